Background: an optimization exercise with open tools, aiming at small area. Do not read the settings as production practice. Where RTL was checked, it was by simulation tests only, not by an equivalence proof against the original. Runs are listed by start time; runs that overlapped did not see each other's results, and the first one shown may already differ from the original design. The series may have gaps, and a smaller design here may also do less where the tests do not look. Function not checked in runs 3 to 8: the RTL went through the layout flow alone.

$ cat run.sh
#!/bin/bash
# synth_recipe.tcl (not shown) runs the flow's synth.tcl, then flattens the netlist and writes it again
# the make line also repeats each setting of config.mk as NAME=value (left out here)
make -C /OpenROAD-flow-scripts/flow DESIGN_CONFIG=/design/flow/config.mk WORK_HOME=/design/flow/orfs CLKGATE_MAP_FILE= SYNTH_SCRIPT=/design/flow/synth_recipe.tcl finish
$ cat design.v
package csi2_data_types_pkg;
parameter bit [5:0] NULL            = 6'h10;
parameter bit [5:0] BLANKING        = 6'h11;
parameter bit [5:0] EMBEDDED        = 6'h12;
parameter bit [5:0] YUV_420_8       = 6'h18;
parameter bit [5:0] YUV_420_10      = 6'h19;
parameter bit [5:0] YUV_420_LEGACY  = 6'h1a;
parameter bit [5:0] YUV_8_CR_SHIFT  = 6'h1c;
parameter bit [5:0] YUV_10_CR_SHIFT = 6'h1d;
parameter bit [5:0] YUV_422_8       = 6'h1e;
parameter bit [5:0] YUV_422_10      = 6'h1f;
parameter bit [5:0] RGB_444         = 6'h20;
parameter bit [5:0] RGB_555         = 6'h21;
parameter bit [5:0] RGB_565         = 6'h22;
parameter bit [5:0] RGB_666         = 6'h23;
parameter bit [5:0] RGB_888         = 6'h24;
parameter bit [5:0] RAW_6           = 6'h28;
parameter bit [5:0] RAW_7           = 6'h29;
parameter bit [5:0] RAW_8           = 6'h2a;
parameter bit [5:0] RAW_10          = 6'h2b;
parameter bit [5:0] RAW_12          = 6'h2c;
parameter bit [5:0] RAW_14          = 6'h2d;
parameter bit [5:0] FRAME_START     = 6'h0;
parameter bit [5:0] FRAME_END       = 6'h1;
parameter bit [5:0] LINE_START      = 6'h2;
parameter bit [5:0] LINE_END        = 6'h3;
endpackage
module dphy_byte_align
(
  input                clk_i,
  input                rst_i,
  input        [7 : 0] unaligned_byte_i,
  input                reset_align_i,
  input                hs_data_valid_i,
  output logic         valid_o,
  output logic [7 : 0] aligned_byte_o
);
localparam bit [7 : 0] SYNC_PATTERN = 8'b10111000;
logic [7 : 0]  unaligned_byte_d1;
logic [7 : 0]  unaligned_byte_d2;
logic [3 : 0]  sync_offset;
logic          found_sync;
logic [15 : 0] compare_window;
logic [3 : 0]  align_shift;
logic          sync_done;
always_ff @( posedge clk_i, posedge rst_i )
  if( rst_i )
    begin
      unaligned_byte_d1 <= '0;
      unaligned_byte_d2 <= '0;
    end
  else
    begin
      unaligned_byte_d1 <= unaligned_byte_i;
      unaligned_byte_d2 <= unaligned_byte_d1;
    end
always_comb
  begin
    sync_offset = 4'd0;
    found_sync  = 1'b0;
    compare_window = { unaligned_byte_d1, unaligned_byte_d2 };
    if( hs_data_valid_i )
      for( int i = 7; i >= 0; i-- )
        begin
          compare_window = { unaligned_byte_d1, unaligned_byte_d2 } >> i;
          if( compare_window[7 : 0] == SYNC_PATTERN )
            begin
              sync_offset = 4'( i );
              found_sync  = 1'b1;
            end
        end
  end
always_ff @( posedge clk_i, posedge rst_i )
  if( rst_i )
    begin
      align_shift <= 3'd0;
      sync_done   <= 1'b0;
    end
  else
    if( !sync_done && found_sync )
      begin
        align_shift <= sync_offset;
        sync_done   <= 1'b1;
      end
    else
      if( reset_align_i )
        sync_done <= 1'b0;
always_ff @( posedge clk_i, posedge rst_i )
  if( rst_i )
    valid_o <= 1'b0;
  else
    if( reset_align_i || !hs_data_valid_i)
      valid_o <= 1'b0;
    else
      valid_o <= sync_done;
always_ff @( posedge clk_i, posedge rst_i )
  if( rst_i )
    aligned_byte_o <= '0;
  else
    for( int i = 0; i < 8; i++ )
      if( 4'( i ) == align_shift )
        aligned_byte_o <= { unaligned_byte_d1, unaligned_byte_d2 } >> i;
endmodule
module dphy_word_align #(
  parameter int DATA_LANES = 4
)(
  input                                    clk_i,
  input                                    rst_i,
  input                                    eop_i,
  input        [DATA_LANES - 1 : 0][7 : 0] byte_data_i,
  input        [DATA_LANES - 1 : 0]        valid_i,
  output logic                             reset_align_o,
  output logic [DATA_LANES - 1 : 0][7 : 0] word_o,
  output logic                             valid_o
);
logic [DATA_LANES - 1 : 0][7 : 0] word_d1;
logic [DATA_LANES - 1 : 0][7 : 0] word_d2;
logic [DATA_LANES - 1 : 0][7 : 0] word_d3;
logic [DATA_LANES - 1 : 0]        valid_d1;
logic [DATA_LANES - 1 : 0]        valid_d2;
logic [DATA_LANES - 1 : 0]        valid_d3;
logic [DATA_LANES - 1 : 0][1 : 0] sel_delay;
logic [DATA_LANES - 1 : 0][1 : 0] sel_delay_reg;
logic                             one_lane_sync;
logic                             all_lanes_valid;
logic                             invalid_start;
assign all_lanes_valid = &valid_d1;
assign invalid_start   = one_lane_sync && !all_lanes_valid;
assign reset_align_o   = eop_i || invalid_start;
always_ff @( posedge clk_i, posedge rst_i )
  if( rst_i )
    begin
      word_d1  <= '0;
      word_d2  <= '0;
      word_d3  <= '0;
      valid_d1 <= '0;
      valid_d2 <= '0;
      valid_d3 <= '0;
    end
  else
    begin
      word_d1  <= byte_data_i;
      word_d2  <= word_d1;
      word_d3  <= word_d2;
      valid_d1 <= valid_i;
      valid_d2 <= valid_d1;
      valid_d3 <= valid_d2;
    end
always_ff @( posedge clk_i, posedge rst_i )
  if( rst_i )
    valid_o <= 1'b0;
  else
    if( eop_i )
      valid_o <= 1'b0;
    else
      if( all_lanes_valid && &valid_i )
        valid_o <= 1'b1;
always_comb
  begin
    one_lane_sync = 1'b0;
    for( int i = 0; i < DATA_LANES; i++ )
      if( valid_d1[i] && valid_d2[i] && valid_d3[i] )
        one_lane_sync = 1'b1;
  end
always_ff @( posedge clk_i, posedge rst_i )
  if( rst_i )
    sel_delay_reg <= '0;
  else
    sel_delay_reg <= sel_delay;
always_comb
  begin
    sel_delay = sel_delay_reg;
    if( all_lanes_valid && !valid_o )
      for( int i = 0; i < DATA_LANES; i++ )
        if( valid_d3[i] )
          sel_delay[i] = 2'd2;
        else
          if( valid_d2[i] )
            sel_delay[i] = 2'd1;
          else
            sel_delay[i] = 2'd0;
  end
always_ff @( posedge clk_i, posedge rst_i )
  if( rst_i )
    word_o <= '0;
  else
    for( int i = 0; i < DATA_LANES; i++ )
      if( sel_delay[i] == 2'd2 )
        word_o[i] <= word_d3[i];
      else
        if( sel_delay[i] == 2'd1 )
          word_o[i] <= word_d2[i];
        else
          word_o[i] <= word_d1[i];
endmodule
module dphy_32b_map #(
  parameter int DATA_LANES = 4
)(
  input                                    clk_i,
  input                                    rst_i,
  input        [DATA_LANES - 1 : 0][7 : 0] word_data_i,
  input                                    valid_i,
  input                                    eop_i,
  output logic [31:0]                      maped_data_o,
  output logic                             valid_o
);
logic [3 : 0] word_pos;
logic         word_done;
always_ff @( posedge clk_i, posedge rst_i )
  if( rst_i )
    word_pos <= 'b1;
  else
    if( word_done || eop_i )
      word_pos <= 'b1;
    else
      if( valid_i )
        word_pos <= { word_pos[2 : 0], word_pos[3] };
generate
  case( DATA_LANES )
    1:
      begin : one_lane
        always_ff @( posedge clk_i, posedge rst_i )
          if( rst_i )
            maped_data_o <= '0;
          else
            for( int i = 0; i < 4; i++ )
              if( word_pos[i] )
                maped_data_o[(i + 1) * 8 - 1 -: 8] <= word_data_i;
        always_ff @( posedge clk_i, posedge rst_i )
          if( rst_i )
            valid_o <= 1'b0;
          else
            if( word_pos == 4'b1000 && !eop_i )
              valid_o <= valid_i;
            else
              valid_o <= 1'b0;
          assign word_done = ( word_pos == 4'b1000 && valid_i );
      end
    2:
      begin : two_lanes
        always_ff @( posedge clk_i, posedge rst_i )
          if( rst_i )
            maped_data_o <= '0;
          else
            for( int i = 0; i < 2; i++ )
              if( word_pos[i] )
                maped_data_o[( i + 1) * 16 - 1 -: 16] <= word_data_i;
        always_ff @( posedge clk_i, posedge rst_i )
          if( rst_i )
            valid_o <= 1'b0;
          else
            if( ( word_pos == 4'b1000 || word_pos == 4'b0010 ) &&
                !eop_i )
              valid_o <= valid_i;
            else
              valid_o <= 1'b0;
        assign word_done = ( ( word_pos == 4'b1000 || word_pos == 4'b0010 ) && valid_i );
      end
    3:
      begin : three_lanes
        logic [15:0] old_bytes;
        always_ff @( posedge clk_i, posedge rst_i )
          if( rst_i )
            begin
              maped_data_o <= '0;
              old_bytes    <= '0;
            end
          else
            case( word_pos )
              4'b0001:
                begin
                  maped_data_o[23 : 0] <= word_data_i;
                end
              4'b0010:
                begin
                  maped_data_o[31 : 24] <= word_data_i[0];
                  old_bytes             <= word_data_i[2:1];
                end
              4'b0100:
                begin
                  maped_data_o[15 : 0]  <= old_bytes;
                  maped_data_o[31 : 16] <= word_data_i[1 : 0];
                  old_bytes[7 : 0]      <= word_data_i[2];
                end
              4'b1000:
                begin
                  maped_data_o[7 : 0]  <= old_bytes[7 : 0];
                  maped_data_o[31 : 8] <= word_data_i;
                end
              default:
                begin
                  maped_data_o <= maped_data_o;
                  old_bytes    <= old_bytes;
                end
            endcase
        always_ff @( posedge clk_i, posedge rst_i )
          if( rst_i )
            valid_o <= 1'b0;
          else
            if( word_pos != 4'b0001 && !eop_i )
              valid_o <= valid_i;
            else
              valid_o <= 1'b0;
        assign word_done = ( word_pos == 4'b1000 && valid_i );
      end
    4:
      begin : four_lanes
        always_ff @( posedge clk_i, posedge rst_i )
          if( rst_i )
            maped_data_o <= '0;
          else
            maped_data_o <= word_data_i;
        always_ff @( posedge clk_i, posedge rst_i )
          if( rst_i )
            valid_o <= 1'b0;
          else
            if( !eop_i )
              valid_o <= valid_i;
        assign word_done = valid_i;
      end
    default:
      begin : unspecified_lanes
        always_ff @( posedge clk_i, posedge rst_i )
          if( rst_i )
            maped_data_o <= '0;
          else
            maped_data_o <= maped_data_o;
        always_ff @( posedge clk_i, posedge rst_i )
          if( rst_i )
            valid_o <= 1'b0;
          else
            valid_o <= valid_o;
        assign word_done = 1'b0;
      end
  endcase
endgenerate
endmodule
module csi2_hamming_dec
(
  input                 clk_i,
  input                 rst_i,
  input                 valid_i,
  input        [31 : 0] data_i,
  input                 pkt_done_i,
  output logic          error_o,
  output logic          error_corrected_o,
  output logic [31 : 0] data_o,
  output logic          valid_o
);
logic [5 : 0]         generated_parity;
logic [5 : 0]         syndrome;
logic [4 : 0]         err_bit_pos;
logic [31 : 0]        data_d;
logic                 valid_d;
logic                 header_valid;
logic                 header_passed;
logic                 error_detected;
assign syndrome       = generated_parity ^ data_i[29 : 24];
logic [4 : 0] err_bit_rom_q;
always_comb
  case( syndrome )
    6'd0: err_bit_rom_q = 5'h1F;
    6'd1: err_bit_rom_q = 5'h1F;
    6'd2: err_bit_rom_q = 5'h1F;
    6'd3: err_bit_rom_q = 5'h1F;
    6'd4: err_bit_rom_q = 5'h1F;
    6'd5: err_bit_rom_q = 5'h1F;
    6'd6: err_bit_rom_q = 5'h1F;
    6'd7: err_bit_rom_q = 5'h00;
    6'd8: err_bit_rom_q = 5'h1F;
    6'd9: err_bit_rom_q = 5'h1F;
    6'd10: err_bit_rom_q = 5'h1F;
    6'd11: err_bit_rom_q = 5'h01;
    6'd12: err_bit_rom_q = 5'h1F;
    6'd13: err_bit_rom_q = 5'h02;
    6'd14: err_bit_rom_q = 5'h03;
    6'd15: err_bit_rom_q = 5'h1F;
    6'd16: err_bit_rom_q = 5'h1F;
    6'd17: err_bit_rom_q = 5'h1F;
    6'd18: err_bit_rom_q = 5'h1F;
    6'd19: err_bit_rom_q = 5'h04;
    6'd20: err_bit_rom_q = 5'h1F;
    6'd21: err_bit_rom_q = 5'h05;
    6'd22: err_bit_rom_q = 5'h06;
    6'd23: err_bit_rom_q = 5'h1F;
    6'd24: err_bit_rom_q = 5'h1F;
    6'd25: err_bit_rom_q = 5'h07;
    6'd26: err_bit_rom_q = 5'h08;
    6'd27: err_bit_rom_q = 5'h1F;
    6'd28: err_bit_rom_q = 5'h09;
    6'd29: err_bit_rom_q = 5'h1F;
    6'd30: err_bit_rom_q = 5'h1F;
    6'd31: err_bit_rom_q = 5'h14;
    6'd32: err_bit_rom_q = 5'h1F;
    6'd33: err_bit_rom_q = 5'h1F;
    6'd34: err_bit_rom_q = 5'h1F;
    6'd35: err_bit_rom_q = 5'h0A;
    6'd36: err_bit_rom_q = 5'h1F;
    6'd37: err_bit_rom_q = 5'h0B;
    6'd38: err_bit_rom_q = 5'h0C;
    6'd39: err_bit_rom_q = 5'h1F;
    6'd40: err_bit_rom_q = 5'h1F;
    6'd41: err_bit_rom_q = 5'h0D;
    6'd42: err_bit_rom_q = 5'h0E;
    6'd43: err_bit_rom_q = 5'h1F;
    6'd44: err_bit_rom_q = 5'h0F;
    6'd45: err_bit_rom_q = 5'h1F;
    6'd46: err_bit_rom_q = 5'h1F;
    6'd47: err_bit_rom_q = 5'h15;
    6'd48: err_bit_rom_q = 5'h1F;
    6'd49: err_bit_rom_q = 5'h10;
    6'd50: err_bit_rom_q = 5'h11;
    6'd51: err_bit_rom_q = 5'h1F;
    6'd52: err_bit_rom_q = 5'h12;
    6'd53: err_bit_rom_q = 5'h1F;
    6'd54: err_bit_rom_q = 5'h1F;
    6'd55: err_bit_rom_q = 5'h16;
    6'd56: err_bit_rom_q = 5'h13;
    6'd57: err_bit_rom_q = 5'h1F;
    6'd58: err_bit_rom_q = 5'h1F;
    6'd59: err_bit_rom_q = 5'h17;
    6'd60: err_bit_rom_q = 5'h1F;
    6'd61: err_bit_rom_q = 5'h1F;
    6'd62: err_bit_rom_q = 5'h1F;
    6'd63: err_bit_rom_q = 5'h1F;
    default: err_bit_rom_q = 5'h1F;
  endcase
assign header_valid   = valid_d && !header_passed && !pkt_done_i;
always_ff @( posedge clk_i, posedge rst_i )
  if( rst_i )
    err_bit_pos <= '1;
  else
    err_bit_pos <= err_bit_rom_q;
always_ff @( posedge clk_i, posedge rst_i )
  if( rst_i )
    header_passed <= 1'b0;
  else
    if( pkt_done_i )
      header_passed <= 1'b0;
    else
      if( header_valid )
        header_passed <= 1'b1;
always_ff @( posedge clk_i, posedge rst_i )
  if( rst_i )
    error_detected <= 1'b0;
  else
    if( pkt_done_i )
      error_detected <= 1'b0;
    else
      if( syndrome != 6'd0 )
        error_detected <= 1'b1;
      else
        error_detected <= 1'b0;
always_ff @( posedge clk_i, posedge rst_i )
  if( rst_i )
    begin
      data_d  <= '0;
      valid_d <= '0;
    end
  else
    if( pkt_done_i )
      begin
        data_d  <= 32'd0;
        valid_d <= 1'b0;
      end
    else
      begin
        data_d  <= data_i;
        valid_d <= valid_i;
      end
always_comb
  begin
    generated_parity[0] = data_i[0]  ^ data_i[1]  ^ data_i[2]  ^ data_i[4]  ^ data_i[5]  ^
                          data_i[7]  ^ data_i[10] ^ data_i[11] ^ data_i[13] ^ data_i[16] ^
                          data_i[20] ^ data_i[21] ^ data_i[22] ^ data_i[23];
    generated_parity[1] = data_i[0]  ^ data_i[1]  ^ data_i[3]  ^ data_i[4]  ^ data_i[6]  ^
                          data_i[8]  ^ data_i[10] ^ data_i[12] ^ data_i[14] ^ data_i[17] ^
                          data_i[20] ^ data_i[21] ^ data_i[22] ^ data_i[23];
    generated_parity[2] = data_i[0]  ^ data_i[2]  ^ data_i[3]  ^ data_i[5]  ^ data_i[6]  ^
                          data_i[9]  ^ data_i[11] ^ data_i[12] ^ data_i[15] ^ data_i[18] ^
                          data_i[20] ^ data_i[21] ^ data_i[22];
    generated_parity[3] = data_i[1]  ^ data_i[2]  ^ data_i[3]  ^ data_i[7]  ^ data_i[8]  ^
                          data_i[9]  ^ data_i[13] ^ data_i[14] ^ data_i[15] ^ data_i[19] ^
                          data_i[20] ^ data_i[21] ^ data_i[23];
    generated_parity[4] = data_i[4]  ^ data_i[5]  ^ data_i[6]  ^ data_i[7]  ^ data_i[8]  ^
                          data_i[9]  ^ data_i[16] ^ data_i[17] ^ data_i[18] ^ data_i[19] ^
                          data_i[20] ^ data_i[22] ^ data_i[23];
    generated_parity[5] = data_i[10] ^ data_i[11] ^ data_i[12] ^ data_i[13] ^ data_i[14] ^
                          data_i[15] ^ data_i[16] ^ data_i[17] ^ data_i[18] ^ data_i[19] ^
                          data_i[21] ^ data_i[22] ^ data_i[23];
  end
always_ff @( posedge clk_i, posedge rst_i )
  if( rst_i )
    begin
      error_o           <= 1'b0;
      error_corrected_o <= 1'b0;
    end
  else
    if( pkt_done_i )
      begin
        error_o           <= 1'b0;
        error_corrected_o <= 1'b0;
      end
    else
      if( header_valid && error_detected )
        begin
          error_o <= 1'b1;
          if( err_bit_pos != 5'h1f )
            error_corrected_o <= 1'b1;
        end
always_ff @( posedge clk_i, posedge rst_i )
  if( rst_i )
    data_o <= '0;
  else
    begin
      data_o <= data_d;
      if( header_valid && error_detected && err_bit_pos != 5'h1f )
        for( int i = 0; i < 24; i++ )
          if( i == err_bit_pos )
            data_o[i] <= !data_d[i];
    end
always_ff @( posedge clk_i, posedge rst_i )
  if( rst_i )
    valid_o <= 1'b0;
  else
    if( pkt_done_i )
      valid_o <= 1'b0;
    else
      valid_o <= valid_d;
endmodule
import csi2_data_types_pkg::*;
module csi2_to_axi4_stream #(
  parameter int FRAMES_TO_IGNORE = 20
)(
  input                 clk_i,
  input                 rst_i,
  input                 enable_i,
  input [31 : 0]        data_i,
  input                 valid_i,
  input                 error_i,
  output                phy_rst_o,
  output logic [31 : 0] pkt_o_tdata,
  output logic [3 : 0]  pkt_o_tstrb,
  output logic          pkt_o_tlast,
  output logic          pkt_o_tvalid
);
localparam int FRAME_CNT_WIDTH = $clog2( FRAMES_TO_IGNORE ) + 1;
logic                           valid_d1;
logic                           pkt_running;
logic                           last_word;
logic                           header_valid;
logic                           short_pkt;
logic                           long_pkt;
logic [15 : 0]                  byte_cnt, byte_cnt_comb;
logic                           disable_flag;
logic                           enable_d1;
logic                           enable_d2;
logic                           frame_start;
logic                           stream_stable;
logic [FRAME_CNT_WIDTH - 1 : 0] ignore_cnt;
assign header_valid = valid_i && !valid_d1 && !error_i && 
                      !pkt_running;
assign long_pkt     = header_valid && data_i[5 : 0] >= 6'h10;
assign short_pkt    = header_valid && data_i[5 : 0] <  6'h10;
assign last_word    = pkt_running && byte_cnt_comb == '0;
assign phy_rst_o    = short_pkt || last_word || error_i || disable_flag;
assign frame_start  = header_valid && data_i[5 : 0] == FRAME_START;
always_ff @( posedge clk_i, posedge rst_i )
  if( rst_i )
    begin
      enable_d1 <= '0;
      enable_d2 <= '0;
    end
  else
    begin
      enable_d1 <= enable_i;
      enable_d2 <= enable_d1;
    end
always_ff @( posedge clk_i, posedge rst_i )
  if( rst_i )
    disable_flag <= 1'b0;
  else
    if( ( !pkt_running && !header_valid || last_word ) && !enable_d2 )
      disable_flag <= 1'b1;
    else
      if( enable_d2 )
        disable_flag <= 1'b0;
always_ff @( posedge clk_i, posedge rst_i )
  if( rst_i )
    valid_d1 <= '0;
  else
    valid_d1 <= valid_i;
always_ff @( posedge clk_i, posedge rst_i )
  if( rst_i )
    pkt_running <= '0;
  else
    if( long_pkt )
      pkt_running <= 1'b1;
    else
      if( phy_rst_o )
        pkt_running <= 1'b0;
always_ff @( posedge clk_i, posedge rst_i )
  if( rst_i )
    byte_cnt <= '0;
  else
    byte_cnt <= byte_cnt_comb;
always_comb
  begin
    byte_cnt_comb = byte_cnt;
    if( long_pkt )
      byte_cnt_comb = data_i[23 : 8] + 2'd2;
    else
      if( valid_i )
        if( byte_cnt < 16'd4 )
          byte_cnt_comb = '0;
        else
          byte_cnt_comb = byte_cnt - 3'd4;
  end
always_ff @( posedge clk_i, posedge rst_i )
  if( rst_i )
    ignore_cnt <= '0;
  else
    if( disable_flag )
      ignore_cnt <= '0;
    else
      if( frame_start && ignore_cnt < FRAMES_TO_IGNORE )
        ignore_cnt <= ignore_cnt + 1'b1;
assign stream_stable = ignore_cnt == FRAMES_TO_IGNORE;
always_ff @( posedge clk_i, posedge rst_i )
  if( rst_i )
    begin
      pkt_o_tvalid <= '0;
      pkt_o_tdata  <= '0;
    end
  else
    if( header_valid || pkt_running && valid_i && stream_stable )
      begin
        pkt_o_tvalid <= 1'b1;
        pkt_o_tdata  <= data_i;
      end
    else
      begin
        pkt_o_tvalid <= 1'b0;
        pkt_o_tdata  <= '0;
      end
always_ff @( posedge clk_i, posedge rst_i )
  if( rst_i )
    pkt_o_tstrb <= '0;
  else
    if( last_word )
      for( int i = 0; i < 4; i++ )
        if( i < byte_cnt )
          pkt_o_tstrb[i] <= 1'b1;
        else
          pkt_o_tstrb[i] <= 1'b0;
    else
      pkt_o_tstrb <= '1;
always_ff @( posedge clk_i, posedge rst_i )
  if( rst_i )
    pkt_o_tlast <= '0;
  else
    if( short_pkt || last_word )
      pkt_o_tlast <= 1'b1;
    else
      pkt_o_tlast <= 1'b0;
endmodule
module crc_calc #(
  parameter int                    POLY       = 16'h1021,
  parameter int                    CRC_SIZE   = 16,
  parameter int                    DATA_WIDTH = 32,
  parameter bit [CRC_SIZE - 1 : 0] INIT       = '1,
  parameter bit                    REF_IN     = 1'b1,
  parameter bit                    REF_OUT    = 1'b1,
  parameter bit [CRC_SIZE - 1 : 0] XOR_OUT    = '0
)(
  input                             clk_i,
  input                             rst_i,
  input                             soft_reset_i,
  input                             valid_i,
  input        [DATA_WIDTH - 1 : 0] data_i,
  output logic [CRC_SIZE - 1 : 0]   crc_o
);
logic [CRC_SIZE - 1 : 0] crc;
logic [CRC_SIZE - 1 : 0] crc_next;
logic                    fb;
always_comb
  begin
    crc_next = crc;
    for( int i = 0; i < DATA_WIDTH; i++ )
      begin
        fb       = crc_next[CRC_SIZE - 1] ^
                   ( REF_IN ? data_i[i] : data_i[DATA_WIDTH - 1 - i] );
        crc_next = { crc_next[CRC_SIZE - 2 : 0], 1'b0 } ^
                   ( fb ? POLY[CRC_SIZE - 1 : 0] : '0 );
      end
  end
always_ff @( posedge clk_i, posedge rst_i )
  if( rst_i )
    crc <= INIT;
  else
    if( soft_reset_i )
      crc <= INIT;
    else
      if( valid_i )
        crc <= crc_next;
always_comb
  for( int i = 0; i < CRC_SIZE; i++ )
    crc_o[i] = ( REF_OUT ? crc[CRC_SIZE - 1 - i] : crc[i] ) ^ XOR_OUT[i];
endmodule
module csi2_crc_calc
(
  input                 clk_i,
  input                 rst_i,
  input  [31 : 0]       tdata_i,
  input  [3 : 0]        tstrb_i,
  input                 tvalid_i,
  input                 tlast_i,
  output logic          crc_passed_o,
  output logic          crc_failed_o
);
localparam int CSI2_CRC_POLY = 16'h1021;
logic [15 : 0] main_crc;
logic [15 : 0] crc_8bit;
logic [15 : 0] crc_8bit_prev;
logic [15 : 0] crc_16bit;
logic [15 : 0] crc_16bit_prev;
logic [15 : 0] crc_24bit;
logic [15 : 0] crc_24bit_prev;
logic [15 : 0] crc_32bit;
logic [15 : 0] crc_32bit_prev;
logic          payload_in_progress;
logic          long_pkt_payload_valid;
logic [31 : 0] long_pkt_payload;
logic          long_pkt_eop;
logic          long_pkt_eop_d1;
logic          crc_passed;
logic          crc_failed;
assign long_pkt_payload       = tdata_i;
assign long_pkt_payload_valid = tvalid_i && payload_in_progress;
assign long_pkt_eop           = tlast_i && payload_in_progress;
always_ff @( posedge clk_i, posedge rst_i )
  if( rst_i )
    payload_in_progress <= '0;
  else
    if( !payload_in_progress && tvalid_i &&
        tdata_i[7 : 0] > 8'hf )
      payload_in_progress <= 1'b1;
    else
      if( payload_in_progress && tvalid_i &&
          tlast_i )
        payload_in_progress <= 1'b0;
always_ff @( posedge clk_i, posedge rst_i )
  if( rst_i )
    long_pkt_eop_d1 <= 1'b0;
  else
    long_pkt_eop_d1 <= long_pkt_eop;
crc_calc #(
  .POLY         ( CSI2_CRC_POLY          ),
  .CRC_SIZE     ( 16                     ),
  .DATA_WIDTH   ( 32                     ),
  .INIT         ( 16'hffff               ),
  .REF_IN       ( 1                      ),
  .REF_OUT      ( 1                      ),
  .XOR_OUT      ( 16'h0                  )
) main_calc (
  .clk_i        ( clk_i                  ),
  .rst_i        ( rst_i                  ),
  .soft_reset_i ( long_pkt_eop_d1        ),
  .valid_i      ( long_pkt_payload_valid ),
  .data_i       ( long_pkt_payload       ),
  .crc_o        ( main_crc               )
);
always_comb
  begin
    crc_8bit      = main_crc;
    crc_8bit_prev = main_crc;
    for( int i = 0; i < 8; i++ )
      begin
        crc_8bit[15] = crc_8bit_prev[0] ^ long_pkt_payload[i];
        for( int j = 1; j < 16; j++ )
          if( CSI2_CRC_POLY[j] )
            crc_8bit[15 - j] = crc_8bit_prev[16 - j] ^ crc_8bit_prev[0] ^ 
                               long_pkt_payload[i];
          else
            crc_8bit[15 - j] = crc_8bit_prev[16 - j];
        crc_8bit_prev = crc_8bit;
      end
  end
always_comb
  begin
    crc_16bit      = main_crc;
    crc_16bit_prev = main_crc;
    for( int i = 0; i < 16; i++ )
      begin
        crc_16bit[15] = crc_16bit_prev[0] ^ long_pkt_payload[i];
        for( int j = 1; j < 16; j++ )
          if( CSI2_CRC_POLY[j] )
            crc_16bit[15 - j] = crc_16bit_prev[16 - j] ^ crc_16bit_prev[0] ^ 
                                long_pkt_payload[i];
          else
            crc_16bit[15 - j] = crc_16bit_prev[16 - j];
        crc_16bit_prev = crc_16bit;
      end
  end
always_comb
  begin
    crc_24bit      = main_crc;
    crc_24bit_prev = main_crc;
    for( int i = 0; i < 24; i++ )
      begin
        crc_24bit[15] = crc_24bit_prev[0] ^ long_pkt_payload[i];
        for( int j = 1; j < 16; j++ )
          if( CSI2_CRC_POLY[j] )
            crc_24bit[15 - j] = crc_24bit_prev[16 - j] ^ crc_24bit_prev[0] ^ 
                               long_pkt_payload[i];
          else
            crc_24bit[15 - j] = crc_24bit_prev[16 - j];
        crc_24bit_prev = crc_24bit;
      end
  end
always_comb
  begin
    crc_32bit      = main_crc;
    crc_32bit_prev = main_crc;
    for( int i = 0; i < 32; i++ )
      begin
        crc_32bit[15] = crc_32bit_prev[0] ^ long_pkt_payload[i];
        for( int j = 1; j < 16; j++ )
          if( CSI2_CRC_POLY[j] )
            crc_32bit[15 - j] = crc_32bit_prev[16 - j] ^ crc_32bit_prev[0] ^ 
                               long_pkt_payload[i];
          else
            crc_32bit[15 - j] = crc_32bit_prev[16 - j];
        crc_32bit_prev = crc_32bit;
      end
  end
assign crc_passed = ( long_pkt_eop &&
                      ( ( tstrb_i == 4'b0001 && crc_8bit  == '0 ) ||
                        ( tstrb_i == 4'b0011 && crc_16bit == '0 ) ||
                        ( tstrb_i == 4'b0111 && crc_24bit == '0 ) ||
                        ( tstrb_i == 4'b1111 && crc_32bit == '0 ) ) );
assign crc_failed = ( long_pkt_eop &&
                      ( ( tstrb_i == 4'b0001 && crc_8bit  != '0 ) ||
                        ( tstrb_i == 4'b0011 && crc_16bit != '0 ) ||
                        ( tstrb_i == 4'b0111 && crc_24bit != '0 ) ||
                        ( tstrb_i == 4'b1111 && crc_32bit != '0 ) ) );
always_ff @( posedge clk_i, posedge rst_i )
  if( rst_i )
    begin
      crc_passed_o <= '0;
      crc_failed_o <= '0;
    end
  else
    begin
      crc_passed_o <= crc_passed;
      crc_failed_o <= crc_failed;
    end
endmodule
import csi2_data_types_pkg::*;
module csi2_pkt_handler
(
  input                 clk_i,
  input                 rst_i,
  input        [31 : 0] pkt_i_tdata,
  input        [3 : 0]  pkt_i_tstrb,
  input                 pkt_i_tvalid,
  output logic          pkt_i_tready,
  output logic          frame_start_o,
  output logic          frame_end_o,
  output logic [31 : 0] pkt_o_tdata,
  output logic          pkt_o_tvalid,
  output logic          pkt_o_tlast,
  input                 pkt_o_tready
);
assign pkt_i_tready = pkt_o_tready;
enum logic [1 : 0] { IDLE_S,
                     RUN_S,
                     IGNORE_CRC_S } state, next_state;
logic [15 : 0] byte_cnt, byte_cnt_comb;
logic [15 : 0] pkt_size;
always_ff @( posedge clk_i, posedge rst_i )
  if( rst_i )
    state <= IDLE_S;
  else
    state <= next_state;
always_comb
  begin
    next_state = state;
    case( state )
      IDLE_S:
        begin
          if( pkt_i_tvalid && pkt_i_tready &&
              pkt_i_tdata[5 : 0] == RAW_10 )
            next_state = RUN_S;
        end
      RUN_S:
        begin
          if( pkt_i_tready &&
              byte_cnt >= pkt_size )
            if( pkt_size[1 : 0] == 2'd0 || pkt_size[1 : 0] == 2'd3 )
              next_state = IGNORE_CRC_S;
            else
              next_state = IDLE_S;
        end
      IGNORE_CRC_S:
        begin
          if(pkt_i_tvalid && pkt_i_tready )
            next_state = IDLE_S;
        end
    endcase
  end
always_ff @( posedge clk_i, posedge rst_i )
  if( rst_i )
    pkt_size <= '0;
  else
    if( state == IDLE_S && pkt_i_tvalid && pkt_i_tready &&
        pkt_i_tdata[5 : 0] == RAW_10 )
      pkt_size <= pkt_i_tdata[23 : 8];
always_ff @( posedge clk_i, posedge rst_i )
  if ( rst_i )
    byte_cnt <= '0;
  else
    byte_cnt <= byte_cnt_comb;
always_comb
  begin
    byte_cnt_comb = byte_cnt;
    if( state == RUN_S )
      begin
        if( pkt_i_tvalid && pkt_i_tready )
          for( int i = 0; i < 4; i ++ )
            if( pkt_i_tstrb[i] )
              byte_cnt_comb = byte_cnt_comb + 1'b1;
      end
    else
      byte_cnt_comb = '0;
  end
always_ff @( posedge clk_i, posedge rst_i )
  if( rst_i )
    frame_start_o <= '0;
  else
    if( pkt_i_tvalid && pkt_i_tready )
      if( pkt_i_tdata[5 : 0] == FRAME_START && state == IDLE_S )
        frame_start_o <= 1'b1;
      else
        frame_start_o <= 1'b0;
always_ff @( posedge clk_i, posedge rst_i )
  if( rst_i )
    frame_end_o <= '0;
  else
    if( pkt_i_tvalid && pkt_i_tready  )
      if( pkt_i_tdata[5 : 0] == FRAME_END && state == IDLE_S )
        frame_end_o <= 1'b1;
      else
        frame_end_o <= 1'b0;
always_ff @( posedge clk_i, posedge rst_i )
  if( rst_i )
    pkt_o_tdata <= '0;
  else
    if( pkt_i_tvalid && pkt_i_tready )
      pkt_o_tdata <= pkt_i_tdata;
always_ff @( posedge clk_i, posedge rst_i )
  if( rst_i )
    pkt_o_tvalid <= '0;
  else
    if( state == RUN_S && pkt_i_tvalid && 
        pkt_i_tready && byte_cnt < pkt_size )
      pkt_o_tvalid <= 1'b1;
    else
      if( pkt_i_tready )
        pkt_o_tvalid <= 1'b0;
always_ff @( posedge clk_i, posedge rst_i )
  if( rst_i )
    pkt_o_tlast <= '0;
  else
    if( state == RUN_S && byte_cnt_comb >= pkt_size &&
        byte_cnt < pkt_size )
      pkt_o_tlast <= 1'b1;
    else
      if( pkt_i_tready )
        pkt_o_tlast <= 1'b0;
endmodule
module csi2_raw10_32b_40b_gbx
(
  input                 clk_i,
  input                 rst_i,
  input        [31 : 0] pkt_i_tdata,
  input                 pkt_i_tvalid,
  input                 pkt_i_tlast,
  output logic          pkt_i_tready,
  output logic [39 : 0] pkt_o_tdata,
  output logic          pkt_o_tvalid,
  output logic          pkt_o_tlast,
  input                 pkt_o_tready
);
logic [31 : 0] tdata_d1;
assign pkt_i_tready = pkt_o_tready;
enum logic [2 : 0] { FIRST_WORD_S,
                     SECOND_WORD_S,
                     THIRD_WORD_S,
                     FOURTH_WORD_S,
                     FITH_WORD_S } state, next_state;
always_ff @( posedge clk_i, posedge rst_i )
  if( rst_i )
    state <= FIRST_WORD_S;
  else
    state <= next_state;
always_comb
  begin
    next_state = state;
    case( state )
      FIRST_WORD_S:
        begin
          if( pkt_i_tvalid && pkt_i_tready && !pkt_i_tlast )
            next_state = SECOND_WORD_S;
        end
      SECOND_WORD_S:
        begin
          if( pkt_i_tvalid && pkt_i_tready )
            if( pkt_i_tlast )
              next_state = FIRST_WORD_S;
            else
              next_state = THIRD_WORD_S;
        end
      THIRD_WORD_S:
        begin
          if( pkt_i_tvalid && pkt_i_tready )
            if( pkt_i_tlast )
              next_state = FIRST_WORD_S;
            else
              next_state = FOURTH_WORD_S;
        end
      FOURTH_WORD_S:
        begin
          if( pkt_i_tvalid && pkt_i_tready )
            if( pkt_i_tlast )
              next_state = FIRST_WORD_S;
            else
              next_state = FITH_WORD_S;
        end
      FITH_WORD_S:
        begin
          if( pkt_i_tvalid && pkt_i_tready )
            next_state = FIRST_WORD_S;
        end
    endcase
  end
always_ff @( posedge clk_i, posedge rst_i )
  if( rst_i )
    tdata_d1  <= '0;
  else
    if( pkt_i_tready && pkt_i_tvalid )
      tdata_d1  <= pkt_i_tdata;
always_ff @( posedge clk_i, posedge rst_i )
  if ( rst_i )
    pkt_o_tdata <= '0;
  else
    if( pkt_i_tvalid && pkt_i_tready )
      case( state )
        FIRST_WORD_S:
          begin
            pkt_o_tdata[7 : 0]   <= pkt_i_tdata[7 : 0];
            pkt_o_tdata[15 : 8]  <= pkt_i_tdata[15 : 8];
            pkt_o_tdata[23 : 16] <= pkt_i_tdata[23 : 16];
            pkt_o_tdata[31 : 24] <= pkt_i_tdata[31 : 24];
          end
        SECOND_WORD_S:
          begin
            pkt_o_tdata[39 : 32] <= pkt_i_tdata[7 : 0];
          end
        THIRD_WORD_S:
          begin
            pkt_o_tdata[7 : 0]   <= tdata_d1[15 : 8];
            pkt_o_tdata[15 : 8]  <= tdata_d1[23 : 16];
            pkt_o_tdata[23 : 16] <= tdata_d1[31 : 24];
            pkt_o_tdata[31 : 24] <= pkt_i_tdata[7 : 0];
            pkt_o_tdata[39 : 32] <= pkt_i_tdata[15 : 8];
          end
        FOURTH_WORD_S:
          begin
            pkt_o_tdata[7 : 0]   <= tdata_d1[23 : 16];
            pkt_o_tdata[15 : 8]  <= tdata_d1[31 : 24];
            pkt_o_tdata[23 : 16] <= pkt_i_tdata[7 : 0];
            pkt_o_tdata[31 : 24] <= pkt_i_tdata[15 : 8];
            pkt_o_tdata[39 : 32] <= pkt_i_tdata[23 : 16];
          end
        FITH_WORD_S:
          begin
            pkt_o_tdata[7 : 0]   <= tdata_d1[31 : 24];
            pkt_o_tdata[15 : 8]  <= pkt_i_tdata[7 : 0];
            pkt_o_tdata[23 : 16] <= pkt_i_tdata[15 : 8];
            pkt_o_tdata[31 : 24] <= pkt_i_tdata[23 : 16];
            pkt_o_tdata[39 : 32] <= pkt_i_tdata[31 : 24];
          end
      endcase
always_ff @( posedge clk_i, posedge rst_i )
  if( rst_i )
    pkt_o_tvalid <= 1'b0;
  else
    if( state != FIRST_WORD_S && pkt_i_tvalid && pkt_i_tready )
      pkt_o_tvalid <= 1'b1;
    else
      if( pkt_o_tready )
        pkt_o_tvalid <= 1'b0;
always_ff @( posedge clk_i, posedge rst_i )
  if( rst_i )
    pkt_o_tlast <= 1'b0;
  else
    if( pkt_i_tvalid && pkt_i_tready )
      pkt_o_tlast <= pkt_i_tlast;
endmodule
module csi2_rx_core
(
  input                clk_i,
  input                rst_i,
  input                enable_i,
  input  [15 : 0]      byte_data_i,
  input  [1 : 0]       hs_data_valid_i,
  output               header_err_o,
  output               corr_header_err_o,
  output               crc_err_o,
  output               frame_start_o,
  output               frame_end_o,
  output [39 : 0]      px_tdata_o,
  output               px_tvalid_o,
  output               px_tlast_o
);
localparam int DATA_LANES = 2;
logic [DATA_LANES - 1 : 0]        hs_data_valid_d1;
logic [DATA_LANES - 1 : 0]        hs_data_valid_d2;
logic [DATA_LANES - 1 : 0][7 : 0] aligned_byte_data;
logic [DATA_LANES - 1 : 0]        aligned_byte_valid;
logic                             reset_align;
logic [DATA_LANES - 1 : 0][7 : 0] word_data;
logic                             word_valid;
logic          phy_rst;
logic [31 : 0] phy_data;
logic          phy_data_valid;
logic          header_error;
logic          header_error_corrected;
logic          pkt_error;
logic          crc_passed;
logic          crc_failed;
logic [31 : 0] corrected_phy_data;
logic          corrected_phy_data_valid;
logic [31 : 0] pkt_tdata;
logic [3 : 0]  pkt_tstrb;
logic          pkt_tlast;
logic          pkt_tvalid;
logic [31 : 0] payload_tdata;
logic          payload_tvalid;
logic          payload_tlast;
logic          payload_tready;
logic          pkt_tready;
always_ff @( posedge clk_i, posedge rst_i )
  if( rst_i )
    begin
      hs_data_valid_d1 <= '0;
      hs_data_valid_d2 <= '0;
    end
  else
    begin
      hs_data_valid_d1 <= hs_data_valid_i;
      hs_data_valid_d2 <= hs_data_valid_d1;
    end
generate
  for( genvar i = 0; i < DATA_LANES; i++ )
    begin : byte_align
      dphy_byte_align byte_align
      (
        .clk_i            ( clk_i                         ),
        .rst_i            ( rst_i                         ),
        .unaligned_byte_i ( byte_data_i[i * 8 + 7 -: 8]   ),
        .reset_align_i    ( reset_align                   ),
        .hs_data_valid_i  ( hs_data_valid_d2[i]           ),
        .valid_o          ( aligned_byte_valid[i]         ),
        .aligned_byte_o   ( aligned_byte_data[i]          )
      );
    end
endgenerate
dphy_word_align #(
  .DATA_LANES    ( DATA_LANES         )
) word_align (
  .clk_i         ( clk_i              ),
  .rst_i         ( rst_i              ),
  .eop_i         ( phy_rst            ),
  .byte_data_i   ( aligned_byte_data  ),
  .valid_i       ( aligned_byte_valid ),
  .reset_align_o ( reset_align        ),
  .word_o        ( word_data          ),
  .valid_o       ( word_valid         )
);
dphy_32b_map #(
  .DATA_LANES   ( DATA_LANES     )
) mapper (
  .clk_i        ( clk_i          ),
  .rst_i        ( rst_i          ),
  .word_data_i  ( word_data      ),
  .eop_i        ( phy_rst        ),
  .valid_i      ( word_valid     ),
  .maped_data_o ( phy_data       ),
  .valid_o      ( phy_data_valid )
);
assign pkt_error         = header_error && !header_error_corrected;
assign crc_err_o         = crc_failed;
assign header_err_o      = header_error;
assign corr_header_err_o = header_error_corrected;
csi2_hamming_dec header_corrector (
  .clk_i             ( clk_i                    ),
  .rst_i             ( rst_i                    ),
  .valid_i           ( phy_data_valid           ),
  .data_i            ( phy_data                 ),
  .pkt_done_i        ( phy_rst                  ),
  .error_o           ( header_error             ),
  .error_corrected_o ( header_error_corrected   ),
  .data_o            ( corrected_phy_data       ),
  .valid_o           ( corrected_phy_data_valid )
);
csi2_to_axi4_stream #(
  .FRAMES_TO_IGNORE ( 0                        )
) axi4_conv (
  .clk_i            ( clk_i                    ),
  .rst_i            ( rst_i                    ),
  .enable_i         ( enable_i                 ),
  .data_i           ( corrected_phy_data       ),
  .valid_i          ( corrected_phy_data_valid ),
  .error_i          ( pkt_error                ),
  .phy_rst_o        ( phy_rst                  ),
  .pkt_o_tdata      ( pkt_tdata                ),
  .pkt_o_tstrb      ( pkt_tstrb                ),
  .pkt_o_tlast      ( pkt_tlast                ),
  .pkt_o_tvalid     ( pkt_tvalid               )
);
csi2_crc_calc crc_calc (
  .clk_i        ( clk_i        ),
  .rst_i        ( rst_i        ),
  .tdata_i      ( pkt_tdata    ),
  .tstrb_i      ( pkt_tstrb    ),
  .tvalid_i     ( pkt_tvalid   ),
  .tlast_i      ( pkt_tlast    ),
  .crc_passed_o ( crc_passed   ),
  .crc_failed_o ( crc_failed   )
);
csi2_pkt_handler payload_extractor
(
  .clk_i         ( clk_i          ),
  .rst_i         ( rst_i          ),
  .pkt_i_tdata   ( pkt_tdata      ),
  .pkt_i_tstrb   ( 4'b1111        ),
  .pkt_i_tvalid  ( pkt_tvalid     ),
  .pkt_i_tready  ( pkt_tready     ),
  .frame_start_o ( frame_start_o  ),
  .frame_end_o   ( frame_end_o    ),
  .pkt_o_tdata   ( payload_tdata  ),
  .pkt_o_tvalid  ( payload_tvalid ),
  .pkt_o_tlast   ( payload_tlast  ),
  .pkt_o_tready  ( payload_tready )
);
csi2_raw10_32b_40b_gbx gbx
(
  .clk_i        ( clk_i          ),
  .rst_i        ( rst_i          ),
  .pkt_i_tdata  ( payload_tdata  ),
  .pkt_i_tvalid ( payload_tvalid ),
  .pkt_i_tlast  ( payload_tlast  ),
  .pkt_i_tready ( payload_tready ),
  .pkt_o_tdata  ( px_tdata_o     ),
  .pkt_o_tvalid ( px_tvalid_o    ),
  .pkt_o_tlast  ( px_tlast_o     ),
  .pkt_o_tready ( 1'b1           )
);
endmodule
$ cat config.mk
export PLATFORM = sky130hd
export DESIGN_NAME = csi2_rx_core
export DESIGN_NICKNAME = csi2_rx_core
export VERILOG_FILES = /design/flow/design.v
export SDC_FILE = /design/flow/constraint.sdc
export NUM_CORES = 4
export LEC_CHECK = 0
export CAP_MARGIN = 20
export CORE_MARGIN = 2
export CORE_UTILIZATION = 40
export SLEW_MARGIN = 20
$ cat constraint.sdc
create_clock -name core_clock -period 5.0 [get_ports {clk_i}]
set_input_delay 1.0000 -clock core_clock [delete_from_list [all_inputs] [get_ports {clk_i}]]
set_output_delay 1.0000 -clock core_clock [all_outputs]
set_load 0.01 [all_outputs]
==> flow_summary.ini, run 1 <==
[final_layout]
seqCellArea_sq_um = 11700
n_antenna_cell = 0
design_area_sq_um = 26600
n_fill_cell = 5377
final_nets = 2253
top_register = gbx.pkt_o_tdata
largest_reg_flops = 40
area_delta_synth_final_pct = 14.4
multiInputGateArea_sq_um = 11100
stdcell_count = 2987
drive_gt1_frac = 0.146

[min_path]
hold_class = flip-flop to flip-flop

[logic_synthesis]
synth_seq_area_share = 0.503
synth-edff-count = 0
syn-cell-area_sq_um = 23200
synth_area_per_cell_sq_um = 10.9
yosysWarnings = 10
ys_async_sr_fraction = 1.00
synth_nets = 2194
synth.distinct_cells = 86
ys.flop_type = dfrtp_1
ys_seq_elements = 466
syn_inst = 2125

[timing]
holdWs_ns = 0.343
slew_viol_final = 0
worst_slack_ns = 0.207
hold_violations = 0
fmax_mhz = 209
tightest_slew_ns = 1.07
relSlewSlack = 0.289
fin_crit_ns = 4.79
period_share = 0.959
fin_skew_ns = 0.0330
setup_viol_count_final = 0

[cts]
root_buffer = clkbuf_16
numCtsBuffers = 49
cts.sinks = 466
clk_latency_ns = 0.60
cts_tree = built
clk_pin_slew_ns = 0.06
cts_hold_buf = 0
h-tree-depth = 2
clockBufferDepth = 3

[worst_setup_path]
arrival_ns = 5.25
required_ns = 5.46
end_kind = flip-flop
path_buf_inv = 1
path_class = flip-flop to flip-flop
critPathMaxFanout = 11
worstPathCellList = ha_1 -> buf_4 -> or4b_1 -> nand3_2 -> nand4_1 -> or4_4 -> or4_4 -> nor3b_4 -> xnor2_1 -> nand4bb_1 -> o2111ai_2 -> o311ai_2 -> ha_1 -> and3_1 -> a221oi_1 -> a21oi_1
cp_slowest_cell = or4_4
start_kind = flip-flop
cpPeakStageDelay_ns = 0.56
cp_top_family = simple AND/OR/NAND/NOR gates

[global_route]
gr-usage-all-layers = 0.179
grt_pass1_vias = 16200
grt_overflow = 0
grt_antenna_before_repair = 0
grt_pass1_wl_mm = 87.3
grt_max_degree = 133

[placement]
dp_hpwl_mm = 37.6
dp_slack_ns = 0.120
gp_congestion = 0.897
dp_cells = 2898
port_buffers = 67
detailed_place.area_sq_um = 24800

[detailed_routing]
dr_total_vias = 15900
highest_layer = met4
via_per_inst = 5.32
routed_wl_mm = 52.3
first_pass_iters = 5
drt-met1-wl_mm = 23.0
post_drt_wl_per_cell_microns = 17.5
wl_met2_mm = 25.7
ant_nets = 0
drc_errors = 0
initialDrtViolationCount = 984
met3_length_mm = 2.00

[floorplanning]
io_pins = 68
die_w_microns = 245
start_util = 0.404
std_cell_rows = 88
die_y_microns = 245
core_sq_um = 57600
die_area_sq_um = 60100

[outcome]
status = complete, no violations

[job]
cap_violations = 0
==> cells in the final DEF, fill, tap and decap left out, types with 32 or more instances in the layout <==
cell,count
nand2_1,179
nor3_1,33
a21oi_1,63
nor2_1,158
xnor2_1,145
a221oi_1,47
clkdlybuf4s50_1,67
xor2_1,80
mux2_2,119
and3_1,42
dfrtp_1,442
mux2i_1,67
o21ai_0,96
nand3_1,39
buf_4,32
clkbuf_16,49
ha_1,47
and2_1,48
inv_1,51
==> through the flow <==
step	TNS [ns]	utilization
final	0	0.462
after global routing	-0.00500	0.462
after CTS	0	0.461
after detailed placement	0	0.431
after global placement	0	0.431
after floorplan	-1029.13	-
==> layer usage <==
layer  GRT usage  vias to the layer above
li1            -                     7609
met1       0.236                     7864
met2       0.303                      329
met3      0.0225                       95
met4      0.0610                        0
met5           0                        -
==> path summary, 6_finish.rpt <==
path	depth (start not counted)	slack, ns	start	endpoint
setup / recovery	16	0.21	payload_extractor.byte_cnt[0]$_DFF_PP0_	payload_extractor.pkt_o_tlast$_DFF_PP0_
hold / removal	0	0.34	byte_align[0].byte_align.aligned_byte_o[7]$_DFFE_PP0P_	word_align.word_d1[7]$_DFF_PP0_
setup reg to reg	16	0.21	payload_extractor.byte_cnt[0]$_DFF_PP0_	payload_extractor.pkt_o_tlast$_DFF_PP0_
hold reg to reg	0	0.34	byte_align[0].byte_align.aligned_byte_o[7]$_DFFE_PP0P_	word_align.word_d1[7]$_DFF_PP0_
max in group asynchronous	3	2.97	rst_i	gbx.state[0]$_DFFE_PP0P_
min in group asynchronous	2	0.86	rst_i	byte_align[0].byte_align.unaligned_byte_d1[1]$_DFF_PP0_
==> cells by family after synthesis <==
logic type / Yosys count / share of synthesized area
multiplexers: 190 / 0.0904
buffers and inverters: 148 / 0.0242
XOR/XNOR: 252 / 0.107
AND/OR/NAND/NOR: 663 / 0.146
adder cells (fa/ha/maj): 48 / 0.0258
flip-flops: 466 / 0.503
AO/OA/AOI/OAI: 358 / 0.104
==> cells in the mapped netlist, drive strengths merged (22+ instances only) <==
cell type  number  share of area
dfrtp         444           0.48
nand2         179          0.029
xnor2         165          0.071
nor2          158          0.026
mux2          119          0.058
o21ai          99          0.021
xor2           86          0.035
clkbuf         80          0.013
mux2i          67          0.029
a21oi          64          0.014
inv            52         0.0084
a221oi         48          0.018
and2           48          0.013
ha             48          0.026
and3           42          0.011
nand3          40         0.0088
nor3           33         0.0071
nand2b         27         0.0073
nor2b          25         0.0067
dfstp          22          0.025
==> timing repair <==
item | 4_1_cts | 5_1_grt
setup endpoints to repair | 0 | 1
resized for setup | 0 | 10
buffers inserted | 0 | 0
==> final cells by class <==
| type | instances | share of cell area |
|---|---|---|
| Inverter | 53 | 0.00762 |
| Clock buffer | 71 | 0.0537 |
| Clock inverter | 18 | 0.00932 |
| Multi-Input combinational cell | 1511 | 0.416 |
| Tap cell | 765 | 0.0360 |
| Timing Repair Buffer | 103 | 0.0371 |
| Sequential cell | 466 | 0.440 |
Power of run 1 is not shown: the default activity estimate is doubtful for this run.
==> run 2: changes to the inputs <==
==> design.v (replaced) <==
module csi2_rx_core
(
  input                 clk_i,
  input                 rst_i,
  input                 enable_i,
  input  [15 : 0]       byte_data_i,
  input  [1 : 0]        hs_data_valid_i,
  output logic          header_err_o,
  output logic          corr_header_err_o,
  output logic          crc_err_o,
  output logic          frame_start_o,
  output logic          frame_end_o,
  output logic [39 : 0] px_tdata_o,
  output logic          px_tvalid_o,
  output logic          px_tlast_o
);
localparam bit [7 : 0] SYNC_PATTERN = 8'b10111000;
logic phy_rst;
logic [1 : 0] hs_d1;
logic [1 : 0] hs_d2;
logic         en_d1;
logic         en_d2;
always_ff @( posedge clk_i, posedge rst_i )
  if( rst_i )
    begin
      hs_d1 <= '0;
      hs_d2 <= '0;
      en_d1 <= 1'b0;
      en_d2 <= 1'b0;
    end
  else
    begin
      hs_d1 <= hs_data_valid_i;
      hs_d2 <= hs_d1;
      en_d1 <= enable_i;
      en_d2 <= en_d1;
    end
logic [1 : 0][7 : 0] ub_d1;
logic [1 : 0][7 : 0] ub_d2;
logic [1 : 0][7 : 0] ba_byte;
logic [1 : 0][2 : 0] ba_shift;
logic [1 : 0]        ba_done;
logic [1 : 0]        ba_valid;
logic [1 : 0][2 : 0] ba_offs;
logic [1 : 0]        ba_found;
logic [1 : 0]        ba_lock;
logic                reset_align;
always_comb
  for( int l = 0; l < 2; l++ )
    begin
      ba_offs[l]  = 3'd0;
      ba_found[l] = 1'b0;
      for( int i = 7; i >= 0; i-- )
        if( 8'( { ub_d1[l], ub_d2[l] } >> i ) == SYNC_PATTERN )
          begin
            ba_offs[l]  = 3'( i );
            ba_found[l] = 1'b1;
          end
      ba_lock[l] = !ba_done[l] && ba_found[l] && hs_d2[l];
    end
always_ff @( posedge clk_i )
  for( int l = 0; l < 2; l++ )
    begin
      ub_d1[l]   <= byte_data_i[l * 8 +: 8];
      ub_d2[l]   <= ub_d1[l];
      ba_byte[l] <= 8'( { ub_d1[l], ub_d2[l] } >> ba_shift[l] );
      if( ba_lock[l] )
        ba_shift[l] <= ba_offs[l];
    end
always_ff @( posedge clk_i, posedge rst_i )
  if( rst_i )
    begin
      ba_done  <= '0;
      ba_valid <= '0;
    end
  else
    for( int l = 0; l < 2; l++ )
      begin
        if( ba_lock[l] )
          ba_done[l] <= 1'b1;
        else
          if( reset_align )
            ba_done[l] <= 1'b0;
        ba_valid[l] <= !reset_align && hs_d2[l] && ba_done[l];
      end
logic [1 : 0][7 : 0] wd1;
logic [1 : 0][7 : 0] wd2;
logic [1 : 0][7 : 0] wd3;
logic [1 : 0][7 : 0] wa_word;
logic [1 : 0]        vd1;
logic [1 : 0]        vd2;
logic [1 : 0]        vd3;
logic [1 : 0][1 : 0] sel_reg;
logic [1 : 0][1 : 0] sel;
logic                wa_valid;
logic                all_valid;
assign all_valid   = &vd1;
assign reset_align = phy_rst || ( |( vd1 & vd2 & vd3 ) && !all_valid );
always_comb
  for( int l = 0; l < 2; l++ )
    if( all_valid && !wa_valid )
      sel[l] = vd3[l] ? 2'd2 : vd2[l] ? 2'd1 : 2'd0;
    else
      sel[l] = sel_reg[l];
always_ff @( posedge clk_i )
  begin
    wd1     <= ba_byte;
    wd2     <= wd1;
    wd3     <= wd2;
    sel_reg <= sel;
    for( int l = 0; l < 2; l++ )
      wa_word[l] <= sel[l][1] ? wd3[l] : sel[l][0] ? wd2[l] : wd1[l];
  end
always_ff @( posedge clk_i, posedge rst_i )
  if( rst_i )
    begin
      vd1      <= '0;
      vd2      <= '0;
      vd3      <= '0;
      wa_valid <= 1'b0;
    end
  else
    begin
      vd1 <= ba_valid;
      vd2 <= vd1;
      vd3 <= vd2;
      if( phy_rst )
        wa_valid <= 1'b0;
      else
        if( all_valid && &ba_valid )
          wa_valid <= 1'b1;
    end
logic          map_hi;
logic [31 : 0] map_data;
logic          map_valid;
always_ff @( posedge clk_i )
  if( map_hi )
    map_data[31 : 16] <= wa_word;
  else
    map_data[15 : 0]  <= wa_word;
always_ff @( posedge clk_i, posedge rst_i )
  if( rst_i )
    begin
      map_hi    <= 1'b0;
      map_valid <= 1'b0;
    end
  else
    begin
      if( phy_rst )
        map_hi <= 1'b0;
      else
        if( wa_valid )
          map_hi <= !map_hi;
      map_valid <= map_hi && wa_valid && !phy_rst;
    end
logic [31 : 0] hdr_word;
logic          hdr_valid_d;
logic          hdr_passed;
logic          hdr_flip;
logic          hdr_valid;
logic          hdr_first;
logic [5 : 0]  parity;
logic [5 : 0]  syndrome;
logic [23 : 0] err_mask;
logic          correctable;
logic [31 : 0] word_c;
logic          pkt_error;
localparam bit [143 : 0] ERR_SYNDROME = {
  6'd59, 6'd55, 6'd47, 6'd31, 6'd56, 6'd52, 6'd50, 6'd49,
  6'd44, 6'd42, 6'd41, 6'd38, 6'd37, 6'd35, 6'd28, 6'd26,
  6'd25, 6'd22, 6'd21, 6'd19, 6'd14, 6'd13, 6'd11, 6'd7 };
always_comb
  begin
    parity[0] = hdr_word[0]  ^ hdr_word[1]  ^ hdr_word[2]  ^ hdr_word[4]  ^ hdr_word[5]  ^
                hdr_word[7]  ^ hdr_word[10] ^ hdr_word[11] ^ hdr_word[13] ^ hdr_word[16] ^
                hdr_word[20] ^ hdr_word[21] ^ hdr_word[22] ^ hdr_word[23];
    parity[1] = hdr_word[0]  ^ hdr_word[1]  ^ hdr_word[3]  ^ hdr_word[4]  ^ hdr_word[6]  ^
                hdr_word[8]  ^ hdr_word[10] ^ hdr_word[12] ^ hdr_word[14] ^ hdr_word[17] ^
                hdr_word[20] ^ hdr_word[21] ^ hdr_word[22] ^ hdr_word[23];
    parity[2] = hdr_word[0]  ^ hdr_word[2]  ^ hdr_word[3]  ^ hdr_word[5]  ^ hdr_word[6]  ^
                hdr_word[9]  ^ hdr_word[11] ^ hdr_word[12] ^ hdr_word[15] ^ hdr_word[18] ^
                hdr_word[20] ^ hdr_word[21] ^ hdr_word[22];
    parity[3] = hdr_word[1]  ^ hdr_word[2]  ^ hdr_word[3]  ^ hdr_word[7]  ^ hdr_word[8]  ^
                hdr_word[9]  ^ hdr_word[13] ^ hdr_word[14] ^ hdr_word[15] ^ hdr_word[19] ^
                hdr_word[20] ^ hdr_word[21] ^ hdr_word[23];
    parity[4] = hdr_word[4]  ^ hdr_word[5]  ^ hdr_word[6]  ^ hdr_word[7]  ^ hdr_word[8]  ^
                hdr_word[9]  ^ hdr_word[16] ^ hdr_word[17] ^ hdr_word[18] ^ hdr_word[19] ^
                hdr_word[20] ^ hdr_word[22] ^ hdr_word[23];
    parity[5] = hdr_word[10] ^ hdr_word[11] ^ hdr_word[12] ^ hdr_word[13] ^ hdr_word[14] ^
                hdr_word[15] ^ hdr_word[16] ^ hdr_word[17] ^ hdr_word[18] ^ hdr_word[19] ^
                hdr_word[21] ^ hdr_word[22] ^ hdr_word[23];
  end
assign syndrome = parity ^ hdr_word[29 : 24];
always_comb
  for( int i = 0; i < 24; i++ )
    err_mask[i] = syndrome == ERR_SYNDROME[i * 6 +: 6];
assign correctable = |err_mask;
assign hdr_first   = hdr_valid_d && !hdr_passed && !phy_rst;
assign word_c      = { hdr_word[31 : 24],
                       hdr_word[23 : 0] ^ ( hdr_flip ? err_mask : 24'd0 ) };
assign pkt_error   = header_err_o && !corr_header_err_o;
always_ff @( posedge clk_i )
  begin
    if( map_valid )
      hdr_word <= map_data;
    hdr_flip <= hdr_first && correctable;
  end
always_ff @( posedge clk_i, posedge rst_i )
  if( rst_i )
    begin
      hdr_valid_d       <= 1'b0;
      hdr_passed        <= 1'b0;
      hdr_valid         <= 1'b0;
      header_err_o      <= 1'b0;
      corr_header_err_o <= 1'b0;
    end
  else
    if( phy_rst )
      begin
        hdr_valid_d       <= 1'b0;
        hdr_passed        <= 1'b0;
        hdr_valid         <= 1'b0;
        header_err_o      <= 1'b0;
        corr_header_err_o <= 1'b0;
      end
    else
      begin
        hdr_valid_d <= map_valid;
        hdr_valid   <= hdr_valid_d;
        if( hdr_first )
          begin
            hdr_passed <= 1'b1;
            if( syndrome != 6'd0 )
              header_err_o <= 1'b1;
            if( correctable )
              corr_header_err_o <= 1'b1;
          end
      end
logic          ax_running;
logic          ax_disable;
logic [15 : 0] ax_cnt;
logic          ax_tvalid;
logic          ax_tlast;
logic [1 : 0]  ax_strb;
logic [31 : 0] ax_data;
logic          ax_header;
logic          ax_long;
logic          ax_short;
logic          ax_last;
logic          ax_take;
assign ax_header = hdr_valid && !pkt_error && !ax_running;
assign ax_long   = ax_header && ( word_c[5 : 4] != 2'd0 );
assign ax_short  = ax_header && ( word_c[5 : 4] == 2'd0 );
assign ax_last   = ax_running &&
                   ( hdr_valid ? ( ( ax_cnt[15 : 2] == 14'd0 && ax_cnt[1 : 0] != 2'd3 ) ||
                                   &ax_cnt[15 : 1] )
                               : ( ax_cnt == 16'hfffe ) );
assign ax_take   = ax_header || ax_running && hdr_valid;
assign phy_rst   = ax_short || ax_last || pkt_error || ax_disable;
always_ff @( posedge clk_i )
  begin
    if( ax_long )
      ax_cnt <= word_c[23 : 8];
    else
      if( hdr_valid )
        ax_cnt[15 : 2] <= ax_cnt[15 : 2] - 1'b1;
    if( ax_take )
      ax_data <= word_c;
    ax_strb <= ax_last ? ax_cnt[1 : 0] + 1'b1 : 2'd3;
  end
always_ff @( posedge clk_i, posedge rst_i )
  if( rst_i )
    begin
      ax_running <= 1'b0;
      ax_disable <= 1'b0;
      ax_tvalid  <= 1'b0;
      ax_tlast   <= 1'b0;
    end
  else
    begin
      if( ax_long )
        ax_running <= 1'b1;
      else
        if( phy_rst )
          ax_running <= 1'b0;
      if( ( !ax_running && !ax_header || ax_last ) && !en_d2 )
        ax_disable <= 1'b1;
      else
        if( en_d2 )
          ax_disable <= 1'b0;
      ax_tvalid <= ax_take;
      ax_tlast  <= ax_short || ax_last;
    end
logic          crc_run;
logic          crc_eop_d1;
logic [15 : 0] crc;
logic [4 : 0][15 : 0] crc_b;
logic          crc_eop;
logic          crc_bad;
function automatic logic [15 : 0] crc_step( input logic [15 : 0] c, input logic [7 : 0] b );
  logic [15 : 0] r;
  r = c;
  for( int i = 0; i < 8; i++ )
    r = ( r >> 1 ) ^ ( ( r[0] ^ b[i] ) ? 16'h8408 : 16'h0 );
  crc_step = r;
endfunction
assign crc_b[0] = crc;
assign crc_b[1] = crc_step( crc_b[0], ax_data[7 : 0]   );
assign crc_b[2] = crc_step( crc_b[1], ax_data[15 : 8]  );
assign crc_b[3] = crc_step( crc_b[2], ax_data[23 : 16] );
assign crc_b[4] = crc_step( crc_b[3], ax_data[31 : 24] );
assign crc_eop = ax_tlast && crc_run;
always_comb
  case( ax_strb )
    2'd0:    crc_bad = crc_b[1] != 16'd0;
    2'd1:    crc_bad = crc_b[2] != 16'd0;
    2'd2:    crc_bad = crc_b[3] != 16'd0;
    default: crc_bad = crc_b[4] != 16'd0;
  endcase
always_ff @( posedge clk_i, posedge rst_i )
  if( rst_i )
    begin
      crc_run    <= 1'b0;
      crc_eop_d1 <= 1'b0;
      crc        <= 16'hffff;
      crc_err_o  <= 1'b0;
    end
  else
    begin
      if( !crc_run && ax_tvalid && ax_data[7 : 0] > 8'hf )
        crc_run <= 1'b1;
      else
        if( crc_run && ax_tvalid && ax_tlast )
          crc_run <= 1'b0;
      crc_eop_d1 <= crc_eop;
      if( crc_eop_d1 )
        crc <= 16'hffff;
      else
        if( ax_tvalid && crc_run )
          crc <= crc_b[4];
      crc_err_o <= crc_eop && ax_tvalid && crc_bad;
    end
localparam bit [1 : 0] IDLE_S = 2'd0;
localparam bit [1 : 0] RUN_S  = 2'd1;
localparam bit [1 : 0] IGN_S  = 2'd2;
logic [1 : 0]  pl_state;
logic [13 : 0] pl_left;
logic          pl_inf;
logic          pl_ign;
logic          pl_tvalid;
logic          pl_tlast;
logic          pl_start;
logic          pl_done;
assign pl_start = pl_state == IDLE_S && ax_tvalid && ax_data[5 : 0] == 6'h2b;
assign pl_done  = !pl_inf && pl_left == 14'd0;
always_ff @( posedge clk_i )
  if( pl_start )
    begin
      pl_left <= ax_data[23 : 10] + ( ax_data[9 : 8] != 2'd0 );
      pl_inf  <= &ax_data[23 : 10] && ax_data[9 : 8] != 2'd0;
      pl_ign  <= ax_data[9] == ax_data[8];
    end
  else
    if( ax_tvalid )
      pl_left <= pl_left - 1'b1;
always_ff @( posedge clk_i, posedge rst_i )
  if( rst_i )
    begin
      pl_state      <= IDLE_S;
      frame_start_o <= 1'b0;
      frame_end_o   <= 1'b0;
      pl_tvalid     <= 1'b0;
      pl_tlast      <= 1'b0;
    end
  else
    begin
      case( pl_state )
        IDLE_S:
          if( pl_start )
            pl_state <= RUN_S;
        RUN_S:
          if( pl_done )
            pl_state <= pl_ign ? IGN_S : IDLE_S;
        IGN_S:
          if( ax_tvalid )
            pl_state <= IDLE_S;
        default:
          pl_state <= pl_state;
      endcase
      if( ax_tvalid )
        begin
          frame_start_o <= pl_state == IDLE_S && ax_data[5 : 0] == 6'h00;
          frame_end_o   <= pl_state == IDLE_S && ax_data[5 : 0] == 6'h01;
        end
      pl_tvalid <= pl_state == RUN_S && ax_tvalid && !pl_done;
      pl_tlast  <= pl_state == RUN_S && ax_tvalid && !pl_inf && pl_left == 14'd1;
    end
localparam bit [2 : 0] G1_S = 3'd0;
localparam bit [2 : 0] G2_S = 3'd1;
localparam bit [2 : 0] G3_S = 3'd2;
localparam bit [2 : 0] G4_S = 3'd3;
localparam bit [2 : 0] G5_S = 3'd4;
logic [2 : 0]  gb_state;
logic [31 : 8] gb_prev;
always_ff @( posedge clk_i )
  if( pl_tvalid )
    gb_prev <= ax_data[31 : 8];
always_ff @( posedge clk_i, posedge rst_i )
  if( rst_i )
    begin
      gb_state    <= G1_S;
      px_tdata_o  <= '0;
      px_tvalid_o <= 1'b0;
      px_tlast_o  <= 1'b0;
    end
  else
    begin
      px_tvalid_o <= gb_state != G1_S && pl_tvalid;
      if( pl_tvalid )
        begin
          px_tlast_o <= pl_tlast;
          case( gb_state )
            G1_S:
              begin
                px_tdata_o[31 : 0] <= ax_data;
                if( !pl_tlast )
                  gb_state <= G2_S;
              end
            G2_S:
              begin
                px_tdata_o[39 : 32] <= ax_data[7 : 0];
                gb_state <= pl_tlast ? G1_S : G3_S;
              end
            G3_S:
              begin
                px_tdata_o <= { ax_data[15 : 0], gb_prev[31 : 8] };
                gb_state <= pl_tlast ? G1_S : G4_S;
              end
            G4_S:
              begin
                px_tdata_o <= { ax_data[23 : 0], gb_prev[31 : 16] };
                gb_state <= pl_tlast ? G1_S : G5_S;
              end
            G5_S:
              begin
                px_tdata_o <= { ax_data[31 : 0], gb_prev[31 : 24] };
                gb_state <= G1_S;
              end
            default:
              gb_state <= gb_state;
          endcase
        end
    end
endmodule
==> run 2 against run 1 <==
Register-to-register slack better by 0.64 ns. Die area down 25%. Area after synthesis down 26%. Synthesized cell count down 31%.
==> flow_summary.ini, run 2 <==
[logic_synthesis]
synth-edff-count = 158
syn-cell-area_sq_um = 17300
synth.distinct_cells = 73
synth_area_per_cell_sq_um = 11.8
ys_async_sr_fraction = 0.261
synth_nets = 1508
synthXorXnorAreaFrac = 0.136
synth_seq_area_share = 0.554
synth_area_leaders = edfxtp_1 (27%), dfxtp_1 (14%), dfrtp_1 (12%), mux2i_1 (5.0%), xnor2_1 (4.9%)
yosysWarnings = 1
synth.mux.area_fraction = 0.0670
netlist.area_leader.share = 0.274
synth_common_cells = edfxtp_1 (158), nor2_1 (134), dfxtp_1 (119)
syn_inst = 1473
ys.flop_type = edfxtp_1
ys_seq_elements = 375
synth_compound_area_frac = 0.0888
synth_top_family_by_area = XOR/XNOR gates
netlist.top_cell.by_area = edfxtp_1
synth.most_common_cell = edfxtp_1
synth_adder_area_share = 0.0101
yosys.area_share.simple = 0.117

[worst_setup_path]
path_class = flip-flop to flip-flop
cp_top_family = XOR/XNOR gates
cpPeakStageDelay_ns = 0.71
end_kind = flip-flop
worstPathCellList = xor2_1 -> xnor3_2 -> xor2_1 -> nand3_1 -> and2_4 -> or4_1 -> nand2_1 -> o21a_1 -> mux2_2
path_buf_inv = 0
critPathMaxFanout = 16
cp_slowest_cell = o21a_1
setup.worst_path.start = hdr_word[22]$_DFFE_PP_
crit_path_frequent_cell = xor2_1
reg2reg_from = hdr_word[22]$_DFFE_PP_
rrSetupSlack_ns = 0.85
timing.rr.end = ax_cnt[15]$_DFFE_PP_
arrival_ns = 4.44
required_ns = 5.29
start_kind = flip-flop
worstRegToRegCells = 9

[timing]
period_share = 0.831
hold_violations = 0
fin_skew_ns = 0.0436
tns_ns = 0
fmax_mhz = 241
setup_viol_count_final = 0
tightest_slew_ns = 0.956
fin_crit_ns = 4.15
rsz0062_at_grt = no
slew_viol_final = 0
relSlewSlack = 0.361

[floorplanning]
std_cell_rows = 76
core_sq_um = 42900
start_util = 0.404
io_pins = 68
die_area_sq_um = 45000
die_y_microns = 212
die_w_microns = 212

[detailed_routing]
wl_met2_mm = 19.9
drt-met1-wl_mm = 17.6
met3_length_mm = 1.90
drc_errors = 0
highest_layer = met4
post_drt_wl_per_cell_microns = 18.7
first_pass_iters = 5
dr_total_vias = 11200
ant_nets = 0
via_per_inst = 5.20
initialDrtViolationCount = 865
routed_wl_mm = 40.3

[cts]
numCtsBuffers = 41
cts.sinks = 375
cts_resized = 0
h-tree-depth = 2
clockBufferDepth = 3
root_buffer = clkbuf_16
cts_hold_buf = 0
clk_latency_ns = 0.58
cts_tree = built
clk_pin_slew_ns = 0.06
cts_setup_buffers = 0

[final_layout]
n_antenna_cell = 0
top_register = px_tdata_o
area_delta_synth_final_pct = 15.5
mostFrequentLayoutCells = edfxtp_1 (158), nor2_1 (133), dfxtp_1 (119)
largest_reg_flops = 40
layout_commonest_cell = edfxtp_1
final_nets = 1567
n_fill_cell = 3924
drive_gt1_frac = 0.110

[min_path]
worstHoldStart = ba_byte[9]$_DFF_P_
hold-path-endpoint = wd1[9]$_DFF_P_
hold_class = flip-flop to flip-flop
hold_depth = 0

[placement]
port_buffers = 67
gp_congestion = 0.880
dp_hpwl_mm = 29.0

[global_route]
grt_antenna_before_repair = 0
grt_pass1_vias = 11000
gr-usage-all-layers = 0.181
grt_max_degree = 56
grt_pass1_wl_mm = 62.5
grt_overflow = 0

[outcome]
status = complete, no violations

[job]
cap_violations = 0
-- run 2: worst register-to-register path, stage by stage, from the launching register on --
cell      delay [ns]
edfxtp_1        0.46
xor2_1          0.29
xnor3_2         0.55
xor2_1          0.47
nand3_1         0.17
and2_4          0.20
or4_1           0.50
nand2_1         0.10
o21a_1          0.71
mux2_2          0.43
-- run 2: layout make-up --
cell class,instances,area [sq um],area share
sequential,375,9600,0.480
multi-input combinational,985,7270,0.363
clock buffer,51,1120,0.0559
timing repair buffer,85,806,0.0403
tap,585,732,0.0366
clock inverter,25,313,0.0156
inverter,44,168,0.00838
-- run 2: through the flow --
step / util / instances / setup slack [ns] / hold WS (ns) / cell area (sq um)
after global placement: 0.433 / 2074 / 0.983 / 0.310 / 18600
after floorplan: - / 1473 / 1.46 / 0.310 / 17300
final: 0.467 / 2150 / 0.847 / 0.323 / 20000
after CTS: 0.466 / 2150 / 0.857 / 0.323 / 20000
after detailed placement: 0.433 / 2074 / 0.916 / 0.312 / 18600
after global routing: 0.467 / 2150 / 0.628 / 0.327 / 20000
-- run 2: cell families (layout without fill, tap and decap cells) --
kind of cell               count (synthesis)  after routing
xor gates and xnor gates                 209            209
adders and majority gates                 14             14
buffers and inverters                    113            205
DFF                                      375            375
and+or+nand+nor                          417            417
muxes                                    110            110
AOI/OAI and AO/OA                        235            235
-- run 2: worst max path at each step --
stage          slack [ns]  cells past startpoint                     end
5_1_grt              0.63                      9    ax_cnt[15]$_DFFE_PP_
2_1_floorplan        1.46                      1  ax_disable$_DFFE_PP0P_
3_3_place_gp         0.98                      9     ax_cnt[6]$_DFFE_PP_
4_1_cts              0.86                      9    ax_cnt[15]$_DFFE_PP_
6_report             0.85                      9    ax_cnt[15]$_DFFE_PP_
3_5_place_dp         0.92                      9    ax_cnt[15]$_DFFE_PP_
-- run 2: routing by layer --
metal,global-route usage,up-vias
met5,0,-
met4,0.0585,0
met3,0.0292,57
met2,0.313,279
met1,0.232,5439
li1,-,5408
Power of run 2 is not shown: the default activity estimate is doubtful for this run.
==> run 3: changes to the inputs <==
--- a/design.v
+++ b/design.v
@@ -135,8 +135,5 @@
 logic          map_valid;
 always_ff @( posedge clk_i )
-  if( map_hi )
-    map_data[31 : 16] <= wa_word;
-  else
-    map_data[15 : 0]  <= wa_word;
+  map_data <= { wa_word, map_data[31 : 16] };
 always_ff @( posedge clk_i, posedge rst_i )
   if( rst_i )
--- a/config.mk
+++ b/config.mk
@@ -9,3 +9,4 @@
 export CORE_MARGIN = 2
 export CORE_UTILIZATION = 40
+export CTS_BUF_LIST = sky130_fd_sc_hd__clkbuf_4
 export SLEW_MARGIN = 20
==> run 3 against run 2 <==
Still clean on timing, DRC and antenna. Area after synthesis down 0.84%. Via count up 3.2%. Routed wire length down 1.1%. Highest routed layer unchanged.
==> flow_summary.ini, run 3 <==
[outcome]
status = complete, no violations

[min_path]
worstHoldStart = ba_byte[2]$_DFF_P_
hold-path-endpoint = wd1[2]$_DFF_P_
hold_depth = 0
hold_class = flip-flop to flip-flop

[timing]
relSlewSlack = 0.332
fin_crit_ns = 3.97
slew_viol_final = 0
setup_viol_count_final = 0
rsz0062_at_grt = no
tns_ns = 0
tightest_slew_ns = 0.998
fmax_mhz = 252
period_share = 0.794
hold_violations = 0
fin_skew_ns = 0.0748

[floorplanning]
io_pins = 68
die_w_microns = 211
std_cell_rows = 75
die_area_sq_um = 44600
core_sq_um = 42100
die_y_microns = 211
start_util = 0.408

[job]
cap_violations = 0

[cts]
numCtsBuffers = 97
h-tree-depth = 3
clk_pin_slew_ns = 0.07
cts.sinks = 375
cts_resized = 0
cts_hold_buf = 0
root_buffer = clkbuf_4
cts_setup_buffers = 0
cts_tree = built
clockBufferDepth = 3
clk_latency_ns = 0.79

[logic_synthesis]
ys_async_sr_fraction = 0.261
ys_seq_elements = 375
synth_adder_area_share = 0.0102
synth_seq_area_share = 0.540
synth_compound_area_frac = 0.0867
synth-edff-count = 126
synthXorXnorAreaFrac = 0.146
yosysWarnings = 1
netlist.top_cell.by_area = edfxtp_1
synth.distinct_cells = 80
netlist.area_leader.share = 0.220
synth_area_leaders = edfxtp_1 (22%), dfxtp_1 (18%), dfrtp_1 (12%), mux2i_1 (5.1%), xnor2_1 (4.8%)
synth_area_per_cell_sq_um = 11.4
syn-cell-area_sq_um = 17200
synth.most_common_cell = dfxtp_1
syn_inst = 1502
synth.mux.area_fraction = 0.0682
synth_top_family_by_area = XOR/XNOR gates
synth_nets = 1537
yosys.area_share.simple = 0.123
synth_common_cells = dfxtp_1 (151), nand2_1 (141), nor2_1 (131)
ys.flop_type = dfxtp_1

[worst_setup_path]
end_kind = flip-flop
setup.worst_path.start = hdr_word[1]$_DFFE_PP_
critPathMaxFanout = 10
start_kind = flip-flop
timing.rr.end = ax_cnt[12]$_DFFE_PP_
required_ns = 5.50
arrival_ns = 4.47
rrSetupSlack_ns = 1.03
reg2reg_from = hdr_word[1]$_DFFE_PP_
path_class = flip-flop to flip-flop
worstRegToRegCells = 10

[detailed_routing]
via_per_inst = 5.16
post_drt_wl_per_cell_microns = 17.8
dr_total_vias = 11500
initialDrtViolationCount = 687
first_pass_iters = 5
drc_errors = 0
routed_wl_mm = 39.8
ant_nets = 0

[final_layout]
largest_reg_flops = 40
area_delta_synth_final_pct = 14.7
layout_commonest_cell = dfxtp_1
top_register = px_tdata_o
final_nets = 1656
mostFrequentLayoutCells = dfxtp_1 (151), clkbuf_4 (147), nand2_1 (141)
drive_gt1_frac = 0.151

[placement]
gp_congestion = 0.875
port_buffers = 67
dp_hpwl_mm = 28.2

[global_route]
grt_antenna_before_repair = 2
grt_overflow = 0
gr-usage-all-layers = 0.182
grt_pass1_vias = 11600
grt_max_degree = 65
grt_pass1_wl_mm = 63.1
-- run 3: cell count changes in the layout (fill, tap and decap cells not counted), moves of 8 or more --
cell,previous run,this run
clkinv_1,5,21
dfxtp_1,119,151
o22a_1,17,4
o221ai_1,3,23
edfxtp_1,158,126
a21oi_1,56,67
o21ai_0,71,79
clkbuf_16,42,0
and3_1,12,4
clkbuf_4,1,147
a221oi_1,43,18
nor3_1,34,44
nand2_1,112,141
-- run 3: area by class of cell --
cell class | count | area, sq um
fill | 3909 | 22400
sequential | 375 | 9280
multi-input combinational | 1019 | 7470
clock buffer | 147 | 1100
timing repair buffer | 90 | 843
tap | 539 | 674
clock inverter | 28 | 165
inverter | 38 | 145
antenna | 2 | 5.00
-- run 3: worst max-delay path, cell delays in order (launching register included) --
cell,delay [ns]
edfxtp_1,0.44
xnor3_1,0.46
xnor3_2,0.55
nand2b_1,0.21
mux2_2,0.31
a211o_1,0.30
a21o_1,0.21
a211oi_2,0.24
and2b_1,0.39
buf_4,0.29
mux2_4,0.32
-- run 3: kinds of logic after synthesis --
kind of cell             count (synthesis)
AO/OA/AOI/OAI                          238
AND/OR/NAND/NOR                        443
flip-flops                             375
multiplexers                           111
XOR/XNOR                               213
adder cells (fa/ha/maj)                 14
buffers and inverters                  108
-- run 3: how the worst max path moves through the flow --
stage / endpoint / cells after the start
4_1_cts: ax_cnt[12]$_DFFE_PP_ / 10
6_report: ax_cnt[12]$_DFFE_PP_ / 10
3_3_place_gp: ax_cnt[11]$_DFFE_PP_ / 10
5_1_grt: ax_cnt[11]$_DFFE_PP_ / 10
2_1_floorplan: ax_disable$_DFFE_PP0P_ / 1
3_5_place_dp: ax_cnt[7]$_DFFE_PP_ / 10
-- run 3: per-stage QoR --
stage	std cells	util	area [sq um]	hold WS [ns]	setup WS (ns)
6_report	2238	0.467	19700	0.288	1.03
5_1_grt	2238	0.467	19700	0.307	0.751
4_1_cts	2236	0.467	19700	0.300	0.988
3_5_place_dp	2061	0.437	18400	0.312	1.05
3_3_place_gp	2061	0.437	18400	0.310	1.09
2_1_floorplan	1502	-	17200	0.310	1.46
-- run 3: per-layer routing --
layer,global-route usage,up-vias,part of all wire
met4,0.0675,0,0.023
li1,-,5612,-
met2,0.313,336,0.49
met5,0,-,0
met1,0.220,5520,0.43
met3,0.0458,72,0.056
Power of run 3 is not shown: the default activity estimate is doubtful for this run.
==> run 4: changes to the inputs <==
--- a/config.mk
+++ b/config.mk
@@ -9,4 +9,5 @@
 export CORE_MARGIN = 2
 export CORE_UTILIZATION = 40
-export CTS_BUF_LIST = sky130_fd_sc_hd__clkbuf_4
+export CTS_BUF_LIST = sky130_fd_sc_hd__clkbuf_2
+export CTS_CLUSTER_SIZE = 20
 export SLEW_MARGIN = 20
==> run 4 against run 3 <==
Routed wire length is 0.71% lower. Highest routed layer unchanged. Critical endpoint unchanged. Still clean. Utilization is 0.91 points lower. Final cell count hardly changed. Worst setup slack worse by 0.012 ns. Maximum frequency is 0.31% lower.
==> flow_summary.ini, run 4 <==
[outcome]
status = complete, no violations

[detailed_routing]
post_drt_wl_per_cell_microns = 17.7
drc_errors = 0
drt-met1-wl_mm = 17.2
met3_length_mm = 2.06
initialDrtViolationCount = 777
ant_nets = 0
dr_total_vias = 11500
routed_wl_mm = 39.6
first_pass_iters = 5
highest_layer = met4
via_per_inst = 5.12
wl_met2_mm = 19.4

[worst_setup_path]
path_class = flip-flop to flip-flop
cpPeakStageDelay_ns = 0.52
cp_slowest_cell = edfxtp_1
required_ns = 5.72
rrSetupSlack_ns = 1.02
end_kind = flip-flop
critPathMaxFanout = 10
path_buf_inv = 1
arrival_ns = 4.70
cp_top_family = XOR/XNOR gates
start_kind = flip-flop
worstPathCellList = xor3_2 -> xnor3_1 -> nand2b_1 -> mux2_2 -> a211o_1 -> a21o_1 -> a211oi_2 -> and2b_1 -> buf_4 -> mux2_4

[job]
cap_violations = 0

[floorplanning]
die_y_microns = 211
core_sq_um = 42100
std_cell_rows = 75
io_pins = 68
die_w_microns = 211
start_util = 0.408
die_area_sq_um = 44600

[final_layout]
layout_commonest_cell = dfxtp_1
final_core_util = 0.458
mostFrequentLayoutCells = dfxtp_1 (151), clkbuf_2 (147), nand2_1 (141)
design_area_sq_um = 19300
final_nets = 1656
drive_gt1_frac = 0.151
top_register = px_tdata_o
area_delta_synth_final_pct = 12.4
largest_reg_flops = 40

[logic_synthesis]
ys_seq_elements = 375
synth.most_common_cell = dfxtp_1
synth_common_cells = dfxtp_1 (151), nand2_1 (141), nor2_1 (131)
yosysWarnings = 1
syn-cell-area_sq_um = 17200
synth_area_leaders = edfxtp_1 (22%), dfxtp_1 (18%), dfrtp_1 (12%), mux2i_1 (5.1%), xnor2_1 (4.8%)
ys_async_sr_fraction = 0.261
netlist.area_leader.share = 0.220
synth_area_per_cell_sq_um = 11.4
netlist.top_cell.by_area = edfxtp_1
synth_nets = 1537
synth.distinct_cells = 80
synth_seq_area_share = 0.540
syn_inst = 1502
ys.flop_type = dfxtp_1
synth-edff-count = 126

[cts]
root_buffer = clkbuf_2
numCtsBuffers = 97
clockBufferDepth = 3
cts_resized = 0
cts_setup_buffers = 0
cts_tree = built
h-tree-depth = 3
clk_latency_ns = 1.00
cts_hold_buf = 0
clk_pin_slew_ns = 0.10
cts.sinks = 375

[timing]
tns_ns = 0
tightest_slew_ns = 0.995
relSlewSlack = 0.334
fmax_mhz = 251
setup_viol_count_final = 0
slew_viol_final = 0
fin_skew_ns = 0.110
period_share = 0.797
fin_crit_ns = 3.98
hold_violations = 0
rsz0062_at_grt = no

[placement]
port_buffers = 67
detailed_place.area_sq_um = 18400
dp_hpwl_mm = 28.2
gp_congestion = 0.875

[global_route]
grt_overflow = 0
grt_pass1_vias = 11500
gr-usage-all-layers = 0.181
grt_pass1_wl_mm = 62.7
grt_max_degree = 65
grt_antenna_before_repair = 2

[min_path]
hold_class = flip-flop to flip-flop
==> run 4: cell counts after synthesis <==
No cell type changed its count.
==> run 4: cells by family (layout without fill, tap and decap cells) <==
kind of cell / Yosys count / in the layout / synth area share
AO/OA/AOI/OAI: 238 / 238 / 0.0867
XOR/XNOR: 213 / 213 / 0.146
AND/OR/NAND/NOR: 443 / 443 / 0.123
other: 0 / 3 / 0
flip-flops: 375 / 375 / 0.540
multiplexers: 111 / 111 / 0.0682
adder cells (fa/ha/maj): 14 / 14 / 0.0102
buffers and inverters: 108 / 304 / 0.0254
==> run 4: layer usage <==
metal,GRT usage,vias up
met3,0.0419,69
li1,-,5615
met2,0.311,302
met5,0,-
met4,0.0651,0
met1,0.222,5489
==> run 4: per-stage QoR <==
| stage | hold slack (ns) | cells | setup WS [ns] |
|---|---|---|---|
| after floorplan | 0.310 | 1502 | 1.46 |
| after global placement | 0.310 | 2061 | 1.09 |
| after detailed placement | 0.312 | 2061 | 1.05 |
| after CTS | 0.275 | 2237 | 0.949 |
| after global routing | 0.293 | 2239 | 0.713 |
| final | 0.270 | 2240 | 1.02 |
==> run 4: worst reg2reg max path, delay by kind of cell (launching register included) <==
family / cells / cell delay, ns
flip-flops: 1 / 0.52
XOR/XNOR: 2 / 0.98
buffers and inverters: 1 / 0.29
multiplexers: 2 / 0.63
AND/OR/NAND/NOR: 2 / 0.54
AO/OA/AOI/OAI: 3 / 0.74
==> run 4: area by class of cell <==
type / instances / area (sq um)
sequential: 375 / 9280
antenna: 3 / 7.51
timing repair buffer: 90 / 843
inverter: 38 / 145
clock inverter: 29 / 149
multi-input combinational: 1019 / 7470
clock buffer: 147 / 736
fill: 3946 / 22800
tap: 539 / 674
==> run 4: worst paths after layout <==
path,from,end,cells after the start
worst max-delay path,hdr_word[21]$_DFFE_PP_,ax_cnt[12]$_DFFE_PP_,10
worst min-delay path,wd1[13]$_DFF_P_,wd2[13]$_DFF_P_,0
worst max register to register,hdr_word[21]$_DFFE_PP_,ax_cnt[12]$_DFFE_PP_,10
worst min register to register,wd1[13]$_DFF_P_,wd2[13]$_DFF_P_,0
max in group asynchronous,rst_i,crc[12]$_DFFE_PP1P_,3
min in group asynchronous,rst_i,vd3[1]$_DFF_PP0_,2
Power of run 4 is not shown: the default activity estimate is doubtful for this run.
==> run 5: changes to the inputs <==
--- a/config.mk
+++ b/config.mk
@@ -9,5 +9,4 @@
 export CORE_MARGIN = 2
 export CORE_UTILIZATION = 40
-export CTS_BUF_LIST = sky130_fd_sc_hd__clkbuf_2
-export CTS_CLUSTER_SIZE = 20
+export CTS_BUF_LIST = sky130_fd_sc_hd__clkbuf_8
 export SLEW_MARGIN = 20
==> run 5 against run 4 <==
Still clean. Sequential share of layout area is 0.84 points lower. Register-to-register slack hardly changed. Utilization is 0.82 points higher. Routed wire length is 0.24% lower. Clock skew is 0.079 ns lower. Final cell count is 2.9% lower. Clock-buffer cell count is 75 lower. Critical path depth stayed put. First-iteration DRC count is 7.3% higher. Worst setup slack better by 0.012 ns. Synthesized cell count stayed put. Critical path type unchanged. Highest routed layer unchanged.
==> flow_summary.ini, run 5 <==
[outcome]
status = complete, no violations

[min_path]
hold-path-endpoint = wd1[2]$_DFF_P_
worstHoldStart = ba_byte[2]$_DFF_P_
hold_class = flip-flop to flip-flop
hold_depth = 0

[detailed_routing]
post_drt_wl_per_cell_microns = 18.1
initialDrtViolationCount = 834
via_per_inst = 5.19
drc_errors = 0
first_pass_iters = 5
ant_nets = 0
dr_total_vias = 11300
routed_wl_mm = 39.5

[floorplanning]
io_pins = 68
core_sq_um = 42100
die_w_microns = 211
die_y_microns = 211
die_area_sq_um = 44600
std_cell_rows = 75
start_util = 0.408

[timing]
tns_ns = 0
fin_skew_ns = 0.0309
period_share = 0.794
slew_viol_final = 0
fin_crit_ns = 3.97
fmax_mhz = 252
rsz0062_at_grt = no
hold_violations = 0
relSlewSlack = 0.335
tightest_slew_ns = 0.994
setup_viol_count_final = 0

[final_layout]
n_fill_cell = 3866
seqCellArea_sq_um = 9280
mostFrequentLayoutCells = dfxtp_1 (151), nand2_1 (141), nor2_1 (131)
layout_commonest_cell = dfxtp_1
top_register = px_tdata_o
multiInputGateArea_sq_um = 7470
area_delta_synth_final_pct = 14.4
n_antenna_cell = 0
final_nets = 1620
drive_gt1_frac = 0.114
largest_reg_flops = 40

[worst_setup_path]
arrival_ns = 4.37
reg2reg_from = hdr_word[1]$_DFFE_PP_
cp_slowest_cell = xnor3_2
critPathMaxFanout = 10
cpPeakStageDelay_ns = 0.54
rrSetupSlack_ns = 1.03
start_kind = flip-flop
timing.rr.end = ax_cnt[12]$_DFFE_PP_
end_kind = flip-flop
path_buf_inv = 1
cp_top_family = XOR/XNOR gates
path_class = flip-flop to flip-flop
required_ns = 5.39
worstRegToRegCells = 10
worstPathCellList = xnor3_1 -> xnor3_2 -> nand2b_1 -> mux2_2 -> a211o_1 -> a21o_1 -> a211oi_2 -> and2b_1 -> buf_4 -> mux2_4

[logic_synthesis]
syn_inst = 1502
synth_area_per_cell_sq_um = 11.4
synth_nets = 1537
synth-edff-count = 126
synth.distinct_cells = 80
synth.most_common_cell = dfxtp_1
syn-cell-area_sq_um = 17200
synth_seq_area_share = 0.540
ys_seq_elements = 375
netlist.area_leader.share = 0.220
yosysWarnings = 1
synth_area_leaders = edfxtp_1 (22%), dfxtp_1 (18%), dfrtp_1 (12%), mux2i_1 (5.1%), xnor2_1 (4.8%)
netlist.top_cell.by_area = edfxtp_1
ys.flop_type = dfxtp_1
ys_async_sr_fraction = 0.261
synth_common_cells = dfxtp_1 (151), nand2_1 (141), nor2_1 (131)

[cts]
cts.sinks = 375
clockBufferDepth = 3
cts_setup_buffers = 0
numCtsBuffers = 61
cts_tree = built
cts_hold_buf = 0
root_buffer = clkbuf_8
cts_resized = 0
clk_pin_slew_ns = 0.07
clk_latency_ns = 0.67
h-tree-depth = 2

[global_route]
grt_overflow = 0
gr-usage-all-layers = 0.180
grt_max_degree = 65
grt_pass1_vias = 11200
grt_pass1_wl_mm = 62.2
grt_antenna_before_repair = 0

[placement]
gp_congestion = 0.875
port_buffers = 67
dp_hpwl_mm = 28.2

[job]
cap_violations = 0
-- run 5: cell counts after synthesis --
Identical to the previous run, type by type.
-- run 5: worst max path at each step --
stage | cells after the start | slack [ns] | endpoint | startpoint
6_report | 10 | 1.03 | ax_cnt[12]$_DFFE_PP_ | hdr_word[1]$_DFFE_PP_
5_1_grt | 10 | 0.74 | ax_cnt[7]$_DFFE_PP_ | hdr_word[20]$_DFFE_PP_
4_1_cts | 10 | 0.99 | ax_cnt[12]$_DFFE_PP_ | hdr_word[1]$_DFFE_PP_
3_5_place_dp | 10 | 1.05 | ax_cnt[7]$_DFFE_PP_ | hdr_word[1]$_DFFE_PP_
3_3_place_gp | 10 | 1.09 | ax_cnt[11]$_DFFE_PP_ | hdr_word[21]$_DFFE_PP_
2_1_floorplan | 1 | 1.46 | ax_disable$_DFFE_PP0P_ | rst_i
-- run 5: worst reg2reg max path: cells and delay by family (launching register included) --
| kind | cells | cell delay, ns |
|---|---|---|
| AO/OA/AOI/OAI | 3 | 0.74 |
| XOR/XNOR | 2 | 1.00 |
| buffers and inverters | 1 | 0.29 |
| flip-flops | 1 | 0.44 |
| multiplexers | 2 | 0.63 |
| AND/OR/NAND/NOR | 2 | 0.60 |
-- run 5: metrics by stage --
step | utilization | cell area (sq um) | instances | setup slack (ns) | hold slack, ns
2_1_floorplan | - | 17200 | 1502 | 1.46 | 0.310
3_3_place_gp | 0.437 | 18400 | 2061 | 1.09 | 0.310
3_5_place_dp | 0.437 | 18400 | 2061 | 1.05 | 0.312
4_1_cts | 0.466 | 19600 | 2175 | 0.986 | 0.323
5_1_grt | 0.466 | 19700 | 2175 | 0.745 | 0.326
6_report | 0.466 | 19700 | 2175 | 1.03 | 0.319
-- run 5: layout make-up --
cell class / count / area share
clock buffers: 72 / 0.0504
clock inverters: 42 / 0.0125
inverters: 38 / 0.00739
multi-input cells: 1019 / 0.380
flip-flops and latches: 375 / 0.472
well taps: 539 / 0.0343
repair buffers: 90 / 0.0429
-- run 5: kinds of logic (layout without fill, tap and decap cells) --
family,Yosys count,count (layout),share of synthesized area
AND/OR/NAND/NOR,443,443,0.123
flip-flops,375,375,0.540
AO/OA/AOI/OAI,238,238,0.0867
XOR/XNOR,213,213,0.146
multiplexers,111,111,0.0682
buffers and inverters,108,242,0.0254
adder cells (fa/ha/maj),14,14,0.0102
-- run 5: per-layer routing --
| layer | routed length [microns] | track usage | vias up |
|---|---|---|---|
| met1 | 17200 | 0.226 | 5452 |
| li1 | - | - | 5487 |
| met3 | 1920 | 0.0320 | 77 |
| met5 | 0 | 0 | - |
| met2 | 19300 | 0.306 | 275 |
| met4 | 1130 | 0.0738 | 0 |
Power of run 5 is not shown: the default activity estimate is doubtful for this run.
==> run 6: changes to the inputs <==
--- a/design.v
+++ b/design.v
@@ -262,6 +262,7 @@
       if( hdr_valid )
         ax_cnt[15 : 2] <= ax_cnt[15 : 2] - 1'b1;
-    if( ax_take )
+    if( hdr_valid )
       ax_data <= word_c;
+    ax_tlast <= ax_short || ax_last;
     ax_strb <= ax_last ? ax_cnt[1 : 0] + 1'b1 : 2'd3;
   end
@@ -272,5 +273,4 @@
       ax_disable <= 1'b0;
       ax_tvalid  <= 1'b0;
-      ax_tlast   <= 1'b0;
     end
   else
@@ -287,5 +287,4 @@
           ax_disable <= 1'b0;
       ax_tvalid <= ax_take;
-      ax_tlast  <= ax_short || ax_last;
     end
 logic          crc_run;
@@ -315,11 +314,18 @@
     default: crc_bad = crc_b[4] != 16'd0;
   endcase
+always_ff @( posedge clk_i )
+  begin
+    crc_eop_d1 <= crc_eop;
+    if( crc_eop_d1 || !crc_run )
+      crc <= 16'hffff;
+    else
+      if( ax_tvalid )
+        crc <= crc_b[4];
+  end
 always_ff @( posedge clk_i, posedge rst_i )
   if( rst_i )
     begin
-      crc_run    <= 1'b0;
-      crc_eop_d1 <= 1'b0;
-      crc        <= 16'hffff;
-      crc_err_o  <= 1'b0;
+      crc_run   <= 1'b0;
+      crc_err_o <= 1'b0;
     end
   else
@@ -330,10 +336,4 @@
         if( crc_run && ax_tvalid && ax_tlast )
           crc_run <= 1'b0;
-      crc_eop_d1 <= crc_eop;
-      if( crc_eop_d1 )
-        crc <= 16'hffff;
-      else
-        if( ax_tvalid && crc_run )
-          crc <= crc_b[4];
       crc_err_o <= crc_eop && ax_tvalid && crc_bad;
     end
@@ -345,4 +345,5 @@
 logic          pl_inf;
 logic          pl_ign;
+logic          pl_rem;
 logic          pl_tvalid;
 logic          pl_tlast;
@@ -350,9 +351,13 @@
 logic          pl_done;
 assign pl_start = pl_state == IDLE_S && ax_tvalid && ax_data[5 : 0] == 6'h2b;
-assign pl_done  = !pl_inf && pl_left == 14'd0;
+assign pl_done  = !pl_inf && pl_left == ( pl_rem ? 14'h3fff : 14'd0 );
+always_ff @( posedge clk_i )
+  pl_tlast <= pl_state == RUN_S && ax_tvalid && !pl_inf &&
+              pl_left == ( pl_rem ? 14'd0 : 14'd1 );
 always_ff @( posedge clk_i )
   if( pl_start )
     begin
-      pl_left <= ax_data[23 : 10] + ( ax_data[9 : 8] != 2'd0 );
+      pl_left <= ax_data[23 : 10];
+      pl_rem  <= ax_data[9 : 8] != 2'd0;
       pl_inf  <= &ax_data[23 : 10] && ax_data[9 : 8] != 2'd0;
       pl_ign  <= ax_data[9] == ax_data[8];
@@ -368,5 +373,4 @@
       frame_end_o   <= 1'b0;
       pl_tvalid     <= 1'b0;
-      pl_tlast      <= 1'b0;
     end
   else
@@ -391,5 +395,4 @@
         end
       pl_tvalid <= pl_state == RUN_S && ax_tvalid && !pl_done;
-      pl_tlast  <= pl_state == RUN_S && ax_tvalid && !pl_inf && pl_left == 14'd1;
     end
 localparam bit [2 : 0] G1_S = 3'd0;
--- a/config.mk
+++ b/config.mk
@@ -10,3 +10,5 @@
 export CORE_UTILIZATION = 40
 export CTS_BUF_LIST = sky130_fd_sc_hd__clkbuf_8
+export CTS_CLUSTER_DIAMETER = 60
+export CTS_CLUSTER_SIZE = 16
 export SLEW_MARGIN = 20
==> run 6 against run 5 <==
Clock-buffer cell count shrank 35. Synthesized cell count is 0.73% lower. Routed wire length down 0.96%. Still clean. Maximum frequency down 9.7%.
==> flow_summary.ini, run 6 <==
[outcome]
status = complete, no violations

[timing]
period_share = 0.879
fmax_mhz = 227
fin_crit_ns = 4.40
rsz0062_at_grt = no
tns_ns = 0
slew_viol_final = 0
setup_viol_count_final = 0
hold_violations = 0
relSlewSlack = 0.342
fin_skew_ns = 0.0397
tightest_slew_ns = 0.978

[worst_setup_path]
worstPathCellList = xnor3_1 -> xor2_1 -> xor2_1 -> nand3_1 -> a222oi_1 -> xor2_1 -> nor4_1 -> nor4_2 -> and4_1
crit_path_frequent_cell = xor2_1
path_buf_inv = 0
arrival_ns = 4.94
end_kind = flip-flop
cp_top_family = XOR/XNOR gates
critPathMaxFanout = 13
start_kind = flip-flop
required_ns = 5.55
cpPeakStageDelay_ns = 0.83
cp_slowest_cell = nor4_2
path_class = flip-flop to flip-flop

[detailed_routing]
routed_wl_mm = 39.1
via_per_inst = 5.28
post_drt_wl_per_cell_microns = 18.5
drc_errors = 0
ant_nets = 0
dr_total_vias = 11200
first_pass_iters = 7
initialDrtViolationCount = 887

[logic_synthesis]
synth.distinct_cells = 72
ys.flop_type = dfxtp_1
synth_seq_area_share = 0.548
synth_area_per_cell_sq_um = 11.2
synth.most_common_cell = dfxtp_1
syn-cell-area_sq_um = 16800
synth_nets = 1523
netlist.top_cell.by_area = edfxtp_1
netlist.area_leader.share = 0.227
synth-edff-count = 127
ys_async_sr_fraction = 0.210
syn_inst = 1491
synth_area_leaders = edfxtp_1 (23%), dfxtp_1 (20%), dfrtp_1 (12%), xnor2_1 (5.9%), mux2i_1 (5.7%)
ys_seq_elements = 376
synth_common_cells = dfxtp_1 (170), nand2_1 (146), edfxtp_1 (127)
yosysWarnings = 1

[cts]
cts_hold_buf = 0
cts_tree = built
clockBufferDepth = 3
cts_setup_buffers = 0
cts.sinks = 376
clk_latency_ns = 0.61
cts_resized = 0
numCtsBuffers = 35
root_buffer = clkbuf_8
h-tree-depth = 2
clk_pin_slew_ns = 0.10

[final_layout]
largest_reg_flops = 40
n_fill_cell = 3957
area_delta_synth_final_pct = 11.8
n_antenna_cell = 0
drive_gt1_frac = 0.0774
layout_commonest_cell = dfxtp_1
top_register = px_tdata_o
mostFrequentLayoutCells = dfxtp_1 (170), nand2_1 (146), edfxtp_1 (127)
final_nets = 1582

[placement]
gp_congestion = 0.887
port_buffers = 67
dp_hpwl_mm = 28.2

[floorplanning]
die_area_sq_um = 43600
std_cell_rows = 75
io_pins = 68
die_w_microns = 209
core_sq_um = 41700
die_y_microns = 209
start_util = 0.403

[min_path]
hold_class = flip-flop to flip-flop

[global_route]
gr-usage-all-layers = 0.182
grt_overflow = 0
grt_antenna_before_repair = 1
grt_pass1_wl_mm = 62.0
grt_max_degree = 65
grt_pass1_vias = 10900

[job]
cap_violations = 0
[run 6: worst paths after layout]
check | start | endpoint | slack [ns] | cells past startpoint
worst min-delay path | ba_byte[14]$_DFF_P_ | wd1[14]$_DFF_P_ | 0.31 | 0
worst min register to register | ba_byte[14]$_DFF_P_ | wd1[14]$_DFF_P_ | 0.31 | 0
min in group asynchronous | rst_i | hs_d1[1]$_DFF_PP0_ | 0.82 | 2
max in group asynchronous | rst_i | gb_state[0]$_DFFE_PP0P_ | 3.15 | 3
worst max-delay path | hdr_word[22]$_DFFE_PP_ | ba_valid[0]$_DFF_PP0_ | 0.60 | 9
worst max register to register | hdr_word[22]$_DFFE_PP_ | ba_valid[0]$_DFF_PP0_ | 0.60 | 9
[run 6: per-stage QoR]
stage,hold slack (ns),utilization,cell area [sq um],setup WS [ns],instances
CTS,0.319,0.450,18700,0.642,2116
finish,0.315,0.450,18800,0.603,2116
floorplan,0.310,-,16800,1.38,1491
detailed placement,0.312,0.433,18000,0.652,2052
global placement,0.310,0.433,18000,0.754,2052
global route,0.331,0.450,18800,0.232,2116
[run 6: kinds of logic (layout without fill, tap and decap cells)]
| kind of cell | Yosys count | after routing | share of synthesized area |
|---|---|---|---|
| AND/OR/NAND/NOR | 432 | 432 | 0.125 |
| flip-flops | 376 | 376 | 0.548 |
| AO/OA/AOI/OAI | 237 | 237 | 0.0891 |
| XOR/XNOR | 209 | 209 | 0.133 |
| multiplexers | 117 | 117 | 0.0715 |
| buffers and inverters | 109 | 195 | 0.0251 |
| adder cells (fa/ha/maj) | 11 | 11 | 0.00821 |
[run 6: layout make-up]
type | count | area [sq um] | area share
Sequential cell | 376 | 9200 | 0.490
Multi-Input combinational cell | 1006 | 7180 | 0.383
Timing Repair Buffer | 93 | 866 | 0.0462
Tap cell | 539 | 674 | 0.0360
Clock buffer | 37 | 509 | 0.0272
Clock inverter | 27 | 181 | 0.00968
Inverter | 38 | 144 | 0.00767
[run 6: per-layer routing]
layer  global-route usage  share of wire  up-vias
li1                     -              -     5436
met2                0.301           0.48      313
met4               0.0648          0.028        2
met1                0.236           0.44     5358
met5                    0        0.00033        -
met3               0.0385          0.054       70
Power of run 6 is not shown: the default activity estimate is doubtful for this run.
==> run 7: changes to the inputs <==
--- a/config.mk
+++ b/config.mk
@@ -9,6 +9,6 @@
 export CORE_MARGIN = 2
 export CORE_UTILIZATION = 40
-export CTS_BUF_LIST = sky130_fd_sc_hd__clkbuf_8
-export CTS_CLUSTER_DIAMETER = 60
-export CTS_CLUSTER_SIZE = 16
+export CTS_BUF_LIST = sky130_fd_sc_hd__clkbuf_16
+export CTS_CLUSTER_DIAMETER = 80
+export CTS_CLUSTER_SIZE = 25
 export SLEW_MARGIN = 20
==> run 7 against run 6 <==
Die area unchanged. Critical endpoint unchanged. Sequential cell count unchanged. Critical path depth did not move.
==> flow_summary.ini, run 7 <==
[detailed_routing]
first_pass_iters = 7
drt-met1-wl_mm = 17.1
ant_nets = 0
highest_layer = met5
wl_met2_mm = 18.7
drc_errors = 0
post_drt_wl_per_cell_microns = 18.6
dr_total_vias = 11200
routed_wl_mm = 38.9
initialDrtViolationCount = 892
via_per_inst = 5.33
met3_length_mm = 2.10

[placement]
port_buffers = 67
gp_congestion = 0.887
dp_hpwl_mm = 28.2

[logic_synthesis]
yosys.area_share.simple = 0.125
ys_seq_elements = 376
synth.distinct_cells = 72
synth_seq_area_share = 0.548
synth.most_common_cell = dfxtp_1
synth_area_per_cell_sq_um = 11.2
syn_inst = 1491
yosysWarnings = 1
synth_top_family_by_area = XOR/XNOR gates
synth.mux.area_fraction = 0.0715
syn-cell-area_sq_um = 16800
synthXorXnorAreaFrac = 0.133
synth_common_cells = dfxtp_1 (170), nand2_1 (146), edfxtp_1 (127)
synth_adder_area_share = 0.00821
netlist.top_cell.by_area = edfxtp_1
synth-edff-count = 127
ys_async_sr_fraction = 0.210
synth_nets = 1523
netlist.area_leader.share = 0.227
ys.flop_type = dfxtp_1
synth_compound_area_frac = 0.0891
synth_area_leaders = edfxtp_1 (23%), dfxtp_1 (20%), dfrtp_1 (12%), xnor2_1 (5.9%), mux2i_1 (5.7%)

[job]
cap_violations = 0

[worst_setup_path]
cp_slowest_cell = nor4_2
start_kind = flip-flop
path_class = flip-flop to flip-flop
worstRegToRegCells = 9
arrival_ns = 4.86
end_kind = flip-flop
worstPathCellList = xnor3_1 -> xor2_1 -> xor2_1 -> nand3_1 -> a222oi_1 -> xor2_1 -> nor4_1 -> nor4_2 -> and4_1
path_buf_inv = 0
crit_cells = 9
critPathMaxFanout = 13
cp_top_family = XOR/XNOR gates
required_ns = 5.49
crit_path_frequent_cell = xor2_1
cpPeakStageDelay_ns = 0.83

[cts]
cts_tree = built
cts.sinks = 376
h-tree-depth = 1
cts_resized = 0
numCtsBuffers = 23
root_buffer = clkbuf_16
clockBufferDepth = 3
clk_pin_slew_ns = 0.09
clk_latency_ns = 0.55
cts_setup_buffers = 0
cts_hold_buf = 0

[floorplanning]
die_w_microns = 209
std_cell_rows = 75
die_y_microns = 209
io_pins = 68
die_area_sq_um = 43600
start_util = 0.403
core_sq_um = 41700

[timing]
tns_ns = 0
hold_violations = 0
fin_skew_ns = 0.0192
tightest_slew_ns = 0.982
slew_viol_final = 0
fmax_mhz = 229
fin_crit_ns = 4.37
period_share = 0.875
relSlewSlack = 0.340
setup_viol_count_final = 0
rsz0062_at_grt = no

[final_layout]
top_register = px_tdata_o
largest_reg_flops = 40
final_nets = 1570
layout_commonest_cell = dfxtp_1
drive_gt1_frac = 0.0689
n_antenna_cell = 0
area_delta_synth_final_pct = 12.4
mostFrequentLayoutCells = dfxtp_1 (170), nand2_1 (146), edfxtp_1 (127)

[global_route]
grt_antenna_before_repair = 1
grt_pass1_vias = 10700
grt_max_degree = 65
grt_overflow = 0
grt_pass1_wl_mm = 61.6
gr-usage-all-layers = 0.179

[min_path]
hold_depth = 0
hold_class = flip-flop to flip-flop

[outcome]
status = complete, no violations
-- run 7: layout make-up --
| class | count | area [sq um] |
|---|---|---|
| Clock buffer | 25 | 626 |
| Fill cell | 3930 | 22800 |
| Inverter | 38 | 144 |
| Timing Repair Buffer | 93 | 866 |
| Tap cell | 539 | 674 |
| Clock inverter | 16 | 158 |
| Multi-Input combinational cell | 1006 | 7180 |
| Sequential cell | 376 | 9200 |
-- run 7: metal layers --
metal | GRT usage | up-vias
li1 | - | 5405
met1 | 0.236 | 5384
met2 | 0.302 | 314
met3 | 0.0280 | 59
met4 | 0.0569 | 2
met5 | 0 | -
-- run 7: path summary, 6_finish.rpt --
kind	endpoint	slack, ns	start
max in group asynchronous	gb_state[0]$_DFFE_PP0P_	3.08	rst_i
worst max register to register	ba_valid[0]$_DFF_PP0_	0.63	hdr_word[22]$_DFFE_PP_
worst max-delay path	ba_valid[0]$_DFF_PP0_	0.63	hdr_word[22]$_DFFE_PP_
worst min register to register	ub_d2[7]$_DFF_P_	0.32	ub_d1[7]$_DFF_P_
min in group asynchronous	hs_d1[1]$_DFF_PP0_	0.87	rst_i
worst min-delay path	ub_d2[7]$_DFF_P_	0.32	ub_d1[7]$_DFF_P_
-- run 7: kinds of logic after synthesis --
logic type	count (synthesis)
AO/OA/AOI/OAI	237
buffers and inverters	109
AND/OR/NAND/NOR	432
multiplexers	117
flip-flops	376
XOR/XNOR	209
adder cells (fa/ha/maj)	11
-- run 7: metrics by stage --
step	setup slack (ns)	cells	cell area (sq um)	hold WS, ns	util
floorplan	1.38	1491	16800	0.310	-
global placement	0.754	2052	18000	0.310	0.433
detailed placement	0.652	2052	18000	0.312	0.433
CTS	0.648	2093	18800	0.320	0.452
global route	0.229	2093	18800	0.325	0.452
finish	0.627	2093	18800	0.318	0.452
-- run 7: worst register-to-register path, delay by kind of cell (launching register included) --
family | cells | cell delay [ns]
DFF | 1 | 0.51
AOI/OAI and AO/OA | 1 | 0.37
and+or+nand+nor | 4 | 1.55
xor gates and xnor gates | 4 | 1.89
Power of run 7 is not shown: the default activity estimate is doubtful for this run.
==> run 8: changes to the inputs <==
--- a/config.mk
+++ b/config.mk
@@ -6,9 +6,10 @@
 export NUM_CORES = 4
 export LEC_CHECK = 0
+export ABC_AREA = 1
 export CAP_MARGIN = 20
 export CORE_MARGIN = 2
 export CORE_UTILIZATION = 40
-export CTS_BUF_LIST = sky130_fd_sc_hd__clkbuf_16
-export CTS_CLUSTER_DIAMETER = 80
-export CTS_CLUSTER_SIZE = 25
+export CTS_BUF_LIST = sky130_fd_sc_hd__clkbuf_8
+export CTS_CLUSTER_DIAMETER = 60
+export CTS_CLUSTER_SIZE = 16
 export SLEW_MARGIN = 20
==> run 8 against run 7 <==
Clock-buffer cell count increased by 12. Utilization grew 0.15 points. Still clean. Largest cell class unchanged. Area after synthesis up 2.6%. Sequential cell count did not move. Critical path depth increased by 14. First-iteration DRC count is 59% higher. Register-to-register slack better by 0.82 ns.
==> flow_summary.ini, run 8 <==
[placement]
port_buffers = 67
dp_hpwl_mm = 37.8
detailed_place.area_sq_um = 18400
gp_congestion = 0.979

[logic_synthesis]
synth_common_cells = nand2_1 (431), inv_1 (181), dfxtp_1 (170)
ys_async_sr_fraction = 0.210
netlist.top_cell.by_area = edfxtp_1
ys.flop_type = dfxtp_1
synth.most_common_cell = nand2_1
synth-edff-count = 127
yosysWarnings = 1
synth_seq_area_share = 0.534
syn_inst = 1934
synth.distinct_cells = 54
syn-cell-area_sq_um = 17200
synth_area_leaders = edfxtp_1 (22%), dfxtp_1 (20%), dfrtp_1 (11%), nand2_1 (9.4%), o21ai_0 (4.5%)
synth_nets = 1966
netlist.area_leader.share = 0.222
ys_seq_elements = 376
synth_area_per_cell_sq_um = 8.90

[global_route]
grt_antenna_before_repair = 0
gr-usage-all-layers = 0.224
gr-usage-met1 = 0.300
grt_overflow = 0
use_met3 = 0.0316
busiest_layer = met2
use_met2 = 0.370
grt_pass1_wl_mm = 76.4
grt_pass1_vias = 13000
grt_max_degree = 48

[cts]
numCtsBuffers = 34
cts_resized = 0
cts_hold_buf = 0
root_buffer = clkbuf_8
cts.sinks = 376
cts_tree = built
cts_setup_buffers = 0
clk_pin_slew_ns = 0.10
clk_latency_ns = 0.61
h-tree-depth = 2
clockBufferDepth = 3

[floorplanning]
start_util = 0.408
die_area_sq_um = 44700
die_w_microns = 211
io_pins = 68
std_cell_rows = 75
die_y_microns = 211
core_sq_um = 42200

[final_layout]
top_register = px_tdata_o
area_delta_synth_final_pct = 11.3
final_core_util = 0.454
final_nets = 2035
drive_gt1_frac = 0.0794
design_area_sq_um = 19200
largest_reg_flops = 40
mostFrequentLayoutCells = nand2_1 (431), inv_1 (191), dfxtp_1 (170)
layout_commonest_cell = nand2_1
n_antenna_cell = 0

[worst_setup_path]
critPathMaxFanout = 8
required_ns = 5.48
path_buf_inv = 1
cp_top_family = simple AND/OR/NAND/NOR gates
end_kind = flip-flop
cpPeakStageDelay_ns = 0.51
path_class = flip-flop to flip-flop
worstPathCellList = inv_2 -> nand2_1 -> nand2_1 -> xor2_1 -> nand2_1 -> nand2_1 -> nand3_1 -> nand2_2 -> nand2_2 -> nand2_1 -> nand2_1 -> nand3_2 -> nand2_2 -> nand2_1 -> nand3_1 -> nand2_2 -> nand2_2 -> nand2_2 -> nand2_1 -> nand2_1 -> nand3_1 -> nor2_1 -> a21oi_1
arrival_ns = 4.03
cp_slowest_cell = edfxtp_1
crit_path_frequent_cell = nand2_1
start_kind = flip-flop

[timing]
hold_violations = 0
fin_skew_ns = 0.0348
fmax_mhz = 282
rsz0062_at_grt = no
period_share = 0.710
tightest_slew_ns = 0.899
tns_ns = 0
slew_viol_final = 0
fin_crit_ns = 3.55
setup_viol_count_final = 0
relSlewSlack = 0.398

[detailed_routing]
via_per_inst = 5.28
drc_errors = 0
ant_nets = 0
post_drt_wl_per_cell_microns = 19.2
routed_wl_mm = 49.4
first_pass_iters = 6
dr_total_vias = 13600
initialDrtViolationCount = 1419

[job]
cap_violations = 0

[min_path]
hold_class = flip-flop to flip-flop

[outcome]
status = complete, no violations
-- run 8: cell types whose count changed in the layout (fill, tap and decap cells not counted), moves of 18 or more --
cell | before | now
clkbuf_8 | 0 | 37
nor3_1 | 42 | 24
inv_1 | 39 | 191
a21oi_1 | 58 | 36
nand2_1 | 146 | 431
clkbuf_16 | 25 | 0
nand3_1 | 27 | 142
xnor3_1 | 21 | 2
mux2i_1 | 93 | 11
nand2_2 | 0 | 46
mux2_2 | 21 | 2
o21ai_0 | 84 | 154
nor2_1 | 99 | 152
xnor2_1 | 113 | 62
-- run 8: final cells by class --
| cell class | instances | area [sq um] |
|---|---|---|
| repair buffers | 79 | 761 |
| clock buffers | 37 | 509 |
| flip-flops and latches | 376 | 9200 |
| clock inverters | 24 | 208 |
| fillers | 4128 | 23100 |
| multi-input cells | 1318 | 7080 |
| well taps | 539 | 674 |
| inverters | 194 | 736 |
-- run 8: worst reg2reg max path: cells and delay by family, from the launching register on --
family	cells	cell delay [ns]
and+or+nand+nor	20	2.33
DFF	1	0.51
xor gates and xnor gates	1	0.32
buffers and inverters	1	0.18
AOI/OAI and AO/OA	1	0.07
-- run 8: layer usage --
layer	part of all wire	up-vias
met3	0.054	112
met5	0	-
met1	0.45	6379
li1	-	6613
met2	0.46	460
met4	0.036	0
-- run 8: kinds of logic after synthesis --
group / after synthesis / share of synthesized area
AND/OR/NAND/NOR: 875 / 0.227
flip-flops: 376 / 0.534
AO/OA/AOI/OAI: 292 / 0.101
buffers and inverters: 240 / 0.0545
XOR/XNOR: 127 / 0.0675
multiplexers: 13 / 0.00771
adder cells (fa/ha/maj): 11 / 0.00800
-- run 8: path summary, 6_finish.rpt --
kind,startpoint,endpoint,slack [ns],cells after the start
worst max-delay path,ax_data[1]$_DFFE_PP_,crc_err_o$_DFF_PP0_,1.45,23
worst min-delay path,wa_word[11]$_DFF_P_,map_data[27]$_DFF_P_,0.33,0
worst max register to register,ax_data[1]$_DFFE_PP_,crc_err_o$_DFF_PP0_,1.45,23
worst min register to register,wa_word[11]$_DFF_P_,map_data[27]$_DFF_P_,0.33,0
max in group asynchronous,rst_i,px_tdata_o[6]$_DFFE_PP0P_,3.26,3
min in group asynchronous,rst_i,px_tdata_o[4]$_DFFE_PP0P_,0.83,2
-- run 8: metrics by stage --
| step | hold slack (ns) | std cells | worst slack, ns |
|---|---|---|---|
| 2_1_floorplan | 0.310 | 1934 | 1.98 |
| 3_3_place_gp | 0.311 | 2506 | 1.47 |
| 3_5_place_dp | 0.312 | 2506 | 1.50 |
| 4_1_cts | 0.325 | 2567 | 1.47 |
| 5_1_grt | 0.333 | 2567 | 1.08 |
| 6_report | 0.327 | 2567 | 1.45 |
Power of run 8 is not shown: the default activity estimate is doubtful for this run.
==> run 9: changes to the inputs <==
--- a/design.v
+++ b/design.v
@@ -396,10 +396,5 @@
       pl_tvalid <= pl_state == RUN_S && ax_tvalid && !pl_done;
     end
-localparam bit [2 : 0] G1_S = 3'd0;
-localparam bit [2 : 0] G2_S = 3'd1;
-localparam bit [2 : 0] G3_S = 3'd2;
-localparam bit [2 : 0] G4_S = 3'd3;
-localparam bit [2 : 0] G5_S = 3'd4;
-logic [2 : 0]  gb_state;
+logic [4 : 0]  gb_st;
 logic [31 : 8] gb_prev;
 always_ff @( posedge clk_i )
@@ -409,5 +404,5 @@
   if( rst_i )
     begin
-      gb_state    <= G1_S;
+      gb_st       <= 5'b00001;
       px_tdata_o  <= '0;
       px_tvalid_o <= 1'b0;
@@ -416,38 +411,19 @@
   else
     begin
-      px_tvalid_o <= gb_state != G1_S && pl_tvalid;
+      px_tvalid_o <= !gb_st[0] && pl_tvalid;
       if( pl_tvalid )
         begin
           px_tlast_o <= pl_tlast;
-          case( gb_state )
-            G1_S:
-              begin
-                px_tdata_o[31 : 0] <= ax_data;
-                if( !pl_tlast )
-                  gb_state <= G2_S;
-              end
-            G2_S:
-              begin
-                px_tdata_o[39 : 32] <= ax_data[7 : 0];
-                gb_state <= pl_tlast ? G1_S : G3_S;
-              end
-            G3_S:
-              begin
-                px_tdata_o <= { ax_data[15 : 0], gb_prev[31 : 8] };
-                gb_state <= pl_tlast ? G1_S : G4_S;
-              end
-            G4_S:
-              begin
-                px_tdata_o <= { ax_data[23 : 0], gb_prev[31 : 16] };
-                gb_state <= pl_tlast ? G1_S : G5_S;
-              end
-            G5_S:
-              begin
-                px_tdata_o <= { ax_data[31 : 0], gb_prev[31 : 24] };
-                gb_state <= G1_S;
-              end
-            default:
-              gb_state <= gb_state;
-          endcase
+          gb_st      <= ( pl_tlast || gb_st[4] ) ? 5'b00001 : { gb_st[3 : 0], 1'b0 };
+          if( gb_st[0] )
+            px_tdata_o[31 : 0] <= ax_data;
+          if( gb_st[1] )
+            px_tdata_o[39 : 32] <= ax_data[7 : 0];
+          if( gb_st[2] )
+            px_tdata_o <= { ax_data[15 : 0], gb_prev[31 : 8] };
+          if( gb_st[3] )
+            px_tdata_o <= { ax_data[23 : 0], gb_prev[31 : 16] };
+          if( gb_st[4] )
+            px_tdata_o <= { ax_data[31 : 0], gb_prev[31 : 24] };
         end
     end
==> flow/run.sh (new file) <==
#!/bin/bash
# The standard layout flow; only the port buffers are the smallest
# buffer cell instead of the delay buffer buffer_ports picks by default.
bash standard.sh BUFFER_PORTS_ARGS="-buffer_cell sky130_fd_sc_hd__buf_1" finish > standard.log 2>&1
==> standard.sh (new file) <==
#!/bin/bash
# synth_recipe.tcl (not shown) runs the flow's synth.tcl, then flattens the netlist and writes it again
# the make line also repeats each setting of config.mk as NAME=value (left out here)
make -C /OpenROAD-flow-scripts/flow DESIGN_CONFIG=/design/flow/config.mk WORK_HOME=/design/flow/orfs CLKGATE_MAP_FILE= SYNTH_SCRIPT=/design/flow/synth_recipe.tcl "${@:-finish}"
--- a/config.mk
+++ b/config.mk
@@ -6,5 +6,4 @@
 export NUM_CORES = 4
 export LEC_CHECK = 0
-export ABC_AREA = 1
 export CAP_MARGIN = 20
 export CORE_MARGIN = 2
removed: run.sh
==> run 9 against run 8 <==
Still clean on timing, DRC and antenna. Clock-buffer cell count stayed put. Die area decreased by 2.9%. Routed wire length down 25%. Hold slack improved by 0.0016 ns. Worst setup slack got worse by 0.39 ns. Final cell count down 18%. Sequential share of layout area rose by 2.7 points. Critical path type unchanged.
==> flow_summary.ini, run 9 <==
[global_route]
use_met3 = 0.0297
use_met2 = 0.285
busiest_layer = met2
grt_antenna_before_repair = 0
grt_pass1_vias = 10000
gr-usage-all-layers = 0.171
gr-usage-met1 = 0.227
grt_max_degree = 83
grt_overflow = 0
grt_pass1_wl_mm = 58.0

[cts]
root_buffer = clkbuf_8
numCtsBuffers = 35
cts_setup_buffers = 0
h-tree-depth = 2
clk_pin_slew_ns = 0.10
clockBufferDepth = 3
cts.sinks = 378
cts_resized = 0
cts_hold_buf = 0
clk_latency_ns = 0.61
cts_tree = built

[worst_setup_path]
reg2reg_from = hdr_word[23]$_DFFE_PP_
rrSetupSlack_ns = 1.06
critPathMaxFanout = 16
start_kind = flip-flop
setup.worst_path.start = hdr_word[23]$_DFFE_PP_
cp_slowest_cell = o21ai_2
worstPathCellList = xnor2_1 -> xnor3_1 -> xnor3_1 -> or3b_1 -> nor3_2 -> xnor2_1 -> inv_2 -> o21ai_2 -> mux2_1
cpPeakStageDelay_ns = 0.66
required_ns = 5.37
path_class = flip-flop to flip-flop
arrival_ns = 4.30
end_kind = flip-flop

[logic_synthesis]
syn_inst = 1500
synth_area_per_cell_sq_um = 11.1
netlist.area_leader.share = 0.228
synth_nets = 1532
ys_async_sr_fraction = 0.214
synth_seq_area_share = 0.554
netlist.top_cell.by_area = edfxtp_1
synth-edff-count = 127
synth.distinct_cells = 67
synth.most_common_cell = dfxtp_1
synth_area_leaders = edfxtp_1 (23%), dfxtp_1 (20%), dfrtp_1 (12%), xnor2_1 (4.8%), a21oi_1 (4.3%)
ys_seq_elements = 378
syn-cell-area_sq_um = 16700
ys.flop_type = dfxtp_1
yosysWarnings = 1
synth_common_cells = dfxtp_1 (170), a21oi_1 (143), nor2_1 (142)

[detailed_routing]
post_drt_wl_per_cell_microns = 17.7
via_per_inst = 5.09
first_pass_iters = 5
initialDrtViolationCount = 898
dr_total_vias = 10700
routed_wl_mm = 37.2
ant_nets = 0
drc_errors = 0

[floorplanning]
io_pins = 68
die_area_sq_um = 43400
die_w_microns = 208
std_cell_rows = 74
start_util = 0.407
die_y_microns = 208
core_sq_um = 41000

[final_layout]
largest_reg_flops = 40
drive_gt1_frac = 0.0694
top_register = px_tdata_o
area_delta_synth_final_pct = 9.35
layout_commonest_cell = dfxtp_1
n_antenna_cell = 0
mostFrequentLayoutCells = dfxtp_1 (170), nor2_1 (142), a21oi_1 (141)
final_nets = 1575

[timing]
slew_viol_final = 0
fin_skew_ns = 0.0299
period_share = 0.787
rsz0062_at_grt = no
fin_crit_ns = 3.94
setup_viol_count_final = 0
hold_violations = 0
relSlewSlack = 0.382
tns_ns = 0
tightest_slew_ns = 0.903
fmax_mhz = 254

[outcome]
status = complete, no violations

[min_path]
hold_class = input pin to asynchronous set/reset pin

[placement]
dp_hpwl_mm = 26.3
gp_congestion = 0.851
port_buffers = 67

[job]
cap_violations = 0
-- run 9: critical path, delay by kind of cell (launching register included) --
kind | cells | cell delay [ns]
DFF | 1 | 0.47
and+or+nand+nor | 2 | 0.66
AOI/OAI and AO/OA | 1 | 0.66
buffers and inverters | 1 | 0.07
xor gates and xnor gates | 4 | 1.42
muxes | 1 | 0.40
-- run 9: metrics by stage --
step                instances  area, sq um  utilization  setup slack, ns  hold slack, ns
detailed placement       2037        17400        0.425             1.06           0.312
global placement         2037        17400        0.425             1.19           0.310
CTS                      2101        18200        0.444             1.04           0.328
finish                   2102        18300        0.445             1.06           0.328
global route             2102        18300        0.445            0.821           0.316
floorplan                1500        16700            -             1.59           0.310
-- run 9: area by class of cell --
type                       instances  area (sq um)
clock buffer                      37           509
tap                              532           666
fill                            3813         22800
multi-input combinational       1011          7050
sequential                       378          9250
clock inverter                    27           285
inverter                          38           144
timing repair buffer              79           354
-- run 9: path summary, 6_finish.rpt --
path,endpoint,cells after the start
max in group asynchronous,gb_st[0]$_DFFE_PP1P_,4
min in group core_clock,map_data[27]$_DFF_P_,0
max,ax_cnt[9]$_DFFE_PP_,9
min reg2reg,map_data[27]$_DFF_P_,0
max reg2reg,ax_cnt[9]$_DFFE_PP_,9
min,vd2[0]$_DFF_PP0_,2
-- run 9: logic make-up after synthesis --
family	synth area share
buffers and inverters	0.0256
xor gates and xnor gates	0.140
adders and majority gates	0.00824
AOI/OAI and AO/OA	0.0883
and+or+nand+nor	0.127
DFF	0.554
muxes	0.0574
-- run 9: per-layer routing --
metal	vias up	part of all wire	wire, microns
met5	-	0	0
met4	0	0.021	785
met3	49	0.051	1910
met2	282	0.48	17700
met1	5029	0.45	16800
li1	5339	-	-
Power of run 9 is not shown: the default activity estimate is doubtful for this run.
==> run 10: changes to the inputs <==
--- a/config.mk
+++ b/config.mk
@@ -8,5 +8,5 @@
 export CAP_MARGIN = 20
 export CORE_MARGIN = 2
-export CORE_UTILIZATION = 40
+export CORE_UTILIZATION = 65
 export CTS_BUF_LIST = sky130_fd_sc_hd__clkbuf_8
 export CTS_CLUSTER_DIAMETER = 60
==> run 10 against run 9 <==
Still clean. Sequential cell count is the same. Worst setup slack lost 0.033 ns. Non-clock buffer count grew 3. Largest cell class unchanged.
==> flow_summary.ini, run 10 <==
[outcome]
status = complete, no violations

[timing]
tns_ns = 0
fin_skew_ns = 0.0294
period_share = 0.794
fin_crit_ns = 3.97
holdWs_ns = 0.333
slew_viol_final = 0
relSlewSlack = 0.386
hold_violations = 0
fmax_mhz = 252
tightest_slew_ns = 0.920
setup_viol_count_final = 0
rsz0062_at_grt = no

[global_route]
grt_max_degree = 83
gr-usage-all-layers = 0.274
grt_pass1_vias = 10500
grt_pass1_wl_mm = 57.2
grt_overflow = 0
grt_antenna_before_repair = 0

[cts]
clk_pin_slew_ns = 0.09
cts_resized = 0
clockBufferDepth = 3
h-tree-depth = 2
cts_tree = built
cts_hold_buf = 0
clk_latency_ns = 0.56
cts_setup_buffers = 0
root_buffer = clkbuf_8
numCtsBuffers = 34
cts.sinks = 378

[logic_synthesis]
ys_seq_elements = 378
synth_seq_area_share = 0.554
netlist.area_leader.share = 0.228
ys.flop_type = dfxtp_1
yosysWarnings = 1
synth_top_family_by_area = XOR/XNOR gates
synth.most_common_cell = dfxtp_1
synth_area_leaders = edfxtp_1 (23%), dfxtp_1 (20%), dfrtp_1 (12%), xnor2_1 (4.8%), a21oi_1 (4.3%)
synth.mux.area_fraction = 0.0574
syn_inst = 1500
syn-cell-area_sq_um = 16700
synth_adder_area_share = 0.00824
synth_common_cells = dfxtp_1 (170), a21oi_1 (143), nor2_1 (142)
synth_compound_area_frac = 0.0883
synth.distinct_cells = 67
synth_area_per_cell_sq_um = 11.1
synth-edff-count = 127
synthXorXnorAreaFrac = 0.140
netlist.top_cell.by_area = edfxtp_1
synth_nets = 1532
yosys.area_share.simple = 0.127
ys_async_sr_fraction = 0.214

[worst_setup_path]
end_kind = flip-flop
cp_top_family = XOR/XNOR gates
setup.worst_path.start = hdr_word[23]$_DFFE_PP_
start_kind = flip-flop
timing.rr.end = ax_cnt[5]$_DFFE_PP_
crit_cells = 9
worstPathCellList = xnor2_1 -> xnor3_1 -> xnor3_1 -> or3b_1 -> nor3_2 -> xnor2_1 -> inv_2 -> o21ai_2 -> mux2_1
reg2reg_from = hdr_word[23]$_DFFE_PP_
path_buf_inv = 1
cpPeakStageDelay_ns = 0.69
worstRegToRegCells = 9
critPathMaxFanout = 16
required_ns = 5.29
arrival_ns = 4.26
cp_slowest_cell = o21ai_2
path_class = flip-flop to flip-flop
rrSetupSlack_ns = 1.03
critPathCapture = ax_cnt[5]$_DFFE_PP_

[floorplanning]
die_y_microns = 164
io_pins = 68
core_sq_um = 25200
die_area_sq_um = 27000
start_util = 0.663
std_cell_rows = 58
die_w_microns = 164

[final_layout]
stdcell_count = 1899
final_nets = 1577
largest_reg_flops = 40
layout_commonest_cell = dfxtp_1
mostFrequentLayoutCells = dfxtp_1 (170), a21oi_1 (142), nor2_1 (142)
drive_gt1_frac = 0.0682
top_register = px_tdata_o
final_core_util = 0.713
area_delta_synth_final_pct = 7.47
n_antenna_cell = 0

[placement]
dp_hpwl_mm = 25.6
gp_congestion = 0.911
port_buffers = 67
dp_cells = 1839

[min_path]
hold_class = flip-flop to flip-flop

[detailed_routing]
post_drt_wl_per_cell_microns = 19.0
routed_wl_mm = 36.1
initialDrtViolationCount = 1019
dr_total_vias = 11000
ant_nets = 0
first_pass_iters = 5
via_per_inst = 5.79
drc_errors = 0

[job]
cap_violations = 0
==> run 10: changes by cell type in the layout (fill, tap and decap cells not counted), moves of 3 or more <==
cell	before	now
clkinv_2	1	4
clkinv_8	3	0
inv_6	5	1
buf_4	11	15
==> run 10: layout make-up <==
cell class	instances	area, sq um
clock buffer	37	509
clock inverter	23	224
fill	1828	7240
inverter	38	144
multi-input combinational	1011	7040
sequential	378	9250
tap	330	413
timing repair buffer	82	364
==> run 10: per-stage QoR <==
step / cell area [sq um] / worst slack, ns
floorplan: 16700 / 1.59
global placement: 17200 / 1.21
detailed placement: 17200 / 1.10
CTS: 17900 / 1.02
global route: 17900 / 0.865
finish: 17900 / 1.03
==> run 10: cells by family after synthesis <==
group | count (synthesis)
buffers and inverters | 111
adder cells (fa/ha/maj) | 11
multiplexers | 88
AO/OA/AOI/OAI | 273
AND/OR/NAND/NOR | 441
flip-flops | 378
XOR/XNOR | 198
==> run 10: metal layers <==
layer	GRT usage	share of wire
met1	0.367	0.43
met2	0.463	0.48
met3	0.0343	0.052
met4	0.0957	0.034
met5	0	0
==> run 10: worst register-to-register path, stage by stage, from the launching register on <==
cell	delay, ns
edfxtp_1	0.46
xnor2_1	0.33
xnor3_1	0.45
xnor3_1	0.48
or3b_1	0.50
nor3_2	0.16
xnor2_1	0.19
inv_2	0.06
o21ai_2	0.69
mux2_1	0.40
==> run 10: how the worst min path moves through the flow <==
stage / cells after the start / end / slack, ns / start
final: 0 / wd1[2]$_DFF_P_ / 0.33 / ba_byte[2]$_DFF_P_
after global placement: 0 / wd1[14]$_DFF_P_ / 0.31 / ba_byte[14]$_DFF_P_
after floorplan: 0 / map_data[16]$_DFF_P_ / 0.31 / wa_word[0]$_DFF_P_
after detailed placement: 0 / map_data[25]$_DFF_P_ / 0.31 / wa_word[9]$_DFF_P_
after CTS: 0 / wd1[6]$_DFF_P_ / 0.33 / ba_byte[6]$_DFF_P_
after global routing: 0 / map_data[28]$_DFF_P_ / 0.34 / wa_word[12]$_DFF_P_
Power of run 10 is not shown: the default activity estimate is doubtful for this run.
==> run 11: changes to the inputs <==
==> flow/run.sh (replaced) <==
#!/bin/bash
# The standard layout flow (standard.sh) with two changes:
#  1. after the standard synthesis, its combinational logic is mapped
#     again by ABC with an area-oriented script (flow/area.abc); the
#     registers, their names and cells are left as they are;
#  2. the port buffers are the smallest buffer cell (buf_1) instead of
#     the delay buffer that buffer_ports picks by default.
# Each tool's output goes to a log file of its own in this folder.
set -euo pipefail
F=flow
RES=orfs/results/$FLOW_PLATFORM/csi2_rx_core/base
LIB=$FLOW_HOME/platforms/$FLOW_PLATFORM/lib/sky130_fd_sc_hd__tt_025C_1v80.lib
YOSYS=$FLOW_HOME/../tools/install/yosys/bin/yosys
[ -x "$YOSYS" ] || YOSYS=yosys

# 1. standard synthesis
bash standard.sh synth > 1_standard_synth.log 2>&1

# 2. area re-mapping of the combinational logic
mkdir -p resyn
python3 $F/split_lib.py $LIB resyn/keep.lib resyn/comb.lib
DONT_USE=$(grep -o -- "-dont_use [A-Za-z0-9_]*" orfs/logs/$FLOW_PLATFORM/csi2_rx_core/base/1_2_yosys.log | sort -u | tr '\n' ' ')
cp $RES/1_2_yosys.v resyn/1_2_yosys.standard.v
cat > resyn/resyn.ys <<EOT
read_liberty -lib resyn/keep.lib
read_liberty -ignore_miss_func resyn/comb.lib
read_verilog resyn/1_2_yosys.standard.v
hierarchy -top $FLOW_TOP
flatten
opt_clean -purge
tee -o resyn/stat_before.txt stat -liberty $LIB
abc -script $F/area.abc -liberty $LIB $DONT_USE
read_liberty -lib -overwrite resyn/comb.lib
opt_clean -purge
setundef -zero
splitnets
opt_clean -purge
hilomap -singleton -hicell sky130_fd_sc_hd__conb_1 HI -locell sky130_fd_sc_hd__conb_1 LO
insbuf -buf sky130_fd_sc_hd__buf_4 A X
check -assert -mapped
tee -o resyn/stat_after.txt stat -liberty $LIB
write_verilog -noattr -nohex -nodec resyn/1_2_yosys.area.v
EOT
$YOSYS -s resyn/resyn.ys > 2_resyn_yosys.log 2>&1
cp resyn/1_2_yosys.area.v $RES/1_2_yosys.v
rm -f $RES/1_synth.odb $RES/1_synth.sdc

# 3. the rest of the standard flow, with buf_1 port buffers
bash standard.sh BUFFER_PORTS_ARGS="-buffer_cell sky130_fd_sc_hd__buf_1" finish > 3_standard_finish.log 2>&1
==> flow/area.abc (new file) <==
strash
dc2
dch -f
amap
mfs2
strash
dc2
dch -f
amap
==> flow/split_lib.py (new file) <==
#!/usr/bin/env python3
"""Split a Liberty file into the cells kept as they are (flip-flops,
latches, tie cells: seq.lib) and the combinational cells whose
functions are read in for re-mapping (comb.lib)."""
import re
import sys

text = open(sys.argv[1]).read()
starts = [m.start() for m in re.finditer(r'\n\s*cell\s*\(', text)]
head = text[:starts[0]]
end = text.rindex('}')
cells = [text[s:(starts[i + 1] if i + 1 < len(starts) else end)]
         for i, s in enumerate(starts)]
keep = [c for c in cells
        if re.search(r'\b(ff|latch|statetable)\s*\(', c) or 'conb' in c[:80]]
comb = [c for c in cells if c not in keep]
open(sys.argv[2], 'w').write(head + ''.join(keep) + '\n}\n')
open(sys.argv[3], 'w').write(head + ''.join(comb) + '\n}\n')
--- a/config.mk
+++ b/config.mk
@@ -8,5 +8,5 @@
 export CAP_MARGIN = 20
 export CORE_MARGIN = 2
-export CORE_UTILIZATION = 65
+export CORE_UTILIZATION = 40
 export CTS_BUF_LIST = sky130_fd_sc_hd__clkbuf_8
 export CTS_CLUSTER_DIAMETER = 60
==> run 11 against run 10 <==
Hold slack worse by 0.012 ns. Maximum frequency is 14% lower. Clock skew is 0.0096 ns higher. Sequential share of layout area is 2.8 points higher. First-iteration DRC count is 7.4% lower. Non-clock buffer count is 22 higher. Synthesized cell count is 2.4% higher.
==> flow_summary.ini, run 11 <==
[cts]
clk_latency_ns = 0.60
root_buffer = clkbuf_8
numCtsBuffers = 36
h-tree-depth = 2
clockBufferDepth = 3
clk_pin_slew_ns = 0.09
cts_tree = built
cts.sinks = 378

[timing]
fin_skew_ns = 0.0390
period_share = 0.920
tns_ns = 0
hold_violations = 0
fin_crit_ns = 4.60
setup_viol_count_final = 0
tightest_slew_ns = 1.09
fmax_mhz = 217
holdWs_ns = 0.320
relSlewSlack = 0.274
slew_viol_final = 0
rsz0062_at_grt = no

[worst_setup_path]
worstPathCellList = nor2_1 -> nand2_1 -> or2_0 -> or2_0 -> or2_0 -> or2_0 -> or2_0 -> or2_0 -> or2_0 -> or3_1 -> nor2_1 -> nand2_1 -> or4_1 -> o41ai_1 -> nor2_1 -> o21ai_0 -> nor2_1 -> o311ai_1 -> nor2b_1 -> or2_0
path_buf_inv = 0
cp_slowest_cell = edfxtp_1
crit_path_frequent_cell = or2_0
critPathMaxFanout = 4
path_class = flip-flop to flip-flop
start_kind = flip-flop
end_kind = flip-flop
required_ns = 5.46
cpPeakStageDelay_ns = 0.41
cp_top_family = simple AND/OR/NAND/NOR gates
arrival_ns = 5.06
rrSetupSlack_ns = 0.40

[detailed_routing]
first_pass_iters = 10
routed_wl_mm = 41.3
drc_errors = 0
post_drt_wl_per_cell_microns = 19.0
initialDrtViolationCount = 944
ant_nets = 0
dr_total_vias = 11900
via_per_inst = 5.49

[placement]
gp_congestion = 0.955
dp_hpwl_mm = 30.4
dp_cells = 2111
port_buffers = 67

[job]
cap_violations = 0

[floorplanning]
std_cell_rows = 71
io_pins = 68
start_util = 0.407
die_w_microns = 200
die_y_microns = 200
die_area_sq_um = 40000
core_sq_um = 37800

[final_layout]
layout_commonest_cell = nor2_1
final_core_util = 0.451
largest_reg_flops = 40
top_register = px_tdata_o
area_delta_synth_final_pct = 10.7
stdcell_count = 2176
mostFrequentLayoutCells = nor2_1 (179), dfxtp_1 (170), clkinv_1 (168)
drive_gt1_frac = 0.0601
n_antenna_cell = 0
final_nets = 1659

[global_route]
grt_max_degree = 50
gr-usage-all-layers = 0.208
grt_pass1_vias = 11200
grt_pass1_wl_mm = 63.7
grt_antenna_before_repair = 0
grt_overflow = 0

[logic_synthesis]
yosysWarnings = 1
syn_inst = 1536
synth_area_per_cell_sq_um = 10.0
syn-cell-area_sq_um = 15400
synth_nets = 1557

[outcome]
status = complete, no violations

[min_path]
hold_class = flip-flop to flip-flop
[run 11: repair_timing]
action                                  in CTS  in global routing
hold buffers                                 0                  0
gates resized for setup                      0                  3
endpoints found under the hold margin        0                  0
setup buffers                                0                  0
endpoints found under the setup margin       0                 11
[run 11: final timing paths]
kind                                     startpoint                         end  cells after the start
worst max-delay path            ax_cnt[2]$_DFFE_PP_      ba_done[0]$_DFFE_PP0P_                     20
worst min-delay path            ba_byte[15]$_DFF_P_             wd1[15]$_DFF_P_                      0
worst max register to register  ax_cnt[2]$_DFFE_PP_      ba_done[0]$_DFFE_PP0P_                     20
worst min register to register  ba_byte[15]$_DFF_P_             wd1[15]$_DFF_P_                      0
max in group asynchronous                     rst_i   frame_start_o$_DFFE_PP0P_                      3
min in group asynchronous                     rst_i  px_tdata_o[28]$_DFFE_PP0P_                      2
[run 11: area by class of cell]
class,count,area [sq um]
Clock buffer,39,537
Sequential cell,378,9250
Fill cell,3667,20700
Clock inverter,26,218
Inverter,169,636
Multi-Input combinational cell,949,5220
Timing Repair Buffer,104,529
Tap cell,511,639
[run 11: worst register-to-register path, delay by kind of cell, from the launching register on]
| family | cells | cell delay, ns |
|---|---|---|
| simple gates | 17 | 3.66 |
| flops | 1 | 0.41 |
| compound gates | 3 | 0.43 |
[run 11: per-layer routing]
layer	wire, microns	GRT usage	vias to the layer above	share of wire
met5	0	0	-	0
met4	1970	0.0985	0	0.048
met3	2200	0.0274	104	0.053
met2	20000	0.360	419	0.48
met1	17100	0.259	5557	0.41
li1	-	-	5857	-
[run 11: metrics by stage]
stage	cell area [sq um]	worst slack (ns)
after detailed placement	16300	0.391
after CTS	17000	0.364
after global placement	16300	0.517
final	17000	0.399
after global routing	17000	0.0192
after floorplan	15400	0.493
Power of run 11 is not shown: the default activity estimate is doubtful for this run.
==> run 12: changes to the inputs <==
--- a/flow/run.sh
+++ b/flow/run.sh
@@ -28,4 +28,5 @@
 hierarchy -top $FLOW_TOP
 flatten
+rename -hide w:*.*
 opt_clean -purge
 tee -o resyn/stat_before.txt stat -liberty $LIB
==> run 12 against run 11 <==
Worst setup slack better by 0.031 ns. Clock skew is 0.010 ns lower. Hold slack better by 0.011 ns. Non-clock buffer count is 11 lower. Global-route usage is 0.12 points lower. Highest routed layer unchanged.
==> flow_summary.ini, run 12 <==
[timing]
hold_violations = 0
tightest_slew_ns = 1.04
rsz0062_at_grt = no
slew_viol_final = 0
relSlewSlack = 0.309
fin_crit_ns = 4.57
period_share = 0.914
fin_skew_ns = 0.0286
tns_ns = 0
setup_viol_count_final = 0
fmax_mhz = 219

[floorplanning]
die_area_sq_um = 39300
io_pins = 68
core_sq_um = 37400
die_w_microns = 198
die_y_microns = 198
std_cell_rows = 71
start_util = 0.403

[worst_setup_path]
worstPathCellList = nor2_1 -> nand2_1 -> or2_0 -> or2_0 -> or2_0 -> or2_0 -> or2_0 -> or2_0 -> or2_0 -> or3_1 -> nor2_1 -> nand2_1 -> or4_1 -> o41ai_1 -> nor2_1 -> o21ai_0 -> nor2_1 -> o311ai_1 -> nor2b_1 -> or2_0
timing.rr.end = ba_done[0]$_DFFE_PP0P_
path_buf_inv = 0
start_kind = flip-flop
cp_top_family = simple AND/OR/NAND/NOR gates
cp_slowest_cell = edfxtp_1
path_class = flip-flop to flip-flop
critPathMaxFanout = 4
required_ns = 5.46
worstRegToRegCells = 20
cpPeakStageDelay_ns = 0.42
crit_path_frequent_cell = or2_0
end_kind = flip-flop
reg2reg_from = ax_cnt[2]$_DFFE_PP_
rrSetupSlack_ns = 0.43
arrival_ns = 5.03

[cts]
cts_setup_buffers = 0
clk_pin_slew_ns = 0.09
root_buffer = clkbuf_8
cts.sinks = 378
numCtsBuffers = 34
clk_latency_ns = 0.58
clockBufferDepth = 3
cts_tree = built
h-tree-depth = 2

[min_path]
hold_depth = 0
worstHoldStart = ub_d1[7]$_DFF_P_
hold_class = flip-flop to flip-flop
hold-path-endpoint = ub_d2[7]$_DFF_P_

[placement]
gp_congestion = 0.963
port_buffers = 67
dp_hpwl_mm = 29.9

[final_layout]
area_delta_synth_final_pct = 11.9
n_antenna_cell = 0
multiInputGateArea_sq_um = 5220
layout_commonest_cell = nor2_1
largest_reg_flops = 40
seqCellArea_sq_um = 9250
mostFrequentLayoutCells = nor2_1 (180), clkinv_1 (170), dfxtp_1 (170)
n_fill_cell = 3579
top_register = px_tdata_o
drive_gt1_frac = 0.0485
final_nets = 1646

[logic_synthesis]
syn-cell-area_sq_um = 15100
yosysWarnings = 1
syn_inst = 1496
synth_area_per_cell_sq_um = 10.1
synth_nets = 1517

[global_route]
grt_max_degree = 53
grt_antenna_before_repair = 0
grt_overflow = 0
grt_pass1_vias = 11100
gr-usage-all-layers = 0.207
grt_pass1_wl_mm = 62.3

[detailed_routing]
drc_errors = 0
ant_nets = 0
via_per_inst = 5.43
routed_wl_mm = 40.4
dr_total_vias = 11700
first_pass_iters = 8
initialDrtViolationCount = 953
post_drt_wl_per_cell_microns = 18.7

[job]
cap_violations = 0

[outcome]
status = complete, no violations
## run 12: cell types whose count changed in the layout (fill, tap and decap cells not counted), sizes merged
cell | before | now
bufinv | 1 | 2
buf | 104 | 93
clkbuf | 39 | 35
clkinvlp | 2 | 1
## run 12: worst reg2reg max path, cell delays in order, from the launching register on
cell	delay (ns)
edfxtp_1	0.42
nor2_1	0.19
nand2_1	0.10
or2_0	0.24
or2_0	0.25
or2_0	0.26
or2_0	0.25
or2_0	0.25
or2_0	0.26
or2_0	0.27
or3_1	0.41
nor2_1	0.17
nand2_1	0.08
or4_1	0.39
o41ai_1	0.13
nor2_1	0.11
o21ai_0	0.13
nor2_1	0.11
o311ai_1	0.14
nor2b_1	0.10
or2_0	0.21
## run 12: area by class of cell
class	instances	area share
Timing Repair Buffer	93	0.0265
Clock buffer	35	0.0286
Inverter	169	0.0378
Multi-Input combinational cell	949	0.309
Sequential cell	378	0.548
Tap cell	511	0.0379
Clock inverter	26	0.0114
## run 12: how the worst max path moves through the flow
stage / start / endpoint / slack (ns) / cells past startpoint
floorplan: gb_st[4]$_DFFE_PP0P_ / px_tdata_o[19]$_DFFE_PP0P_ / 0.49 / 5
global placement: ax_cnt[2]$_DFFE_PP_ / ba_done[1]$_DFFE_PP0P_ / 0.50 / 20
detailed placement: ax_cnt[2]$_DFFE_PP_ / ba_done[0]$_DFFE_PP0P_ / 0.40 / 20
CTS: ax_cnt[2]$_DFFE_PP_ / ba_done[0]$_DFFE_PP0P_ / 0.39 / 20
global route: ax_cnt[2]$_DFFE_PP_ / ba_done[0]$_DFFE_PP0P_ / 0.005 / 20
finish: ax_cnt[2]$_DFFE_PP_ / ba_done[0]$_DFFE_PP0P_ / 0.43 / 20
## run 12: metrics by stage
step / hold slack [ns] / setup WS (ns) / cells / instance area (sq um) / utilization
detailed placement: 0.312 / 0.402 / 2100 / 16200 / 0.433
CTS: 0.333 / 0.391 / 2161 / 16900 / 0.451
global placement: 0.310 / 0.500 / 2100 / 16200 / 0.433
floorplan: 0.310 / 0.493 / 1496 / 15100 / -
global route: 0.341 / 0.00520 / 2161 / 16900 / 0.451
finish: 0.331 / 0.430 / 2161 / 16900 / 0.451
## run 12: repair_timing
| action | CTS | global route |
|---|---|---|
| endpoints found under the setup margin | 0 | 5 |
| gates resized for setup | 0 | 3 |
| hold buffers | 0 | 0 |
## run 12: per-layer routing
metal / part of all wire / GRT usage
met1: 0.41 / 0.250
met2: 0.49 / 0.360
met3: 0.057 / 0.0359
met4: 0.043 / 0.0955
met5: 0 / 0
Power of run 12 is not shown: the default activity estimate is doubtful for this run.
==> run 13: changes to the inputs <==
--- a/config.mk
+++ b/config.mk
@@ -8,5 +8,5 @@
 export CAP_MARGIN = 20
 export CORE_MARGIN = 2
-export CORE_UTILIZATION = 40
+export CORE_UTILIZATION = 70
 export CTS_BUF_LIST = sky130_fd_sc_hd__clkbuf_8
 export CTS_CLUSTER_DIAMETER = 60
==> run 13 against run 12 <==
Sequential cell count did not move. Largest cell class unchanged. Still clean on timing, DRC and antenna. Sequential share of layout area rose by 1.6 points. Clock skew rose by 0.021 ns. Highest routed layer unchanged.
==> flow_summary.ini, run 13 <==
[outcome]
status = complete, no violations

[logic_synthesis]
synth_area_per_cell_sq_um = 10.1
syn-cell-area_sq_um = 15100
synth_nets = 1517
yosysWarnings = 1
syn_inst = 1496

[timing]
period_share = 0.944
tns_ns = 0
relSlewSlack = 0.253
setup_viol_count_final = 0
holdWs_ns = 0.324
fin_skew_ns = 0.0494
fin_crit_ns = 4.72
fmax_mhz = 212
slew_viol_final = 0
tightest_slew_ns = 1.12
hold_violations = 0

[detailed_routing]
met3_length_mm = 3.31
post_drt_wl_per_cell_microns = 20.8
drc_errors = 0
ant_nets = 0
dr_total_vias = 12400
highest_layer = met4
via_per_inst = 6.49
wl_met2_mm = 19.3
first_pass_iters = 9
drt-met1-wl_mm = 14.5
initialDrtViolationCount = 1403
routed_wl_mm = 39.7

[cts]
cts_hold_buf = 0
clk_latency_ns = 0.63
numCtsBuffers = 28
root_buffer = clkbuf_8
clockBufferDepth = 3
clk_pin_slew_ns = 0.10
h-tree-depth = 1
cts.sinks = 378
cts_tree = built

[final_layout]
final_core_util = 0.777
multiInputGateArea_sq_um = 5240
n_fill_cell = 1404
mostFrequentLayoutCells = nor2_1 (177), dfxtp_1 (170), clkinv_1 (168)
stdcell_count = 1909
drive_gt1_frac = 0.0410
largest_reg_flops = 40
top_register = px_tdata_o
final_nets = 1635
n_antenna_cell = 0
layout_commonest_cell = nor2_1
seqCellArea_sq_um = 9250
area_delta_synth_final_pct = 8.70

[floorplanning]
die_area_sq_um = 22700
core_sq_um = 21100
io_pins = 68
std_cell_rows = 53
start_util = 0.715
die_y_microns = 151
die_w_microns = 151

[worst_setup_path]
cp_slowest_cell = edfxtp_1
worstPathCellList = nor2_2 -> nand2_1 -> or2_0 -> or2_0 -> or2_0 -> or2_0 -> or2_0 -> or2_0 -> or2_0 -> or3_1 -> nor2_2 -> nand2_1 -> or4_1 -> o41ai_1 -> nor2_1 -> o21ai_1 -> nor2_1 -> o311ai_1 -> nor2b_1 -> or2_0
path_class = flip-flop to flip-flop
critPathMaxFanout = 4
required_ns = 5.52
cpPeakStageDelay_ns = 0.43
arrival_ns = 5.24
end_kind = flip-flop
crit_path_frequent_cell = or2_0
start_kind = flip-flop

[min_path]
hold_class = flip-flop to flip-flop

[global_route]
grt_pass1_wl_mm = 61.1
grt_overflow = 0
grt_max_degree = 50
grt_antenna_before_repair = 0
gr-usage-all-layers = 0.351
grt_pass1_vias = 11700

[placement]
dp_cells = 1858
port_buffers = 67
gp_congestion = 1.05
dp_hpwl_mm = 28.5

[job]
cap_violations = 0
-- run 13: final cells by class --
cell class,count,area share
clock buffers,29,0.0244
clock inverters,21,0.00710
inverters,169,0.0388
multi-input cells,949,0.320
flip-flops and latches,378,0.564
well taps,275,0.0210
repair buffers,88,0.0250
-- run 13: critical path, delay by kind of cell (launching register included) --
| family | cells | cell delay, ns |
|---|---|---|
| flip-flops | 1 | 0.43 |
| AND/OR/NAND/NOR | 17 | 3.73 |
| AO/OA/AOI/OAI | 3 | 0.45 |
-- run 13: path summary, 6_finish.rpt --
path | start | endpoint | slack (ns) | cells after the start
setup / recovery | ax_cnt[2]$_DFFE_PP_ | ba_done[1]$_DFFE_PP0P_ | 0.28 | 20
hold / removal | wa_word[2]$_DFF_P_ | map_data[18]$_DFF_P_ | 0.32 | 0
setup reg to reg | ax_cnt[2]$_DFFE_PP_ | ba_done[1]$_DFFE_PP0P_ | 0.28 | 20
hold reg to reg | wa_word[2]$_DFF_P_ | map_data[18]$_DFF_P_ | 0.32 | 0
max in group asynchronous | rst_i | crc_err_o$_DFF_PP0_ | 3.47 | 3
min in group asynchronous | rst_i | px_tdata_o[7]$_DFFE_PP0P_ | 0.49 | 2
-- run 13: metal layers --
layer | vias to the layer above | global-route usage
li1 | 5800 | -
met1 | 5698 | 0.434
met2 | 724 | 0.594
met3 | 173 | 0.0509
met4 | 0 | 0.200
met5 | - | 0
-- run 13: through the flow --
stage | area (sq um) | setup slack [ns]
2_1_floorplan | 15100 | 0.493
3_3_place_gp | 15800 | 0.413
3_5_place_dp | 15800 | 0.317
4_1_cts | 16400 | 0.217
5_1_grt | 16400 | -0.0219
6_report | 16400 | 0.280
-- run 13: what timing repair did --
item | 4_1_cts | 5_1_grt
setup endpoints to repair | 0 | 26
setup buffers | 0 | 1
gates resized for setup | 0 | 11
Power of run 13 is not shown: the default activity estimate is doubtful for this run.
==> run 14: changes to the inputs <==
==> flow/area.abc (replaced) <==
strash
&get -n
&deepsyn -T 30
&put
dch -f
amap
mfs2
strash
dch -f
amap
--- a/config.mk
+++ b/config.mk
@@ -8,5 +8,5 @@
 export CAP_MARGIN = 20
 export CORE_MARGIN = 2
-export CORE_UTILIZATION = 70
+export CORE_UTILIZATION = 40
 export CTS_BUF_LIST = sky130_fd_sc_hd__clkbuf_8
 export CTS_CLUSTER_DIAMETER = 60
==> run 14 against run 13 <==
Still clean on timing, DRC and antenna. First-iteration DRC count fell by 36%. Cell area up 2.4%. Sequential cell count did not move. Maximum frequency up 3.6%. Global-route usage fell by 14 points. Synthesized cell count about the same. Utilization fell by 32 points. Final cell count is 12% higher.
==> flow_summary.ini, run 14 <==
[cts]
clockBufferDepth = 3
clk_latency_ns = 0.58
cts.sinks = 378
root_buffer = clkbuf_8
clk_pin_slew_ns = 0.10
cts_tree = built
numCtsBuffers = 37
h-tree-depth = 2

[timing]
hold_violations = 0
relSlewSlack = 0.402
setup_viol_count_final = 0
fin_crit_ns = 4.56
slew_viol_final = 0
tns_ns = 0
rsz0062_at_grt = no
tightest_slew_ns = 0.897
fin_skew_ns = 0.0231
period_share = 0.911
fmax_mhz = 219

[final_layout]
final_nets = 1654
mostFrequentLayoutCells = nor2_1 (271), dfxtp_1 (170), clkinv_1 (167)
largest_reg_flops = 40
layout_commonest_cell = nor2_1
n_antenna_cell = 0
area_delta_synth_final_pct = 12.7
n_fill_cell = 3536
top_register = px_tdata_o
drive_gt1_frac = 0.0584

[placement]
dp_hpwl_mm = 30.2
gp_congestion = 0.940
port_buffers = 67

[global_route]
grt_pass1_vias = 11100
grt_overflow = 0
grt_antenna_before_repair = 0
grt_pass1_wl_mm = 62.9
gr-usage-all-layers = 0.211
grt_max_degree = 56

[detailed_routing]
dr_total_vias = 11700
first_pass_iters = 6
via_per_inst = 5.51
post_drt_wl_per_cell_microns = 19.0
drc_errors = 0
routed_wl_mm = 40.6
ant_nets = 0
initialDrtViolationCount = 899

[worst_setup_path]
start_kind = flip-flop
critPathMaxFanout = 4
required_ns = 5.48
arrival_ns = 5.03
worstPathCellList = nor2_1 -> nand2_1 -> or2_0 -> or2_0 -> or2_0 -> or2_0 -> or2_0 -> or2_0 -> or2_0 -> or2_0 -> or3_1 -> a2111oi_0 -> nor2_1 -> nor2_2 -> nor2_1 -> o21ai_0 -> nor2_1 -> o21ai_0 -> nor2b_1 -> or2_0
cpPeakStageDelay_ns = 0.42
crit_path_frequent_cell = or2_0
cp_slowest_cell = edfxtp_1
end_kind = flip-flop
path_class = flip-flop to flip-flop

[outcome]
status = complete, no violations

[floorplanning]
start_util = 0.407
die_w_microns = 197
die_area_sq_um = 38800
std_cell_rows = 70
io_pins = 68
core_sq_um = 36600
die_y_microns = 197

[job]
cap_violations = 0

[logic_synthesis]
synth_area_per_cell_sq_um = 9.95
syn-cell-area_sq_um = 14900
yosysWarnings = 1
synth_nets = 1518
syn_inst = 1497

[min_path]
hold_class = flip-flop to flip-flop
## run 14: changes by cell type in the layout (fill, tap and decap cells not counted), moves of 15 or more
cell     change
nor2_1      +94
nand2_1     -49
o22a_1      -19
a22oi_1     -15
a21oi_1     +17
nor3_1      +25
o21ai_0     -42
## run 14: area by class of cell
| type | instances | area [sq um] | area share |
|---|---|---|---|
| Clock buffer | 39 | 537 | 0.0320 |
| Clock inverter | 29 | 260 | 0.0155 |
| Inverter | 168 | 633 | 0.0377 |
| Multi-Input combinational cell | 951 | 5040 | 0.300 |
| Sequential cell | 378 | 9250 | 0.551 |
| Tap cell | 468 | 586 | 0.0349 |
| Timing Repair Buffer | 97 | 477 | 0.0284 |
## run 14: what timing repair did
item                                    4_1_cts  5_1_grt
hold buffers                                  0        0
gates resized for setup                       0        8
endpoints found under the setup margin        0       20
buffers inserted                              0        0
## run 14: final timing paths
| check | from | endpoint | slack, ns | depth (start not counted) |
|---|---|---|---|---|
| setup / recovery | ax_cnt[2]$_DFFE_PP_ | ba_done[1]$_DFFE_PP0P_ | 0.44 | 20 |
| hold / removal | ba_byte[10]$_DFF_P_ | wd1[10]$_DFF_P_ | 0.32 | 0 |
| setup reg to reg | ax_cnt[2]$_DFFE_PP_ | ba_done[1]$_DFFE_PP0P_ | 0.44 | 20 |
| hold reg to reg | ba_byte[10]$_DFF_P_ | wd1[10]$_DFF_P_ | 0.32 | 0 |
| max in group asynchronous | rst_i | hdr_valid$_DFF_PP0_ | 3.54 | 3 |
| min in group asynchronous | rst_i | px_tdata_o[4]$_DFFE_PP0P_ | 0.53 | 2 |
## run 14: through the flow
step / instance area, sq um / hold slack (ns) / util / setup slack (ns) / cells
floorplan: 14900 / 0.310 / - / 0.667 / 1497
global placement: 16000 / 0.310 / 0.436 / 0.345 / 2062
detailed placement: 16000 / 0.312 / 0.436 / 0.180 / 2062
CTS: 16800 / 0.320 / 0.458 / 0.151 / 2130
global route: 16800 / 0.328 / 0.458 / 0.00748 / 2130
finish: 16800 / 0.319 / 0.458 / 0.443 / 2130
## run 14: metal layers
metal / track usage / vias to the layer above / share of wire
met5: 0 / - / 0
met4: 0.0841 / 0 / 0.037
met3: 0.0337 / 83 / 0.062
met2: 0.366 / 422 / 0.49
met1: 0.264 / 5464 / 0.41
li1: - / 5761 / -
## run 14: critical path, delay by kind of cell (launching register included)
kind             cells  cell delay (ns)
AND/OR/NAND/NOR     17             3.47
AO/OA/AOI/OAI        3             0.56
flip-flops           1             0.42
Power of run 14 is not shown: the default activity estimate is doubtful for this run.
==> run 15: changes to the inputs <==
--- a/config.mk
+++ b/config.mk
@@ -6,9 +6,9 @@
 export NUM_CORES = 4
 export LEC_CHECK = 0
-export CAP_MARGIN = 20
+export CAP_MARGIN = 0
 export CORE_MARGIN = 2
-export CORE_UTILIZATION = 40
+export CORE_UTILIZATION = 65
 export CTS_BUF_LIST = sky130_fd_sc_hd__clkbuf_8
 export CTS_CLUSTER_DIAMETER = 60
 export CTS_CLUSTER_SIZE = 16
-export SLEW_MARGIN = 20
+export SLEW_MARGIN = 0
==> run 15 against run 14 <==
Area after synthesis stayed put. Sequential cell count stayed put. Non-clock buffer count is 1 higher. Global-route usage is 12 points higher. Clock skew is 0.0070 ns higher.
==> flow_summary.ini, run 15 <==
[cts]
cts_setup_buffers = 0
root_buffer = clkbuf_8
numCtsBuffers = 29
clk_latency_ns = 0.63
cts_tree = built
cts_hold_buf = 0
clk_pin_slew_ns = 0.10
cts.sinks = 378
h-tree-depth = 1
clockBufferDepth = 3

[worst_setup_path]
critPathMaxFanout = 4
required_ns = 5.51
worstRegToRegCells = 20
reg2reg_from = ax_cnt[2]$_DFFE_PP_
end_kind = flip-flop
rrSetupSlack_ns = 0.43
start_kind = flip-flop
timing.rr.end = ba_done[0]$_DFFE_PP0P_
arrival_ns = 5.07
path_class = flip-flop to flip-flop

[detailed_routing]
ant_nets = 0
dr_total_vias = 12000
post_drt_wl_per_cell_microns = 20.9
drc_errors = 0
initialDrtViolationCount = 1335
routed_wl_mm = 40.3
via_per_inst = 6.23
first_pass_iters = 7

[timing]
fin_skew_ns = 0.0301
setup_viol_count_final = 0
tns_ns = 0
period_share = 0.914
tightest_slew_ns = 0.890
rsz0062_at_grt = no
slew_viol_final = 0
worst_slack_ns = 0.432
hold_violations = 0
fmax_mhz = 219
fin_crit_ns = 4.57
relSlewSlack = 0.406

[floorplanning]
start_util = 0.660
io_pins = 68
die_area_sq_um = 24100
core_sq_um = 22600
die_w_microns = 155
die_y_microns = 155
std_cell_rows = 55

[final_layout]
n_fill_cell = 1668
final_nets = 1647
largest_reg_flops = 40
area_delta_synth_final_pct = 9.38
final_core_util = 0.722
layout_commonest_cell = nor2_1
stdcell_count = 1931
top_register = px_tdata_o
mostFrequentLayoutCells = nor2_1 (271), dfxtp_1 (170), clkinv_1 (167)
drive_gt1_frac = 0.0474
n_antenna_cell = 0

[min_path]
worstHoldStart = ub_d1[15]$_DFF_P_
hold-path-endpoint = ub_d2[15]$_DFF_P_
hold_depth = 0
hold_class = flip-flop to flip-flop

[logic_synthesis]
synth_nets = 1518
yosysWarnings = 1
syn-cell-area_sq_um = 14900
syn_inst = 1497
synth_area_per_cell_sq_um = 9.95

[global_route]
grt_max_degree = 49
grt_pass1_vias = 11400
grt_pass1_wl_mm = 62.0
grt_overflow = 0
gr-usage-all-layers = 0.334
grt_antenna_before_repair = 0

[outcome]
status = complete, no violations

[placement]
dp_cells = 1880
dp_hpwl_mm = 30.2
port_buffers = 67
dp_slack_ns = 0.169
gp_congestion = 1.02

[job]
cap_violations = 0
run 15: cell count changes in the layout (fill, tap and decap cells not counted), moves of 2 or more:
cell       previous run  this run
clkbuf_8             39        30
inv_6                 6         1
inv_1                10        14
inv_4                 3         0
bufinv_16             2         0
inv_12                2         0
run 15: final cells by class:
| class | count | area [sq um] | area share |
|---|---|---|---|
| repair buffers | 98 | 484 | 0.0297 |
| clock buffers | 30 | 413 | 0.0253 |
| well taps | 285 | 357 | 0.0219 |
| inverters | 168 | 632 | 0.0388 |
| flip-flops and latches | 378 | 9250 | 0.568 |
| multi-input cells | 951 | 5050 | 0.310 |
| clock inverters | 21 | 114 | 0.00699 |
run 15: worst max path at each step:
stage,slack [ns],from,end,cells after the start
detailed placement,0.17,ax_data[1]$_DFFE_PP_,crc_err_o$_DFF_PP0_,21
finish,0.43,ax_cnt[2]$_DFFE_PP_,ba_done[0]$_DFFE_PP0P_,20
global route,0.04,ax_cnt[2]$_DFFE_PP_,ba_done[1]$_DFFE_PP0P_,20
global placement,0.34,ax_data[1]$_DFFE_PP_,crc_err_o$_DFF_PP0_,21
CTS,0.14,ax_data[1]$_DFFE_PP_,crc_err_o$_DFF_PP0_,21
floorplan,0.67,ax_data[1]$_DFFE_PP_,crc_err_o$_DFF_PP0_,21
run 15: what timing repair did:
item                                    4_1_cts  5_1_grt
gates resized for setup                       0       10
endpoints found under the setup margin        0       23
hold endpoints to repair                      0        0
run 15: per-stage QoR:
stage	area (sq um)	hold slack, ns
floorplan	14900	0.310
global placement	15700	0.310
detailed placement	15700	0.312
CTS	16300	0.320
global route	16300	0.311
finish	16300	0.321
run 15: per-layer routing:
layer	track usage	routed length [microns]	vias to the layer above
met5	0	0	-
met4	0.175	2440	0
met1	0.413	15300	5479
met2	0.565	19400	668
li1	-	-	5729
met3	0.0568	3240	150
run 15: critical path, cell delays in order (launching register included):
cell and delay, ns:
edfxtp_1 0.41, nor2_1 0.22, nand2_1 0.11, or2_0 0.24
or2_0 0.25, or2_0 0.25, or2_0 0.25, or2_0 0.25
or2_0 0.26, or2_0 0.26, or2_0 0.27, or3_1 0.43
a2111oi_1 0.28, nor2_1 0.09, nor2_2 0.15, nor2_1 0.07
o21ai_0 0.10, nor2_1 0.13, o21ai_0 0.15, nor2b_1 0.09
or2_0 0.21
Power of run 15 is not shown: the default activity estimate is doubtful for this run.
==> run 16: changes to the inputs <==
--- a/flow/run.sh
+++ b/flow/run.sh
@@ -5,5 +5,6 @@
 #     registers, their names and cells are left as they are;
 #  2. the port buffers are the smallest buffer cell (buf_1) instead of
-#     the delay buffer that buffer_ports picks by default.
+#     the delay buffer that buffer_ports picks by default;
+#  3. clock tree synthesis adds no dummy loads.
 # Each tool's output goes to a log file of its own in this folder.
 set -euo pipefail
@@ -48,3 +49,5 @@
 
 # 3. the rest of the standard flow, with buf_1 port buffers
-bash standard.sh BUFFER_PORTS_ARGS="-buffer_cell sky130_fd_sc_hd__buf_1" finish > 3_standard_finish.log 2>&1
+bash standard.sh BUFFER_PORTS_ARGS="-buffer_cell sky130_fd_sc_hd__buf_1" \
+  CTS_ARGS="-sink_clustering_enable -repair_clock_nets -dont_use_dummy_load -sink_clustering_size 16 -sink_clustering_max_diameter 60 -buf_list sky130_fd_sc_hd__clkbuf_8" \
+  finish > 3_standard_finish.log 2>&1
--- a/config.mk
+++ b/config.mk
@@ -12,3 +12,4 @@
 export CTS_CLUSTER_DIAMETER = 60
 export CTS_CLUSTER_SIZE = 16
+export GPL_TIMING_DRIVEN = 0
 export SLEW_MARGIN = 0
==> run 16 against run 15 <==
Utilization down 0.55 points. Non-clock buffer count down 23. Maximum frequency shrank 1.2%. Area after synthesis did not move. Die area unchanged. Sequential cell count unchanged. Global-route usage decreased by 2.4 points. Final cell count down 2.0%. Highest routed layer unchanged. Critical path type unchanged.
==> flow_summary.ini, run 16 <==
[min_path]
hold-path-endpoint = wd1[11]$_DFF_P_
worstHoldStart = ba_byte[11]$_DFF_P_
hold_depth = 0
hold_class = flip-flop to flip-flop

[detailed_routing]
via_per_inst = 6.27
dr_total_vias = 11900
ant_nets = 0
first_pass_iters = 6
initialDrtViolationCount = 1152
post_drt_wl_per_cell_microns = 20.0
drc_errors = 0
routed_wl_mm = 37.9

[logic_synthesis]
yosysWarnings = 1
syn-cell-area_sq_um = 14900
synth_area_per_cell_sq_um = 9.95
synth_nets = 1518
syn_inst = 1497

[timing]
setup_viol_count_final = 0
period_share = 0.925
hold_violations = 0
worst_slack_ns = 0.377
slew_viol_final = 0
tightest_slew_ns = 1.37
relSlewSlack = 0.0850
fin_skew_ns = 0.0565
fmax_mhz = 216
fin_crit_ns = 4.62

[worst_setup_path]
start_kind = flip-flop
rrSetupSlack_ns = 0.38
required_ns = 5.39
worstRegToRegCells = 18
arrival_ns = 5.01
critPathMaxFanout = 6
timing.rr.end = crc_err_o$_DFF_PP0_
reg2reg_from = ax_data[2]$_DFFE_PP_
path_class = flip-flop to flip-flop
end_kind = flip-flop

[global_route]
grt_pass1_vias = 10600
grt_overflow = 0
grt_antenna_before_repair = 0
grt_pass1_wl_mm = 57.7
gr-usage-all-layers = 0.310
grt_max_degree = 82

[floorplanning]
start_util = 0.660
die_y_microns = 155
core_sq_um = 22600
io_pins = 68
die_w_microns = 155
std_cell_rows = 55
die_area_sq_um = 24100

[final_layout]
layout_commonest_cell = nor2_1
area_delta_synth_final_pct = 8.54
final_core_util = 0.716
top_register = px_tdata_o
n_antenna_cell = 0
drive_gt1_frac = 0.0442
design_area_sq_um = 16200
mostFrequentLayoutCells = nor2_1 (269), dfxtp_1 (170), clkinv_1 (162)
largest_reg_flops = 40
final_nets = 1630

[outcome]
status = complete, no violations

[job]
cap_violations = 0

[placement]
dp_slack_ns = -0.689
dp_hpwl_mm = 27.6
detailed_place.area_sq_um = 15600
gp_congestion = 0.987
port_buffers = 67

[cts]
cts_tree = built
clk_pin_slew_ns = 0.10
root_buffer = clkbuf_8
numCtsBuffers = 34
clockBufferDepth = 3
cts.sinks = 378
h-tree-depth = 2
clk_latency_ns = 0.55
cts_hold_buf = 0
==> run 16: repair_timing <==
action / CTS / global route
buffers inserted: 0 / 5
endpoints found under the setup margin: 2 / 33
gates cloned: 0 / 1
gates resized for setup: 6 / 28
pin swaps: 0 / 0
==> run 16: layer usage <==
| layer | up-vias | global-route usage | part of all wire | wire length [microns] |
|---|---|---|---|---|
| li1 | 5669 | - | - | - |
| met1 | 5440 | 0.426 | 0.41 | 15400 |
| met2 | 641 | 0.495 | 0.46 | 17300 |
| met3 | 108 | 0.0490 | 0.090 | 3400 |
| met4 | 0 | 0.129 | 0.044 | 1670 |
| met5 | - | 0 | 0 | 0 |
==> run 16: per-stage QoR <==
step           hold slack [ns]  std cells  TNS, ns
2_1_floorplan            0.310       1497        0
3_3_place_gp             0.310       1849   -45.08
3_5_place_dp             0.312       1852   -0.787
4_1_cts                  0.273       1886        0
5_1_grt                  0.271       1892  -0.0505
6_report                 0.268       1892        0
==> run 16: how the worst max path moves through the flow <==
stage,from,end,slack [ns]
after detailed placement,ax_data[1]$_DFFE_PP_,crc_err_o$_DFF_PP0_,-0.69
after floorplan,ax_data[1]$_DFFE_PP_,crc_err_o$_DFF_PP0_,0.67
after global routing,ax_cnt[2]$_DFFE_PP_,ba_done[1]$_DFFE_PP0P_,-0.03
after global placement,gb_st[4]$_DFFE_PP0P_,px_tdata_o[31]$_DFFE_PP0P_,-1.45
after CTS,ax_data[1]$_DFFE_PP_,crc_err_o$_DFF_PP0_,0.04
final,ax_data[2]$_DFFE_PP_,crc_err_o$_DFF_PP0_,0.38
==> run 16: layout make-up <==
cell class / count / area [sq um]
Timing Repair Buffer: 75 / 332
Sequential cell: 378 / 9250
Clock buffer: 34 / 468
Multi-Input combinational cell: 951 / 5110
Timing Repair inverter: 1 / 7.51
Tap cell: 285 / 357
Fill cell: 1683 / 6400
Inverter: 168 / 646
==> run 16: critical path, cell delays in order, from the launching register on <==
cell and delay, ns:
edfxtp_1 0.43, clkinv_1 0.30, a21oi_2 0.34, nand2_1 0.10
o21ai_1 0.19, clkinv_1 0.20, o21ai_1 0.32, clkinv_1 0.25
o21ai_0 0.37, clkinv_1 0.19, o22ai_1 0.26, nor2_1 0.10
a21oi_2 0.17, nor2_1 0.07, a21oi_1 0.21, nand4_1 0.12
o32a_1 0.36, nor4b_4 0.33, nor3_1 0.19
Power of run 16 is not shown: the default activity estimate is doubtful for this run.
==> run 17: changes to the inputs <==
--- a/config.mk
+++ b/config.mk
@@ -12,4 +12,3 @@
 export CTS_CLUSTER_DIAMETER = 60
 export CTS_CLUSTER_SIZE = 16
-export GPL_TIMING_DRIVEN = 0
 export SLEW_MARGIN = 0
==> run 17 against run 16 <==
Maximum frequency rose by 1.3%. Die area did not move. Non-clock buffer count rose by 23. First-iteration DRC count rose by 14%. Sequential cell count did not move. Via count rose by 1.5%. Hold slack improved by 0.016 ns. Critical path depth rose by 2. Critical endpoint is now ba_done[0]$_DFFE_PP0P_. Largest cell class unchanged.
==> flow_summary.ini, run 17 <==
[worst_setup_path]
start_kind = flip-flop
worstPathCellList = nor2_1 -> nand2_1 -> or2_0 -> or2_0 -> or2_0 -> or2_0 -> or2_0 -> or2_0 -> or2_0 -> or2_0 -> or3_1 -> a2111oi_1 -> nor2_1 -> nor2_2 -> nor2_1 -> o21ai_0 -> nor2_1 -> o21ai_0 -> nor2b_1 -> or2_0
arrival_ns = 5.07
cpPeakStageDelay_ns = 0.43
critPathMaxFanout = 4
crit_path_frequent_cell = or2_0
required_ns = 5.50
cp_slowest_cell = or3_1
end_kind = flip-flop
path_class = flip-flop to flip-flop

[detailed_routing]
via_per_inst = 6.30
drc_errors = 0
dr_total_vias = 12000
first_pass_iters = 7
ant_nets = 0
initialDrtViolationCount = 1318
post_drt_wl_per_cell_microns = 21.1
routed_wl_mm = 40.3

[timing]
rsz0062_at_grt = no
period_share = 0.913
fin_crit_ns = 4.56
relSlewSlack = 0.393
tightest_slew_ns = 0.910
tns_ns = 0
hold_violations = 0
fin_skew_ns = 0.0498
setup_viol_count_final = 0
slew_viol_final = 0
fmax_mhz = 219

[final_layout]
top_register = px_tdata_o
layout_commonest_cell = nor2_1
largest_reg_flops = 40
drive_gt1_frac = 0.0431
final_nets = 1647
n_fill_cell = 1686
mostFrequentLayoutCells = nor2_1 (271), dfxtp_1 (170), clkinv_1 (167)
area_delta_synth_final_pct = 8.56

[min_path]
hold_class = flip-flop to flip-flop

[placement]
gp_congestion = 1.02
port_buffers = 67
dp_hpwl_mm = 30.2

[floorplanning]
die_area_sq_um = 24100
die_w_microns = 155
io_pins = 68
die_y_microns = 155
std_cell_rows = 55
start_util = 0.660
core_sq_um = 22600

[global_route]
grt_antenna_before_repair = 0
gr-usage-all-layers = 0.333
grt_overflow = 0
grt_max_degree = 49
grt_pass1_wl_mm = 61.8
grt_pass1_vias = 11300

[logic_synthesis]
yosysWarnings = 1
syn_inst = 1497
syn-cell-area_sq_um = 14900
synth_nets = 1518
synth_area_per_cell_sq_um = 9.95

[cts]
cts_tree = built
clk_pin_slew_ns = 0.09
h-tree-depth = 1
root_buffer = clkbuf_8
clockBufferDepth = 3
cts_hold_buf = 0
clk_latency_ns = 0.61
numCtsBuffers = 29
cts.sinks = 378

[outcome]
status = complete, no violations

[job]
cap_violations = 0
## run 17: critical path: cells and delay by family, from the launching register on
kind	cells	cell delay, ns
compound gates	3	0.53
flops	1	0.41
simple gates	17	3.52
## run 17: cell type report
type	count	area, sq um	share of cell area
timing repair buffer	98	484	0.0299
tap	285	357	0.0221
antenna	1	2.50	0.000155
clock buffer	29	399	0.0247
multi-input combinational	951	5050	0.312
inverter	168	632	0.0391
sequential	378	9250	0.572
## run 17: path summary, 6_finish.rpt
kind | startpoint | to | slack, ns | cells past startpoint
setup reg to reg | ax_cnt[2]$_DFFE_PP_ | ba_done[0]$_DFFE_PP0P_ | 0.44 | 20
hold reg to reg | ub_d1[15]$_DFF_P_ | ub_d2[15]$_DFF_P_ | 0.28 | 0
min in group asynchronous | rst_i | px_tdata_o[11]$_DFFE_PP0P_ | 0.48 | 2
hold / removal | ub_d1[15]$_DFF_P_ | ub_d2[15]$_DFF_P_ | 0.28 | 0
max in group asynchronous | rst_i | pl_state[0]$_DFFE_PP0P_ | 3.49 | 3
setup / recovery | ax_cnt[2]$_DFFE_PP_ | ba_done[0]$_DFFE_PP0P_ | 0.44 | 20
## run 17: metal layers
layer / GRT usage / share of wire
met1: 0.412 / 0.37
met2: 0.569 / 0.48
met3: 0.0526 / 0.081
met5: 0 / 0
met4: 0.172 / 0.062
## run 17: what timing repair did
action                                  CTS  global route
endpoints found under the setup margin    0            22
resized for setup                         0            10
buffers inserted                          0             0
## run 17: stage by stage
step	hold WS, ns	std cells	instance area [sq um]	setup slack, ns	utilization
CTS	0.282	1909	16100	0.141	0.715
detailed placement	0.312	1880	15700	0.169	0.697
finish	0.283	1910	16200	0.435	0.716
global placement	0.310	1880	15700	0.343	0.697
floorplan	0.310	1497	14900	0.667	-
global route	0.274	1909	16200	0.0296	0.716
Power of run 17 is not shown: the default activity estimate is doubtful for this run.
==> run 18: changes to the inputs <==
--- a/config.mk
+++ b/config.mk
@@ -8,5 +8,5 @@
 export CAP_MARGIN = 0
 export CORE_MARGIN = 2
-export CORE_UTILIZATION = 65
+export CORE_UTILIZATION = 72
 export CTS_BUF_LIST = sky130_fd_sc_hd__clkbuf_8
 export CTS_CLUSTER_DIAMETER = 60
==> run 18 against run 17 <==
Routed wire length grew 4.3%. Clock-buffer cell count is the same. Register-to-register slack lost 0.02 ns. Sequential cell count is the same. Hold slack gained 0.046 ns. Utilization grew 7.7 points. Area after synthesis is the same. Final cell count shrank 1.2%. Non-clock buffer count shrank 7. Global-route usage grew 4.9 points. Maximum frequency shrank 0.34%. Sequential share of layout area grew 0.25 points.
==> flow_summary.ini, run 18 <==
[timing]
slew_viol_final = 0
tightest_slew_ns = 1.28
tns_ns = 0
setup_viol_count_final = 0
fin_skew_ns = 0.0689
fin_crit_ns = 4.58
hold_violations = 0
holdWs_ns = 0.330
relSlewSlack = 0.147
period_share = 0.916
fmax_mhz = 218

[detailed_routing]
via_per_inst = 6.59
initialDrtViolationCount = 1388
first_pass_iters = 8
post_drt_wl_per_cell_microns = 22.3
routed_wl_mm = 42.0
ant_nets = 0
dr_total_vias = 12400
drc_errors = 0

[worst_setup_path]
worstRegToRegCells = 18
start_kind = flip-flop
required_ns = 5.33
timing.rr.end = ax_cnt[9]$_DFFE_PP_
setup.worst_path.start = hdr_word[23]$_DFFE_PP_
arrival_ns = 4.91
critPathCapture = ax_cnt[9]$_DFFE_PP_
end_kind = flip-flop
rrSetupSlack_ns = 0.42
path_class = flip-flop to flip-flop
reg2reg_from = hdr_word[23]$_DFFE_PP_
critPathMaxFanout = 15

[final_layout]
largest_reg_flops = 40
mostFrequentLayoutCells = nor2_1 (271), dfxtp_1 (170), clkinv_1 (167)
area_delta_synth_final_pct = 8.08
layout_commonest_cell = nor2_1
stdcell_count = 1888
seqCellArea_sq_um = 9250
top_register = px_tdata_o
design_area_sq_um = 16100
n_fill_cell = 1268
drive_gt1_frac = 0.0396
final_nets = 1640
multiInputGateArea_sq_um = 5050

[cts]
clk_pin_slew_ns = 0.10
cts.sinks = 378
root_buffer = clkbuf_8
cts_tree = built
cts_hold_buf = 0
h-tree-depth = 1
numCtsBuffers = 29
clk_latency_ns = 0.60
clockBufferDepth = 3

[placement]
dp_hpwl_mm = 31.4
port_buffers = 67
gp_congestion = 1.02
detailed_place.area_sq_um = 15700
dp_cells = 1856

[logic_synthesis]
synth_nets = 1518
synth_area_per_cell_sq_um = 9.95
syn_inst = 1497
yosysWarnings = 1
syn-cell-area_sq_um = 14900

[floorplanning]
core_sq_um = 20300
die_area_sq_um = 21900
die_y_microns = 148
std_cell_rows = 52
io_pins = 68
die_w_microns = 148
start_util = 0.734

[outcome]
status = complete, no violations

[global_route]
grt_overflow = 0
grt_pass1_vias = 12200
grt_pass1_wl_mm = 64.3
gr-usage-all-layers = 0.382
grt_antenna_before_repair = 0
grt_max_degree = 51

[min_path]
hold_class = flip-flop to flip-flop

[job]
cap_violations = 0
==> run 18: how the worst min path moves through the flow <==
stage | end | cells after the start | start | slack [ns]
final | map_data[23]$_DFF_P_ | 0 | wa_word[7]$_DFF_P_ | 0.33
after global routing | wd1[13]$_DFF_P_ | 0 | ba_byte[13]$_DFF_P_ | 0.34
after CTS | wd2[0]$_DFF_P_ | 0 | wd1[0]$_DFF_P_ | 0.33
after detailed placement | map_data[17]$_DFF_P_ | 0 | wa_word[1]$_DFF_P_ | 0.31
after global placement | map_data[30]$_DFF_P_ | 0 | wa_word[14]$_DFF_P_ | 0.31
after floorplan | map_data[16]$_DFF_P_ | 0 | wa_word[0]$_DFF_P_ | 0.31
==> run 18: critical path, cell delays in order, from the launching register on <==
cell and delay [ns]:
edfxtp_1 0.45, clkinv_1 0.15, o22ai_1 0.28, xnor2_1 0.15, o21ai_0 0.44, nor2_1 0.10
a21oi_1 0.16, xor2_1 0.38, clkinv_1 0.15, nand3_1 0.17, or3_1 0.16, nor2_1 0.05
o21ai_0 0.52, nor3_1 0.16, nor2_1 0.40, clkinv_1 0.16, buf_4 0.22, nor2_1 0.15
a31oi_1 0.06
==> run 18: per-stage QoR <==
step,utilization,worst slack (ns)
after floorplan,-,0.667
after global placement,0.771,0.314
after detailed placement,0.771,0.0303
after CTS,0.791,0.123
after global routing,0.793,-0.00552
final,0.793,0.420
==> run 18: final cells by class <==
type                    count  share of cell area
well taps                 270              0.0210
flip-flops and latches    378               0.574
repair buffers             91              0.0268
diodes                      1            0.000155
clock buffers              29              0.0248
multi-input cells         951               0.314
inverters                 168              0.0393
==> run 18: metal layers <==
layer  up-vias  part of all wire  global-route usage
li1       5694                 -                   -
met1      5667              0.35               0.443
met2       856              0.49               0.663
met3       230             0.086              0.0556
met4         0             0.082               0.253
met5         -                 0                   0
==> run 18: timing repair <==
item,4_1_cts,5_1_grt
endpoints found under the setup margin,1,13
setup buffers,0,2
pin swaps,0,0
gates resized for setup,1,10
Power of run 18 is not shown: the default activity estimate is doubtful for this run.
==> run 19: changes to the inputs <==
--- a/design.v
+++ b/design.v
@@ -46,16 +46,13 @@
 logic [1 : 0]        ba_lock;
 logic                reset_align;
+logic [1 : 0][7 : 0] ba_match;
 always_comb
   for( int l = 0; l < 2; l++ )
     begin
-      ba_offs[l]  = 3'd0;
-      ba_found[l] = 1'b0;
-      for( int i = 7; i >= 0; i-- )
-        if( 8'( { ub_d1[l], ub_d2[l] } >> i ) == SYNC_PATTERN )
-          begin
-            ba_offs[l]  = 3'( i );
-            ba_found[l] = 1'b1;
-          end
-      ba_lock[l] = !ba_done[l] && ba_found[l] && hs_d2[l];
+      for( int i = 0; i < 8; i++ )
+        ba_match[l][i] = 8'( { ub_d1[l], ub_d2[l] } >> i ) == SYNC_PATTERN;
+      ba_found[l] = |ba_match[l];
+      ba_offs[l]  = { |( ba_match[l] & 8'hf0 ), |( ba_match[l] & 8'hcc ), |( ba_match[l] & 8'haa ) };
+      ba_lock[l]  = !ba_done[l] && ba_found[l] && hs_d2[l];
     end
 always_ff @( posedge clk_i )
==> run 19 against run 18 <==
Final cell count down 0.42%. Cell area down 0.19%. Synthesized cell count down 0.33%. Utilization grew 0.10 points. Hold slack got worse by 0.022 ns. Clock-buffer cell count increased by 1. Sequential cell count unchanged. Global-route usage is 2.1 points lower. Clock skew decreased by 0.0047 ns. Critical path type unchanged. Largest cell class unchanged.
==> flow_summary.ini, run 19 <==
[detailed_routing]
ant_nets = 0
dr_total_vias = 12200
initialDrtViolationCount = 1380
post_drt_wl_per_cell_microns = 21.3
first_pass_iters = 6
drc_errors = 0
via_per_inst = 6.51
routed_wl_mm = 40.0

[cts]
numCtsBuffers = 30
root_buffer = clkbuf_8
clk_pin_slew_ns = 0.09
cts_setup_buffers = 0
clockBufferDepth = 3
h-tree-depth = 1
cts_tree = built
clk_latency_ns = 0.61
cts.sinks = 378

[timing]
tightest_slew_ns = 0.949
setup_viol_count_final = 0
hold_violations = 0
fmax_mhz = 214
rsz0062_at_grt = no
period_share = 0.935
tns_ns = 0
slew_viol_final = 0
relSlewSlack = 0.361
fin_skew_ns = 0.0642
fin_crit_ns = 4.67

[final_layout]
largest_reg_flops = 40
final_core_util = 0.794
seqCellArea_sq_um = 9250
design_area_sq_um = 16100
multiInputGateArea_sq_um = 5020
area_delta_synth_final_pct = 7.96
n_fill_cell = 1267
top_register = px_tdata_o
drive_gt1_frac = 0.0366
mostFrequentLayoutCells = nor2_1 (245), dfxtp_1 (170), clkinv_1 (169)
n_antenna_cell = 0
final_nets = 1633
layout_commonest_cell = nor2_1
stdcell_count = 1880

[worst_setup_path]
arrival_ns = 5.13
path_class = flip-flop to flip-flop
end_kind = flip-flop
required_ns = 5.46
start_kind = flip-flop
critPathMaxFanout = 4

[min_path]
hold_class = flip-flop to flip-flop

[floorplanning]
die_y_microns = 148
io_pins = 68
die_w_microns = 148
die_area_sq_um = 21800
std_cell_rows = 52
start_util = 0.735
core_sq_um = 20200

[global_route]
grt_max_degree = 54
grt_pass1_vias = 11300
grt_overflow = 0
grt_antenna_before_repair = 0
gr-usage-all-layers = 0.361
grt_pass1_wl_mm = 61.0

[placement]
dp_cells = 1850
port_buffers = 67
detailed_place.area_sq_um = 15600
dp_hpwl_mm = 30.0
gp_congestion = 0.970

[logic_synthesis]
syn-cell-area_sq_um = 14900
synth_nets = 1513
syn_inst = 1492
synth_area_per_cell_sq_um = 9.97
yosysWarnings = 1

[outcome]
status = complete, no violations

[job]
cap_violations = 0
==> run 19: routing by layer <==
metal	up-vias	share of wire	GRT usage
met2	807	0.48	0.610
met5	-	0	0
met1	5574	0.37	0.469
met3	171	0.10	0.0528
met4	0	0.051	0.159
li1	5693	-	-
==> run 19: area by class of cell <==
cell class,instances,area share
inverters,170,0.0398
well taps,270,0.0210
clock buffers,30,0.0257
repair buffers,88,0.0255
multi-input cells,944,0.313
flip-flops and latches,378,0.575
==> run 19: timing repair <==
action | 4_1_cts | 5_1_grt
hold endpoints to repair | 0 | 0
setup endpoints to repair | 0 | 19
gates resized for setup | 0 | 6
hold buffers | 0 | 0
==> run 19: metrics by stage <==
step | hold WS, ns | setup WS, ns
6_report | 0.308 | 0.327
5_1_grt | 0.304 | 0.0136
4_1_cts | 0.308 | 0.112
3_5_place_dp | 0.312 | 0.226
3_3_place_gp | 0.310 | 0.372
2_1_floorplan | 0.310 | 0.724
==> run 19: critical path: stages, from the launching register on <==
cell and delay (ns):
edfxtp_1 0.42, nor2_1 0.19, nand2_1 0.11, or2_0 0.25, nor2_1 0.17, clkinv_1 0.12, nor2_1 0.16, clkinv_1 0.11
nor2_1 0.15, clkinv_1 0.12, or3_1 0.41, nor2_1 0.19, clkinv_1 0.10, nor2_1 0.14, clkinv_1 0.10, nor2_1 0.14
clkinv_1 0.10, nor2_1 0.22, a31oi_1 0.17, nor2_2 0.21, nor2_1 0.08, o21ai_0 0.11, nor2_1 0.15, o21ai_0 0.27
nor2b_1 0.12, or2_0 0.23
==> run 19: final timing paths <==
kind,endpoint,slack (ns),cells past startpoint,startpoint
setup / recovery,ba_done[1]$_DFFE_PP0P_,0.33,25,ax_cnt[2]$_DFFE_PP_
hold reg to reg,map_data[24]$_DFF_P_,0.31,0,wa_word[8]$_DFF_P_
hold / removal,map_data[24]$_DFF_P_,0.31,0,wa_word[8]$_DFF_P_
setup reg to reg,ba_done[1]$_DFFE_PP0P_,0.33,25,ax_cnt[2]$_DFFE_PP_
min in group asynchronous,vd2[1]$_DFF_PP0_,0.43,2,rst_i
max in group asynchronous,px_tdata_o[12]$_DFFE_PP0P_,3.45,3,rst_i
Power of run 19 is not shown: the default activity estimate is doubtful for this run.
==> run 20: changes to the inputs <==
--- a/config.mk
+++ b/config.mk
@@ -12,3 +12,4 @@
 export CTS_CLUSTER_DIAMETER = 60
 export CTS_CLUSTER_SIZE = 16
+export GPL_TIMING_DRIVEN = 0
 export SLEW_MARGIN = 0
==> run 20 against run 19 <==
Routed wire length fell by 3.7%. Global-route usage fell by 1.2 points. Worst setup slack got worse by 0.085 ns. Largest cell class unchanged. Hold slack improved by 0.0019 ns. Synthesized cell count did not move. Critical path type unchanged. Area after synthesis did not move. Sequential cell count did not move. Critical path depth fell by 4. First-iteration DRC count fell by 5.5%. Still clean on timing, DRC and antenna. Die area did not move. Critical endpoint is now crc_err_o$_DFF_PP0_.
==> flow_summary.ini, run 20 <==
[detailed_routing]
drc_errors = 0
dr_total_vias = 12200
ant_nets = 0
via_per_inst = 6.54
post_drt_wl_per_cell_microns = 20.7
initialDrtViolationCount = 1304
routed_wl_mm = 38.5
first_pass_iters = 6

[worst_setup_path]
arrival_ns = 5.24
worstRegToRegCells = 21
cp_slowest_cell = edfxtp_1
reg2reg_from = ax_data[0]$_DFFE_PP_
start_kind = flip-flop
critPathCapture = crc_err_o$_DFF_PP0_
cpPeakStageDelay_ns = 0.53
required_ns = 5.48
setup.worst_path.start = ax_data[0]$_DFFE_PP_
timing.rr.end = crc_err_o$_DFF_PP0_
path_class = flip-flop to flip-flop
worstPathCellList = nor2_1 -> a21oi_2 -> clkinv_1 -> o21ai_0 -> clkinv_1 -> o21ai_1 -> clkinv_1 -> o22ai_1 -> clkinv_1 -> o22ai_1 -> nand2_1 -> o21ai_0 -> nor2_1 -> a21oi_2 -> o21ai_0 -> nor2_1 -> a21oi_1 -> nor3_1 -> nor2_1 -> nor4b_2 -> nor3_2
rrSetupSlack_ns = 0.24
end_kind = flip-flop
critPathMaxFanout = 7

[final_layout]
final_core_util = 0.791
drive_gt1_frac = 0.0351
final_nets = 1618
mostFrequentLayoutCells = nor2_1 (241), dfxtp_1 (170), clkinv_1 (165)
layout_commonest_cell = nor2_1
area_delta_synth_final_pct = 7.51
top_register = px_tdata_o
largest_reg_flops = 40

[timing]
rsz0062_at_grt = yes
hold_violations = 0
fin_crit_ns = 4.76
tightest_slew_ns = 1.36
fmax_mhz = 210
period_share = 0.951
relSlewSlack = 0.0953
fin_skew_ns = 0.0608
setup_viol_count_final = 0
slew_viol_final = 0

[outcome]
status = complete, no violations

[cts]
clk_latency_ns = 0.62
cts_tree = built
cts.sinks = 378
root_buffer = clkbuf_8
h-tree-depth = 1
clk_pin_slew_ns = 0.10
numCtsBuffers = 29
clockBufferDepth = 3

[floorplanning]
die_y_microns = 148
io_pins = 68
std_cell_rows = 52
die_area_sq_um = 21800
die_w_microns = 148
start_util = 0.735
core_sq_um = 20200

[logic_synthesis]
syn_inst = 1492
syn-cell-area_sq_um = 14900
synth_nets = 1513
yosysWarnings = 1
synth_area_per_cell_sq_um = 9.97

[global_route]
gr-usage-all-layers = 0.349
grt_antenna_before_repair = 0
grt_max_degree = 82
grt_overflow = 0
grt_pass1_wl_mm = 59.6
grt_pass1_vias = 11500

[placement]
port_buffers = 67
dp_hpwl_mm = 27.6
gp_congestion = 0.979

[min_path]
hold_class = flip-flop to flip-flop

[job]
cap_violations = 0
## run 20: worst min-delay path by stage
stage | startpoint | endpoint | slack [ns] | cells after the start
after floorplan | wa_word[0]$_DFF_P_ | map_data[16]$_DFF_P_ | 0.31 | 0
after CTS | wa_word[9]$_DFF_P_ | map_data[25]$_DFF_P_ | 0.29 | 0
after detailed placement | wa_word[7]$_DFF_P_ | map_data[23]$_DFF_P_ | 0.31 | 0
after global placement | ba_byte[3]$_DFF_P_ | wd1[3]$_DFF_P_ | 0.31 | 0
after global routing | wa_word[9]$_DFF_P_ | map_data[25]$_DFF_P_ | 0.30 | 0
final | wa_word[9]$_DFF_P_ | map_data[25]$_DFF_P_ | 0.31 | 0
## run 20: critical path, delay by kind of cell (launching register included)
kind / cells / cell delay [ns]
and+or+nand+nor: 8 / 1.22
DFF: 1 / 0.53
AOI/OAI and AO/OA: 9 / 2.21
buffers and inverters: 4 / 0.67
## run 20: cell type report
| cell class | instances | area, sq um |
|---|---|---|
| repair buffers | 74 | 317 |
| flip-flops and latches | 378 | 9250 |
| fillers | 1303 | 4240 |
| clock buffers | 29 | 399 |
| well taps | 270 | 338 |
| diodes | 1 | 2.50 |
| multi-input cells | 944 | 5050 |
| inverters | 170 | 647 |
## run 20: stage by stage
step	setup slack (ns)	area [sq um]	hold slack (ns)	setup TNS (ns)	instances
floorplan	0.724	14900	0.310	0	1492
global placement	-0.682	15500	0.311	-14.27	1829
detailed placement	-0.681	15500	0.312	-14.39	1832
CTS	0.0495	15900	0.291	0	1861
global route	-0.119	16000	0.297	-0.125	1865
finish	0.243	16000	0.310	0	1866
## run 20: metal layers
| layer | track usage | wire, microns | part of all wire |
|---|---|---|---|
| met1 | 0.463 | 14500 | 0.37 |
| met2 | 0.573 | 18200 | 0.47 |
| met3 | 0.0608 | 4090 | 0.11 |
| met4 | 0.152 | 1830 | 0.047 |
| met5 | 0 | 0 | 0 |
## run 20: repair_timing
| item | CTS | global route |
|---|---|---|
| buffers inserted | 0 | 4 |
| setup endpoints to repair | 43 | 38 |
| pin swaps | 0 | 2 |
| resized for setup | 10 | 10 |
| hold buffers | 0 | 0 |
Power of run 20 is not shown: the default activity estimate is doubtful for this run.
==> run 21: changes to the inputs <==
--- a/flow/run.sh
+++ b/flow/run.sh
@@ -1,4 +1,4 @@
 #!/bin/bash
-# The standard layout flow (standard.sh) with two changes:
+# The standard layout flow (standard.sh) with three changes:
 #  1. after the standard synthesis, its combinational logic is mapped
 #     again by ABC with an area-oriented script (flow/area.abc); the
==> run 21 against run 20 <==
Routed wire length stayed put. Via count is the same. Hold slack did not move. Area after synthesis did not move. Utilization unchanged. Die area stayed put. First-iteration DRC count unchanged. Critical path type unchanged. Critical endpoint unchanged.
==> flow_summary.ini, run 21 <==
[floorplanning]
std_cell_rows = 52
io_pins = 68
core_sq_um = 20200
start_util = 0.735
die_w_microns = 148
die_area_sq_um = 21800
die_y_microns = 148

[detailed_routing]
via_per_inst = 6.54
routed_wl_mm = 38.5
ant_nets = 0
drc_errors = 0
first_pass_iters = 6
initialDrtViolationCount = 1304
post_drt_wl_per_cell_microns = 20.7
dr_total_vias = 12200

[timing]
relSlewSlack = 0.0953
setup_viol_count_final = 0
period_share = 0.951
rsz0062_at_grt = yes
tightest_slew_ns = 1.36
hold_violations = 0
fin_skew_ns = 0.0608
fmax_mhz = 210
fin_crit_ns = 4.76
slew_viol_final = 0

[final_layout]
design_area_sq_um = 16000
top_register = px_tdata_o
mostFrequentLayoutCells = nor2_1 (241), dfxtp_1 (170), clkinv_1 (165)
area_delta_synth_final_pct = 7.51
layout_commonest_cell = nor2_1
n_fill_cell = 1303
final_nets = 1618
drive_gt1_frac = 0.0351
largest_reg_flops = 40

[cts]
cts_hold_buf = 0
clk_pin_slew_ns = 0.10
cts_tree = built
root_buffer = clkbuf_8
numCtsBuffers = 29
h-tree-depth = 1
clk_latency_ns = 0.62
cts.sinks = 378
clockBufferDepth = 3

[min_path]
hold_depth = 0
hold_class = flip-flop to flip-flop
worstHoldStart = wa_word[9]$_DFF_P_
hold-path-endpoint = map_data[25]$_DFF_P_

[placement]
detailed_place.area_sq_um = 15500
dp_hpwl_mm = 27.6
gp_congestion = 0.979
port_buffers = 67

[logic_synthesis]
syn_inst = 1492
synth_nets = 1513
syn-cell-area_sq_um = 14900
synth_area_per_cell_sq_um = 9.97
yosysWarnings = 1

[worst_setup_path]
end_kind = flip-flop
path_class = flip-flop to flip-flop
start_kind = flip-flop
timing.rr.end = crc_err_o$_DFF_PP0_
reg2reg_from = ax_data[0]$_DFFE_PP_
arrival_ns = 5.24
worstRegToRegCells = 21
rrSetupSlack_ns = 0.24
required_ns = 5.48
critPathMaxFanout = 7

[global_route]
grt_max_degree = 82
grt_antenna_before_repair = 0
grt_pass1_wl_mm = 59.6
gr-usage-all-layers = 0.349
grt_overflow = 0
grt_pass1_vias = 11500

[outcome]
status = complete, no violations

[job]
cap_violations = 0
## run 21: critical path: stages (launching register included)
cell	delay (ns)
edfxtp_1	0.53
nor2_1	0.09
a21oi_2	0.21
clkinv_1	0.17
o21ai_0	0.27
clkinv_1	0.19
o21ai_1	0.32
clkinv_1	0.14
o22ai_1	0.29
clkinv_1	0.17
o22ai_1	0.32
nand2_1	0.09
o21ai_0	0.24
nor2_1	0.13
a21oi_2	0.31
o21ai_0	0.18
nor2_1	0.12
a21oi_1	0.07
nor3_1	0.18
nor2_1	0.08
nor4b_2	0.37
nor3_2	0.16
## run 21: timing repair
action                                  4_1_cts  5_1_grt
pin swaps                                     0        2
setup buffers                                 0        4
resized for setup                            10       10
endpoints found under the setup margin       43       38
## run 21: worst max-delay path by stage
stage | depth (start not counted) | endpoint | from
2_1_floorplan | 16 | ax_cnt[4]$_DFFE_PP_ | hdr_word[23]$_DFFE_PP_
5_1_grt | 19 | crc_err_o$_DFF_PP0_ | ax_data[0]$_DFFE_PP_
3_3_place_gp | 7 | pl_left[12]$_DFFE_PP_ | ax_tvalid$_DFF_PP0_
6_report | 21 | crc_err_o$_DFF_PP0_ | ax_data[0]$_DFFE_PP_
3_5_place_dp | 17 | ax_cnt[5]$_DFFE_PP_ | hdr_word[23]$_DFFE_PP_
4_1_cts | 21 | crc_err_o$_DFF_PP0_ | ax_data[0]$_DFFE_PP_
## run 21: cell type report
| cell class | count | area (sq um) | share of cell area |
|---|---|---|---|
| well taps | 270 | 338 | 0.0211 |
| clock buffers | 29 | 399 | 0.0249 |
| flip-flops and latches | 378 | 9250 | 0.578 |
| repair buffers | 74 | 317 | 0.0198 |
| multi-input cells | 944 | 5050 | 0.316 |
| diodes | 1 | 2.50 | 0.000156 |
| inverters | 170 | 647 | 0.0404 |
## run 21: metrics by stage
stage	worst slack, ns	setup TNS (ns)	hold WS (ns)	utilization	instances
after floorplan	0.724	0	0.310	-	1492
after global routing	-0.119	-0.125	0.297	0.791	1865
after detailed placement	-0.681	-14.39	0.312	0.767	1832
after CTS	0.0495	0	0.291	0.788	1861
final	0.243	0	0.310	0.791	1866
after global placement	-0.682	-14.27	0.311	0.765	1829
## run 21: per-layer routing
metal / global-route usage / routed length [microns]
met5: 0 / 0
met4: 0.152 / 1830
met3: 0.0608 / 4090
met2: 0.573 / 18200
met1: 0.463 / 14500
Power of run 21 is not shown: the default activity estimate is doubtful for this run.

[re-timing with driven ports]
In the flow no input, the clock included, has a driving cell. The finished layouts below were timed again as built, in two steps. Step 1 assumes that a clkbuf_16 drives the clock port and a buf_2 every other input. Step 2, shift: input delay + t, output delay - t, t = (earliest + latest rising clock arrival at the registers) / 2. This alone moves slack from input paths to output paths. Three values: ideal, step 1, step 2; two values: the first two.
| run | shift t [ns] | setup slack, ns | worst hold slack (ns) | worst data-port slew with drivers (ns) |
|---|---|---|---|---|
| run 1 | 0.639 | 0.207 / 0.207 / 0.207 | 0.343 / 0.343 / 0.343 | 0.03 |
| run 2 | 0.612 | 0.847 / 0.847 / 0.847 | 0.323 / 0.323 / 0.323 | 0.03 |
| run 3 | 0.796 | 1.028 / 1.028 / 1.028 | 0.288 / 0.288 / 0.288 | 0.03 |
| run 4 | 0.994 | 1.016 / 1.016 / 1.016 | 0.270 / 0.270 / 0.270 | 0.03 |
| run 5 | 0.698 | 1.028 / 1.028 / 1.028 | 0.319 / 0.319 / 0.319 | 0.03 |
| run 6 | 0.637 | 0.603 / 0.603 / 0.603 | 0.315 / 0.315 / 0.315 | 0.03 |
| run 7 | 0.590 | 0.627 / 0.627 / 0.627 | 0.318 / 0.318 / 0.318 | 0.03 |
| run 8 | 0.643 | 1.449 / 1.449 / 1.449 | 0.327 / 0.327 / 0.327 | 0.04 |
| run 9 | 0.647 | 1.064 / 1.064 / 1.064 | 0.328 / 0.303 / 0.328 | 0.03 |
| run 10 | 0.585 | 1.031 / 1.031 / 1.031 | 0.333 / 0.333 / 0.333 | 0.03 |
| run 11 | 0.629 | 0.399 / 0.399 / 0.399 | 0.320 / 0.320 / 0.320 | 0.04 |
| run 12 | 0.615 | 0.430 / 0.430 / 0.430 | 0.331 / 0.331 / 0.331 | 0.04 |
| run 13 | 0.659 | 0.280 / 0.280 / 0.280 | 0.324 / 0.324 / 0.324 | 0.04 |
| run 14 | 0.618 | 0.443 / 0.443 / 0.443 | 0.319 / 0.319 / 0.319 | 0.05 |
| run 15 | 0.657 | 0.432 / 0.432 / 0.432 | 0.321 / 0.321 / 0.321 | 0.03 |
| run 16 | 0.562 | 0.377 / 0.377 / 0.377 | 0.268 / 0.268 / 0.268 | 0.03 |
| run 17 | 0.633 | 0.435 / 0.435 / 0.435 | 0.283 / 0.283 / 0.283 | 0.03 |
| run 18 | 0.613 | 0.420 / 0.420 / 0.420 | 0.330 / 0.330 / 0.330 | 0.03 |
| run 19 | 0.620 | 0.327 / 0.327 / 0.327 | 0.308 / 0.308 / 0.308 | 0.05 |
| run 20 | 0.631 | 0.243 / 0.243 / 0.243 | 0.310 / 0.310 / 0.310 | 0.03 |
| run 21 | 0.631 | 0.243 / 0.243 / 0.243 | 0.310 / 0.310 / 0.310 | 0.03 |
After both steps every run listed still meets setup and hold.
